Context: an optimization exercise on an open-source flow, tuned for small area. The choices shown serve that exercise and are no tape-out recipe. At most, simulation tests tie the RTL to the original design; equivalence was not proved. Runs are listed by start time; runs that overlapped did not see each other's results, and the first one shown may already differ from the original design. The series may have gaps, and a smaller design here may also do less where the tests do not look. The RTL of runs 2, 12 and 15 was laid out without a check of its function. The clock cells of runs 5 to 15 come from the design's own scripts or RTL, not from TritonCTS. The clock port is modelled as an ideal driver, which makes a skipped or thinned clock tree look cheaper than it is; a real chip needs a root buffer or a tree. Power figures rest on the tool's default switching activity, not on a simulated workload.

File: design/flow/config.mk
export PLATFORM = sky130hd
export DESIGN_NAME = clock
export DESIGN_NICKNAME = clock
export VERILOG_FILES = /design/flow/design.v
export SDC_FILE = /design/flow/constraint.sdc
export NUM_CORES = 4
export LEC_CHECK = 0
export CAP_MARGIN = 20
export CORE_MARGIN = 2
export CORE_UTILIZATION = 40
export PLACE_DENSITY = 0.6
export SLEW_MARGIN = 20
File: design/flow/constraint.sdc
create_clock -name core_clock -period 10.0 [get_ports {clk}]
set_input_delay 2.0000 -clock core_clock [delete_from_list [all_inputs] [get_ports {clk}]]
set_output_delay 2.0000 -clock core_clock [all_outputs]
set_load 0.01 [all_outputs]
File: design/flow/design.v
`timescale 1ns / 1ps
module clock(
input clk,
input rst,
input hours_increment,
input hours_decrement,
input mins_increment,
input mins_decrement,
output [7:0] SEG,
output [5:0] ENABLE
    );
localparam  one_sec = 11999;  
reg [13:0] count;
reg [3:0] seconds;
reg [3:0] t_secs;
reg [3:0] minutes;
reg [3:0] t_mins;
reg [3:0] hours;
reg [3:0] t_hours;
wire hour_inc, hour_dec, min_inc, min_dec;
debouncer inst1 (.CLK(clk), .rst(rst), .switch_input(hours_increment), .trans_dn(hour_inc));
debouncer inst2 (.CLK(clk), .rst(rst), .switch_input(hours_decrement), .trans_dn(hour_dec));
debouncer inst3 (.CLK(clk), .rst(rst), .switch_input(mins_increment), .trans_dn(min_inc));
debouncer inst4 (.CLK(clk), .rst(rst), .switch_input(mins_decrement), .trans_dn(min_dec));
refresh in(.clk(clk), .rst(rst), .seconds(seconds), .t_secs(t_secs), .minutes(minutes), .t_mins(t_mins), .hours(hours), .t_hours(t_hours) ,  .SEG(SEG), .ENABLE(ENABLE));  
always @(posedge clk)
if (rst)
begin
	count <= 0;
	seconds <= 0;
	t_secs <= 0;
	minutes <= 0;
	t_mins <= 0;
	hours <= 0;
	t_hours <= 0;
end
else
begin
	if(hour_inc)
	 begin
		hours <= hours + 1;
		if (hours == 9 && t_hours == 0)
		 begin
			hours <= 0;
			t_hours <= 1;
		 end
		if (hours == 2 && t_hours == 1)
		 begin
			hours <= 1;
			t_hours <= 0;
		 end
	 end
	else if (hour_dec)
	 begin
		hours <= hours - 1;
		if (t_hours == 1 && hours == 0)
		 begin
			t_hours <= 0;
			hours <= 9;
		 end
		if (t_hours == 0 && hours == 1)
		 begin
			t_hours <= 1;
			hours <= 2;
		 end
	 end
	else if (min_inc)
	 begin
		minutes <= minutes + 1;
		if (minutes == 9 && t_mins < 5)
		 begin
			minutes <= 0;
			t_mins <= t_mins + 1;
		 end
		if (minutes == 9 && t_mins == 5)
		 begin
			minutes <= 0;
			t_mins <= 0;
		 end
	 end
	else if (min_dec)
	 begin
		minutes <= minutes - 1;
		if (minutes == 0 && t_mins > 0)
		 begin
			minutes <= 9;
			t_mins <= t_mins - 1;
		 end
		if (minutes == 0 && t_mins == 0)
		 begin
			t_mins <= 5;
			minutes <= 9;
		 end
	 end
	count <= count + 1;
	if (count == one_sec)
	begin
		count <= 0;
		seconds <= seconds + 1;
		if (seconds == 9)
		begin
			seconds <= 0;
			t_secs <= t_secs + 1;
			if (t_secs == 5)
			 begin
				t_secs <= 0;
				minutes <= minutes + 1;
				if (minutes == 9)
			    	begin
					minutes <= 0;
					t_mins <= t_mins + 1;
					if (t_mins == 5)
						begin
						t_mins <= 0;
						hours <= hours + 1;
						if (hours == 9 && t_hours == 0)
							begin
								hours <= 0;
								t_hours <= t_hours + 1;	
							end
						if (hours == 2 && t_hours == 1)
							begin
								t_hours <= 0;
								hours <= 1;
							end
						end	
				 end
			end
		end
	end
end
endmodule
module debouncer(
    input CLK,
    input rst,
    input switch_input,
    output reg state,
    output trans_up,
    output trans_dn
    );
reg sync_0, sync_1;
always @(posedge CLK) 
begin
  if (rst) sync_0 <= 1'b0;
  else sync_0 <= switch_input;
end
always @(posedge CLK) 
begin
  if (rst) sync_1 <= 1'b0;
  else sync_1 <= sync_0;
end
reg [6:0] count;
wire idle = (state == sync_1);
wire finished = &count;	 
always @(posedge CLK)
begin
  if (rst)
  begin
    count <= 0;
    state <= 0;
  end
  else if (idle)
  begin
    count <= 0;
  end
  else 
  begin
    count <= count + 7'd1;  
    if (finished)
    begin
      state <= ~state;  
    end
  end
end
assign trans_dn = ~idle & finished & ~state;
assign trans_up = ~idle & finished & state;
endmodule
module refresh(
    input clk,
    input rst,
    input [3:0] seconds, t_secs, minutes, t_mins, hours, t_hours,
    output [7:0] SEG,
    output reg [5:0] ENABLE
    );
localparam refresh_rate = 49;	 
reg [3:0] digit_data;
reg [2:0] digit_posn;
reg [23:0] prescaler;
to_7_seg decoder(.clk (clk), .rst(rst), .SEG(SEG), .count (digit_data));   
always @(posedge clk)
if (rst)
begin
  ENABLE <= 6'b000000;
  prescaler <= 0;
  digit_posn <= 0;
  digit_data <= 0;
end
else
begin
  prescaler <= prescaler + 24'd1;
  if (prescaler == refresh_rate)
  begin
    ENABLE <= 6'b111111;	
    prescaler <= 0;
    digit_posn <= digit_posn + 3'd1;
    if (digit_posn == 0)
    begin
      ENABLE <= 6'b111110;
      digit_data <= seconds;
    end
    else if (digit_posn == 3'd1)
    begin
      ENABLE <= 6'b111101;
      digit_data <= t_secs;
    end
    else if (digit_posn == 3'd2)
    begin
      ENABLE <= 6'b111011;
      digit_data <= minutes;
    end
    else if (digit_posn == 3'd3)
    begin
      ENABLE <= 6'b110111;
      digit_data <= t_mins;	
    end
    else if (digit_posn == 3'd4)
    begin
      ENABLE <= 6'b101111;
      digit_data <= hours;	
    end
    else  
    begin
      ENABLE <= 6'b011111;
      digit_data <= t_hours;
      digit_posn <= 0;	
    end
  end
end
endmodule
module to_7_seg(
		input clk,
		input rst,
		input  [3:0] count,
		output reg [7:0] SEG
    );
always @(posedge clk)
if (rst)
	SEG <= 8'b00000000;
else
begin
	case(count)
	4'd0: SEG <= 8'b11111100;
	4'd1: SEG <= 8'b01100000;
	4'd2: SEG <= 8'b11011010;
	4'd3: SEG <= 8'b11110010;
	4'd4: SEG <= 8'b01100110;
	4'd5: SEG <= 8'b10110110;
	4'd6: SEG <= 8'b10111110;
	4'd7: SEG <= 8'b11100000;
	4'd8: SEG <= 8'b11111110;
	4'd9: SEG <= 8'b11110110;
	default: SEG <= 8'b00000000;
	endcase
end
endmodule
File: design/flow/run.sh
#!/bin/bash
# synth_recipe.tcl (not shown) runs the flow's synth.tcl, then flattens the netlist and writes it again
# the make line also repeats each setting of config.mk as NAME=value (left out here)
make -C /OpenROAD-flow-scripts/flow DESIGN_CONFIG=/design/flow/config.mk WORK_HOME=/design/flow/orfs CLKGATE_MAP_FILE= SYNTH_SCRIPT=/design/flow/synth_recipe.tcl finish
==> load_flow_metrics.sql, run 1 <==
INSERT INTO impl_metrics (metric_group, metric, value, unit) VALUES
('outcome', 'status', 'no timing/DRC/antenna violations', ''),
('route', 'drt_iter0_drc', '313', ''),
('sta', 'slew_headroom', '0.364', ''),
('clock_network', 'cts_buffers', '17', ''),
('critical_path', 'reg2reg_setup_slack', '7260', 'ps'),
('synth', 'dominantRegCellSynth', 'sky130_fd_sc_hd__dfxtp_1', ''),
('synth', 'synth.area.top_cells', 'sky130_fd_sc_hd__dfxtp_1 (39%), sky130_fd_sc_hd__nor2_1 (7.0%), sky130_fd_sc_hd__ha_1 (6.7%)', ''),
('critical_path', 'rr_endpoint', 't_mins[3]', ''),
('synth', 'yosys.cell_count.top_type', 'sky130_fd_sc_hd__dfxtp_1', ''),
('synth', 'post_synth.cell_area_avg', '8.37', 'um^2'),
('critical_path', 'worst-endpoint-arrival', '1330', 'ps'),
('critical_path', 'timing.critical_path.cells', 'clkdlybuf4s50_1', ''),
('critical_path', 'startpoint_type', 'flop', ''),
('synth', 'synth_edf_count', '0', ''),
('route', 'ant_nets', '0', ''),
('critical_path', 'cpMaxStageDelayCell', 'sky130_fd_sc_hd__clkdlybuf4s50_1', ''),
('synth', 'synth_top_cell_by_area', 'sky130_fd_sc_hd__dfxtp_1', ''),
('final_layout', 'nFillCells', '1419', ''),
('critical_path', 'cp.depth', '1', ''),
('clock_network', 'ctsHtreeMaxLevel', '4', ''),
('floorplanning', 'floorplan.initialDensity', '0.409', ''),
('pwr', 'leakagePower', '2.61', 'nW'),
('critical_path', 'timing_worst_setup_path_type', 'reg2out', ''),
('global_routing', 'grt_util_all_layers', '0.161', ''),
('placed_design', 'dp_slack', '6250', 'ps'),
('critical_path', 'critPathRequiredTime', '8000', 'ps'),
('clock_network', 'worst_setup_hold_path_clk_slew', '50', 'ps'),
('route', 'routed_wl_per_cell', '13.2', 'um'),
('synth', 'syn-cell-area', '6200', 'um^2'),
('floorplanning', 'rows', '45', ''),
('clock_network', 'clock_insertion_delay_worst_skew', '420', 'ps'),
('synth', 'synth_warnings', '4', ''),
('final_layout', 'final_core_util', '0.473', ''),
('synth', 'netlist_instances', '741', ''),
('global_routing', 'global_route.overflow_total', '0', ''),
('clock_network', 'post_cts_resize_count', '0', ''),
('global_routing', 'number_of_global_route_vias_before_repair', '4912', ''),
('job', 'max_cap_viol_count', '0', ''),
('sta', 'rsz0062_at_grt', 'no', ''),
('sta', 'worst_clock_skew', '7.29', 'ps'),
('sta', 'finalCriticalPeriod', '3330', 'ps'),
('pwr', 'power_per_cell_area', '167', 'nW/um^2'),
('sta', 'post-route-worst-setup-slack', '6670', 'ps'),
('global_routing', 'grt_pass1_wl', '21700', 'um'),
('sta', 'finalHoldViolCount', '0', ''),
('critical_path', 'cp-endpoint', 'ENABLE[5]', ''),
('critical_path', 'crit_path_start', 'in.ENABLE[5]', ''),
('floorplanning', 'top_level_ports', '20', ''),
('final_layout', 'antennaDiodeCount', '0', ''),
('critical_path', 'worstPathBufferInverterCount', '1', ''),
('critical_path', 'path_max_fanout', '2', ''),
('clock_network', 'cts_tree', 'built', ''),
('clock_network', 'cts_setup_buffers', '0', ''),
('synth', 'synth_fp_nets', '780', ''),
('pwr', 'peakVddDrop', '125', 'uV'),
('synth', 'post_synth_num_cell_types', '68', ''),
('final_layout', 'layout_cell_share_with_drive_strength_beyond_1', '0.0615', ''),
('route', 'first_pass_iters', '5', ''),
('critical_path', 'worst_r2r_startpoint', 'count[0]', ''),
('critical_path', 'setup.worst_path.end_class', 'output port', ''),
('final_layout', 'area.growth.synth_to_final', '15.5', '%'),
('floorplanning', 'die_height', '128', 'um'),
('placed_design', 'dpl.hpwl', '8700', 'um'),
('critical_path', 'timing.reg2reg.worst_path_depth', '7', ''),
('worst_hold_path', 'hp-class', 'reg2reg', ''),
('global_routing', 'grt_start_max_net_pins', '64', ''),
('placed_design', 'globalplace.congestion', '0.810', ''),
('synth', 'synthTopCellsByCount', 'sky130_fd_sc_hd__dfxtp_1 (122), sky130_fd_sc_hd__nor2_1 (115), sky130_fd_sc_hd__nand2_1 (50), sky130_fd_sc_hd__a21oi_1 (39), sky130_fd_sc_hd__nand3_1 (35)', ''),
('clock_network', 'cts.sinks', '122', ''),
('floorplanning', 'die-width', '128', 'um'),
('final_layout', 'nNetsFinal', '790', '');
## per-layer routing
| layer | share of wire | up-vias | track usage |
|---|---|---|---|
| met5 | 0 | - | 0 |
| met4 | 0.022 | 0 | 0.0806 |
| met3 | 0.027 | 23 | 0.0395 |
| met2 | 0.46 | 70 | 0.265 |
| met1 | 0.49 | 2391 | 0.196 |
| li1 | - | 2587 | - |
## cells in the final DEF (no fill, tap or decap), types with 4 or more instances in the layout
master / Yosys / routed
sky130_fd_sc_hd__nor2_1: 115 / 115
sky130_fd_sc_hd__bufinv_16: 0 / 5
sky130_fd_sc_hd__dfxtp_1: 122 / 122
sky130_fd_sc_hd__nand3b_1: 4 / 4
sky130_fd_sc_hd__nand2_1: 50 / 50
sky130_fd_sc_hd__mux2i_1: 12 / 12
sky130_fd_sc_hd__xor2_1: 30 / 30
sky130_fd_sc_hd__nand2b_1: 12 / 12
sky130_fd_sc_hd__clkbuf_8: 0 / 4
sky130_fd_sc_hd__nor4b_1: 4 / 4
sky130_fd_sc_hd__a211oi_1: 11 / 11
sky130_fd_sc_hd__o21ai_0: 30 / 30
sky130_fd_sc_hd__xnor2_1: 26 / 26
sky130_fd_sc_hd__inv_1: 32 / 32
sky130_fd_sc_hd__ha_1: 33 / 33
sky130_fd_sc_hd__and4_1: 4 / 4
sky130_fd_sc_hd__nor4_1: 5 / 5
sky130_fd_sc_hd__clkdlybuf4s50_1: 0 / 17
sky130_fd_sc_hd__nor3b_1: 4 / 4
sky130_fd_sc_hd__nand4_1: 11 / 11
sky130_fd_sc_hd__a21o_1: 8 / 8
sky130_fd_sc_hd__o211ai_1: 7 / 7
sky130_fd_sc_hd__nand3_1: 35 / 35
sky130_fd_sc_hd__nor3_1: 22 / 22
sky130_fd_sc_hd__clkbuf_16: 0 / 17
sky130_fd_sc_hd__and3_1: 13 / 13
sky130_fd_sc_hd__a21oi_1: 39 / 39
sky130_fd_sc_hd__clkbuf_1: 23 / 4
sky130_fd_sc_hd__or3_1: 10 / 10
sky130_fd_sc_hd__nor2b_1: 17 / 17
## state kept, by name, summed over array words and instances, names as in the netlist, 6 cells and up
name / count
inst2.count: 7
in.prescaler: 24
inst4.count: 7
inst1.count: 7
in.ENABLE: 6
count: 14
inst3.count: 7
in.decoder.SEG: 7
## worst reg2reg max path, delay by kind of cell, from the launching register on
family | cells | cell delay, ps
adders and majority gates | 1 | 230
and+or+nand+nor | 6 | 2070
DFF | 1 | 360
## layout make-up
type / instances / area (um^2) / area share
clock buffers: 25 / 495 / 0.0692
repair buffers: 20 / 190 / 0.0266
multi-input cells: 558 / 3520 / 0.491
flip-flops and latches: 122 / 2440 / 0.341
clock inverters: 7 / 160 / 0.0224
well taps: 188 / 235 / 0.0328
inverters: 32 / 120 / 0.0168
## through the flow
stage                     instances  power (W)  hold WS [ps]  area (um^2)
after floorplan                 741   0.000519           413         6200
after global placement          920   0.000526           419         6510
after detailed placement        920   0.000526           425         6510
after CTS                       952    0.00121           434         7160
after global routing            952    0.00123           453         7160
final                           952    0.00119           433         7160
## where the power goes
group          switching, W  internal (W)
Combinational     0.0000119    0.00000824
Sequential       0.00000376      0.000492
Clock              0.000209      0.000468
## worst min-delay path by stage
stage	startpoint	endpoint	depth (start not counted)
finish	inst3.sync_0	inst3.sync_1	1
global route	inst2.sync_0	inst2.sync_1	1
CTS	inst3.sync_0	inst3.sync_1	1
detailed placement	inst2.sync_0	inst2.sync_1	1
global placement	inst3.sync_0	inst3.sync_1	1
floorplan	inst2.count[0]	inst2.count[0]	1
## logic make-up (layout without fill, tap and decap cells)
group           Yosys count  after routing  share of synthesized area
simple gates            334            334                      0.279
buf+inv                  61             84                     0.0383
fa+ha+maj                33             33                     0.0666
compound gates          121            121                      0.121
other cells               1              1                   0.000605
mux                      13             13                     0.0212
xor+xnor                 56             56                     0.0791
flops                   122            122                      0.394
==> run 2: changes to the inputs <==
==> design/flow/design.v (replaced) <==
module clock(
input clk,
input rst,
input hours_increment,
input hours_decrement,
input mins_increment,
input mins_decrement,
output [7:0] SEG,
output [5:0] ENABLE
    );
reg [3:0] seconds;
reg [2:0] t_secs;
reg [3:0] minutes;
reg [2:0] t_mins;
reg [3:0] hours;
reg       t_hours;
wire hour_inc, hour_dec, min_inc, min_dec;
wire tick;    
wire sec;     
debouncer inst1 (.CLK(clk), .rst(rst), .switch_input(hours_increment), .trans_dn(hour_inc));
debouncer inst2 (.CLK(clk), .rst(rst), .switch_input(hours_decrement), .trans_dn(hour_dec));
debouncer inst3 (.CLK(clk), .rst(rst), .switch_input(mins_increment), .trans_dn(min_inc));
debouncer inst4 (.CLK(clk), .rst(rst), .switch_input(mins_decrement), .trans_dn(min_dec));
refresh in(.clk(clk), .rst(rst), .seconds(seconds), .t_secs(t_secs), .minutes(minutes),
           .t_mins(t_mins), .hours(hours), .t_hours(t_hours), .sec(sec), .SEG(SEG), .ENABLE(ENABLE));
wire s9  = seconds[3] & seconds[0];
wire ts5 = t_secs[2] & t_secs[0];
wire m9  = minutes[3] & minutes[0];
wire m0  = ~|minutes;
wire tm5 = t_mins[2] & t_mins[0];
wire tm0 = ~|t_mins;
wire h9  = (hours == 4'd9);
wire h2  = (hours == 4'd2);
wire h1  = (hours == 4'd1);
wire h0  = (hours == 4'd0);
always @(posedge clk)
if (rst)
begin
	seconds <= 0;
	t_secs <= 0;
	minutes <= 0;
	t_mins <= 0;
	hours <= 0;
	t_hours <= 0;
end
else
begin
	if (hour_inc)
	begin
		hours <= hours + 4'd1;
		if (h9 && !t_hours) begin hours <= 0; t_hours <= 1; end
		if (h2 && t_hours)  begin hours <= 1; t_hours <= 0; end
	end
	else if (hour_dec)
	begin
		hours <= hours - 4'd1;
		if (t_hours && h0)  begin t_hours <= 0; hours <= 9; end
		if (!t_hours && h1) begin t_hours <= 1; hours <= 2; end
	end
	else if (min_inc)
	begin
		minutes <= minutes + 4'd1;
		if (m9) begin minutes <= 0; t_mins <= tm5 ? 3'd0 : t_mins + 3'd1; end
	end
	else if (min_dec)
	begin
		minutes <= minutes - 4'd1;
		if (m0) begin minutes <= 9; t_mins <= tm0 ? 3'd5 : t_mins - 3'd1; end
	end
	if (sec)
	begin
		seconds <= seconds + 4'd1;
		if (s9)
		begin
			seconds <= 0;
			t_secs <= t_secs + 3'd1;
			if (ts5)
			begin
				t_secs <= 0;
				minutes <= minutes + 4'd1;
				if (m9)
				begin
					minutes <= 0;
					t_mins <= t_mins + 3'd1;
					if (tm5)
					begin
						t_mins <= 0;
						hours <= hours + 4'd1;
						if (h9 && !t_hours) begin hours <= 0; t_hours <= 1; end
						if (h2 && t_hours)  begin hours <= 1; t_hours <= 0; end
					end
				end
			end
		end
	end
end
endmodule
module debouncer(
    input CLK,
    input rst,
    input switch_input,
    output trans_dn
    );
reg sync_0, sync_1, state;
reg [6:0] count;
wire idle = (state == sync_1);
wire z = ~|count[5:0];
wire finished = z & ~count[6];
always @(posedge CLK)
begin
  if (rst) begin
    sync_0 <= 1'b0;
    sync_1 <= 1'b0;
    state <= 1'b0;
  end else begin
    sync_0 <= switch_input;
    sync_1 <= sync_0;
    if (~idle & finished) state <= ~state;
  end
end
always @(posedge CLK)
  if (idle) count <= 7'b0000001;
  else count <= {count[5:0], count[6] ^ count[5] ^ z};
assign trans_dn = ~idle & finished & ~state;
endmodule
module refresh(
    input clk,
    input rst,
    input [3:0] seconds, input [2:0] t_secs, input [3:0] minutes,
    input [2:0] t_mins, input [3:0] hours, input t_hours,
    output sec,
    output [7:0] SEG,
    output reg [5:0] ENABLE
    );
reg [5:0] pre;
reg [2:0] posn;
reg [5:0] hi;
reg [3:0] digit_data;    
reg [3:0] digit_shown;   
wire step = ~pre[0] & ~pre[1] & ~pre[3] & ~pre[5];    
wire p5 = (posn == 3'd5);
wire hi_last = ~hi[0] & hi[2] & hi[3] & ~hi[5];      
assign sec = step & p5 & hi_last;
always @(posedge clk)
if (rst)
begin
  pre <= 6'b000001;
  posn <= 3'd7;
  hi <= 6'b000010;
  digit_data <= 0;
  digit_shown <= 4'hf;
end
else
begin
  digit_shown <= digit_data;
  pre <= step ? 6'b000001 : {pre[4:0], pre[5] ^ pre[0]};
  if (step)
  begin
    posn <= p5 ? 3'd0 : (posn == 3'd7) ? 3'd1 : posn + 3'd1;
    if (p5) hi <= hi_last ? 6'b000010 : {hi[4:0], hi[5] ^ hi[0]};
    case (posn)
      3'd1: digit_data <= {1'b0, t_secs};
      3'd2: digit_data <= minutes;
      3'd3: digit_data <= {1'b0, t_mins};
      3'd4: digit_data <= hours;
      3'd5: digit_data <= {3'b000, t_hours};
      default: digit_data <= seconds;
    endcase
  end
end
always @*
  case (posn)
    3'd1: ENABLE = 6'b111110;
    3'd2: ENABLE = 6'b111101;
    3'd3: ENABLE = 6'b111011;
    3'd4: ENABLE = 6'b110111;
    3'd5: ENABLE = 6'b101111;
    3'd0: ENABLE = 6'b011111;
    default: ENABLE = 6'b000000;
  endcase
to_7_seg decoder(.count(digit_shown), .SEG(SEG));
endmodule
module to_7_seg(
		input  [3:0] count,
		output reg [7:0] SEG
    );
always @*
	case(count)
	4'd0: SEG = 8'b11111100;
	4'd1: SEG = 8'b01100000;
	4'd2: SEG = 8'b11011010;
	4'd3: SEG = 8'b11110010;
	4'd4: SEG = 8'b01100110;
	4'd5: SEG = 8'b10110110;
	4'd6: SEG = 8'b10111110;
	4'd7: SEG = 8'b11100000;
	4'd8: SEG = 8'b11111110;
	4'd9: SEG = 8'b11110110;
	default: SEG = 8'b00000000;
	endcase
endmodule
--- a/design/flow/config.mk
+++ b/design/flow/config.mk
@@ -5,6 +5,7 @@
 export SDC_FILE = /design/flow/constraint.sdc
 export NUM_CORES = 4
 export LEC_CHECK = 0
+export ABC_AREA = 1
 export CAP_MARGIN = 20
 export CORE_MARGIN = 2
 export CORE_UTILIZATION = 40
==> load_flow_metrics.sql, run 2 <==
INSERT INTO impl_metrics (metric_group, metric, value, unit) VALUES
('synth', 'synth_fp_nets', '625', ''),
('synth', 'synthTopCellsByCount', 'sky130_fd_sc_hd__nor2_1 (107), sky130_fd_sc_hd__inv_1 (105), sky130_fd_sc_hd__nand2_1 (99), sky130_fd_sc_hd__dfxtp_1 (85), sky130_fd_sc_hd__o21ai_0 (38)', ''),
('synth', 'synth_top_cell_by_area', 'sky130_fd_sc_hd__dfxtp_1', ''),
('worst_hold_path', 'hp-class', 'reg2reg', ''),
('critical_path', 'cpMaxStageDelayCell', 'sky130_fd_sc_hd__clkdlybuf4s50_1', ''),
('final_layout', 'antennaDiodeCount', '0', ''),
('final_layout', 'area.growth.synth_to_final', '12.7', '%'),
('pwr', 'p_sw_frac', '0.243', ''),
('floorplanning', 'die-area', '11400', 'um^2'),
('final_layout', 'layout_cell_share_with_drive_strength_beyond_1', '0.0642', ''),
('pwr', 'leakagePower', '2.20', 'nW'),
('sta', 'fin_setup_tns', '0', 'ps'),
('global_routing', 'antenna_found_initial', '0', ''),
('floorplanning', 'core', '10300', 'um^2'),
('critical_path', 'worst_r2r_startpoint', 'in.posn[1]', ''),
('worst_hold_path', 'hold_depth', '2', ''),
('sta', 'timing.fmax', '0.244', 'GHz'),
('floorplanning', 'floorplan.initialDensity', '0.410', ''),
('worst_hold_path', 'worstHoldStart', 'inst1.sync_0', ''),
('final_layout', 'nFillCells', '1070', ''),
('synth', 'post_synth_num_cell_types', '41', ''),
('critical_path', 'reg2reg_setup_slack', '8020', 'ps'),
('route', 'ant_nets', '0', ''),
('global_routing', 'grt_pass1_wl', '14400', 'um'),
('sta', 'rsz0062_at_grt', 'no', ''),
('final_layout', 'nNetsFinal', '648', ''),
('critical_path', 'setup.worst_path.end_class', 'output port', ''),
('sta', 'max_slew.worst_pin.slew', '587', 'ps'),
('route', 'drc_errors', '0', ''),
('critical_path', 'critical_path.most_common_cell', 'sky130_fd_sc_hd__inv_1', ''),
('job', 'max_cap_viol_count', '0', ''),
('route', 'first_pass_iters', '5', ''),
('critical_path', 'rr_endpoint', 'hours[3]', ''),
('critical_path', 'startpoint_type', 'flop', ''),
('pwr', 'power.sequential.fraction', '0.542', ''),
('floorplanning', 'top_level_ports', '20', ''),
('critical_path', 'path_max_fanout', '4', ''),
('route', 'totalWireLength', '8200', 'um'),
('clock_network', 'cts_setup_buffers', '0', ''),
('route', 'drt_iter0_drc', '116', ''),
('synth', 'part_of_the_yosys_area_used_for_sequential_elements', '0.404', ''),
('clock_network', 'clock_insertion_delay_worst_skew', '350', 'ps'),
('route', 'routed_wl_per_cell', '10.8', 'um'),
('synth', 'synth_edf_count', '0', ''),
('placed_design', 'port_buffers', '18', ''),
('critical_path', 'timing.reg2reg.worst_path_depth', '11', ''),
('clock_network', 'hold_buffers', '0', ''),
('global_routing', 'grt_util_all_layers', '0.153', ''),
('synth', 'ys_async_sr_fraction', '0', ''),
('global_routing', 'number_of_global_route_vias_before_repair', '3403', ''),
('sta', 'drv_slew', '0', ''),
('sta', 'setup-violations-final', '0', ''),
('critical_path', 'worst-endpoint-arrival', '2100', 'ps'),
('clock_network', 'cts_tree', 'built', ''),
('floorplanning', 'rows', '37', ''),
('critical_path', 'worstPathBufferInverterCount', '4', ''),
('critical_path', 'timing_worst_setup_path_type', 'reg2out', ''),
('synth', 'post_synth.cell_area_avg', '7.08', 'um^2'),
('synth', 'netlist_instances', '595', ''),
('clock_network', 'ctsHtreeMaxLevel', '3', ''),
('synth', 'dominantRegCellSynth', 'sky130_fd_sc_hd__dfxtp_1', ''),
('final_layout', 'final_common_cell', 'sky130_fd_sc_hd__nor2_1', ''),
('pwr', 'power_frac_clock', '0.385', ''),
('pwr', 'peakVddDrop', '77.6', 'uV'),
('synth', 'yosys.cell_count.top_type', 'sky130_fd_sc_hd__nor2_1', ''),
('synth', 'post-synth-top-area-fraction', '0.404', ''),
('pwr', 'power_per_cell_area', '136', 'nW/um^2'),
('clock_network', 'post_cts_resize_count', '0', ''),
('route', 'via_count', '3614', ''),
('clock_network', 'cts.sinks', '85', ''),
('pwr', 'combinationalPowerShare', '0.073', ''),
('synth', 'synth_warnings', '4', ''),
('clock_network', 'clockBufferDepth', '2', ''),
('clock_network', 'worst_setup_hold_path_clk_slew', '80', 'ps'),
('sta', 'finalCriticalPeriod', '4100', 'ps'),
('critical_path', 'largest_delay_contributor_family_on_the_critical_path', 'buffers and inverters', ''),
('pwr', 'switching_power_of_the_nets', '0.000157', 'W'),
('pwr', 'cell_internal_pwr', '0.000489', 'W'),
('sta', 'min_period_over_period', '0.410', ''),
('floorplanning', 'die_height', '107', 'um'),
('critical_path', 'critPathRequiredTime', '8000', 'ps'),
('synth', 'ys_seq_elements', '85', ''),
('critical_path', 'timing.critical_path.cells', 'inv_1, ha_1, inv_1, nor2_1, nor2_1, inv_1, or2_2, clkdlybuf4s50_1', ''),
('sta', 'finalHoldViolCount', '0', ''),
('synth', 'synth.area.top_cells', 'sky130_fd_sc_hd__dfxtp_1 (40%), sky130_fd_sc_hd__nor2_1 (9.5%), sky130_fd_sc_hd__inv_1 (9.4%)', ''),
('sta', 'slew_headroom', '0.608', ''),
('floorplanning', 'die-width', '107', 'um'),
('synth', 'syn-cell-area', '4210', 'um^2'),
('clock_network', 'clock-root-buffer', 'sky130_fd_sc_hd__clkbuf_8', ''),
('final_layout', 'commonest_cells_after_routing_fill_and_taps_aside', 'sky130_fd_sc_hd__nor2_1 (107), sky130_fd_sc_hd__inv_1 (105), sky130_fd_sc_hd__nand2_1 (99)', ''),
('outcome', 'status', 'no timing/DRC/antenna violations', ''),
('clock_network', 'cts_buffers', '9', ''),
('placed_design', 'dpl.hpwl', '6170', 'um'),
('route', 'vias_per_cell', '4.76', ''),
('worst_hold_path', 'worstHoldEndpoint', 'inst1.sync_1', ''),
('critical_path', 'cp_peak_stage_delay', '480', 'ps'),
('sta', 'worst_clock_skew', '9.30', 'ps'),
('placed_design', 'globalplace.congestion', '0.800', ''),
('sta', 'hold_slack', '405', 'ps'),
('global_routing', 'global_route.overflow_total', '0', ''),
('global_routing', 'grt_start_max_net_pins', '33', '');
## run 2: cell count changes after synthesis, sizes merged, moves of 21 or more
cell | previous run | this run
nand2 | 50 | 103
xnor2 | 26 | 2
dfxtp | 122 | 85
inv | 32 | 109
xor2 | 30 | 3
clkbuf | 24 | 3
## run 2: tightest hold or removal path, stage by stage (launching register included)
cell and delay [ps]:
sky130_fd_sc_hd__dfxtp_1 300, sky130_fd_sc_hd__inv_1 40, sky130_fd_sc_hd__nor2_1 30
## run 2: kinds of logic (layout without fill, tap and decap cells)
family	after synthesis	after routing	synth area share
buf+inv	116	144	0.105
fa+ha+maj	24	24	0.0713
compound gates	95	95	0.124
xor+xnor	5	5	0.0122
flops	85	85	0.404
other cells	1	1	0.000890
simple gates	269	269	0.284
## run 2: worst max-delay path by stage
stage | from | slack, ps | cells after the start | end
2_1_floorplan | rst | 6780 | 8 | SEG[4]
3_3_place_gp | rst | 6210 | 9 | SEG[4]
3_5_place_dp | rst | 6180 | 9 | SEG[4]
4_1_cts | in.posn[0] | 5880 | 8 | ENABLE[2]
5_1_grt | in.posn[0] | 5760 | 8 | ENABLE[2]
6_report | in.posn[0] | 5900 | 8 | ENABLE[2]
## run 2: cell type report
cell class              instances  area [um^2]  share of cell area
multi-input cells             394         2070               0.436
flip-flops and latches         85         1700               0.359
well taps                     136          170              0.0359
inverters                     109          409              0.0862
clock inverters                 6         68.8              0.0145
clock buffers                  10          138              0.0290
repair buffers                 19          188              0.0395
## run 2: metal layers
metal  wire length, um  part of all wire  up-vias  global-route usage
li1                  -                 -     1914                   -
met1              3970              0.48     1638               0.190
met2              3880              0.47       52               0.267
met3               238             0.029       10              0.0292
met4               108             0.013        0              0.0510
met5                 0                 0        -                   0
## run 2: power by group through the flow
stage / logic (W) / registers, W / clock network [W]
after floorplan: 0.0000322 / 0.000358 / 0
after global placement: 0.0000467 / 0.000358 / 0
after detailed placement: 0.0000472 / 0.000359 / 0
after CTS: 0.0000476 / 0.000351 / 0.000261
after global routing: 0.0000540 / 0.000352 / 0.000272
final: 0.0000470 / 0.000350 / 0.000249
## run 2: stage by stage
| step | power (W) | instances | util | worst slack [ps] | area, um^2 |
|---|---|---|---|---|---|
| 6_report | 0.000646 | 759 | 0.462 | 5900 | 4750 |
| 5_1_grt | 0.000677 | 759 | 0.462 | 5760 | 4750 |
| 4_1_cts | 0.000659 | 759 | 0.462 | 5880 | 4750 |
| 3_5_place_dp | 0.000406 | 743 | 0.442 | 6180 | 4540 |
| 3_3_place_gp | 0.000405 | 743 | 0.442 | 6210 | 4540 |
| 2_1_floorplan | 0.000391 | 595 | - | 6780 | 4210 |
==> run 3: changes to the inputs <==
==> design/flow/design.v (replaced) <==
module clock(
input clk,
input rst,
input hours_increment,
input hours_decrement,
input mins_increment,
input mins_decrement,
output [7:0] SEG,
output [5:0] ENABLE
    );
reg [3:0] seconds;
reg [2:0] t_secs;
reg [3:0] minutes;
reg [2:0] t_mins;
reg [3:0] hours;
reg       t_hours;
wire hour_inc, hour_dec, min_inc, min_dec;
wire sec;     
debouncer inst1 (.CLK(clk), .rst(rst), .switch_input(hours_increment), .trans_dn(hour_inc));
debouncer inst2 (.CLK(clk), .rst(rst), .switch_input(hours_decrement), .trans_dn(hour_dec));
debouncer inst3 (.CLK(clk), .rst(rst), .switch_input(mins_increment), .trans_dn(min_inc));
debouncer inst4 (.CLK(clk), .rst(rst), .switch_input(mins_decrement), .trans_dn(min_dec));
refresh in(.clk(clk), .rst(rst), .seconds(seconds), .t_secs(t_secs), .minutes(minutes),
           .t_mins(t_mins), .hours(hours), .t_hours(t_hours), .sec(sec), .SEG(SEG), .ENABLE(ENABLE));
wire s9  = seconds[3] & seconds[0];
wire ts5 = t_secs[2] & t_secs[0];
wire m9  = minutes[3] & minutes[0];
wire m0  = ~|minutes;
wire tm5 = t_mins[2] & t_mins[0];
wire tm0 = ~|t_mins;
wire b_hu = hour_inc;
wire b_hd = hour_dec & ~hour_inc;
wire b_mu = min_inc & ~hour_inc & ~hour_dec;
wire b_md = min_dec & ~hour_inc & ~hour_dec & ~min_inc;
wire c_s  = sec & s9;         
wire c_m  = c_s & ts5;        
wire c_h  = c_m & m9 & tm5;   
wire m_up = c_m | b_mu;
wire m_dn = b_md & ~c_m;
wire tm_up = m_up & m9;
wire tm_dn = b_md & m0;       
wire h_up = c_h | b_hu;
wire h_dn = b_hd & ~c_h;
wire up_t = t_hours ? (hours == 4'd2) : (hours == 4'd9);    
wire dn_t = t_hours ? (hours == 4'd0) : (hours == 4'd1);    
wire [3:0] h_inc = up_t ? {3'b000, t_hours} : hours + 4'd1;
wire [3:0] h_dec = dn_t ? {t_hours, 1'b0, ~t_hours, t_hours} : hours - 4'd1;
always @(posedge clk)
if (rst)
begin
	seconds <= 0;
	t_secs <= 0;
	minutes <= 0;
	t_mins <= 0;
	hours <= 0;
	t_hours <= 0;
end
else
begin
	if (sec) seconds <= s9 ? 4'd0 : seconds + 4'd1;
	if (c_s) t_secs <= ts5 ? 3'd0 : t_secs + 3'd1;
	if (m_up) minutes <= m9 ? 4'd0 : minutes + 4'd1;
	else if (m_dn) minutes <= m0 ? 4'd9 : minutes - 4'd1;
	if (tm_up) t_mins <= tm5 ? 3'd0 : t_mins + 3'd1;
	else if (tm_dn) t_mins <= tm0 ? 3'd5 : t_mins - 3'd1;
	if (h_up) hours <= h_inc;
	else if (h_dn) hours <= h_dec;
	t_hours <= t_hours ^ ((h_up & up_t) | (b_hd & dn_t));
end
endmodule
module debouncer(
    input CLK,
    input rst,
    input switch_input,
    output trans_dn
    );
reg sync_0_n;    
reg sync_1;
reg state;
reg [6:0] cnt_y;
wire [6:0] x = cnt_y ^ 7'b0101010;
wire idle = (state == sync_1);
wire z = ~|x[5:0];
wire finished = z & ~x[6];
wire fb = x[6] ^ (x[5] | z);
always @(posedge CLK)
begin
  sync_0_n <= ~(switch_input & ~rst);
  sync_1 <= ~(sync_0_n | rst);
  state <= ~rst & (finished ? sync_1 : state);
end
always @(posedge CLK)
  cnt_y <= (idle ? 7'b0000001 : {x[5:0], fb}) ^ 7'b0101010;
assign trans_dn = finished & sync_1 & ~state;
endmodule
module refresh(
    input clk,
    input rst,
    input [3:0] seconds, input [2:0] t_secs, input [3:0] minutes,
    input [2:0] t_mins, input [3:0] hours, input t_hours,
    output sec,
    output [7:0] SEG,
    output reg [5:0] ENABLE
    );
reg [5:0] pre;
reg [2:0] posn;
reg [5:0] hi;
reg [3:0] digit_data;      
reg [3:0] digit_shown_n;   
wire step = ~pre[0] & ~pre[1] & ~pre[3] & ~pre[5];    
wire hi_last = ~hi[0] & hi[2] & hi[3] & ~hi[5];      
wire p5 = posn[2] & posn[0] & ~posn[1];
assign sec = step & p5 & hi_last;
always @(posedge clk)
begin
  digit_shown_n <= ~(digit_data | {4{rst}});
  pre <= (rst | step) ? 6'b000001 : {pre[4:0], pre[5] ^ pre[0]};
end
always @(posedge clk)
if (rst)
begin
  posn <= 3'd7;
  hi <= 6'b000010;
  digit_data <= 0;
end
else if (step)
begin
  posn <= p5 ? 3'd0 : (posn == 3'd7) ? 3'd1 : posn + 3'd1;
  if (p5) hi <= hi_last ? 6'b000010 : {hi[4:0], hi[5] ^ hi[0]};
  case (posn)
    3'd1: digit_data <= {1'b0, t_secs};
    3'd2: digit_data <= minutes;
    3'd3: digit_data <= {1'b0, t_mins};
    3'd4: digit_data <= hours;
    3'd5: digit_data <= {3'b000, t_hours};
    default: digit_data <= seconds;
  endcase
end
always @*
  case (posn)
    3'd1: ENABLE = 6'b111110;
    3'd2: ENABLE = 6'b111101;
    3'd3: ENABLE = 6'b111011;
    3'd4: ENABLE = 6'b110111;
    3'd5: ENABLE = 6'b101111;
    3'd0: ENABLE = 6'b011111;
    default: ENABLE = 6'b000000;
  endcase
to_7_seg decoder(.count(~digit_shown_n), .SEG(SEG));
endmodule
module to_7_seg(
		input  [3:0] count,
		output [7:0] SEG
    );
wire [15:0] is = 16'd1 << count;    
wire valid = ~count[3] | ~(count[2] | count[1]);
assign SEG[7] = valid & ~(is[1] | is[4]);
assign SEG[6] = valid & ~(is[5] | is[6]);
assign SEG[5] = valid & ~is[2];
assign SEG[4] = valid & ~(is[1] | is[4] | is[7]);
assign SEG[3] = is[0] | is[2] | is[6] | is[8];
assign SEG[2] = is[0] | is[4] | is[5] | is[6] | is[8] | is[9];
assign SEG[1] = valid & ~(is[0] | is[1] | is[7]);
assign SEG[0] = 1'b0;
endmodule
==> design/flow/flow/run.sh (new file) <==
#!/bin/bash
# Layout flow: the standard synthesis, then the combinational logic between the
# registers re-mapped for area by ABC (every register instance kept as synthesis made
# it), then the standard layout from floorplan to finish.
set -euo pipefail
cd "$(dirname "$0")/.."
W=$PWD
R=$W/orfs/results/$FLOW_PLATFORM/clock/base
LIB=$FLOW_HOME/platforms/$FLOW_PLATFORM/lib/sky130_fd_sc_hd__tt_025C_1v80.lib

bash standard.sh synth > $W/std_synth.log 2>&1

cp $R/1_2_yosys.v $W/std_netlist.v
RS_LIB=$LIB RS_IN=$W/std_netlist.v RS_OUT=$W/resynth_netlist.v RS_TOP=$FLOW_TOP \
RS_SCRIPT="+strash;ifraig;dc2;dch -f;map -a;mfs2;strash;dch -f;map -a;mfs2;strash;dch -f;map -a;topo" \
  yosys -c $W/flow/resynth.tcl > $W/resynth.log 2>&1

grep -E 'sky130_fd_sc_hd__(df|edf|sdf|dl)' $W/std_netlist.v | sort > $W/regs_std.txt
grep -E 'sky130_fd_sc_hd__(df|edf|sdf|dl)' $W/resynth_netlist.v | sort > $W/regs_new.txt
cmp $W/regs_std.txt $W/regs_new.txt

cp $W/resynth_netlist.v $R/1_2_yosys.v
rm -f $R/1_synth.odb $R/1_synth.sdc
bash standard.sh > $W/std_layout.log 2>&1
==> design/flow/flow/resynth.tcl (new file) <==
# Re-map the combinational logic of a synthesized netlist for area, keeping every
# flip-flop instance (name, cell type, connections) as it is.
# env: RS_LIB (liberty), RS_IN (netlist), RS_OUT (netlist), RS_TOP, RS_SCRIPT (abc script)
set lib $::env(RS_LIB)
yosys read_liberty -ignore_miss_func $lib
yosys read_verilog -defer $::env(RS_IN)
yosys hierarchy -top $::env(RS_TOP)
# keep sequential cells as instances
yosys setattr -mod -set keep_hierarchy 1 {*__df*} {*__edf*} {*__sdf*} {*__dl*} {*__conb*}
yosys flatten
yosys rename -hide w:_*_.*
yosys opt_clean -purge
yosys opt -purge
yosys abc -liberty $lib -script $::env(RS_SCRIPT) -dont_use *probe* -dont_use *lpflow* -dont_use *clkbuf* -dont_use *clkinv* -dont_use *dly* -dont_use *conb*
yosys opt_clean -purge
yosys setundef -zero
yosys hilomap -singleton -hicell sky130_fd_sc_hd__conb_1 HI -locell sky130_fd_sc_hd__conb_1 LO
yosys insbuf -buf sky130_fd_sc_hd__buf_4 A X
yosys splitnets
yosys opt_clean -purge
yosys select $::env(RS_TOP)
yosys tee -o $::env(RS_OUT).stat stat -liberty $lib
yosys write_verilog -noattr -noexpr -nohex -nodec -selected $::env(RS_OUT)
==> design/flow/standard.sh (new file) <==
#!/bin/bash
# synth_recipe.tcl (not shown) runs the flow's synth.tcl, then flattens the netlist and writes it again
# the make line also repeats each setting of config.mk as NAME=value (left out here)
make -C /OpenROAD-flow-scripts/flow DESIGN_CONFIG=/design/flow/config.mk WORK_HOME=/design/flow/orfs CLKGATE_MAP_FILE= SYNTH_SCRIPT=/design/flow/synth_recipe.tcl "${@:-finish}"
removed: design/flow/run.sh
==> load_flow_metrics.sql, run 3 <==
INSERT INTO impl_metrics (metric_group, metric, value, unit) VALUES
('critical_path', 'startpoint_type', 'flop', ''),
('critical_path', 'timing.critical_path.cells', 'inv_1, nor2_1, inv_1, nor2_1, inv_1, nand2_1, clkdlybuf4s50_1', ''),
('sta', 'slew_headroom', '0.637', ''),
('sta', 'finalHoldViolCount', '0', ''),
('sta', 'timing.fmax', '0.256', 'GHz'),
('route', 'ant_nets', '0', ''),
('sta', 'hold_slack', '375', 'ps'),
('route', 'drt_iter0_drc', '155', ''),
('placed_design', 'globalplace.congestion', '0.892', ''),
('critical_path', 'largest_delay_contributor_family_on_the_critical_path', 'buffers and inverters', ''),
('final_layout', 'area.growth.synth_to_final', '14.9', '%'),
('placed_design', 'dpl.hpwl', '4590', 'um'),
('floorplanning', 'die-area', '8810', 'um^2'),
('clock_network', 'ctsHtreeMaxLevel', '3', ''),
('final_layout', 'nNetsFinal', '467', ''),
('floorplanning', 'die_height', '93.9', 'um'),
('critical_path', 'worst-endpoint-arrival', '1900', 'ps'),
('worst_hold_path', 'hp-class', 'reg2reg', ''),
('clock_network', 'post_cts_resize_count', '0', ''),
('global_routing', 'grt_util_all_layers', '0.155', ''),
('synth', 'post_synth.cell_area_avg', '7.48', 'um^2'),
('critical_path', 'critPathRequiredTime', '8000', 'ps'),
('pwr', 'leakagePower', '1.55', 'nW'),
('final_layout', 'multi_input_comb_area', '1310', 'um^2'),
('clock_network', 'worst_setup_hold_path_clk_slew', '80', 'ps'),
('global_routing', 'number_of_global_route_vias_before_repair', '2469', ''),
('sta', 'drv_slew', '0', ''),
('global_routing', 'antenna_found_initial', '0', ''),
('route', 'routed_wl_per_cell', '10.9', 'um'),
('floorplanning', 'die-width', '93.9', 'um'),
('final_layout', 'layout_cell_share_with_drive_strength_beyond_1', '0.0343', ''),
('worst_hold_path', 'worstHoldEndpoint', 'inst3.sync_1', ''),
('route', 'first_pass_iters', '4', ''),
('job', 'max_cap_viol_count', '0', ''),
('sta', 'min_period_over_period', '0.390', ''),
('sta', 'fin_setup_tns', '0', 'ps'),
('critical_path', 'worstPathBufferInverterCount', '4', ''),
('synth', 'syn-cell-area', '3230', 'um^2'),
('floorplanning', 'floorplan.initialDensity', '0.416', ''),
('clock_network', 'cts_setup_buffers', '0', ''),
('route', 'via_count', '2712', ''),
('critical_path', 'timing_worst_setup_path_type', 'reg2out', ''),
('worst_hold_path', 'hold_depth', '1', ''),
('route', 'totalWireLength', '6220', 'um'),
('sta', 'worst_clock_skew', '6.38', 'ps'),
('critical_path', 'reg2reg_setup_slack', '7090', 'ps'),
('critical_path', 'path_max_fanout', '6', ''),
('final_layout', 'final_common_cell', 'sky130_fd_sc_hd__nor2_1', ''),
('final_layout', 'commonest_cells_after_routing_fill_and_taps_aside', 'sky130_fd_sc_hd__nor2_1 (85), sky130_fd_sc_hd__dfxtp_1 (82), sky130_fd_sc_hd__inv_1 (73)', ''),
('placed_design', 'dp_slack', '6370', 'ps'),
('floorplanning', 'core', '7770', 'um^2'),
('sta', 'setup-violations-final', '0', ''),
('final_layout', 'nFillCells', '789', ''),
('clock_network', 'cts_tree', 'built', ''),
('critical_path', 'cp_peak_stage_delay', '530', 'ps'),
('clock_network', 'cts_buffers', '9', ''),
('global_routing', 'grt_start_max_net_pins', '26', ''),
('sta', 'rsz0062_at_grt', 'no', ''),
('global_routing', 'grt_pass1_wl', '10700', 'um'),
('pwr', 'peakVddDrop', '60.0', 'uV'),
('clock_network', 'clock_insertion_delay_worst_skew', '350', 'ps'),
('placed_design', 'port_buffers', '18', ''),
('critical_path', 'worst_r2r_startpoint', 'in.posn[0]', ''),
('critical_path', 'setup.worst_path.end_class', 'output port', ''),
('final_layout', 'antennaDiodeCount', '0', ''),
('clock_network', 'clockBufferDepth', '2', ''),
('clock_network', 'cts.sinks', '82', ''),
('outcome', 'status', 'no timing/DRC/antenna violations', ''),
('critical_path', 'timing.reg2reg.worst_path_depth', '19', ''),
('route', 'drc_errors', '0', ''),
('synth', 'netlist_instances', '432', ''),
('pwr', 'power_per_cell_area', '160', 'nW/um^2'),
('final_layout', 'layout.area.seq', '1640', 'um^2'),
('synth', 'synth_fp_nets', '438', ''),
('floorplanning', 'top_level_ports', '20', ''),
('sta', 'finalCriticalPeriod', '3900', 'ps'),
('global_routing', 'global_route.overflow_total', '0', ''),
('sta', 'post-route-worst-setup-slack', '6100', 'ps'),
('sta', 'max_slew.worst_pin.slew', '543', 'ps'),
('synth', 'synth_warnings', '3', ''),
('worst_hold_path', 'worstHoldStart', 'inst3.sync_0_n', ''),
('critical_path', 'cpMaxStageDelayCell', 'sky130_fd_sc_hd__clkdlybuf4s50_1', ''),
('clock_network', 'hold_buffers', '0', ''),
('critical_path', 'rr_endpoint', 't_mins[0]', ''),
('route', 'vias_per_cell', '4.77', ''),
('floorplanning', 'rows', '32', ''),
('critical_path', 'critical_path.most_common_cell', 'sky130_fd_sc_hd__inv_1', ''),
('clock_network', 'clock-root-buffer', 'sky130_fd_sc_hd__clkbuf_8', '');
[run 3: changes by cell type in the layout (fill, tap and decap cells not counted), moves of 6 or more]
| cell | previous run | this run |
|---|---|---|
| sky130_fd_sc_hd__nand2_1 | 99 | 64 |
| sky130_fd_sc_hd__inv_1 | 105 | 73 |
| sky130_fd_sc_hd__ha_1 | 24 | 0 |
| sky130_fd_sc_hd__nor2_1 | 107 | 85 |
| sky130_fd_sc_hd__nand3_1 | 33 | 13 |
| sky130_fd_sc_hd__o21ai_0 | 38 | 28 |
| sky130_fd_sc_hd__nor3_1 | 5 | 12 |
| sky130_fd_sc_hd__a21oi_1 | 34 | 28 |
[run 3: power breakdown]
part           switching, W  internal, W  total (W)
clock network      0.000114    0.0000966   0.000210
registers        0.00000502     0.000335   0.000340
logic             0.0000252    0.0000178  0.0000430
total              0.000144     0.000450   0.000594
[run 3: worst max path at each step]
stage           endpoint  depth (start not counted)                 from  slack (ps)
3_3_place_gp    in.hi[1]                          6                  rst        6390
3_5_place_dp    in.hi[1]                          6                  rst        6370
2_1_floorplan     SEG[4]                          6  in.digit_shown_n[2]        7050
4_1_cts        ENABLE[2]                          7           in.posn[1]        6070
5_1_grt        ENABLE[2]                          7           in.posn[1]        5920
6_report       ENABLE[2]                          7           in.posn[1]        6100
[run 3: metal layers]
| layer | global-route usage | wire, um | up-vias |
|---|---|---|---|
| met5 | 0 | 0 | - |
| met4 | 0.0652 | 92 | 0 |
| met3 | 0.0409 | 190 | 7 |
| met2 | 0.240 | 2720 | 34 |
| met1 | 0.203 | 3210 | 1213 |
| li1 | - | - | 1458 |
[run 3: cell type report]
type                            count  share of cell area
Tap cell                          102              0.0344
Multi-Input combinational cell    276               0.352
Timing Repair Buffer               19              0.0506
Clock buffer                       12              0.0391
Sequential cell                    82               0.442
Clock inverter                      4             0.00742
Inverter                           73              0.0739
[run 3: metrics by stage]
step | instances | area (um^2) | util | power [W]
floorplan | 432 | 3230 | - | 0.000375
global placement | 552 | 3540 | 0.455 | 0.000391
detailed placement | 552 | 3540 | 0.455 | 0.000391
CTS | 568 | 3710 | 0.478 | 0.000602
global route | 568 | 3710 | 0.478 | 0.000623
finish | 568 | 3710 | 0.478 | 0.000594
==> run 4: changes to the inputs <==
--- a/design/flow/flow/run.sh
+++ b/design/flow/flow/run.sh
@@ -21,4 +21,8 @@
 
 cp $W/resynth_netlist.v $R/1_2_yosys.v
 rm -f $R/1_synth.odb $R/1_synth.sdc
-bash standard.sh > $W/std_layout.log 2>&1
+# port buffers of the smallest buffer; a small clock tree without dummy loads
+bash standard.sh \
+  "BUFFER_PORTS_ARGS=-buffer_cell sky130_fd_sc_hd__buf_1" \
+  "CTS_ARGS=-sink_clustering_enable -repair_clock_nets -dont_use_dummy_load -buf_list sky130_fd_sc_hd__clkbuf_8 -root_buf sky130_fd_sc_hd__clkbuf_8 -sink_clustering_size 30 -sink_clustering_max_diameter 150" \
+  finish > $W/std_layout.log 2>&1
==> load_flow_metrics.sql, run 4 <==
INSERT INTO impl_metrics (metric_group, metric, value, unit) VALUES
('outcome', 'status', 'no timing/DRC/antenna violations', ''),
('global_routing', 'grt_util_all_layers', '0.155', ''),
('clock_network', 'clock-root-buffer', 'sky130_fd_sc_hd__clkbuf_8', ''),
('pwr', 'power_per_cell_area', '158', 'nW/um^2'),
('critical_path', 'startpoint_type', 'flop', ''),
('sta', 'fin_setup_tns', '0', 'ps'),
('sta', 'finalHoldViolCount', '0', ''),
('job', 'max_cap_viol_count', '0', ''),
('critical_path', 'critPathRequiredTime', '8000', 'ps'),
('clock_network', 'cts_tree', 'built', ''),
('placed_design', 'port_buffers', '18', ''),
('clock_network', 'cts_buffers', '9', ''),
('final_layout', 'final_common_cell', 'sky130_fd_sc_hd__nor2_1', ''),
('sta', 'setup-violations-final', '0', ''),
('final_layout', 'nFillCells', '798', ''),
('sta', 'rsz0062_at_grt', 'no', ''),
('route', 'drc_errors', '0', ''),
('global_routing', 'global_route.overflow_total', '0', ''),
('final_layout', 'area.growth.synth_to_final', '9.88', '%'),
('global_routing', 'grt_start_max_net_pins', '26', ''),
('sta', 'timing.fmax', '0.278', 'GHz'),
('critical_path', 'largest_delay_contributor_family_on_the_critical_path', 'buffers and inverters', ''),
('final_layout', 'antennaDiodeCount', '0', ''),
('pwr', 'peakVddDrop', '68.6', 'uV'),
('critical_path', 'setup.worst_path.end_class', 'output port', ''),
('global_routing', 'grt_pass1_wl', '10700', 'um'),
('synth', 'netlist_instances', '432', ''),
('critical_path', 'worst-endpoint-arrival', '1590', 'ps'),
('floorplanning', 'rows', '32', ''),
('critical_path', 'reg2reg_setup_slack', '7020', 'ps'),
('final_layout', 'nNetsFinal', '467', ''),
('sta', 'finalCriticalPeriod', '3590', 'ps'),
('sta', 'hold_slack', '363', 'ps'),
('final_layout', 'commonest_cells_after_routing_fill_and_taps_aside', 'sky130_fd_sc_hd__nor2_1 (85), sky130_fd_sc_hd__dfxtp_1 (82), sky130_fd_sc_hd__inv_1 (73)', ''),
('synth', 'post_synth.cell_area_avg', '7.48', 'um^2'),
('clock_network', 'post_cts_resize_count', '0', ''),
('final_layout', 'layout_cell_share_with_drive_strength_beyond_1', '0.0240', ''),
('synth', 'syn-cell-area', '3230', 'um^2'),
('route', 'routed_wl_per_cell', '10.9', 'um'),
('route', 'ant_nets', '0', ''),
('floorplanning', 'die-width', '93.9', 'um'),
('route', 'drt_iter0_drc', '127', ''),
('global_routing', 'antenna_found_initial', '0', ''),
('floorplanning', 'floorplan.initialDensity', '0.416', ''),
('worst_hold_path', 'hold_depth', '1', ''),
('worst_hold_path', 'worstHoldEndpoint', 'inst3.cnt_y[1]', ''),
('clock_network', 'clockBufferDepth', '2', ''),
('clock_network', 'worst_setup_hold_path_clk_slew', '80', 'ps'),
('floorplanning', 'top_level_ports', '20', ''),
('clock_network', 'cts.sinks', '82', ''),
('sta', 'max_slew.worst_pin.slew', '571', 'ps'),
('clock_network', 'cts_setup_buffers', '0', ''),
('critical_path', 'timing.reg2reg.worst_path_depth', '19', ''),
('synth', 'synth_fp_nets', '438', ''),
('critical_path', 'timing_worst_setup_path_type', 'reg2out', ''),
('pwr', 'leakagePower', '1.50', 'nW'),
('global_routing', 'number_of_global_route_vias_before_repair', '2498', ''),
('floorplanning', 'die_height', '93.9', 'um'),
('sta', 'worst_clock_skew', '22.2', 'ps'),
('worst_hold_path', 'hp-class', 'reg2reg', ''),
('worst_hold_path', 'worstHoldStart', 'inst3.cnt_y[0]', ''),
('route', 'via_count', '2735', ''),
('placed_design', 'globalplace.congestion', '0.804', ''),
('sta', 'min_period_over_period', '0.359', ''),
('synth', 'synth_warnings', '3', ''),
('critical_path', 'critical_path.most_common_cell', 'sky130_fd_sc_hd__inv_1', ''),
('floorplanning', 'die-area', '8810', 'um^2'),
('floorplanning', 'core', '7770', 'um^2'),
('critical_path', 'rr_endpoint', 't_mins[0]', ''),
('sta', 'drv_slew', '0', ''),
('clock_network', 'hold_buffers', '0', ''),
('route', 'vias_per_cell', '4.88', ''),
('critical_path', 'cp_peak_stage_delay', '410', 'ps'),
('critical_path', 'cpMaxStageDelayCell', 'sky130_fd_sc_hd__dfxtp_1', ''),
('critical_path', 'worst_r2r_startpoint', 'in.posn[0]', ''),
('route', 'totalWireLength', '6100', 'um'),
('critical_path', 'worstPathBufferInverterCount', '4', ''),
('clock_network', 'ctsHtreeMaxLevel', '3', ''),
('placed_design', 'dpl.hpwl', '4480', 'um'),
('critical_path', 'path_max_fanout', '6', ''),
('critical_path', 'timing.critical_path.cells', 'inv_1, nor2_1, inv_1, nor2_1, inv_1, nand2_1, buf_1', ''),
('route', 'first_pass_iters', '4', ''),
('sta', 'slew_headroom', '0.619', ''),
('clock_network', 'clock_insertion_delay_worst_skew', '350', 'ps');
run 4: power by group:
group,total [W],leakage (nW),switching [W],internal (W)
Clock,0.000181,0.0647,0.000100,0.0000805
Sequential,0.000341,0.667,0.00000502,0.000336
Combinational,0.0000379,0.763,0.0000251,0.0000128
Total,0.000559,1.50,0.000130,0.000429
run 4: how the worst max path moves through the flow:
stage                                    from        end  slack (ps)  depth (start not counted)
after global routing               in.posn[1]  ENABLE[2]        6240                          7
after detailed placement                  rst   in.hi[1]        6710                          6
after floorplan           in.digit_shown_n[2]     SEG[4]        7050                          6
after CTS                          in.posn[1]  ENABLE[2]        6390                          7
final                              in.posn[1]  ENABLE[2]        6410                          7
after global placement                    rst   in.hi[1]        6720                          6
run 4: routing by layer:
| metal | global-route usage | vias to the layer above | routed length (um) |
|---|---|---|---|
| li1 | - | 1443 | - |
| met1 | 0.194 | 1219 | 2990 |
| met2 | 0.248 | 60 | 2680 |
| met3 | 0.0337 | 13 | 280 |
| met4 | 0.0845 | 0 | 146 |
| met5 | 0 | - | 0 |
run 4: final cells by class:
type                    count  area [um^2]  area share
inverters                  73          274      0.0772
clock buffers               9          124      0.0349
multi-input cells         276         1310       0.368
flip-flops and latches     82         1640       0.463
repair buffers             19         75.1      0.0212
well taps                 102          128      0.0360
run 4: metrics by stage:
stage | setup WS, ps | cell area (um^2) | power (W) | std cells | utilization
CTS | 6390 | 3550 | 0.000568 | 561 | 0.457
global placement | 6720 | 3420 | 0.000386 | 552 | 0.441
detailed placement | 6710 | 3420 | 0.000387 | 552 | 0.441
finish | 6410 | 3550 | 0.000559 | 561 | 0.457
global route | 6240 | 3550 | 0.000586 | 561 | 0.457
floorplan | 7050 | 3230 | 0.000375 | 432 | -
run 4: worst register-to-register path, stage by stage (launching register included):
cell and delay, ps:
sky130_fd_sc_hd__dfxtp_1 420, sky130_fd_sc_hd__inv_1 130, sky130_fd_sc_hd__nor2_1 140, sky130_fd_sc_hd__inv_1 80, sky130_fd_sc_hd__nor2_1 200, sky130_fd_sc_hd__nand2_1 140, sky130_fd_sc_hd__nor2_1 150, sky130_fd_sc_hd__nand2_1 100
sky130_fd_sc_hd__nor2_1 120, sky130_fd_sc_hd__inv_1 70, sky130_fd_sc_hd__nor2_1 160, sky130_fd_sc_hd__inv_1 90, sky130_fd_sc_hd__nor2_1 170, sky130_fd_sc_hd__a21oi_1 120, sky130_fd_sc_hd__inv_1 120, sky130_fd_sc_hd__nand2_1 100
sky130_fd_sc_hd__o21ai_0 180, sky130_fd_sc_hd__inv_1 130, sky130_fd_sc_hd__o21ai_0 160, sky130_fd_sc_hd__a21oi_1 50
==> run 5: changes to the inputs <==
==> design/flow/flow/run.sh (replaced) <==
#!/bin/bash
# Layout flow: the standard synthesis; then the combinational logic between the
# registers re-mapped for area by ABC, every register instance kept as synthesis made
# it, and the result proven equivalent to the standard netlist; then the standard
# layout from floorplan to finish, with the smallest buffer on the ports and a flat
# clock tree (post_cts.tcl).
set -euo pipefail
cd "$(dirname "$0")/.."
W=$PWD
R=$W/orfs/results/$FLOW_PLATFORM/clock/base
LIB=$FLOW_HOME/platforms/$FLOW_PLATFORM/lib/sky130_fd_sc_hd__tt_025C_1v80.lib

bash standard.sh synth > $W/std_synth.log 2>&1
cp $R/1_2_yosys.v $W/std_netlist.v

# candidate re-mappings; the smallest one proven equivalent is kept
SCRIPTS=(
  "+strash;&get -n;&deepsyn -T 60;&put;dch -f;&get -n;&nf -R 1000;&put;mfs2;strash;dch -f;&get -n;&nf -R 1000;&put;topo"
  "+strash;&get -n;&deepsyn -T 60;&put;&get -n;&dch -f;&nf -R 1000;&put;topo"
  "+strash;ifraig;dc2;dch -f;map -a;mfs2;strash;dch -f;map -a;mfs2;strash;dch -f;map -a;topo"
)
best=$W/std_netlist.v
best_area=$(awk '/Chip area/ {print $NF}' <(yosys -p "read_liberty -lib $LIB; read_verilog $W/std_netlist.v; stat -liberty $LIB" 2>&1))
echo "standard netlist area $best_area" > $W/resynth_summary.log
for i in "${!SCRIPTS[@]}"; do
  (
    RS_LIB=$LIB RS_IN=$W/std_netlist.v RS_OUT=$W/resynth_$i.v RS_TOP=$FLOW_TOP RS_SCRIPT="${SCRIPTS[$i]}" \
      yosys -c $W/flow/resynth.tcl > $W/resynth_$i.log 2>&1 || true
    EQ_LIB=$LIB EQ_A=$W/std_netlist.v EQ_B=$W/resynth_$i.v EQ_TOP=$FLOW_TOP \
      yosys -c $W/flow/equiv.tcl > $W/equiv_$i.log 2>&1 && touch $W/resynth_$i.ok || true
  ) &
done
wait
for i in "${!SCRIPTS[@]}"; do
  [[ -f $W/resynth_$i.ok ]] || { echo "script $i: not proven" >> $W/resynth_summary.log; continue; }
  a=$(awk '/Chip area/ {print $NF}' $W/resynth_$i.v.stat)
  echo "script $i: area $a" >> $W/resynth_summary.log
  if awk -v a="$a" -v b="$best_area" 'BEGIN {exit !(a < b)}'; then best=$W/resynth_$i.v; best_area=$a; fi
done
echo "kept $best ($best_area)" >> $W/resynth_summary.log

grep -E 'sky130_fd_sc_hd__(df|edf|sdf|dl)' $W/std_netlist.v | sort > $W/regs_std.txt
grep -E 'sky130_fd_sc_hd__(df|edf|sdf|dl)' $best | sort > $W/regs_new.txt
cmp $W/regs_std.txt $W/regs_new.txt

cp $best $R/1_2_yosys.v
rm -f $R/1_synth.odb $R/1_synth.sdc
bash standard.sh \
  "BUFFER_PORTS_ARGS=-buffer_cell sky130_fd_sc_hd__buf_1" \
  "CTS_ARGS=-sink_clustering_enable -repair_clock_nets -dont_use_dummy_load -buf_list sky130_fd_sc_hd__clkbuf_8 -root_buf sky130_fd_sc_hd__clkbuf_8" \
  "POST_CTS_TCL=$W/flow/post_cts.tcl" \
  finish > $W/std_layout.log 2>&1
==> design/flow/flow/equiv.tcl (new file) <==
# Combinational equivalence of two netlists that share their register instances:
# every register input and primary output must be the same function.
# env: EQ_LIB, EQ_A, EQ_B, EQ_TOP
set lib $::env(EQ_LIB)
yosys read_liberty -ignore_miss_func $lib
yosys read_verilog $::env(EQ_A)
yosys hierarchy -top $::env(EQ_TOP)
yosys flatten
yosys rename $::env(EQ_TOP) gold
yosys design -stash gold
yosys read_liberty -ignore_miss_func $lib
yosys read_verilog $::env(EQ_B)
yosys hierarchy -top $::env(EQ_TOP)
yosys flatten
yosys rename $::env(EQ_TOP) gate
yosys design -stash gate
yosys design -copy-from gold -as gold gold
yosys design -copy-from gate -as gate gate
yosys equiv_make gold gate eq
yosys hierarchy -top eq
yosys equiv_simple -seq 2
yosys equiv_induct
yosys equiv_status -assert
==> design/flow/flow/post_cts.tcl (new file) <==
# Replace the clock tree that CTS built by a flat one: the clock port drives
# CLK_NBUF buffers (CLK_BUF cells), each placed at the centre of a cluster of
# registers and driving that cluster's clock pins.
set nbuf 4
if {[info exists ::env(CLK_NBUF)]} { set nbuf $::env(CLK_NBUF) }
set bufm sky130_fd_sc_hd__clkbuf_8
if {[info exists ::env(CLK_BUF)]} { set bufm $::env(CLK_BUF) }
set block [ord::get_db_block]
set db [ord::get_db]
set clk_port_net [$block findNet clk]

# register clock pins
set sinks {}
foreach inst [$block getInsts] {
  if {[[$inst getMaster] isSequential]} {
    lappend sinks [$inst findITerm CLK]
  }
}
# remove the CTS buffers
foreach inst [$block getInsts] {
  set n [$inst getName]
  if {[string match "clkbuf_*" $n] || [string match "clkload*" $n]} {
    set outs {}
    foreach it [$inst getITerms] {
      if {[$it isOutputSignal]} { set net [$it getNet]; if {$net != "NULL"} { lappend outs $net } }
    }
    odb::dbInst_destroy $inst
    foreach net $outs { if {[$net getName] != "clk"} { odb::dbNet_destroy $net } }
  }
}
foreach it $sinks {
  if {[$it getNet] != "NULL"} { $it disconnect }
}
# k-means on the register locations
set pts {}
foreach it $sinks {
  set b [[$it getInst] getBBox]
  lappend pts [list [expr {([$b xMin]+[$b xMax])/2.0}] [expr {([$b yMin]+[$b yMax])/2.0}]]
}
set n [llength $pts]
set cent {}
set sorted [lsort -real -index 0 $pts]
for {set k 0} {$k < $nbuf} {incr k} {
  lappend cent [lindex $sorted [expr {int(($k + 0.5) * $n / $nbuf)}]]
}
for {set iter 0} {$iter < 50} {incr iter} {
  set asg {}
  foreach p $pts {
    set best 0; set bd 1e30
    for {set k 0} {$k < $nbuf} {incr k} {
      set c [lindex $cent $k]
      set d [expr {abs([lindex $p 0]-[lindex $c 0]) + abs([lindex $p 1]-[lindex $c 1])}]
      if {$d < $bd} { set bd $d; set best $k }
    }
    lappend asg $best
  }
  set new {}
  for {set k 0} {$k < $nbuf} {incr k} {
    set sx 0; set sy 0; set c 0
    foreach p $pts a $asg { if {$a == $k} { set sx [expr {$sx+[lindex $p 0]}]; set sy [expr {$sy+[lindex $p 1]}]; incr c } }
    if {$c > 0} { lappend new [list [expr {$sx/$c}] [expr {$sy/$c}]] } else { lappend new [lindex $cent $k] }
  }
  set cent $new
}
set master [$db findMaster $bufm]
for {set k 0} {$k < $nbuf} {incr k} {
  set inst [odb::dbInst_create $block $master "clkbuf_flat_$k"]
  set net [odb::dbNet_create $block "clknet_flat_$k"]
  $net setSigType CLOCK
  [$inst findITerm A] connect $clk_port_net
  [$inst findITerm X] connect $net
  set c [lindex $cent $k]
  $inst setLocation [expr {int([lindex $c 0])}] [expr {int([lindex $c 1])}]
  $inst setPlacementStatus PLACED
  foreach it $sinks a $asg { if {$a == $k} { $it connect $net } }
  puts "clock buffer $k: [llength [lsearch -all $asg $k]] registers"
}
detailed_placement
estimate_parasitics -placement
report_clock_skew
report_check_types -max_slew -max_capacitance
repair_timing -hold
detailed_placement
check_placement -verbose
==> load_flow_metrics.sql, run 5 <==
INSERT INTO impl_metrics (metric_group, metric, value, unit) VALUES
('route', 'via_count', '2351', ''),
('sta', 'finalHoldViolCount', '0', ''),
('pwr', 'leakagePower', '1.26', 'nW'),
('global_routing', 'grt_start_max_net_pins', '36', ''),
('route', 'first_pass_iters', '4', ''),
('placed_design', 'port_buffers', '18', ''),
('synth', 'synth_warnings', '3', ''),
('sta', 'slew_headroom', '0.501', ''),
('route', 'drt_iter0_drc', '121', ''),
('route', 'routed_wl_per_cell', '12.1', 'um'),
('critical_path', 'worst-endpoint-arrival', '1440', 'ps'),
('global_routing', 'grt_pass1_wl', '9830', 'um'),
('pwr', 'p_sw_frac', '0.207', ''),
('pwr', 'switching_power_of_the_nets', '0.0000993', 'W'),
('pwr', 'combinationalPowerShare', '0.053', ''),
('global_routing', 'global_route.overflow_total', '0', ''),
('sta', 'drv_slew', '0', ''),
('final_layout', 'nNetsFinal', '373', ''),
('critical_path', 'cp_peak_stage_delay', '380', 'ps'),
('floorplanning', 'die-area', '8320', 'um^2'),
('synth', 'netlist_instances', '342', ''),
('final_layout', 'layout_cell_share_with_drive_strength_beyond_1', '0.0164', ''),
('sta', 'hold_slack', '387', 'ps'),
('clock_network', 'cts.sinks', '82', ''),
('sta', 'max_slew.worst_pin.slew', '742', 'ps'),
('critical_path', 'critical_path.most_common_cell', 'sky130_fd_sc_hd__a21oi_1', ''),
('global_routing', 'grt_util_all_layers', '0.144', ''),
('final_layout', 'antennaDiodeCount', '0', ''),
('job', 'max_cap_viol_count', '0', ''),
('pwr', 'cell_internal_pwr', '0.000381', 'W'),
('route', 'totalWireLength', '5630', 'um'),
('floorplanning', 'die_height', '91.2', 'um'),
('floorplanning', 'core', '7290', 'um^2'),
('final_layout', 'commonest_cells_after_routing_fill_and_taps_aside', 'sky130_fd_sc_hd__dfxtp_1 (82), sky130_fd_sc_hd__nor2_1 (52), sky130_fd_sc_hd__nand2_1 (43)', ''),
('floorplanning', 'die-width', '91.2', 'um'),
('critical_path', 'timing.critical_path.cells', 'a21oi_1, nand2b_1, a21oi_1, a31oi_1, nor2_1, buf_1', ''),
('clock_network', 'worst_setup_hold_path_clk_slew', '110', 'ps'),
('route', 'vias_per_cell', '5.07', ''),
('pwr', 'peakVddDrop', '87.5', 'uV'),
('pwr', 'power_per_cell_area', '146', 'nW/um^2'),
('placed_design', 'globalplace.congestion', '0.801', ''),
('synth', 'post_synth.cell_area_avg', '8.89', 'um^2'),
('sta', 'timing.fmax', '0.291', 'GHz'),
('floorplanning', 'top_level_ports', '20', ''),
('critical_path', 'cpMaxStageDelayCell', 'sky130_fd_sc_hd__dfxtp_1', ''),
('pwr', 'power.sequential.fraction', '0.706', ''),
('sta', 'setup-violations-final', '0', ''),
('placed_design', 'dpl.hpwl', '4050', 'um'),
('critical_path', 'setup.worst_path.end_class', 'output port', ''),
('global_routing', 'antenna_found_initial', '0', ''),
('outcome', 'status', 'no timing/DRC/antenna violations', ''),
('clock_network', 'clock_insertion_delay_worst_skew', '170', 'ps'),
('route', 'drc_errors', '0', ''),
('floorplanning', 'rows', '31', ''),
('synth', 'syn-cell-area', '3040', 'um^2'),
('final_layout', 'nFillCells', '730', ''),
('route', 'ant_nets', '0', ''),
('final_layout', 'area.growth.synth_to_final', '8.35', '%'),
('pwr', 'power_frac_clock', '0.241', ''),
('sta', 'finalCriticalPeriod', '3440', 'ps'),
('critical_path', 'timing_worst_setup_path_type', 'reg2out', ''),
('sta', 'worst_clock_skew', '11.1', 'ps'),
('synth', 'synth_fp_nets', '348', ''),
('floorplanning', 'floorplan.initialDensity', '0.417', ''),
('sta', 'min_period_over_period', '0.344', ''),
('worst_hold_path', 'hp-class', 'reg2reg', ''),
('sta', 'fin_setup_tns', '0', 'ps'),
('final_layout', 'final_common_cell', 'sky130_fd_sc_hd__dfxtp_1', ''),
('critical_path', 'critPathRequiredTime', '8000', 'ps'),
('critical_path', 'startpoint_type', 'flop', ''),
('critical_path', 'path_max_fanout', '8', ''),
('global_routing', 'number_of_global_route_vias_before_repair', '2202', ''),
('sta', 'rsz0062_at_grt', 'no', '');
-- run 5: critical path: cells and delay by family (launching register included) --
kind                   cells  cell delay, ps
AOI/OAI and AO/OA          3             530
DFF                        1             380
and+or+nand+nor            2             230
buffers and inverters      1             130
-- run 5: power groups by stage --
| stage | clock [W] | combinational, W | sequential, W |
|---|---|---|---|
| 6_report | 0.000116 | 0.0000254 | 0.000339 |
| 5_1_grt | 0.000132 | 0.0000295 | 0.000340 |
| 2_1_floorplan | 0 | 0.0000178 | 0.000345 |
| 3_5_place_dp | 0 | 0.0000255 | 0.000346 |
| 3_3_place_gp | 0 | 0.0000255 | 0.000346 |
-- run 5: layout make-up --
cell class	instances	area [um^2]	share of cell area
multi-input combinational	252	1370	0.415
tap	99	124	0.0376
timing repair buffer	20	82.6	0.0251
inverter	7	26.3	0.00797
sequential	82	1640	0.498
buffer	4	55.1	0.0167
-- run 5: path summary, 6_finish.rpt --
check                                          from             end  slack [ps]  depth (start not counted)
worst max-delay path            in.digit_shown_n[1]          SEG[4]        6560                          6
worst min-delay path                 inst3.cnt_y[4]  inst3.cnt_y[5]         390                          1
worst max register to register            in.pre[0]        hours[3]        6820                         12
worst min register to register       inst3.cnt_y[4]  inst3.cnt_y[5]         390                          1
-- run 5: routing by layer --
layer	global-route usage	wire length [um]	vias to the layer above
met5	0	0	-
met4	0.0328	58	0
met3	0.0390	183	5
met2	0.246	2590	29
met1	0.180	2790	1071
li1	-	-	1246
-- run 5: stage by stage --
stage | utilization | power, W | instances | area [um^2] | worst slack (ps)
finish | 0.452 | 0.000480 | 464 | 3300 | 6560
global route | 0.452 | 0.000501 | 464 | 3300 | 6360
detailed placement | 0.444 | 0.000372 | 460 | 3240 | 6720
global placement | 0.444 | 0.000372 | 460 | 3240 | 6750
floorplan | - | 0.000363 | 342 | 3040 | 6840
==> run 6: changes to the inputs <==
--- a/design/flow/flow/post_cts.tcl
+++ b/design/flow/flow/post_cts.tcl
@@ -3,7 +3,7 @@
 # registers and driving that cluster's clock pins.
 set nbuf 4
 if {[info exists ::env(CLK_NBUF)]} { set nbuf $::env(CLK_NBUF) }
-set bufm sky130_fd_sc_hd__clkbuf_8
+set bufm sky130_fd_sc_hd__clkbuf_16
 if {[info exists ::env(CLK_BUF)]} { set bufm $::env(CLK_BUF) }
 set block [ord::get_db_block]
 set db [ord::get_db]
==> load_flow_metrics.sql, run 6 <==
INSERT INTO impl_metrics (metric_group, metric, value, unit) VALUES
('clock_network', 'clock_insertion_delay_worst_skew', '150', 'ps'),
('route', 'vias_per_cell', '5.06', ''),
('critical_path', 'cpMaxStageDelayCell', 'sky130_fd_sc_hd__dfxtp_1', ''),
('synth', 'post_synth.cell_area_avg', '8.89', 'um^2'),
('global_routing', 'grt_util_all_layers', '0.144', ''),
('synth', 'synth_fp_nets', '348', ''),
('clock_network', 'cts.sinks', '82', ''),
('placed_design', 'dpl.hpwl', '4050', 'um'),
('sta', 'slew_headroom', '0.478', ''),
('route', 'routed_wl_per_cell', '12.1', 'um'),
('route', 'ant_nets', '0', ''),
('placed_design', 'dp_slack', '6720', 'ps'),
('synth', 'netlist_instances', '342', ''),
('global_routing', 'number_of_global_route_vias_before_repair', '2195', ''),
('sta', 'finalHoldViolCount', '0', ''),
('worst_hold_path', 'hold_depth', '1', ''),
('critical_path', 'setup.worst_path.end_class', 'output port', ''),
('pwr', 'peakVddDrop', '94.1', 'uV'),
('sta', 'drv_slew', '0', ''),
('pwr', 'leakagePower', '1.28', 'nW'),
('route', 'via_count', '2347', ''),
('floorplanning', 'die-width', '91.2', 'um'),
('clock_network', 'worst_setup_hold_path_clk_slew', '80', 'ps'),
('sta', 'timing.fmax', '0.294', 'GHz'),
('critical_path', 'cp.depth', '6', ''),
('critical_path', 'startpoint_type', 'flop', ''),
('route', 'first_pass_iters', '4', ''),
('worst_hold_path', 'hp-class', 'reg2reg', ''),
('floorplanning', 'die_height', '91.2', 'um'),
('final_layout', 'antennaDiodeCount', '0', ''),
('critical_path', 'path_max_fanout', '8', ''),
('critical_path', 'worstPathBufferInverterCount', '1', ''),
('sta', 'max_slew.worst_pin.slew', '776', 'ps'),
('final_layout', 'nFillCells', '724', ''),
('global_routing', 'global_route.overflow_total', '0', ''),
('final_layout', 'area.growth.synth_to_final', '9.83', '%'),
('sta', 'min_period_over_period', '0.340', ''),
('synth', 'syn-cell-area', '3040', 'um^2'),
('final_layout', 'layout_cell_share_with_drive_strength_beyond_1', '0.0164', ''),
('pwr', 'power_consumption', '0.000515', 'W'),
('critical_path', 'cp_peak_stage_delay', '370', 'ps'),
('floorplanning', 'die-area', '8320', 'um^2'),
('final_layout', 'commonest_cells_after_routing_fill_and_taps_aside', 'sky130_fd_sc_hd__dfxtp_1 (82), sky130_fd_sc_hd__nor2_1 (52), sky130_fd_sc_hd__nand2_1 (43)', ''),
('final_layout', 'nNetsFinal', '373', ''),
('global_routing', 'antenna_found_initial', '0', ''),
('global_routing', 'grt_pass1_wl', '9860', 'um'),
('critical_path', 'critical_path.most_common_cell', 'sky130_fd_sc_hd__a21oi_1', ''),
('critical_path', 'critPathRequiredTime', '8000', 'ps'),
('sta', 'setup-violations-final', '0', ''),
('route', 'drc_errors', '0', ''),
('sta', 'post-route-worst-setup-slack', '6600', 'ps'),
('critical_path', 'timing_worst_setup_path_type', 'reg2out', ''),
('critical_path', 'timing.critical_path.cells', 'a21oi_1, nand2b_1, a21oi_1, a31oi_1, nor2_1, buf_1', ''),
('sta', 'worst_clock_skew', '8.38', 'ps'),
('synth', 'synth_warnings', '3', ''),
('floorplanning', 'floorplan.initialDensity', '0.417', ''),
('sta', 'finalCriticalPeriod', '3400', 'ps'),
('critical_path', 'timing.reg2reg.worst_path_depth', '12', ''),
('final_layout', 'final_common_cell', 'sky130_fd_sc_hd__dfxtp_1', ''),
('route', 'totalWireLength', '5620', 'um'),
('floorplanning', 'core', '7290', 'um^2'),
('placed_design', 'globalplace.congestion', '0.801', ''),
('route', 'drt_iter0_drc', '126', ''),
('critical_path', 'largest_delay_contributor_family_on_the_critical_path', 'compound AO/OA/AOI/OAI gates', ''),
('job', 'max_cap_viol_count', '0', ''),
('global_routing', 'grt_start_max_net_pins', '36', ''),
('critical_path', 'worst-endpoint-arrival', '1400', 'ps'),
('outcome', 'status', 'no timing/DRC/antenna violations', ''),
('pwr', 'power_per_cell_area', '154', 'nW/um^2'),
('sta', 'rsz0062_at_grt', 'no', ''),
('placed_design', 'port_buffers', '18', ''),
('sta', 'fin_setup_tns', '0', 'ps'),
('floorplanning', 'top_level_ports', '20', ''),
('floorplanning', 'rows', '31', '');
[run 6: routing by layer]
metal,part of all wire,wire (um),track usage
met1,0.49,2750,0.183
met2,0.46,2600,0.244
met3,0.037,210,0.0415
met4,0.010,58,0.0328
met5,0,0,0
[run 6: path summary, 6_finish.rpt]
| check | start | end | slack (ps) |
|---|---|---|---|
| max | in.digit_shown_n[1] | SEG[4] | 6600 |
| min | inst3.cnt_y[4] | inst3.cnt_y[5] | 380 |
| max reg2reg | in.pre[0] | hours[3] | 6830 |
| min reg2reg | inst3.cnt_y[4] | inst3.cnt_y[5] | 380 |
[run 6: stage by stage]
stage                     instance area [um^2]   util  hold slack (ps)  instances
final                                     3340  0.458              378        464
after floorplan                           3040      -              353        342
after global placement                    3240  0.444              357        460
after global routing                      3340  0.458              393        464
after detailed placement                  3240  0.444              361        460
[run 6: where the power goes]
| group | switching [W] | internal, W |
|---|---|---|
| Clock | 0.0000785 | 0.0000726 |
| Combinational | 0.0000154 | 0.00000999 |
| Sequential | 0.00000584 | 0.000333 |
[run 6: worst register-to-register path: stages, from the launching register on]
cell and delay, ps:
sky130_fd_sc_hd__dfxtp_1 340, sky130_fd_sc_hd__nor4_1 270, sky130_fd_sc_hd__buf_4 200, sky130_fd_sc_hd__nand2_1 120, sky130_fd_sc_hd__nor2_1 410, sky130_fd_sc_hd__and3_1 380, sky130_fd_sc_hd__and3_1 300, sky130_fd_sc_hd__nand2_1 140
sky130_fd_sc_hd__o22ai_1 290, sky130_fd_sc_hd__nand3_1 150, sky130_fd_sc_hd__mux2i_1 200, sky130_fd_sc_hd__a21oi_1 70, sky130_fd_sc_hd__a211oi_1 230
[run 6: final cells by class]
type	instances	area, um^2	area share
Timing Repair Buffer	20	82.6	0.0247
Sequential cell	82	1640	0.491
Tap cell	99	124	0.0371
Inverter	7	26.3	0.00787
Buffer	4	100	0.0300
Multi-Input combinational cell	252	1370	0.409
==> run 7: changes to the inputs <==
--- a/design/flow/flow/post_cts.tcl
+++ b/design/flow/flow/post_cts.tcl
@@ -1,10 +1,14 @@
 # Replace the clock tree that CTS built by a flat one: the clock port drives
-# CLK_NBUF buffers (CLK_BUF cells), each placed at the centre of a cluster of
-# registers and driving that cluster's clock pins.
-set nbuf 4
+# one root cell (clk_root; none if empty), which drives nbuf leaf cells (bufm),
+# each placed at the centre of a cluster of registers and driving that
+# cluster's clock pins. With inverters the root and the leaves are both
+# inverters, so the registers see the clock's own polarity.
+set nbuf 5
 if {[info exists ::env(CLK_NBUF)]} { set nbuf $::env(CLK_NBUF) }
-set bufm sky130_fd_sc_hd__clkbuf_16
+set bufm sky130_fd_sc_hd__clkbuf_8
 if {[info exists ::env(CLK_BUF)]} { set bufm $::env(CLK_BUF) }
+set clk_root sky130_fd_sc_hd__clkbuf_2
+if {[info exists ::env(CLK_ROOT)]} { set clk_root $::env(CLK_ROOT) }
 set block [ord::get_db_block]
 set db [ord::get_db]
 set clk_port_net [$block findNet clk]
@@ -63,12 +67,29 @@
   set cent $new
 }
 set master [$db findMaster $bufm]
+set leaf_in_net $clk_port_net
+set in_pin A
+set out_pin X
+if {[string match "*__inv_*" $bufm] || [string match "*__clkinv_*" $bufm]} { set out_pin Y }
+if {$clk_root != ""} {
+  set rinst [odb::dbInst_create $block [$db findMaster $clk_root] "clkbuf_flat_root"]
+  set leaf_in_net [odb::dbNet_create $block "clknet_flat_root"]
+  $leaf_in_net setSigType CLOCK
+  set rout X
+  if {[string match "*__inv_*" $clk_root] || [string match "*__clkinv_*" $clk_root]} { set rout Y }
+  [$rinst findITerm A] connect $clk_port_net
+  [$rinst findITerm $rout] connect $leaf_in_net
+  set sx 0; set sy 0
+  foreach c $cent { set sx [expr {$sx + [lindex $c 0]}]; set sy [expr {$sy + [lindex $c 1]}] }
+  $rinst setLocation [expr {int($sx / $nbuf)}] [expr {int($sy / $nbuf)}]
+  $rinst setPlacementStatus PLACED
+}
 for {set k 0} {$k < $nbuf} {incr k} {
   set inst [odb::dbInst_create $block $master "clkbuf_flat_$k"]
   set net [odb::dbNet_create $block "clknet_flat_$k"]
   $net setSigType CLOCK
-  [$inst findITerm A] connect $clk_port_net
-  [$inst findITerm X] connect $net
+  [$inst findITerm $in_pin] connect $leaf_in_net
+  [$inst findITerm $out_pin] connect $net
   set c [lindex $cent $k]
   $inst setLocation [expr {int([lindex $c 0])}] [expr {int([lindex $c 1])}]
   $inst setPlacementStatus PLACED
==> load_flow_metrics.sql, run 7 <==
INSERT INTO impl_metrics (metric_group, metric, value, unit) VALUES
('outcome', 'status', 'no timing/DRC/antenna violations', ''),
('global_routing', 'number_of_global_route_vias_before_repair', '2189', ''),
('sta', 'rsz0062_at_grt', 'no', ''),
('pwr', 'power_consumption', '0.000503', 'W'),
('synth', 'netlist_instances', '342', ''),
('floorplanning', 'die-area', '8320', 'um^2'),
('global_routing', 'grt_util_all_layers', '0.142', ''),
('critical_path', 'timing_worst_setup_path_type', 'reg2out', ''),
('final_layout', 'final_design_area_no_fill', '3310', 'um^2'),
('floorplanning', 'die-width', '91.2', 'um'),
('critical_path', 'critPathRequiredTime', '8000', 'ps'),
('global_routing', 'antenna_found_initial', '0', ''),
('synth', 'synth_warnings', '3', ''),
('final_layout', 'commonest_cells_after_routing_fill_and_taps_aside', 'sky130_fd_sc_hd__dfxtp_1 (82), sky130_fd_sc_hd__nor2_1 (52), sky130_fd_sc_hd__nand2_1 (43)', ''),
('sta', 'timing.fmax', '0.269', 'GHz'),
('sta', 'worst_clock_skew', '32.5', 'ps'),
('floorplanning', 'die_height', '91.2', 'um'),
('global_routing', 'grt_pass1_wl', '9920', 'um'),
('placed_design', 'dpl.hpwl', '4050', 'um'),
('critical_path', 'startpoint_type', 'flop', ''),
('global_routing', 'grt_start_max_net_pins', '36', ''),
('route', 'first_pass_iters', '4', ''),
('pwr', 'peakVddDrop', '89.2', 'uV'),
('critical_path', 'path_max_fanout', '8', ''),
('final_layout', 'layout_cell_share_with_drive_strength_beyond_1', '0.0218', ''),
('sta', 'min_period_over_period', '0.372', ''),
('sta', 'finalHoldViolCount', '0', ''),
('route', 'drc_errors', '0', ''),
('sta', 'max_slew.worst_pin.slew', '742', 'ps'),
('synth', 'syn-cell-area', '3040', 'um^2'),
('worst_hold_path', 'hp-class', 'reg2reg', ''),
('final_layout', 'final_common_cell', 'sky130_fd_sc_hd__dfxtp_1', ''),
('route', 'drt_iter0_drc', '135', ''),
('pwr', 'power_frac_clock', '0.276', ''),
('placed_design', 'globalplace.congestion', '0.801', ''),
('critical_path', 'setup.worst_path.end_class', 'output port', ''),
('pwr', 'p_sw_frac', '0.225', ''),
('route', 'vias_per_cell', '5.05', ''),
('route', 'via_count', '2353', ''),
('route', 'ant_nets', '0', ''),
('clock_network', 'worst_setup_hold_path_clk_slew', '110', 'ps'),
('critical_path', 'worst-endpoint-arrival', '1720', 'ps'),
('floorplanning', 'rows', '31', ''),
('final_layout', 'nNetsFinal', '375', ''),
('synth', 'post_synth.cell_area_avg', '8.89', 'um^2'),
('pwr', 'combinationalPowerShare', '0.051', ''),
('sta', 'finalCriticalPeriod', '3720', 'ps'),
('sta', 'slew_headroom', '0.501', ''),
('clock_network', 'clock_insertion_delay_worst_skew', '480', 'ps'),
('final_layout', 'area.growth.synth_to_final', '8.97', '%'),
('placed_design', 'placed_cell_area', '3240', 'um^2'),
('placed_design', 'port_buffers', '18', ''),
('sta', 'fin_setup_tns', '0', 'ps'),
('route', 'routed_wl_per_cell', '12.2', 'um'),
('clock_network', 'cts.sinks', '82', ''),
('sta', 'drv_slew', '0', ''),
('pwr', 'power_per_cell_area', '152', 'nW/um^2'),
('route', 'totalWireLength', '5670', 'um'),
('sta', 'setup-violations-final', '0', ''),
('global_routing', 'global_route.overflow_total', '0', ''),
('floorplanning', 'floorplan.initialDensity', '0.417', ''),
('pwr', 'leakagePower', '1.27', 'nW'),
('final_layout', 'antennaDiodeCount', '0', ''),
('job', 'max_cap_viol_count', '0', ''),
('synth', 'synth_fp_nets', '348', ''),
('pwr', 'power.sequential.fraction', '0.674', ''),
('floorplanning', 'core', '7290', 'um^2'),
('pwr', 'switching_power_of_the_nets', '0.000113', 'W'),
('floorplanning', 'top_level_ports', '20', ''),
('pwr', 'cell_internal_pwr', '0.000390', 'W'),
('final_layout', 'final_core_util', '0.455', '');
[run 7: routing by layer]
metal  part of all wire  vias to the layer above  global-route usage
met1               0.49                     1056               0.186
met4              0.016                        0              0.0328
met5                  0                        -                   0
met3              0.040                        7              0.0266
li1                   -                     1254                   -
met2               0.45                       36               0.243
[run 7: layout make-up]
type | instances | area (um^2)
multi-input cells | 252 | 1370
repair buffers | 20 | 82.6
well taps | 99 | 124
inverters | 7 | 26.3
fillers | 725 | 3980
flip-flops and latches | 82 | 1640
plain buffers | 6 | 73.8
[run 7: worst max-delay path, cell delays in order, from the launching register on]
cell	delay, ps
sky130_fd_sc_hd__dfxtp_1	380
sky130_fd_sc_hd__a21oi_1	240
sky130_fd_sc_hd__nand2b_1	150
sky130_fd_sc_hd__a21oi_1	50
sky130_fd_sc_hd__a31oi_1	230
sky130_fd_sc_hd__nor2_1	80
sky130_fd_sc_hd__buf_1	130
[run 7: power groups by stage]
stage	clock, W	sequential, W	combinational (W)
after detailed placement	0	0.000346	0.0000255
after floorplan	0	0.000345	0.0000178
after global routing	0.000159	0.000340	0.0000294
after global placement	0	0.000346	0.0000255
final	0.000139	0.000339	0.0000254
[run 7: worst paths after layout]
check                            from        endpoint  slack (ps)  depth (start not counted)
setup / recovery  in.digit_shown_n[1]          SEG[4]        6280                          6
hold / removal         inst3.cnt_y[2]  inst3.cnt_y[3]         370                          1
setup reg to reg            in.pre[0]        hours[3]        6830                         12
hold reg to reg        inst3.cnt_y[2]  inst3.cnt_y[3]         370                          1
[run 7: per-stage QoR]
step,setup slack (ps),cells,hold WS [ps]
after global placement,6750,460,357
after floorplan,6840,342,353
after global routing,6040,466,401
after detailed placement,6720,460,361
final,6280,466,367
==> run 8: changes to the inputs <==
--- a/design/flow/flow/post_cts.tcl
+++ b/design/flow/flow/post_cts.tcl
@@ -5,9 +5,9 @@
 # inverters, so the registers see the clock's own polarity.
 set nbuf 5
 if {[info exists ::env(CLK_NBUF)]} { set nbuf $::env(CLK_NBUF) }
-set bufm sky130_fd_sc_hd__clkbuf_8
+set bufm sky130_fd_sc_hd__inv_8
 if {[info exists ::env(CLK_BUF)]} { set bufm $::env(CLK_BUF) }
-set clk_root sky130_fd_sc_hd__clkbuf_2
+set clk_root sky130_fd_sc_hd__inv_4
 if {[info exists ::env(CLK_ROOT)]} { set clk_root $::env(CLK_ROOT) }
 set block [ord::get_db_block]
 set db [ord::get_db]
==> load_flow_metrics.sql, run 8 <==
INSERT INTO impl_metrics (metric_group, metric, value, unit) VALUES
('outcome', 'status', 'no timing/DRC/antenna violations', ''),
('sta', 'timing.fmax', '0.287', 'GHz'),
('critical_path', 'reg2reg_setup_slack', '6820', 'ps'),
('global_routing', 'global_route.overflow_total', '0', ''),
('placed_design', 'globalplace.congestion', '0.801', ''),
('final_layout', 'final_common_cell', 'sky130_fd_sc_hd__dfxtp_1', ''),
('floorplanning', 'die_height', '91.2', 'um'),
('placed_design', 'dpl.hpwl', '4050', 'um'),
('final_layout', 'nNetsFinal', '375', ''),
('route', 'drc_errors', '0', ''),
('floorplanning', 'die-width', '91.2', 'um'),
('sta', 'min_period_over_period', '0.349', ''),
('final_layout', 'area.growth.synth_to_final', '8.60', '%'),
('global_routing', 'number_of_global_route_vias_before_repair', '2197', ''),
('critical_path', 'worst-endpoint-arrival', '1490', 'ps'),
('global_routing', 'grt_util_all_layers', '0.141', ''),
('critical_path', 'setup.worst_path.end_class', 'output port', ''),
('synth', 'netlist_instances', '342', ''),
('synth', 'synth_fp_nets', '348', ''),
('sta', 'finalCriticalPeriod', '3490', 'ps'),
('final_layout', 'antennaDiodeCount', '0', ''),
('placed_design', 'dpl.cell_count', '460', ''),
('pwr', 'leakagePower', '1.27', 'nW'),
('route', 'vias_per_cell', '5.08', ''),
('clock_network', 'worst_setup_hold_path_clk_slew', '90', 'ps'),
('worst_hold_path', 'hold_depth', '1', ''),
('sta', 'rsz0062_at_grt', 'no', ''),
('global_routing', 'grt_start_max_net_pins', '36', ''),
('final_layout', 'layout_cell_share_with_drive_strength_beyond_1', '0.0218', ''),
('placed_design', 'port_buffers', '18', ''),
('critical_path', 'path_max_fanout', '8', ''),
('final_layout', 'nFillCells', '726', ''),
('clock_network', 'cts.sinks', '82', ''),
('floorplanning', 'top_level_ports', '20', ''),
('final_layout', 'commonest_cells_after_routing_fill_and_taps_aside', 'sky130_fd_sc_hd__dfxtp_1 (82), sky130_fd_sc_hd__nor2_1 (52), sky130_fd_sc_hd__nand2_1 (43)', ''),
('floorplanning', 'core', '7290', 'um^2'),
('critical_path', 'rr_endpoint', 'hours[3]', ''),
('floorplanning', 'floorplan.initialDensity', '0.417', ''),
('critical_path', 'worst_r2r_startpoint', 'in.pre[0]', ''),
('critical_path', 'critPathRequiredTime', '8000', 'ps'),
('route', 'routed_wl_per_cell', '12.1', 'um'),
('job', 'max_cap_viol_count', '0', ''),
('sta', 'worst_clock_skew', '27.2', 'ps'),
('worst_hold_path', 'worstHoldEndpoint', 'inst3.cnt_y[3]', ''),
('critical_path', 'timing_worst_setup_path_type', 'reg2out', ''),
('pwr', 'power_per_cell_area', '150', 'nW/um^2'),
('synth', 'synth_warnings', '3', ''),
('sta', 'fin_setup_tns', '0', 'ps'),
('floorplanning', 'die-area', '8320', 'um^2'),
('clock_network', 'clock_insertion_delay_worst_skew', '240', 'ps'),
('synth', 'syn-cell-area', '3040', 'um^2'),
('critical_path', 'startpoint_type', 'flop', ''),
('worst_hold_path', 'hp-class', 'reg2reg', ''),
('route', 'first_pass_iters', '4', ''),
('synth', 'post_synth.cell_area_avg', '8.89', 'um^2'),
('pwr', 'peakVddDrop', '82.0', 'uV'),
('sta', 'drv_slew', '0', ''),
('global_routing', 'antenna_found_initial', '0', ''),
('sta', 'setup-violations-final', '0', ''),
('final_layout', 'final_core_util', '0.453', ''),
('route', 'totalWireLength', '5640', 'um'),
('final_layout', 'post_layout_nonfiller_instances', '466', ''),
('route', 'drt_iter0_drc', '118', ''),
('sta', 'finalHoldViolCount', '0', ''),
('floorplanning', 'rows', '31', ''),
('critical_path', 'timing.reg2reg.worst_path_depth', '12', ''),
('route', 'ant_nets', '0', ''),
('sta', 'slew_headroom', '0.500', ''),
('worst_hold_path', 'worstHoldStart', 'inst3.cnt_y[2]', ''),
('route', 'via_count', '2367', ''),
('sta', 'max_slew.worst_pin.slew', '743', 'ps'),
('global_routing', 'grt_pass1_wl', '9900', 'um');
[run 8: layout make-up]
cell class              count  area [um^2]  area share
repair buffers             20         82.6      0.0250
multi-input cells         252         1370       0.414
inverters                  13         88.8      0.0269
flip-flops and latches     82         1640       0.497
well taps                  99          124      0.0375
[run 8: worst max-delay path by stage]
stage	from	to	slack, ps	cells past startpoint
after floorplan	in.digit_shown_n[1]	SEG[2]	6840	3
after global placement	rst	in.hi[1]	6750	4
after detailed placement	rst	in.hi[1]	6720	4
after global routing	in.digit_shown_n[1]	SEG[3]	6310	6
final	in.digit_shown_n[1]	SEG[4]	6510	6
[run 8: where the power goes]
part / internal [W] / switching [W]
Clock: 0.0000190 / 0.000113
Combinational: 0.00000999 / 0.0000154
Sequential: 0.000333 / 0.00000582
Total: 0.000362 / 0.000134
[run 8: routing by layer]
metal / global-route usage / up-vias / part of all wire
met3: 0.0266 / 7 / 0.045
met4: 0.0328 / 0 / 0.016
met1: 0.183 / 1066 / 0.48
met2: 0.244 / 41 / 0.46
li1: - / 1253 / -
met5: 0 / - / 0
[run 8: through the flow]
step	setup WS, ps	instance area (um^2)	hold WS, ps	power (W)
detailed placement	6720	3240	361	0.000372
global placement	6750	3240	357	0.000372
finish	6510	3300	373	0.000497
floorplan	6840	3040	353	0.000363
global route	6310	3300	397	0.000523
[run 8: critical path: stages, from the launching register on]
cell and delay, ps:
sky130_fd_sc_hd__dfxtp_1 370, sky130_fd_sc_hd__a21oi_1 240, sky130_fd_sc_hd__nand2b_1 150, sky130_fd_sc_hd__a21oi_1 50, sky130_fd_sc_hd__a31oi_1 240, sky130_fd_sc_hd__nor2_1 80, sky130_fd_sc_hd__buf_1 130
==> run 9: changes to the inputs <==
--- a/design/flow/flow/run.sh
+++ b/design/flow/flow/run.sh
@@ -14,11 +14,11 @@
 cp $R/1_2_yosys.v $W/std_netlist.v
 
 # candidate re-mappings; the smallest one proven equivalent is kept
-SCRIPTS=(
-  "+strash;&get -n;&deepsyn -T 60;&put;dch -f;&get -n;&nf -R 1000;&put;mfs2;strash;dch -f;&get -n;&nf -R 1000;&put;topo"
-  "+strash;&get -n;&deepsyn -T 60;&put;&get -n;&dch -f;&nf -R 1000;&put;topo"
-  "+strash;ifraig;dc2;dch -f;map -a;mfs2;strash;dch -f;map -a;mfs2;strash;dch -f;map -a;topo"
-)
+SCRIPTS=()
+for seed in 0 1 2 3; do
+  SCRIPTS+=("+strash;&get -n;&deepsyn -T 60 -S $seed;&put;dch -f;&get -n;&nf -R 1000;&put;mfs2;strash;dch -f;&get -n;&nf -R 1000;&put;topo")
+done
+SCRIPTS+=("+strash;ifraig;dc2;dch -f;map -a;mfs2;strash;dch -f;map -a;mfs2;strash;dch -f;map -a;topo")
 best=$W/std_netlist.v
 best_area=$(awk '/Chip area/ {print $NF}' <(yosys -p "read_liberty -lib $LIB; read_verilog $W/std_netlist.v; stat -liberty $LIB" 2>&1))
 echo "standard netlist area $best_area" > $W/resynth_summary.log
--- a/design/flow/config.mk
+++ b/design/flow/config.mk
@@ -9,5 +9,6 @@
 export CAP_MARGIN = 20
 export CORE_MARGIN = 2
 export CORE_UTILIZATION = 40
+export GPL_TIMING_DRIVEN = 0
 export PLACE_DENSITY = 0.6
 export SLEW_MARGIN = 20
==> load_flow_metrics.sql, run 9 <==
INSERT INTO impl_metrics (metric_group, metric, value, unit) VALUES
('synth', 'netlist_instances', '342', ''),
('synth', 'post_synth.cell_area_avg', '8.89', 'um^2'),
('sta', 'finalHoldViolCount', '0', ''),
('placed_design', 'dpl.hpwl', '3990', 'um'),
('sta', 'setup-violations-final', '0', ''),
('final_layout', 'final_common_cell', 'sky130_fd_sc_hd__dfxtp_1', ''),
('clock_network', 'clock_insertion_delay_worst_skew', '240', 'ps'),
('route', 'totalWireLength', '5690', 'um'),
('route', 'drt_iter0_drc', '103', ''),
('job', 'max_cap_viol_count', '0', ''),
('outcome', 'status', 'no timing/DRC/antenna violations', ''),
('critical_path', 'worst-endpoint-arrival', '1530', 'ps'),
('final_layout', 'area.growth.synth_to_final', '8.60', '%'),
('pwr', 'power_per_cell_area', '151', 'nW/um^2'),
('synth', 'syn-cell-area', '3040', 'um^2'),
('sta', 'rsz0062_at_grt', 'no', ''),
('clock_network', 'worst_setup_hold_path_clk_slew', '100', 'ps'),
('critical_path', 'setup.worst_path.end_class', 'output port', ''),
('sta', 'drv_slew', '0', ''),
('final_layout', 'commonest_cells_after_routing_fill_and_taps_aside', 'sky130_fd_sc_hd__dfxtp_1 (82), sky130_fd_sc_hd__nor2_1 (52), sky130_fd_sc_hd__nand2_1 (43)', ''),
('placed_design', 'port_buffers', '18', ''),
('pwr', 'peakVddDrop', '87.4', 'uV'),
('floorplanning', 'die_height', '91.2', 'um'),
('pwr', 'leakagePower', '1.26', 'nW'),
('sta', 'slew_headroom', '0.486', ''),
('sta', 'worst_clock_skew', '32.9', 'ps'),
('route', 'ant_nets', '0', ''),
('route', 'drc_errors', '0', ''),
('global_routing', 'grt_util_all_layers', '0.139', ''),
('critical_path', 'startpoint_type', 'flop', ''),
('critical_path', 'critPathRequiredTime', '8000', 'ps'),
('floorplanning', 'die-width', '91.2', 'um'),
('route', 'vias_per_cell', '5.14', ''),
('final_layout', 'nNetsFinal', '374', ''),
('floorplanning', 'die-area', '8320', 'um^2'),
('final_layout', 'antennaDiodeCount', '0', ''),
('global_routing', 'number_of_global_route_vias_before_repair', '2193', ''),
('synth', 'synth_warnings', '3', ''),
('synth', 'synth_fp_nets', '348', ''),
('critical_path', 'timing_worst_setup_path_type', 'reg2out', ''),
('sta', 'fin_setup_tns', '0', 'ps'),
('route', 'first_pass_iters', '5', ''),
('placed_design', 'globalplace.congestion', '0.760', ''),
('sta', 'finalCriticalPeriod', '3530', 'ps'),
('global_routing', 'grt_start_max_net_pins', '36', ''),
('route', 'routed_wl_per_cell', '12.2', 'um'),
('final_layout', 'layout_cell_share_with_drive_strength_beyond_1', '0.0246', ''),
('worst_hold_path', 'hp-class', 'reg2reg', ''),
('sta', 'timing.fmax', '0.283', 'GHz'),
('global_routing', 'antenna_found_initial', '0', ''),
('floorplanning', 'rows', '31', ''),
('route', 'via_count', '2390', ''),
('critical_path', 'path_max_fanout', '8', ''),
('clock_network', 'cts.sinks', '82', ''),
('floorplanning', 'floorplan.initialDensity', '0.417', ''),
('floorplanning', 'core', '7290', 'um^2'),
('sta', 'min_period_over_period', '0.353', ''),
('global_routing', 'grt_pass1_wl', '9720', 'um'),
('sta', 'max_slew.worst_pin.slew', '764', 'ps'),
('final_layout', 'final_core_util', '0.453', ''),
('global_routing', 'global_route.overflow_total', '0', ''),
('floorplanning', 'top_level_ports', '20', '');
==> run 9: cell count changes in the layout (fill, tap and decap cells not counted), sizes merged <==
cell | before | now
buf | 20 | 19
==> run 9: worst paths after layout <==
kind,from,end,slack [ps],cells after the start
worst max register to register,in.pre[3],t_mins[2],6530,13
worst min-delay path,inst3.sync_0_n,inst3.sync_1,380,1
worst max-delay path,in.digit_shown_n[1],SEG[4],6470,6
worst min register to register,inst3.sync_0_n,inst3.sync_1,380,1
==> run 9: final cells by class <==
| cell class | count | area (um^2) |
|---|---|---|
| buffer | 1 | 7.51 |
| fill | 774 | 3990 |
| inverter | 13 | 88.8 |
| multi-input combinational | 252 | 1370 |
| sequential | 82 | 1640 |
| tap | 99 | 124 |
| timing repair buffer | 18 | 68.8 |
==> run 9: metrics by stage <==
stage	area, um^2	setup slack, ps	instances	hold slack (ps)	power (W)
finish	3300	6470	465	377	0.000498
global route	3300	6130	465	396	0.000524
detailed placement	3230	6200	459	361	0.000372
global placement	3230	5570	459	357	0.000372
floorplan	3040	6840	342	353	0.000363
==> run 9: worst max-delay path: stages, from the launching register on <==
cell                       delay (ps)
sky130_fd_sc_hd__dfxtp_1          390
sky130_fd_sc_hd__a21oi_1          240
sky130_fd_sc_hd__nand2b_1         170
sky130_fd_sc_hd__a21oi_1           50
sky130_fd_sc_hd__a31oi_1          240
sky130_fd_sc_hd__nor2_1            80
sky130_fd_sc_hd__buf_1            130
==> run 9: where the power goes <==
part	total [W]	switching, W	internal (W)
Combinational	0.0000257	0.0000157	0.0000100
Sequential	0.000339	0.00000587	0.000333
Clock	0.000133	0.000114	0.0000190
Total	0.000498	0.000136	0.000362
==> run 9: per-layer routing <==
metal / share of wire / vias up / global-route usage
met2: 0.45 / 43 / 0.235
met1: 0.50 / 1086 / 0.182
met5: 0 / - / 0
li1: - / 1255 / -
met4: 0.017 / 0 / 0.0404
met3: 0.042 / 6 / 0.0257
==> run 10: changes to the inputs <==
--- a/design/flow/flow/resynth.tcl
+++ b/design/flow/flow/resynth.tcl
@@ -15,7 +15,6 @@
 yosys opt_clean -purge
 yosys setundef -zero
 yosys hilomap -singleton -hicell sky130_fd_sc_hd__conb_1 HI -locell sky130_fd_sc_hd__conb_1 LO
-yosys insbuf -buf sky130_fd_sc_hd__buf_4 A X
 yosys splitnets
 yosys opt_clean -purge
 yosys select $::env(RS_TOP)
==> load_flow_metrics.sql, run 10 <==
INSERT INTO impl_metrics (metric_group, metric, value, unit) VALUES
('sta', 'slew_headroom', '0.477', ''),
('route', 'via_count', '2395', ''),
('job', 'max_cap_viol_count', '0', ''),
('worst_hold_path', 'worstHoldStart', 'inst2.cnt_y[0]', ''),
('sta', 'max_slew.worst_pin.slew', '778', 'ps'),
('global_routing', 'grt_util_all_layers', '0.143', ''),
('pwr', 'peakVddDrop', '72.3', 'uV'),
('critical_path', 'setup.worst_path.end_class', 'flop', ''),
('clock_network', 'worst_setup_hold_path_clk_slew', '90', 'ps'),
('synth', 'synth_fp_nets', '347', ''),
('pwr', 'leakagePower', '1.26', 'nW'),
('floorplanning', 'die-width', '91.1', 'um'),
('final_layout', 'nFillCells', '748', ''),
('route', 'ant_nets', '0', ''),
('sta', 'drv_slew', '0', ''),
('critical_path', 'reg2reg_setup_slack', '6450', 'ps'),
('critical_path', 'startpoint_type', 'flop', ''),
('synth', 'netlist_instances', '341', ''),
('critical_path', 'critical_path.most_common_cell', 'sky130_fd_sc_hd__nor2_1', ''),
('worst_hold_path', 'worstHoldEndpoint', 'inst2.cnt_y[1]', ''),
('critical_path', 'path_max_fanout', '8', ''),
('final_layout', 'post_layout_nonfiller_instances', '464', ''),
('sta', 'worst_clock_skew', '44.1', 'ps'),
('route', 'totalWireLength', '5760', 'um'),
('global_routing', 'global_route.overflow_total', '0', ''),
('critical_path', 'largest_delay_contributor_family_on_the_critical_path', 'simple AND/OR/NAND/NOR gates', ''),
('final_layout', 'multi_input_comb_area', '1370', 'um^2'),
('worst_hold_path', 'hp-class', 'reg2reg', ''),
('final_layout', 'layout.area.seq', '1640', 'um^2'),
('global_routing', 'antenna_found_initial', '0', ''),
('global_routing', 'grt_start_max_net_pins', '36', ''),
('critical_path', 'worst-endpoint-arrival', '3610', 'ps'),
('clock_network', 'cts.sinks', '82', ''),
('sta', 'timing.fmax', '0.282', 'GHz'),
('critical_path', 'rr_endpoint', 'hours[3]', ''),
('floorplanning', 'rows', '31', ''),
('synth', 'syn-cell-area', '3030', 'um^2'),
('placed_design', 'dpl.hpwl', '4050', 'um'),
('final_layout', 'nNetsFinal', '373', ''),
('route', 'vias_per_cell', '5.16', ''),
('final_layout', 'commonest_cells_after_routing_fill_and_taps_aside', 'sky130_fd_sc_hd__dfxtp_1 (82), sky130_fd_sc_hd__nor2_1 (52), sky130_fd_sc_hd__nand2_1 (43)', ''),
('sta', 'post-route-worst-setup-slack', '6450', 'ps'),
('final_layout', 'layout_cell_share_with_drive_strength_beyond_1', '0.0219', ''),
('placed_design', 'dp_slack', '6160', 'ps'),
('clock_network', 'clock_insertion_delay_worst_skew', '250', 'ps'),
('placed_design', 'dpl.cell_count', '458', ''),
('worst_hold_path', 'hold_depth', '1', ''),
('final_layout', 'antennaDiodeCount', '0', ''),
('floorplanning', 'floorplan.initialDensity', '0.416', ''),
('final_layout', 'final_common_cell', 'sky130_fd_sc_hd__dfxtp_1', ''),
('floorplanning', 'top_level_ports', '20', ''),
('critical_path', 'critPathRequiredTime', '10060', 'ps'),
('floorplanning', 'core', '7290', 'um^2'),
('route', 'drt_iter0_drc', '102', ''),
('sta', 'fin_setup_tns', '0', 'ps'),
('pwr', 'power_consumption', '0.000499', 'W'),
('pwr', 'power_per_cell_area', '151', 'nW/um^2'),
('critical_path', 'timing_worst_setup_path_type', 'reg2reg', ''),
('sta', 'setup-violations-final', '0', ''),
('global_routing', 'grt_pass1_wl', '10100', 'um'),
('floorplanning', 'die-area', '8300', 'um^2'),
('synth', 'synth_warnings', '3', ''),
('global_routing', 'number_of_global_route_vias_before_repair', '2257', ''),
('outcome', 'status', 'no timing/DRC/antenna violations', ''),
('sta', 'finalHoldViolCount', '0', ''),
('sta', 'rsz0062_at_grt', 'no', ''),
('critical_path', 'cpMaxStageDelayCell', 'sky130_fd_sc_hd__nor4_2', ''),
('final_layout', 'area.growth.synth_to_final', '8.62', '%'),
('synth', 'post_synth.cell_area_avg', '8.90', 'um^2'),
('route', 'drc_errors', '0', ''),
('critical_path', 'timing.critical_path.cells', 'nor4_2, nand2_1, nor2_1, and3_1, and3_1, nand2_1, o22ai_1, nor2_1, nor2_1, inv_1, a21oi_1, a211oi_1', ''),
('route', 'first_pass_iters', '4', ''),
('route', 'routed_wl_per_cell', '12.4', 'um'),
('placed_design', 'port_buffers', '18', ''),
('critical_path', 'cp_peak_stage_delay', '710', 'ps'),
('placed_design', 'globalplace.congestion', '0.804', ''),
('critical_path', 'timing.reg2reg.worst_path_depth', '12', ''),
('floorplanning', 'die_height', '91.1', 'um'),
('sta', 'finalCriticalPeriod', '3550', 'ps'),
('sta', 'min_period_over_period', '0.355', ''),
('critical_path', 'worstPathBufferInverterCount', '1', ''),
('critical_path', 'worst_r2r_startpoint', 'in.pre[3]', '');
-- run 10: changes by cell type in the layout (fill, tap and decap cells not counted), sizes merged --
cell | previous run | this run
buf | 19 | 18
-- run 10: worst max path at each step --
stage | start | end | slack (ps) | cells past startpoint
2_1_floorplan | in.digit_shown_n[1] | SEG[2] | 6840 | 3
6_report | in.pre[3] | hours[3] | 6450 | 12
3_5_place_dp | in.pre[3] | hours[3] | 6160 | 11
3_3_place_gp | rst | t_mins[2] | 5410 | 4
5_1_grt | in.pre[3] | hours[3] | 6130 | 12
-- run 10: power by group --
group          total [W]  leakage [nW]  internal, W  switching [W]
logic          0.0000257         0.557   0.00000977      0.0000159
registers       0.000339         0.667     0.000333     0.00000596
clock network   0.000134        0.0347    0.0000190       0.000115
total           0.000499          1.26     0.000362       0.000137
-- run 10: cell type report --
| type | instances | share of cell area |
|---|---|---|
| inverters | 13 | 0.0270 |
| multi-input cells | 252 | 0.416 |
| flip-flops and latches | 82 | 0.498 |
| well taps | 99 | 0.0376 |
| repair buffers | 18 | 0.0209 |
-- run 10: per-stage QoR --
step / hold WS, ps / utilization / instance area, um^2
3_3_place_gp: 359 / 0.442 / 3230
2_1_floorplan: 353 / - / 3030
6_report: 351 / 0.452 / 3300
3_5_place_dp: 363 / 0.443 / 3230
5_1_grt: 376 / 0.452 / 3300
-- run 10: routing by layer --
metal  vias to the layer above  share of wire  track usage
met5                         -              0            0
met4                         0          0.010       0.0202
met1                      1102           0.50        0.188
li1                       1256              -            -
met2                        32           0.45        0.249
met3                         5          0.040       0.0282
==> run 11: changes to the inputs <==
--- a/design/flow/flow/run.sh
+++ b/design/flow/flow/run.sh
@@ -16,7 +16,7 @@
 # candidate re-mappings; the smallest one proven equivalent is kept
 SCRIPTS=()
 for seed in 0 1 2 3; do
-  SCRIPTS+=("+strash;&get -n;&deepsyn -T 60 -S $seed;&put;dch -f;&get -n;&nf -R 1000;&put;mfs2;strash;dch -f;&get -n;&nf -R 1000;&put;topo")
+  SCRIPTS+=("+strash;&get -n;&deepsyn -T 60 -S $seed;&put;dch -f;&get -n;&nf -R 1000;&put;mfs2;strash;dch -f;&get -n;&nf -R 1000;&put;mfs3 -a;topo")
 done
 SCRIPTS+=("+strash;ifraig;dc2;dch -f;map -a;mfs2;strash;dch -f;map -a;mfs2;strash;dch -f;map -a;topo")
 best=$W/std_netlist.v
==> load_flow_metrics.sql, run 11 <==
INSERT INTO impl_metrics (metric_group, metric, value, unit) VALUES
('critical_path', 'setup.worst_path.end_class', 'output port', ''),
('final_layout', 'layout_cell_share_with_drive_strength_beyond_1', '0.0221', ''),
('route', 'totalWireLength', '5640', 'um'),
('route', 'routed_wl_per_cell', '12.2', 'um'),
('route', 'drc_errors', '0', ''),
('sta', 'drv_slew', '0', ''),
('synth', 'netlist_instances', '338', ''),
('floorplanning', 'top_level_ports', '20', ''),
('route', 'vias_per_cell', '5.16', ''),
('sta', 'rsz0062_at_grt', 'no', ''),
('floorplanning', 'rows', '31', ''),
('final_layout', 'nFillCells', '726', ''),
('sta', 'setup-violations-final', '0', ''),
('synth', 'post_synth.cell_area_avg', '8.89', 'um^2'),
('worst_hold_path', 'hp-class', 'reg2reg', ''),
('clock_network', 'worst_setup_hold_path_clk_slew', '90', 'ps'),
('sta', 'finalCriticalPeriod', '3830', 'ps'),
('critical_path', 'timing_worst_setup_path_type', 'reg2out', ''),
('clock_network', 'clock_insertion_delay_worst_skew', '230', 'ps'),
('route', 'drt_iter0_drc', '120', ''),
('clock_network', 'cts.sinks', '82', ''),
('placed_design', 'dpl.hpwl', '3980', 'um'),
('sta', 'min_period_over_period', '0.383', ''),
('critical_path', 'startpoint_type', 'flop', ''),
('global_routing', 'grt_util_all_layers', '0.138', ''),
('critical_path', 'worst-endpoint-arrival', '1830', 'ps'),
('outcome', 'status', 'no timing/DRC/antenna violations', ''),
('global_routing', 'antenna_found_initial', '0', ''),
('sta', 'fin_setup_tns', '0', 'ps'),
('floorplanning', 'die_height', '90.7', 'um'),
('final_layout', 'antennaDiodeCount', '0', ''),
('job', 'max_cap_viol_count', '0', ''),
('placed_design', 'port_buffers', '18', ''),
('pwr', 'leakagePower', '1.23', 'nW'),
('pwr', 'power_per_cell_area', '152', 'nW/um^2'),
('global_routing', 'grt_start_max_net_pins', '37', ''),
('final_layout', 'commonest_cells_after_routing_fill_and_taps_aside', 'sky130_fd_sc_hd__dfxtp_1 (82), sky130_fd_sc_hd__nor2_1 (51), sky130_fd_sc_hd__nand2_1 (41)', ''),
('route', 'ant_nets', '0', ''),
('sta', 'worst_clock_skew', '17.4', 'ps'),
('sta', 'slew_headroom', '0.471', ''),
('placed_design', 'globalplace.congestion', '0.780', ''),
('synth', 'synth_warnings', '3', ''),
('sta', 'timing.fmax', '0.261', 'GHz'),
('critical_path', 'critPathRequiredTime', '8000', 'ps'),
('final_layout', 'area.growth.synth_to_final', '8.70', '%'),
('synth', 'synth_fp_nets', '344', ''),
('route', 'via_count', '2381', ''),
('final_layout', 'nNetsFinal', '370', ''),
('route', 'first_pass_iters', '4', ''),
('sta', 'max_slew.worst_pin.slew', '788', 'ps'),
('floorplanning', 'core', '7250', 'um^2'),
('floorplanning', 'die-area', '8220', 'um^2'),
('floorplanning', 'die-width', '90.7', 'um'),
('final_layout', 'final_common_cell', 'sky130_fd_sc_hd__dfxtp_1', ''),
('global_routing', 'grt_pass1_wl', '9670', 'um'),
('global_routing', 'number_of_global_route_vias_before_repair', '2049', ''),
('final_layout', 'final_core_util', '0.450', ''),
('global_routing', 'global_route.overflow_total', '0', ''),
('floorplanning', 'floorplan.initialDensity', '0.414', ''),
('synth', 'syn-cell-area', '3010', 'um^2'),
('sta', 'finalHoldViolCount', '0', ''),
('critical_path', 'path_max_fanout', '9', ''),
('pwr', 'peakVddDrop', '75.1', 'uV');
==> run 11: layout make-up <==
class,count,area [um^2],share of cell area
sequential,82,1640,0.502
multi-input combinational,249,1340,0.411
tap,99,124,0.0379
inverter,13,88.8,0.0272
timing repair buffer,18,68.8,0.0211
==> run 11: per-stage QoR <==
stage / total power, W / cell area [um^2] / hold WS [ps] / std cells / worst slack (ps)
floorplan: 0.000362 / 3010 / 358 / 338 / 6730
global placement: 0.000371 / 3200 / 363 / 455 / 5630
detailed placement: 0.000372 / 3200 / 368 / 455 / 6440
global route: 0.000525 / 3270 / 395 / 461 / 5980
finish: 0.000497 / 3270 / 378 / 461 / 6170
==> run 11: report_power, final <==
part	internal [W]	switching [W]
Clock	0.0000190	0.000114
Combinational	0.00000928	0.0000156
Sequential	0.000333	0.00000588
==> run 11: worst paths after layout <==
| kind | from | to | slack [ps] | depth (start not counted) |
|---|---|---|---|---|
| max reg2reg | in.pre[3] | hours[3] | 6350 | 11 |
| min | inst1.sync_0_n | inst1.sync_1 | 380 | 1 |
| max | in.posn[1] | ENABLE[5] | 6170 | 5 |
| min reg2reg | inst1.sync_0_n | inst1.sync_1 | 380 | 1 |
==> run 11: critical path: stages (launching register included) <==
cell                      delay, ps
sky130_fd_sc_hd__dfxtp_1        470
sky130_fd_sc_hd__inv_1          110
sky130_fd_sc_hd__nor3_1         510
sky130_fd_sc_hd__nor2_1         250
sky130_fd_sc_hd__inv_1          100
sky130_fd_sc_hd__buf_1          150
==> run 11: layer usage <==
layer	routed length [um]	track usage
met5	0	0
met4	103	0.0372
met3	233	0.0250
met2	2420	0.205
met1	2880	0.205
==> run 12: changes to the inputs <==
--- a/design/flow/design.v
+++ b/design/flow/design.v
@@ -75,23 +75,23 @@
     output trans_dn
     );
 reg sync_0_n;    
-reg sync_1;
+reg diff;        
 reg state;
 reg [6:0] cnt_y;
 wire [6:0] x = cnt_y ^ 7'b0101010;
-wire idle = (state == sync_1);
+wire idle = ~diff;
 wire z = ~|x[5:0];
 wire finished = z & ~x[6];
 wire fb = x[6] ^ (x[5] | z);
 always @(posedge CLK)
 begin
   sync_0_n <= ~(switch_input & ~rst);
-  sync_1 <= ~(sync_0_n | rst);
-  state <= ~rst & (finished ? sync_1 : state);
+  state <= ~rst & (state ^ (finished & diff));
+  diff <= ~rst & (~sync_0_n ^ state ^ (finished & diff));
 end
 always @(posedge CLK)
   cnt_y <= (idle ? 7'b0000001 : {x[5:0], fb}) ^ 7'b0101010;
-assign trans_dn = finished & sync_1 & ~state;
+assign trans_dn = finished & diff & ~state;
 endmodule
 module refresh(
     input clk,
==> load_flow_metrics.sql, run 12 <==
INSERT INTO impl_metrics (metric_group, metric, value, unit) VALUES
('floorplanning', 'die_height', '91.3', 'um'),
('global_routing', 'grt_start_max_net_pins', '43', ''),
('floorplanning', 'rows', '31', ''),
('sta', 'post-route-worst-setup-slack', '6160', 'ps'),
('floorplanning', 'core', '7330', 'um^2'),
('critical_path', 'startpoint_type', 'flop', ''),
('critical_path', 'path_max_fanout', '7', ''),
('global_routing', 'globalRouteMet3Util', '0.0266', ''),
('sta', 'drv_slew', '0', ''),
('global_routing', 'grt_util_all_layers', '0.136', ''),
('route', 'first_pass_iters', '4', ''),
('job', 'max_cap_viol_count', '0', ''),
('placed_design', 'dpl.hpwl', '3770', 'um'),
('final_layout', 'antennaDiodeCount', '0', ''),
('placed_design', 'port_buffers', '18', ''),
('critical_path', 'cp_peak_stage_delay', '760', 'ps'),
('synth', 'synth_fp_nets', '336', ''),
('final_layout', 'area.growth.synth_to_final', '8.37', '%'),
('placed_design', 'dp_slack', '6250', 'ps'),
('route', 'totalWireLength', '5340', 'um'),
('clock_network', 'cts.sinks', '82', ''),
('worst_hold_path', 'hp-class', 'reg2reg', ''),
('synth', 'synth_warnings', '3', ''),
('clock_network', 'worst_setup_hold_path_clk_slew', '110', 'ps'),
('global_routing', 'global_route.overflow_total', '0', ''),
('worst_hold_path', 'worstHoldStart', 'inst3.cnt_y[4]', ''),
('critical_path', 'crit_path_start', 'in.pre[3]', ''),
('placed_design', 'globalplace.congestion', '0.752', ''),
('final_layout', 'layout_cell_share_with_drive_strength_beyond_1', '0.0198', ''),
('worst_hold_path', 'hold_depth', '1', ''),
('pwr', 'peakVddDrop', '75.3', 'uV'),
('final_layout', 'final_common_cell', 'sky130_fd_sc_hd__dfxtp_1', ''),
('sta', 'finalCriticalPeriod', '3840', 'ps'),
('sta', 'fin_setup_tns', '0', 'ps'),
('sta', 'setup-violations-final', '0', ''),
('worst_hold_path', 'worstHoldEndpoint', 'inst3.cnt_y[5]', ''),
('sta', 'finalHoldViolCount', '0', ''),
('route', 'via_count', '2344', ''),
('critical_path', 'timing.reg2reg.worst_path_depth', '10', ''),
('global_routing', 'grt-busiest-layer', 'met2', ''),
('floorplanning', 'floorplan.initialDensity', '0.416', ''),
('sta', 'timing.fmax', '0.261', 'GHz'),
('sta', 'max_slew.worst_pin.slew', '875', 'ps'),
('global_routing', 'grtUsageMet1', '0.191', ''),
('sta', 'rsz0062_at_grt', 'no', ''),
('pwr', 'power_per_cell_area', '154', 'nW/um^2'),
('final_layout', 'commonest_cells_after_routing_fill_and_taps_aside', 'sky130_fd_sc_hd__dfxtp_1 (82), sky130_fd_sc_hd__nor2_1 (39), sky130_fd_sc_hd__nand2_1 (34)', ''),
('final_layout', 'multi_input_comb_area', '1390', 'um^2'),
('clock_network', 'clock_insertion_delay_worst_skew', '240', 'ps'),
('sta', 'worst_clock_skew', '32.3', 'ps'),
('floorplanning', 'die-area', '8340', 'um^2'),
('critical_path', 'rr_endpoint', 't_hours', ''),
('critical_path', 'critPathRequiredTime', '10150', 'ps'),
('critical_path', 'cpMaxStageDelayCell', 'sky130_fd_sc_hd__nor4_1', ''),
('final_layout', 'layout.area.seq', '1640', 'um^2'),
('synth', 'syn-cell-area', '3050', 'um^2'),
('route', 'routed_wl_per_cell', '11.8', 'um'),
('final_layout', 'nFillCells', '732', ''),
('floorplanning', 'die-width', '91.3', 'um'),
('critical_path', 'critical_path.most_common_cell', 'sky130_fd_sc_hd__and3_1', ''),
('route', 'drt_iter0_drc', '125', ''),
('route', 'ant_nets', '0', ''),
('critical_path', 'worst_r2r_startpoint', 'in.pre[3]', ''),
('critical_path', 'worst-endpoint-arrival', '3990', 'ps'),
('global_routing', 'grt_use_met2', '0.214', ''),
('final_layout', 'nNetsFinal', '362', ''),
('critical_path', 'reg2reg_setup_slack', '6160', 'ps'),
('pwr', 'leakagePower', '1.27', 'nW'),
('route', 'drc_errors', '0', ''),
('global_routing', 'grt_pass1_wl', '9750', 'um'),
('outcome', 'status', 'no timing/DRC/antenna violations', ''),
('critical_path', 'setup.worst_path.end_class', 'flop', ''),
('sta', 'min_period_over_period', '0.384', ''),
('synth', 'post_synth.cell_area_avg', '9.24', 'um^2'),
('sta', 'slew_headroom', '0.411', ''),
('route', 'vias_per_cell', '5.17', ''),
('global_routing', 'number_of_global_route_vias_before_repair', '2123', ''),
('global_routing', 'antenna_found_initial', '0', ''),
('synth', 'netlist_instances', '330', ''),
('critical_path', 'timing_worst_setup_path_type', 'reg2reg', ''),
('floorplanning', 'top_level_ports', '20', ''),
('critical_path', 'timing.critical_path.cells', 'nor4_1, nand2_1, nor2_1, and3_1, and3_1, and2_0, a31oi_1, nor4b_1, o21bai_1, a21oi_1', '');
==> run 12: changes by cell type in the layout (fill, tap and decap cells not counted), sizes merged, moves of 4 or more <==
| cell | change |
|---|---|
| nor2b | +16 |
| nor2 | -12 |
| nand4b | +4 |
| o21bai | +5 |
| nand2b | +4 |
| nor3 | -8 |
| nand2 | -7 |
| o21ai | -11 |
==> run 12: how the worst max path moves through the flow <==
stage / depth (start not counted) / endpoint / slack (ps)
3_3_place_gp: 4 / t_mins[0] / 5780
2_1_floorplan: 5 / SEG[7] / 6870
6_report: 10 / t_hours / 6160
3_5_place_dp: 10 / t_hours / 6250
5_1_grt: 10 / t_hours / 5650
==> run 12: worst max-delay path, delay by kind of cell (launching register included) <==
kind            cells  cell delay [ps]
simple gates        7             2930
compound gates      3              520
flops               1              320
==> run 12: routing by layer <==
| metal | share of wire | vias up | wire, um |
|---|---|---|---|
| met1 | 0.51 | 1104 | 2740 |
| li1 | - | 1204 | - |
| met4 | 0.019 | 0 | 103 |
| met5 | 0 | - | 0 |
| met2 | 0.43 | 28 | 2300 |
| met3 | 0.037 | 8 | 197 |
==> run 12: layout make-up <==
type | instances | share of cell area
inverters | 12 | 0.0257
multi-input cells | 242 | 0.419
flip-flops and latches | 82 | 0.497
well taps | 99 | 0.0375
repair buffers | 18 | 0.0208
==> run 12: power breakdown <==
part	internal, W	switching (W)
registers	0.000336	0.00000982
logic	0.0000141	0.0000168
clock network	0.0000190	0.000114
total	0.000369	0.000141
==> run 12: per-stage QoR <==
stage | power, W | cell area (um^2) | std cells | hold slack, ps | utilization
3_3_place_gp | 0.000384 | 3240 | 447 | 357 | 0.442
6_report | 0.000510 | 3300 | 453 | 373 | 0.451
2_1_floorplan | 0.000373 | 3050 | 330 | 353 | -
3_5_place_dp | 0.000384 | 3240 | 447 | 366 | 0.442
5_1_grt | 0.000537 | 3300 | 453 | 397 | 0.451
==> run 13: changes to the inputs <==
--- a/design/flow/design.v
+++ b/design/flow/design.v
@@ -75,23 +75,23 @@
     output trans_dn
     );
 reg sync_0_n;    
-reg diff;        
+reg sync_1;
 reg state;
 reg [6:0] cnt_y;
 wire [6:0] x = cnt_y ^ 7'b0101010;
-wire idle = ~diff;
+wire idle = (state == sync_1);
 wire z = ~|x[5:0];
 wire finished = z & ~x[6];
 wire fb = x[6] ^ (x[5] | z);
 always @(posedge CLK)
 begin
   sync_0_n <= ~(switch_input & ~rst);
-  state <= ~rst & (state ^ (finished & diff));
-  diff <= ~rst & (~sync_0_n ^ state ^ (finished & diff));
+  sync_1 <= ~(sync_0_n | rst);
+  state <= ~rst & (finished ? sync_1 : state);
 end
 always @(posedge CLK)
   cnt_y <= (idle ? 7'b0000001 : {x[5:0], fb}) ^ 7'b0101010;
-assign trans_dn = finished & diff & ~state;
+assign trans_dn = finished & sync_1 & ~state;
 endmodule
 module refresh(
     input clk,
--- a/design/flow/flow/run.sh
+++ b/design/flow/flow/run.sh
@@ -15,7 +15,7 @@
 
 # candidate re-mappings; the smallest one proven equivalent is kept
 SCRIPTS=()
-for seed in 0 1 2 3; do
+for seed in 0 1 2 3 4 5 6 7; do
   SCRIPTS+=("+strash;&get -n;&deepsyn -T 60 -S $seed;&put;dch -f;&get -n;&nf -R 1000;&put;mfs2;strash;dch -f;&get -n;&nf -R 1000;&put;mfs3 -a;topo")
 done
 SCRIPTS+=("+strash;ifraig;dc2;dch -f;map -a;mfs2;strash;dch -f;map -a;mfs2;strash;dch -f;map -a;topo")
@@ -23,6 +23,8 @@
 best_area=$(awk '/Chip area/ {print $NF}' <(yosys -p "read_liberty -lib $LIB; read_verilog $W/std_netlist.v; stat -liberty $LIB" 2>&1))
 echo "standard netlist area $best_area" > $W/resynth_summary.log
 for i in "${!SCRIPTS[@]}"; do
+  # four at a time
+  if (( i > 0 && i % 4 == 0 )); then wait; fi
   (
     RS_LIB=$LIB RS_IN=$W/std_netlist.v RS_OUT=$W/resynth_$i.v RS_TOP=$FLOW_TOP RS_SCRIPT="${SCRIPTS[$i]}" \
       yosys -c $W/flow/resynth.tcl > $W/resynth_$i.log 2>&1 || true
==> load_flow_metrics.sql, run 13 <==
INSERT INTO impl_metrics (metric_group, metric, value, unit) VALUES
('final_layout', 'layout_cell_share_with_drive_strength_beyond_1', '0.0190', ''),
('global_routing', 'number_of_global_route_vias_before_repair', '2157', ''),
('sta', 'slew_headroom', '0.467', ''),
('floorplanning', 'floorplan.initialDensity', '0.417', ''),
('sta', 'hold_slack', '379', 'ps'),
('synth', 'post_synth.cell_area_avg', '8.81', 'um^2'),
('route', 'vias_per_cell', '5.06', ''),
('synth', 'netlist_instances', '345', ''),
('route', 'via_count', '2366', ''),
('floorplanning', 'top_level_ports', '20', ''),
('final_layout', 'nFillCells', '775', ''),
('sta', 'min_period_over_period', '0.381', ''),
('route', 'drc_errors', '0', ''),
('sta', 'worst_clock_skew', '22.7', 'ps'),
('critical_path', 'setup.worst_path.end_class', 'output port', ''),
('pwr', 'power.sequential.fraction', '0.678', ''),
('critical_path', 'critPathRequiredTime', '8000', 'ps'),
('final_layout', 'final_core_util', '0.452', ''),
('clock_network', 'clock_insertion_delay_worst_skew', '240', 'ps'),
('outcome', 'status', 'no timing/DRC/antenna violations', ''),
('global_routing', 'grt_util_all_layers', '0.136', ''),
('global_routing', 'grt_start_max_net_pins', '37', ''),
('pwr', 'power_per_cell_area', '153', 'nW/um^2'),
('clock_network', 'worst_setup_hold_path_clk_slew', '100', 'ps'),
('final_layout', 'commonest_cells_after_routing_fill_and_taps_aside', 'sky130_fd_sc_hd__dfxtp_1 (82), sky130_fd_sc_hd__nor2_1 (56), sky130_fd_sc_hd__nand2_1 (39)', ''),
('placed_design', 'port_buffers', '18', ''),
('floorplanning', 'rows', '31', ''),
('global_routing', 'antenna_found_initial', '0', ''),
('sta', 'drv_slew', '0', ''),
('sta', 'setup-violations-final', '0', ''),
('clock_network', 'cts.sinks', '82', ''),
('pwr', 'power_frac_clock', '0.267', ''),
('pwr', 'leakagePower', '1.22', 'nW'),
('synth', 'syn-cell-area', '3040', 'um^2'),
('sta', 'max_slew.worst_pin.slew', '792', 'ps'),
('pwr', 'combinationalPowerShare', '0.055', ''),
('final_layout', 'final_common_cell', 'sky130_fd_sc_hd__dfxtp_1', ''),
('global_routing', 'global_route.overflow_total', '0', ''),
('synth', 'synth_warnings', '3', ''),
('placed_design', 'dpl.hpwl', '3930', 'um'),
('sta', 'rsz0062_at_grt', 'no', ''),
('job', 'max_cap_viol_count', '0', ''),
('floorplanning', 'core', '7290', 'um^2'),
('final_layout', 'area.growth.synth_to_final', '8.40', '%'),
('critical_path', 'reg2reg_setup_slack', '6370', 'ps'),
('sta', 'fin_setup_tns', '0', 'ps'),
('sta', 'timing.fmax', '0.263', 'GHz'),
('route', 'totalWireLength', '5490', 'um'),
('synth', 'synth_fp_nets', '351', ''),
('route', 'routed_wl_per_cell', '11.7', 'um'),
('route', 'first_pass_iters', '4', ''),
('sta', 'finalHoldViolCount', '0', ''),
('sta', 'finalCriticalPeriod', '3810', 'ps'),
('pwr', 'peakVddDrop', '68.5', 'uV'),
('final_layout', 'antennaDiodeCount', '0', ''),
('pwr', 'p_sw_frac', '0.277', ''),
('pwr', 'cell_internal_pwr', '0.000364', 'W'),
('route', 'drt_iter0_drc', '180', ''),
('placed_design', 'globalplace.congestion', '0.785', ''),
('pwr', 'switching_power_of_the_nets', '0.000140', 'W'),
('critical_path', 'startpoint_type', 'flop', ''),
('floorplanning', 'die-width', '91.2', 'um'),
('worst_hold_path', 'hp-class', 'reg2reg', ''),
('route', 'ant_nets', '0', ''),
('final_layout', 'nNetsFinal', '377', ''),
('critical_path', 'worst-endpoint-arrival', '1810', 'ps'),
('critical_path', 'path_max_fanout', '12', ''),
('critical_path', 'timing_worst_setup_path_type', 'reg2out', ''),
('floorplanning', 'die-area', '8310', 'um^2'),
('global_routing', 'grt_pass1_wl', '9610', 'um'),
('floorplanning', 'die_height', '91.2', 'um');
-- run 13: area by class of cell --
type                    count  area, um^2  share of cell area
inverters                  14        92.6              0.0281
multi-input cells         255        1370               0.415
well taps                  99         124              0.0376
repair buffers             18        68.8              0.0209
flip-flops and latches     82        1640               0.498
-- run 13: routing by layer --
layer	vias up	GRT usage	wire [um]
met4	0	0.0354	103
met1	1071	0.184	2760
met5	-	0	0
met3	8	0.0232	181
li1	1260	-	-
met2	27	0.227	2440
-- run 13: stage by stage --
stage,worst slack [ps],total power (W),area (um^2),cells
after global routing,5840,0.000530,3290,468
after detailed placement,6410,0.000377,3230,462
after global placement,5530,0.000377,3230,462
after floorplan,6900,0.000367,3040,345
final,6190,0.000504,3290,468
-- run 13: critical path: stages (launching register included) --
cell	delay, ps
sky130_fd_sc_hd__dfxtp_1	520
sky130_fd_sc_hd__nor3b_1	560
sky130_fd_sc_hd__nor2_1	190
sky130_fd_sc_hd__inv_1	140
sky130_fd_sc_hd__buf_1	160
-- run 13: power by group through the flow --
stage	sequential [W]	combinational, W	clock (W)
after detailed placement	0.000350	0.0000279	0
after global placement	0.000349	0.0000276	0
after floorplan	0.000347	0.0000195	0
after global routing	0.000344	0.0000317	0.000155
final	0.000342	0.0000277	0.000135
-- run 13: final timing paths --
check                       from            to  depth (start not counted)
setup reg to reg       in.pre[0]      hours[2]                         12
hold reg to reg   inst2.sync_0_n  inst2.sync_1                          1
hold / removal    inst2.sync_0_n  inst2.sync_1                          1
setup / recovery      in.posn[1]     ENABLE[5]                          4
==> run 14: changes to the inputs <==
--- a/design/flow/flow/run.sh
+++ b/design/flow/flow/run.sh
@@ -15,8 +15,8 @@
 
 # candidate re-mappings; the smallest one proven equivalent is kept
 SCRIPTS=()
-for seed in 0 1 2 3 4 5 6 7; do
-  SCRIPTS+=("+strash;&get -n;&deepsyn -T 60 -S $seed;&put;dch -f;&get -n;&nf -R 1000;&put;mfs2;strash;dch -f;&get -n;&nf -R 1000;&put;mfs3 -a;topo")
+for seed in 0 1 2 3 4 5 6 7 8 9 10 11; do
+  SCRIPTS+=("+strash;&get -n;&deepsyn -T 90 -S $seed;&put;dch -f;&get -n;&nf -R 1000;&put;mfs2;strash;dch -f;&get -n;&nf -R 1000;&put;mfs3 -a;topo")
 done
 SCRIPTS+=("+strash;ifraig;dc2;dch -f;map -a;mfs2;strash;dch -f;map -a;mfs2;strash;dch -f;map -a;topo")
 best=$W/std_netlist.v
--- a/design/flow/flow/post_cts.tcl
+++ b/design/flow/flow/post_cts.tcl
@@ -3,9 +3,9 @@
 # each placed at the centre of a cluster of registers and driving that
 # cluster's clock pins. With inverters the root and the leaves are both
 # inverters, so the registers see the clock's own polarity.
-set nbuf 5
+set nbuf 6
 if {[info exists ::env(CLK_NBUF)]} { set nbuf $::env(CLK_NBUF) }
-set bufm sky130_fd_sc_hd__inv_8
+set bufm sky130_fd_sc_hd__inv_6
 if {[info exists ::env(CLK_BUF)]} { set bufm $::env(CLK_BUF) }
 set clk_root sky130_fd_sc_hd__inv_4
 if {[info exists ::env(CLK_ROOT)]} { set clk_root $::env(CLK_ROOT) }
==> load_flow_metrics.sql, run 14 <==
INSERT INTO impl_metrics (metric_group, metric, value, unit) VALUES
('floorplanning', 'die-width', '90.7', 'um'),
('global_routing', 'grt_pass1_wl', '9630', 'um'),
('critical_path', 'critPathRequiredTime', '8000', 'ps'),
('route', 'first_pass_iters', '4', ''),
('sta', 'worst_clock_skew', '16.2', 'ps'),
('sta', 'timing.fmax', '0.263', 'GHz'),
('route', 'routed_wl_per_cell', '12.2', 'um'),
('critical_path', 'setup.worst_path.end_class', 'output port', ''),
('synth', 'post_synth.cell_area_avg', '8.89', 'um^2'),
('sta', 'drv_slew', '0', ''),
('sta', 'finalHoldViolCount', '0', ''),
('critical_path', 'worst-endpoint-arrival', '1800', 'ps'),
('final_layout', 'commonest_cells_after_routing_fill_and_taps_aside', 'sky130_fd_sc_hd__dfxtp_1 (82), sky130_fd_sc_hd__nor2_1 (51), sky130_fd_sc_hd__nand2_1 (41)', ''),
('final_layout', 'area.growth.synth_to_final', '8.58', '%'),
('final_layout', 'final_common_cell', 'sky130_fd_sc_hd__dfxtp_1', ''),
('floorplanning', 'top_level_ports', '20', ''),
('sta', 'rsz0062_at_grt', 'no', ''),
('clock_network', 'clock_insertion_delay_worst_skew', '230', 'ps'),
('route', 'ant_nets', '0', ''),
('sta', 'min_period_over_period', '0.380', ''),
('final_layout', 'nNetsFinal', '371', ''),
('sta', 'max_slew.worst_pin.slew', '799', 'ps'),
('critical_path', 'path_max_fanout', '9', ''),
('global_routing', 'grt_start_max_net_pins', '37', ''),
('sta', 'slew_headroom', '0.463', ''),
('placed_design', 'globalplace.congestion', '0.780', ''),
('floorplanning', 'die_height', '90.7', 'um'),
('global_routing', 'number_of_global_route_vias_before_repair', '2061', ''),
('floorplanning', 'floorplan.initialDensity', '0.414', ''),
('route', 'drc_errors', '0', ''),
('synth', 'netlist_instances', '338', ''),
('floorplanning', 'die-area', '8220', 'um^2'),
('global_routing', 'grt_util_all_layers', '0.137', ''),
('sta', 'setup-violations-final', '0', ''),
('job', 'max_cap_viol_count', '0', ''),
('route', 'via_count', '2395', ''),
('pwr', 'leakagePower', '1.22', 'nW'),
('route', 'vias_per_cell', '5.18', ''),
('sta', 'hold_slack', '382', 'ps'),
('floorplanning', 'core', '7250', 'um^2'),
('pwr', 'peakVddDrop', '77.2', 'uV'),
('sta', 'finalCriticalPeriod', '3800', 'ps'),
('synth', 'synth_warnings', '3', ''),
('placed_design', 'dpl.hpwl', '3980', 'um'),
('synth', 'synth_fp_nets', '344', ''),
('clock_network', 'cts.sinks', '82', ''),
('route', 'drt_iter0_drc', '113', ''),
('critical_path', 'startpoint_type', 'flop', ''),
('route', 'totalWireLength', '5630', 'um'),
('sta', 'fin_setup_tns', '0', 'ps'),
('global_routing', 'global_route.overflow_total', '0', ''),
('worst_hold_path', 'hold_depth', '1', ''),
('placed_design', 'port_buffers', '18', ''),
('clock_network', 'worst_setup_hold_path_clk_slew', '90', 'ps'),
('synth', 'syn-cell-area', '3010', 'um^2'),
('pwr', 'power_per_cell_area', '151', 'nW/um^2'),
('critical_path', 'timing.reg2reg.worst_path_depth', '11', ''),
('floorplanning', 'rows', '31', ''),
('outcome', 'status', 'no timing/DRC/antenna violations', ''),
('final_layout', 'antennaDiodeCount', '0', ''),
('worst_hold_path', 'hp-class', 'reg2reg', ''),
('critical_path', 'timing_worst_setup_path_type', 'reg2out', ''),
('global_routing', 'antenna_found_initial', '0', ''),
('final_layout', 'layout_cell_share_with_drive_strength_beyond_1', '0.0248', '');
## run 14: routing by layer
| metal | vias to the layer above | global-route usage | wire, um |
|---|---|---|---|
| met4 | 0 | 0.0410 | 121 |
| met2 | 42 | 0.204 | 2380 |
| met3 | 11 | 0.0225 | 222 |
| met5 | - | 0 | 0 |
| li1 | 1250 | - | - |
| met1 | 1092 | 0.203 | 2900 |
## run 14: cell type report
cell class | count | area, um^2
Fill cell | 722 | 3990
Sequential cell | 82 | 1640
Multi-Input combinational cell | 249 | 1340
Tap cell | 99 | 124
Inverter | 14 | 85.1
Timing Repair Buffer | 18 | 68.8
## run 14: final timing paths
kind | start | slack (ps) | endpoint
worst min-delay path | inst1.sync_0_n | 380 | inst1.sync_1
worst min register to register | inst1.sync_0_n | 380 | inst1.sync_1
worst max register to register | in.pre[3] | 6330 | hours[3]
worst max-delay path | in.posn[1] | 6200 | ENABLE[5]
## run 14: report_power, final
group	switching (W)	internal [W]	total (W)
registers	0.00000583	0.000333	0.000339
logic	0.0000156	0.00000928	0.0000249
clock network	0.000113	0.0000167	0.000130
## run 14: critical path: stages (launching register included)
cell                      delay, ps
sky130_fd_sc_hd__dfxtp_1        470
sky130_fd_sc_hd__inv_1          110
sky130_fd_sc_hd__nor3_1         500
sky130_fd_sc_hd__nor2_1         240
sky130_fd_sc_hd__inv_1          100
sky130_fd_sc_hd__buf_1          150
## run 14: stage by stage
step                      setup WS (ps)   util  total power (W)  cells  cell area (um^2)
after floorplan                    6730      -         0.000362    338              3010
after global placement             5630  0.441         0.000371    455              3200
after detailed placement           6440  0.442         0.000372    455              3200
after global routing               6000  0.450         0.000519    462              3260
final                              6200  0.450         0.000494    462              3260
==> run 15: changes to the inputs <==
--- a/design/flow/design.v
+++ b/design/flow/design.v
@@ -75,23 +75,23 @@
     output trans_dn
     );
 reg sync_0_n;    
-reg sync_1;
+reg diff;        
 reg state;
 reg [6:0] cnt_y;
 wire [6:0] x = cnt_y ^ 7'b0101010;
-wire idle = (state == sync_1);
+wire idle = ~diff;
 wire z = ~|x[5:0];
 wire finished = z & ~x[6];
 wire fb = x[6] ^ (x[5] | z);
 always @(posedge CLK)
 begin
   sync_0_n <= ~(switch_input & ~rst);
-  sync_1 <= ~(sync_0_n | rst);
-  state <= ~rst & (finished ? sync_1 : state);
+  state <= ~rst & (state ^ (finished & diff));
+  diff <= ~rst & (~sync_0_n ^ state ^ (finished & diff));
 end
 always @(posedge CLK)
   cnt_y <= (idle ? 7'b0000001 : {x[5:0], fb}) ^ 7'b0101010;
-assign trans_dn = finished & sync_1 & ~state;
+assign trans_dn = finished & diff & ~state;
 endmodule
 module refresh(
     input clk,
==> load_flow_metrics.sql, run 15 <==
INSERT INTO impl_metrics (metric_group, metric, value, unit) VALUES
('placed_design', 'dpl.hpwl', '3790', 'um'),
('sta', 'timing.fmax', '0.269', 'GHz'),
('floorplanning', 'floorplan.initialDensity', '0.416', ''),
('final_layout', 'nNetsFinal', '364', ''),
('placed_design', 'port_buffers', '18', ''),
('global_routing', 'antenna_found_initial', '0', ''),
('critical_path', 'cp_peak_stage_delay', '850', 'ps'),
('global_routing', 'grt_start_max_net_pins', '39', ''),
('critical_path', 'cpMaxStageDelayCell', 'sky130_fd_sc_hd__nor4_1', ''),
('final_layout', 'commonest_cells_after_routing_fill_and_taps_aside', 'sky130_fd_sc_hd__dfxtp_1 (82), sky130_fd_sc_hd__nor2_1 (43), sky130_fd_sc_hd__nand2_1 (38)', ''),
('sta', 'worst_clock_skew', '10.4', 'ps'),
('global_routing', 'grtUsageMet1', '0.177', ''),
('floorplanning', 'die-area', '8330', 'um^2'),
('global_routing', 'grt-busiest-layer', 'met2', ''),
('route', 'drc_errors', '0', ''),
('global_routing', 'global_route.overflow_total', '0', ''),
('global_routing', 'grt_use_met2', '0.214', ''),
('worst_hold_path', 'hp-class', 'reg2reg', ''),
('pwr', 'power_per_cell_area', '151', 'nW/um^2'),
('critical_path', 'critPathRequiredTime', '10170', 'ps'),
('synth', 'syn-cell-area', '3050', 'um^2'),
('pwr', 'power_consumption', '0.000499', 'W'),
('sta', 'setup-violations-final', '0', ''),
('final_layout', 'area.growth.synth_to_final', '8.25', '%'),
('final_layout', 'final_common_cell', 'sky130_fd_sc_hd__dfxtp_1', ''),
('route', 'vias_per_cell', '5.21', ''),
('route', 'drt_iter0_drc', '99', ''),
('sta', 'finalHoldViolCount', '0', ''),
('clock_network', 'cts.sinks', '82', ''),
('pwr', 'peakVddDrop', '85.4', 'uV'),
('critical_path', 'setup.worst_path.end_class', 'flop', ''),
('floorplanning', 'core', '7330', 'um^2'),
('synth', 'post_synth.cell_area_avg', '9.21', 'um^2'),
('final_layout', 'post_layout_nonfiller_instances', '455', ''),
('global_routing', 'grt_util_all_layers', '0.132', ''),
('sta', 'max_slew.worst_pin.slew', '1000', 'ps'),
('critical_path', 'worst-endpoint-arrival', '3900', 'ps'),
('sta', 'fin_setup_tns', '0', 'ps'),
('floorplanning', 'rows', '31', ''),
('clock_network', 'clock_insertion_delay_worst_skew', '230', 'ps'),
('critical_path', 'largest_delay_contributor_family_on_the_critical_path', 'simple AND/OR/NAND/NOR gates', ''),
('job', 'max_cap_viol_count', '0', ''),
('critical_path', 'timing.critical_path.cells', 'nor4_1, nand2_1, nor2_1, and3_1, and3_1, and2_0, a21oi_1, nor2b_1, nand3_1, o21ai_0, nand2_1, o21ai_0, a32oi_1, nor2_1', ''),
('sta', 'slew_headroom', '0.327', ''),
('route', 'ant_nets', '0', ''),
('critical_path', 'startpoint_type', 'flop', ''),
('sta', 'finalCriticalPeriod', '3720', 'ps'),
('route', 'totalWireLength', '5400', 'um'),
('critical_path', 'path_max_fanout', '6', ''),
('critical_path', 'worstPathBufferInverterCount', '0', ''),
('sta', 'hold_slack', '387', 'ps'),
('synth', 'netlist_instances', '331', ''),
('global_routing', 'number_of_global_route_vias_before_repair', '2144', ''),
('outcome', 'status', 'no timing/DRC/antenna violations', ''),
('synth', 'synth_fp_nets', '337', ''),
('sta', 'rsz0062_at_grt', 'no', ''),
('synth', 'synth_warnings', '3', ''),
('pwr', 'leakagePower', '1.24', 'nW'),
('sta', 'drv_slew', '0', ''),
('critical_path', 'timing_worst_setup_path_type', 'reg2reg', ''),
('clock_network', 'worst_setup_hold_path_clk_slew', '100', 'ps'),
('placed_design', 'globalplace.congestion', '0.765', ''),
('final_layout', 'antennaDiodeCount', '0', ''),
('route', 'via_count', '2372', ''),
('route', 'first_pass_iters', '4', ''),
('floorplanning', 'die-width', '91.3', 'um'),
('sta', 'min_period_over_period', '0.372', ''),
('placed_design', 'dpl.cell_count', '448', ''),
('floorplanning', 'die_height', '91.3', 'um'),
('final_layout', 'layout_cell_share_with_drive_strength_beyond_1', '0.0225', ''),
('global_routing', 'globalRouteMet3Util', '0.0216', ''),
('global_routing', 'grt_pass1_wl', '9380', 'um'),
('floorplanning', 'top_level_ports', '20', ''),
('route', 'routed_wl_per_cell', '11.9', 'um');
## run 15: cell types whose count changed in the layout (fill, tap and decap cells not counted), moves of 8 or more
cell,previous run,this run
sky130_fd_sc_hd__nor2_1,51,43
sky130_fd_sc_hd__o21ai_0,18,9
sky130_fd_sc_hd__nor2b_1,4,19
sky130_fd_sc_hd__a21oi_1,26,18
sky130_fd_sc_hd__nor3_1,20,12
## run 15: stage by stage
stage / util / worst slack, ps / cell area, um^2
6_report: 0.450 / 6280 / 3300
5_1_grt: 0.450 / 5770 / 3300
3_5_place_dp: 0.442 / 6320 / 3240
3_3_place_gp: 0.442 / 5550 / 3240
2_1_floorplan: - / 6880 / 3050
## run 15: power breakdown
part	internal, W	switching, W
Sequential	0.000334	0.00000713
Clock	0.0000167	0.000114
Combinational	0.0000117	0.0000154
Total	0.000363	0.000136
## run 15: cell type report
cell class	instances	area [um^2]
multi-input combinational	244	1390
timing repair buffer	18	68.8
fill	751	4030
sequential	82	1640
inverter	12	77.6
tap	99	124
## run 15: path summary, 6_finish.rpt
check	startpoint	end	slack [ps]	cells past startpoint
setup / recovery	in.pre[0]	t_mins[1]	6280	14
hold / removal	inst2.cnt_y[4]	inst2.cnt_y[5]	390	1
setup reg to reg	in.pre[0]	t_mins[1]	6280	14
hold reg to reg	inst2.cnt_y[4]	inst2.cnt_y[5]	390	1
## run 15: routing by layer
layer  up-vias  share of wire  wire length, um
li1       1223              -                -
met1      1101           0.49             2640
met2        36           0.45             2420
met3        12          0.035              190
met4         0          0.026              138
met5         -              0                0

==> port drivers added, routing unchanged <==
The flow's constraints put no driver on any port. The routed layouts listed below were extracted and timed again, unchanged, in two steps.
Step 1, drivers: a clkbuf_16 drives clk and a buf_2 each remaining input, both assumed.
Step 2 moves the port delays by t, midway between the first and last clock arrival at a register: inputs arrive t later, outputs are due t later. That takes back most of the time a late clock gives input paths.
Three values: ideal ports, drivers, drivers and shift; two values: the first two.
run	shift t [ns]	setup slack, ns	worst setup path at the end	pins driven straight from the clock port
run 1	0.451	6.672 / 6.636 / 6.276	input to register	1
run 2	0.379	5.902 / 5.868 / 6.196	input to register	1
run 3	0.373	6.101 / 6.071 / 6.389	input to register	1
run 4	0.366	6.406 / 6.377 / 6.716	input to register	1
run 5	0.230	6.564 / 6.502 / 6.686	input to register	4
run 6	0.222	6.599 / 6.521 / 6.653	input to register	4
run 7	0.488	6.280 / 6.252 / 6.677	input to register	1
run 8	0.260	6.513 / 6.476 / 6.675	input to register	1
run 9	0.259	6.472 / 6.435 / 6.532	input to register	1
run 10	0.260	6.451 / 6.437 / 6.449	input to register	1
run 11	0.261	6.166 / 6.131 / 6.346	register to register	1
run 12	0.265	6.162 / 6.162 / 6.162	register to register	1
run 13	0.264	6.195 / 6.160 / 6.369	register to register	1
run 14	0.257	6.195 / 6.160 / 6.327	register to register	1
run 15	0.262	6.276 / 6.276 / 6.276	register to register	1
After both steps setup and hold are still met in every run listed. The setup slack of run 1, which loses most, moves by -0.036 ns with the drivers and by -0.396 ns with both steps.
